Background: an optimization exercise with open tools, aiming at small area. Do not read the settings as production practice. RTL that was checked went through simulation tests only; none was proved equivalent to the original. Order is by start time. A run may have started before the one above it ended, and the first run may already hold edits. The series may have gaps, and a smaller design here may also do less where the tests do not look. Only the layout flow was run in runs 2 to 7 and 15; the RTL was not checked for function there.

==> design.v <==
module tollboothcontroller (
    input clk, reset,
    input vehicle_detect,
    input rfid_present, rfid_valid, rfid_sufficient,
    input manual_coin, manual_card,
    input vehicle_passgate,
    input maintenance_mode,
    input updaterate,
    input [1:0] vehicle_class,
    input [7:0] rate_input,
    input reset_counters,
    output reg gateopen, gateclose,
    output reg [15:0] vehiclecount0, vehiclecount1, vehiclecount2,  
    output reg [15:0] totalrevenue0, totalrevenue1, totalrevenue2,
    output reg [7:0] evasioncount
);
reg readrfid, askmanual, showerror, evasionalarm;
reg countvehicle, countrevenue, logevasion;
parameter idle = 4'd0,
          read_rfid = 4'd1,
          rfid_ok = 4'd2,
          rfid_fail = 4'd3,
          wait_manual = 4'd4,
          manual_ok = 4'd5,
          manual_fail = 4'd6,
          open_gate = 4'd7,
          gate_evasion = 4'd8,
          maintenance = 4'd9;
reg [3:0] state, nextstate;
reg [7:0] tollrates0, tollrates1, tollrates2;
always @(posedge clk or posedge reset) begin
    if (reset)
        state <= idle;
    else
        state <= nextstate;
end
always @(*) begin
    readrfid = 0;
    gateopen = 0;
    gateclose = 1;
    askmanual = 0;
    showerror = 0;
    evasionalarm = 0;
    countvehicle = 0;
    countrevenue = 0;
    logevasion = 0;
    nextstate = state;
    case (state)
        idle: begin
            if (maintenance_mode)
                nextstate = maintenance;
            else if (vehicle_detect)
                nextstate = read_rfid;
        end
        read_rfid: begin
            readrfid = 1;
            if (rfid_present) begin
                if (rfid_valid && rfid_sufficient)
                    nextstate = rfid_ok;
                else
                    nextstate = rfid_fail;
            end else
                nextstate = rfid_fail;
        end
        rfid_ok: begin
            countvehicle = 1;
            countrevenue = 1;
            nextstate = open_gate;
        end
        rfid_fail: begin
            askmanual = 1;
            nextstate = wait_manual;
        end
        wait_manual: begin
            if (manual_coin || manual_card)
                nextstate = manual_ok;
        end
        manual_ok: begin
            countvehicle = 1;
            countrevenue = 1;
            nextstate = open_gate;
        end
        manual_fail: begin
            showerror = 1;
            nextstate = wait_manual;
        end
        open_gate: begin
            gateopen = 1;
            gateclose = 0;
            if (vehicle_passgate)
                nextstate = idle;
        end
        gate_evasion: begin
            evasionalarm = 1;
            logevasion = 1;
            nextstate = idle;
        end
        maintenance: begin
            if (!maintenance_mode)
                nextstate = idle;
        end
        default: nextstate = idle;
    endcase
    if ((state != open_gate) && vehicle_passgate)
        nextstate = gate_evasion;
end
always @(posedge clk or posedge reset) begin
    if (reset) begin
        vehiclecount0 <= 0;
        vehiclecount1 <= 0;
        vehiclecount2 <= 0;
        totalrevenue0 <= 0;
        totalrevenue1 <= 0;
        totalrevenue2 <= 0;
        tollrates0 <= 8'd50;
        tollrates1 <= 8'd100;
        tollrates2 <= 8'd150;
        evasioncount <= 0;
    end else begin
        if (reset_counters) begin
            case (vehicle_class)
                2'd0: begin vehiclecount0 <= 0; totalrevenue0 <= 0; end
                2'd1: begin vehiclecount1 <= 0; totalrevenue1 <= 0; end
                2'd2: begin vehiclecount2 <= 0; totalrevenue2 <= 0; end
            endcase
            evasioncount <= 0;
        end
        if (countvehicle) begin
            case (vehicle_class)
                2'd0: vehiclecount0 <= vehiclecount0 + 1;
                2'd1: vehiclecount1 <= vehiclecount1 + 1;
                2'd2: vehiclecount2 <= vehiclecount2 + 1;
            endcase
        end
        if (countrevenue) begin
            case (vehicle_class)
                2'd0: totalrevenue0 <= totalrevenue0 + tollrates0;
                2'd1: totalrevenue1 <= totalrevenue1 + tollrates1;
                2'd2: totalrevenue2 <= totalrevenue2 + tollrates2;
            endcase
        end
        if (logevasion)
            evasioncount <= evasioncount + 1;
        if (updaterate) begin
            case (vehicle_class)
                2'd0: tollrates0 <= rate_input;
                2'd1: tollrates1 <= rate_input;
                2'd2: tollrates2 <= rate_input;
            endcase
        end
    end
end
endmodule
==> run.sh <==
#!/bin/bash
# synth_recipe.tcl (not shown) runs the flow's synth.tcl, then flattens the netlist and writes it again
# the make line also repeats each setting of config.mk as NAME=value (left out here)
make -C /OpenROAD-flow-scripts/flow DESIGN_CONFIG=/design/flow/config.mk WORK_HOME=/design/flow/orfs CLKGATE_MAP_FILE= SYNTH_SCRIPT=/design/flow/synth_recipe.tcl finish
==> config.mk <==
export PLATFORM = sky130hd
export DESIGN_NAME = tollboothcontroller
export DESIGN_NICKNAME = tollboothcontroller
export VERILOG_FILES = /design/flow/design.v
export SDC_FILE = /design/flow/constraint.sdc
export NUM_CORES = 4
export LEC_CHECK = 0
export CAP_MARGIN = 20
export CORE_MARGIN = 2
export CORE_UTILIZATION = 40
export SLEW_MARGIN = 20
==> constraint.sdc <==
create_clock -name core_clock -period 5.0 [get_ports {clk}]
set_input_delay 1.0000 -clock core_clock [delete_from_list [all_inputs] [get_ports {clk}]]
set_output_delay 1.0000 -clock core_clock [all_outputs]
set_load 0.01 [all_outputs]
==> out/qor_table.md, run 1 <==
| Metric | Reported |
| --- | --- |
| Status | no timing/DRC/antenna violations |
| First-pass iteration count of the detailed router | 6 |
| Ant diodes | 0 |
| Die height | 136 um |
| Worst path slowest cell | sky130_fd_sc_hd__nand3_1 |
| Deepest clock path buffer count | 2 |
| Worst setup SP type | input port |
| Worst hold-check path type | flip-flop to flip-flop |
| Wire length of the first global-routing pass | 28,800 um |
| Cells along the critical path | clkdlybuf4s50_1 -> nor2b_1 -> nand3_1 -> o311ai_1 -> o41ai_1 |
| DRC violation total after the first TritonRoute iteration | 282 |
| Syn Inst Count | 690 |
| Buffers inserted by post-CTS timing repair | 0 |
| Number of ports placed on the die boundary | 128 |
| Share of cells above drive strength 1 | 10.5% |
| Total Routed Length | 18,000 um |
| Synth Area per Inst | 10.1 um2 |
| Total of max-cap violations | 0 |
| Worst R2R Start | state[3] |
| Cell taking the most area after synthesis | sky130_fd_sc_hd__dfrtp_1 |
| Combinational family with the most area after synthesis | simple AND/OR/NAND/NOR gates |
| Total overflow reported by the global router | 0 |
| Global routing's busiest layer | met2 |
| Worst reg-to-reg setup slack | 2.26 ns |
| Distinct cells, synth | 61 |
| Flip-flop and latch count after synthesis | 132 |
| Count of final hold-check violations | 0 |
| Hold Crit Depth | 1 |
| Fmax | 341 MHz |
| Primary FF master, synth | sky130_fd_sc_hd__dfrtp_1 |
| Floorplan Core Area | 17,200 um2 |
| Fraction of met3 tracks used by global routing | 5.33% |
| Reg-to-reg critical path endpoint | totalrevenue0[15] |
| Adder-Cell Fraction of Synth Area | 5.87% |
| Sequential share of the synthesized area | 47.4% |
| Level count of the clock H-tree | 4 |
| Antenna violations before repair | 0 |
| Initial standard-cell utilization of the core | 40.7% |
| Shortest clock period the worst path allows after layout | 2.93 ns |
| Longest individual stage delay on the worst path | 0.74 ns |
| Clock transition at the registers of the reported paths | 0.06 ns |
| Clock network latency to the later pin of the worst-skew pair | 0.42 ns |
| Post-cts resize count | 0 |
| Commonest cells after routing, fill and taps aside | sky130_fd_sc_hd__clkdlybuf4s50_1 (127), sky130_fd_sc_hd__dfrtp_1 (122), sky130_fd_sc_hd__nand2_1 (94) |
| Number of vias per cell after detailed routing | 5.63 |
| Post-Route Setup TNS | 0 ns |
| Final Net Count | 871 |
| Share of the synthesized area in the top cell type | 43.6% |
| DRC viols | 0 |
| Worst relative slew slack | 42.1% |
| Termination of the worst setup path | vehiclecount2[8] |
| Last weighted congestion value of the routability-driven placer | 0.887 |
| Largest net degree at the start of global routing | 76 |
| Root buffer cell | sky130_fd_sc_hd__clkbuf_16 |
| Area of the die | 18,600 um2 |
| Family with the most delay on the worst path | simple AND/OR/NAND/NOR gates |
| Routed WL per cell | 17.0 um |
| Classification of the worst setup path | input port to flip-flop |
| Share of async-settable or async-resettable flops after synthesis | 100% |
| Quantity of I/O buffers inserted on ports | 127 |
| CTS tree | yes |
| Post-synthesis instance area | 7000 um2 |
| Final Hold Slack | 0.476 ns |
| Top cells by area in the synthesized netlist | sky130_fd_sc_hd__dfrtp_1 (44%), sky130_fd_sc_hd__nand2_1 (5.0%), sky130_fd_sc_hd__ha_1 (5.0%), sky130_fd_sc_hd__nand3_1 (5.0%), sky130_fd_sc_hd__o21ai_0 (4.2%) |
| Setup Skew | 0.0104 ns |
| Number of hold buffers added after CTS | 0 |
| Total number of cells along the worst setup path | 5 |
| Arrival time worst endpoint | 3.22 ns |
| Number of global-route vias before repair | 5,735 |
| Post-DP HPWL | 12,900 um |
| Compound-Gate Fraction of Synth Area | 15.8% |
| GR Util All Layers | 19.7% |
| Start point of the critical path | vehicle_class[1] |
| Share of cell area taken by muxes after synthesis | 7.44% |
| Total count of max-transition violations in the final report | 0 |
| Most common cell after layout, fill and taps aside | sky130_fd_sc_hd__clkdlybuf4s50_1 |
| Worst EP required | 5.29 ns |
| Worst-case setup margin in the final layout | 2.07 ns |
| Worst slack, placed | 1.64 ns |
| Fin util | 52.9% |
| Chip width | 136 um |
| Signed area change from the synthesized netlist to the final layout | 29.9% |
| Detail Route Antenna Nets | 0 |
| Part of the cycle the worst path needs | 58.7% |
| Vias after detailed routing | 5,942 |
| Synth Warn # | 1 |
| Parity-gate share of the synthesized area counting xor and xnor cells | 2.63% |
| Buffers plus inverters on the worst setup path | 1 |
| Crit. End Element | flip-flop |
| Basic-gate share of the synthesized area counting and, or, nand and nor cells | 18.7% |
| Depth of the most critical reg-to-reg path | 5 |
| Met1 capacity usage during global routing | 25.6% |
| Setup repair after global routing missed its margin | no |
| Crit Path Max Fanout | 22 |
| Std cell rows | 48 |
| Number of setup violations in the final report | 0 |
| Worst slew pin tran | 0.866 ns |
| EDFF count, synth | 0 |
| GR met2 Demand/Resource | 32.4% |
| Sinks on Clock Net | 132 |
| Inserted Clock Buffers | 17 |
## area by class of cell
cell class                 instances  area (um2)
clock buffer                      21         470
clock inverter                    11         128
fill                            1538        8090
inverter                          14        55.1
multi-input combinational        524        3540
sequential                       132        3320
tap                              225         282
timing repair buffer             129        1300
## worst register-to-register path, delay by kind of cell (launching register included)
kind          cells  cell delay (ns)
mux               1             0.23
simple gates      4             1.90
flops             1             0.54
## through the flow
step / area [um2] / std cells
2_1_floorplan: 7000 / 690
3_3_place_gp: 8480 / 1024
3_5_place_dp: 8480 / 1024
4_1_cts: 9080 / 1056
5_1_grt: 9090 / 1056
6_report: 9090 / 1056
## cells in the mapped netlist (3+ instances only)
library cell and count:
sky130_fd_sc_hd__a211oi_1 3, sky130_fd_sc_hd__a21o_1 4, sky130_fd_sc_hd__a21oi_1 22, sky130_fd_sc_hd__a31oi_1 8
sky130_fd_sc_hd__and2_1 4, sky130_fd_sc_hd__and3_1 9, sky130_fd_sc_hd__and4_1 4, sky130_fd_sc_hd__buf_2 6
sky130_fd_sc_hd__clkbuf_1 12, sky130_fd_sc_hd__dfrtp_1 122, sky130_fd_sc_hd__dfstp_2 10, sky130_fd_sc_hd__fa_1 3
sky130_fd_sc_hd__ha_1 28, sky130_fd_sc_hd__inv_1 14, sky130_fd_sc_hd__mux2_2 24, sky130_fd_sc_hd__mux2i_1 25
sky130_fd_sc_hd__nand2_1 94, sky130_fd_sc_hd__nand2_2 3, sky130_fd_sc_hd__nand3_1 70, sky130_fd_sc_hd__nand4_1 21
sky130_fd_sc_hd__nor2_1 24, sky130_fd_sc_hd__nor3_1 6, sky130_fd_sc_hd__nor4_1 3, sky130_fd_sc_hd__nor4b_1 5
sky130_fd_sc_hd__o211ai_1 19, sky130_fd_sc_hd__o21ai_0 59, sky130_fd_sc_hd__o221ai_1 3, sky130_fd_sc_hd__o311ai_1 5
sky130_fd_sc_hd__o31ai_1 16, sky130_fd_sc_hd__o41ai_1 7, sky130_fd_sc_hd__xnor2_1 13, sky130_fd_sc_hd__xor2_1 8
## flip-flops by register name, summed over array words and instances, names as in the netlist
signal	count
evasioncount	8
state	4
tollrates0	8
tollrates1	8
tollrates2	8
totalrevenue0	16
totalrevenue1	16
totalrevenue2	16
vehiclecount0	16
vehiclecount1	16
vehiclecount2	16
## routing by layer
metal | share of wire, % | vias up
met4 | 1.4 | 0
li1 | - | 2838
met5 | 0 | -
met3 | 5.4 | 22
met2 | 48 | 161
met1 | 45 | 2921
## worst min-delay path by stage
stage	from	end	slack (ns)
after floorplan	tollrates1[0]	tollrates1[0]	0.48
after global placement	totalrevenue1[15]	totalrevenue1[15]	0.46
after detailed placement	evasioncount[7]	evasioncount[7]	0.47
after CTS	evasioncount[7]	evasioncount[7]	0.48
after global routing	evasioncount[7]	evasioncount[7]	0.50
final	evasioncount[7]	evasioncount[7]	0.48
## kinds of logic (layout without fill, tap and decap cells)
group | after synthesis | after routing
xor gates and xnor gates | 21 | 21
buffers and inverters | 34 | 175
AOI/OAI and AO/OA | 163 | 163
DFF | 132 | 132
adders and majority gates | 31 | 31
muxes | 49 | 49
and+or+nand+nor | 260 | 260
Power of run 1 is not shown: the default activity estimate is doubtful for this run.
==> run 2: changes to the inputs <==
==> design.v (replaced) <==
module tollboothcontroller (
    input clk, reset,
    input vehicle_detect,
    input rfid_present, rfid_valid, rfid_sufficient,
    input manual_coin, manual_card,
    input vehicle_passgate,
    input maintenance_mode,
    input updaterate,
    input [1:0] vehicle_class,
    input [7:0] rate_input,
    input reset_counters,
    output gateopen, gateclose,
    output [15:0] vehiclecount0, vehiclecount1, vehiclecount2,
    output [15:0] totalrevenue0, totalrevenue1, totalrevenue2,
    output [7:0] evasioncount
);
localparam [2:0] IDLE  = 3'd0,
                 READ  = 3'd1,
                 PAY   = 3'd2,
                 FAIL  = 3'd3,
                 WAIT  = 3'd4,
                 OPEN  = 3'd5,
                 EVA   = 3'd6,
                 MAINT = 3'd7;
reg [2:0] state, nextstate;
reg [7:0] tollrates0, tollrates1, tollrates2;
always @(*) begin
    case (state)
        IDLE:  nextstate = maintenance_mode ? MAINT : vehicle_detect ? READ : IDLE;
        READ:  nextstate = (rfid_present && rfid_valid && rfid_sufficient) ? PAY : FAIL;
        PAY:   nextstate = OPEN;
        FAIL:  nextstate = WAIT;
        WAIT:  nextstate = (manual_coin || manual_card) ? PAY : WAIT;
        OPEN:  nextstate = vehicle_passgate ? IDLE : OPEN;
        EVA:   nextstate = IDLE;
        default: nextstate = maintenance_mode ? MAINT : IDLE;
    endcase
    if (state != OPEN && vehicle_passgate)
        nextstate = EVA;
end
always @(posedge clk or posedge reset)
    if (reset) state <= IDLE;
    else       state <= nextstate;
assign gateopen  = (state == OPEN);
assign gateclose = ~gateopen;
wire pay = (state == PAY);
wire eva = (state == EVA);
wire c0 = (vehicle_class == 2'd0);
wire c1 = (vehicle_class == 2'd1);
wire c2 = (vehicle_class == 2'd2);
function [15:0] inc16;           
    input [15:0] q; input en;
    integer i; reg t;
    begin
        t = en;
        for (i = 0; i < 16; i = i + 1) begin
            inc16[i] = q[i] ^ t;
            t = q[i] & t;
        end
    end
endfunction
function [15:0] add16;           
    input [15:0] q; input [7:0] r; input en;
    integer i; reg t, b;
    begin
        t = 1'b0;
        for (i = 0; i < 16; i = i + 1) begin
            b = (i < 8) ? (r[i & 7] & en) : 1'b0;
            add16[i] = q[i] ^ b ^ t;
            t = (q[i] & b) | (q[i] & t) | (b & t);
        end
    end
endfunction
function [7:0] inc8;
    input [7:0] q; input en;
    integer i; reg t;
    begin
        t = en;
        for (i = 0; i < 8; i = i + 1) begin
            inc8[i] = q[i] ^ t;
            t = q[i] & t;
        end
    end
endfunction
wire inc0 = pay & c0, inc1 = pay & c1, inc2 = pay & c2;
reg v0, v1, v2, ve;
always @(posedge clk or posedge reset)
    if (reset) begin
        v0 <= 1'b0; v1 <= 1'b0; v2 <= 1'b0; ve <= 1'b0;
    end else begin
        v0 <= ~(reset_counters & c0 & ~pay);
        v1 <= ~(reset_counters & c1 & ~pay);
        v2 <= ~(reset_counters & c2 & ~pay);
        ve <= ~(reset_counters & ~eva);
    end
reg [15:0] vc0_q, vc1_q, vc2_q, tr0_q, tr1_q, tr2_q;
reg [7:0] ev_q;
assign vehiclecount0 = vc0_q & {16{v0}};
assign vehiclecount1 = vc1_q & {16{v1}};
assign vehiclecount2 = vc2_q & {16{v2}};
assign totalrevenue0 = tr0_q & {16{v0}};
assign totalrevenue1 = tr1_q & {16{v1}};
assign totalrevenue2 = tr2_q & {16{v2}};
assign evasioncount  = ev_q & {8{ve}};
always @(posedge clk) begin
    vc0_q <= inc16(vehiclecount0, inc0);
    vc1_q <= inc16(vehiclecount1, inc1);
    vc2_q <= inc16(vehiclecount2, inc2);
    tr0_q <= add16(totalrevenue0, tollrates0, inc0);
    tr1_q <= add16(totalrevenue1, tollrates1, inc1);
    tr2_q <= add16(totalrevenue2, tollrates2, inc2);
    ev_q  <= inc8(evasioncount, eva);
end
always @(posedge clk or posedge reset)
    if (reset) begin
        tollrates0 <= 8'd50; tollrates1 <= 8'd100; tollrates2 <= 8'd150;
    end else begin
        if (updaterate && c0) tollrates0 <= rate_input;
        if (updaterate && c1) tollrates1 <= rate_input;
        if (updaterate && c2) tollrates2 <= rate_input;
    end
endmodule
==> flow/run.sh (new file) <==
#!/bin/bash
# The standard layout, with the smallest buffer (buf_1) on each port.
set -euo pipefail
bash standard.sh "BUFFER_PORTS_ARGS=-buffer_cell sky130_fd_sc_hd__buf_1" finish > standard.log 2>&1
==> standard.sh (new file) <==
#!/bin/bash
# synth_recipe.tcl (not shown) runs the flow's synth.tcl, then flattens the netlist and writes it again
# the make line also repeats each setting of config.mk as NAME=value (left out here)
make -C /OpenROAD-flow-scripts/flow DESIGN_CONFIG=/design/flow/config.mk WORK_HOME=/design/flow/orfs CLKGATE_MAP_FILE= SYNTH_SCRIPT=/design/flow/synth_recipe.tcl "${@:-finish}"
--- a/config.mk
+++ b/config.mk
@@ -8,4 +8,5 @@
 export CAP_MARGIN = 20
 export CORE_MARGIN = 2
 export CORE_UTILIZATION = 40
+export CTS_BUF_LIST = sky130_fd_sc_hd__clkbuf_2 sky130_fd_sc_hd__clkbuf_4
 export SLEW_MARGIN = 20
removed: run.sh
==> run 2 against run 1 <==
Worst setup slack worse by 2.1 ns. Critical endpoint is now tr2_q[15]. Synthesized cell count shrank 34%. Critical path depth grew 17. Clock skew rose by 0.0041 ns. Worst hold slack improved by 0.029 ns. Via count fell by 40%. Register-to-register slack worse by 2.1 ns. Area after synthesis shrank 18%. Global-route usage fell by 4.9 points. Cell area down 23%. Flip-flop and latch count rose by 3. Fmax is 41% lower. The layout now fails its checks (setup timing).
==> out/qor_table.md, run 2 <==
| Metric | Reported | Delta |
| --- | --- | --- |
| Clock transition at the registers of the reported paths | 0.11 ns | +0.05 ns |
| Last weighted congestion value of the routability-driven placer | 0.734 | -17% |
| Sequential share of the synthesized area | 50.0% | +2.6 points |
| GR Util All Layers | 14.9% | -4.9 points |
| Most common cell in the synthesized netlist | sky130_fd_sc_hd__and2_1 |  |
| Depth of the most critical reg-to-reg path | 20 | +15 |
| Longest individual stage delay on the worst path | 0.36 ns | -0.38 ns |
| Level count of the clock H-tree | 4 | unchanged |
| Worst EP required | 5.42 ns | +0.13 ns |
| Signed area change from the synthesized netlist to the final layout | 22.3% |  |
| Number of hold buffers added after CTS | 0 | unchanged |
| Final Net Count | 723 | -17% |
| Reg-to-reg critical path endpoint | tr0_q[15] |  |
| Post-DP HPWL | 8120 um | -37% |
| Worst reg-to-reg setup slack | 0.18 ns | -2.08 ns |
| Post-route cell area | 7030 um2 | -23% |
| Number of setup violations in the final report | 1 | +1 |
| EDFF count, synth | 0 | unchanged |
| Worst setup SP type | input port |  |
| Worst slew pin tran | 0.385 ns | -0.481 ns |
| Post-DP Area | 6820 um2 | -20% |
| Primary FF master, synth | sky130_fd_sc_hd__dfxtp_1 |  |
| Number of ports placed on the die boundary | 128 | unchanged |
| Most common cell after layout, fill and taps aside | sky130_fd_sc_hd__buf_1 |  |
| Post-synthesis instance area | 5740 um2 | -18% |
| Vias after detailed routing | 3,587 | -40% |
| Chip width | 124 um | -9.1% |
| Total Routed Length | 10,400 um | -42% |
| Count of final hold-check violations | 0 | unchanged |
| Classification of the worst setup path | input port to flip-flop |  |
| Worst R2R Start | state[2] |  |
| Status | failed layout checks |  |
| Detail Route Antenna Nets | 0 | unchanged |
| Worst-case setup margin in the final layout | -0.0166 ns | -2.08 ns |
| Setup Skew | 0.0145 ns | +0.00410 ns |
| Crit Path Max Fanout | 2 | -91% |
| Std cell rows | 43 | -10% |
| Die height | 124 um | -9.1% |
| Termination of the worst setup path | tr2_q[15] |  |
| Deepest clock path buffer count | 2 | unchanged |
| Crit. End Element | flip-flop |  |
| Total count of max-transition violations in the final report | 0 | unchanged |
| Worst relative slew slack | 74.3% | +32 points |
| Arrival time worst endpoint | 5.44 ns | +2.22 ns |
| Top cells by area in the synthesized netlist | sky130_fd_sc_hd__dfxtp_1 (36%), sky130_fd_sc_hd__ha_1 (17%), sky130_fd_sc_hd__and2_1 (13%), sky130_fd_sc_hd__dfrtp_1 (9.1%), sky130_fd_sc_hd__fa_1 (7.3%) |  |
| Most frequent cells after synthesis | sky130_fd_sc_hd__and2_1 (123), sky130_fd_sc_hd__dfxtp_1 (104), sky130_fd_sc_hd__ha_1 (76), sky130_fd_sc_hd__mux2_2 (24) |  |
| Share of async-settable or async-resettable flops after synthesis | 23.0% | -77 points |
| Worst path slowest cell | sky130_fd_sc_hd__fa_2 |  |
| Flip-flop and latch count after synthesis | 135 | +2.3% |
| Synth Warn # | 1 | unchanged |
| Part of the cycle the worst path needs | 100% | +42 points |
| Worst hold-check path type | input port to async pin |  |
| Antenna violations before repair | 1 | +1 |
| Routed WL per cell | 13.0 um | -24% |
| DP Cell Count | 765 | -25% |
| Cell taking the most area after synthesis | sky130_fd_sc_hd__dfxtp_1 |  |
| Setup repair after global routing missed its margin | yes |  |
| Total of max-cap violations | 0 | unchanged |
| Worst slack, placed | -0.692 ns | -2.33 ns |
| List of failed layout checks | setup timing |  |
| DRC viols | 0 | unchanged |
| Shortest clock period the worst path allows after layout | 5.02 ns | +2.08 ns |
| Syn Inst Count | 456 | -34% |
| Distinct cells, synth | 34 | -44% |
| Floorplan Core Area | 13,900 um2 | -19% |
| Cells along the critical path | buf_1 -> and2b_2 -> nor3b_4 -> and2_1 -> ha_2 -> fa_2 -> inv_2 -> fa_2 -> inv_2 -> fa_2 -> fa_2 -> fa_2 -> fa_2 -> fa_2 -> ha_4 -> ha_4 -> ha_4 -> ha_4 -> ha_4 -> ha_4 -> ha_4 -> xor2_1 |  |
| Number of global-route vias before repair | 3,606 | -37% |
| First-pass iteration count of the detailed router | 4 | -2 |
| Quantity of I/O buffers inserted on ports | 127 | unchanged |
| Post-Route Setup TNS | -0.0166 ns | -0.0166 ns |
| Post-route insts no fill | 796 | -25% |
| Wire length of the first global-routing pass | 16,900 um | -41% |
| Start point of the critical path | vehicle_class[0] |  |
| Total overflow reported by the global router | 0 | unchanged |
| Commonest cells after routing, fill and taps aside | sky130_fd_sc_hd__buf_1 (127), sky130_fd_sc_hd__and2_1 (123), sky130_fd_sc_hd__dfxtp_1 (104) |  |
| Fmax | 199 MHz | -41% |
| Largest net degree at the start of global routing | 32 | -58% |
| CTS tree | yes |  |
| Synth Area per Inst | 12.6 um2 | +24% |
| Initial standard-cell utilization of the core | 41.2% | +0.49 points |
| Inserted Clock Buffers | 17 | unchanged |
| DRC violation total after the first TritonRoute iteration | 94 | -67% |
| Root buffer cell | sky130_fd_sc_hd__clkbuf_4 |  |
| Area of the die | 15,300 um2 | -17% |
| Sinks on Clock Net | 135 | +2.3% |
| Share of the synthesized area in the top cell type | 36.2% | -7.4 points |
| Number of vias per cell after detailed routing | 4.51 | -20% |
| Clock network latency to the later pin of the worst-skew pair | 0.52 ns | +0.10 ns |
| Share of cells above drive strength 1 | 21.5% | +11 points |
run 2: layout make-up:
| class | count | area (um2) |
|---|---|---|
| sequential | 135 | 2870 |
| inverter | 15 | 56.3 |
| clock inverter | 9 | 37.5 |
| multi-input combinational | 294 | 3080 |
| tap | 180 | 225 |
| antenna | 1 | 2.50 |
| clock buffer | 21 | 158 |
| fill | 1262 | 6910 |
| timing repair buffer | 141 | 593 |
run 2: what timing repair did:
item | CTS | global route
pin swaps | 9 | 6
setup endpoints to repair | 2 | 5
resized for setup | 1 | 2
buffers inserted | 0 | 0
run 2: through the flow:
stage               util (%)  hold WS, ns
global route            50.4        0.506
global placement        48.9        0.484
finish                  50.4        0.506
detailed placement      48.9        0.491
CTS                     50.4        0.459
floorplan                  -        0.471
run 2: cell families after synthesis:
family / Yosys count / share of synthesized area [%]
AO/OA/AOI/OAI: 11 / 1.22
flip-flops: 135 / 50.0
buffers and inverters: 27 / 1.96
multiplexers: 24 / 4.70
adder cells (fa/ha/maj): 97 / 23.9
XOR/XNOR: 7 / 1.07
AND/OR/NAND/NOR: 155 / 17.2
run 2: worst min-delay path by stage:
stage	end	cells past startpoint
final	state[2]	3
after global routing	v1	3
after global placement	tollrates1[4]	1
after CTS	state[2]	3
after floorplan	tollrates1[1]	1
after detailed placement	tollrates1[4]	1
run 2: per-layer routing:
| layer | wire length [um] | vias up | GRT usage, % | part of all wire, % |
|---|---|---|---|---|
| met5 | 0 | - | 0 | 0 |
| met1 | 4410 | 1682 | 16.9 | 43 |
| li1 | - | 1806 | - | - |
| met4 | 192 | 0 | 7.46 | 1.9 |
| met2 | 5160 | 84 | 25.2 | 50 |
| met3 | 590 | 15 | 4.62 | 5.7 |
run 2: worst max-delay path, delay by kind of cell:
family / cells / cell delay, ns
XOR/XNOR: 1 / 0.14
buffers and inverters: 3 / 0.20
adder cells (fa/ha/maj): 15 / 3.52
AND/OR/NAND/NOR: 3 / 0.57
Power of run 2 is not shown: the default activity estimate is doubtful for this run.
==> run 3: changes to the inputs <==
--- a/design.v
+++ b/design.v
@@ -61,13 +61,18 @@
 endfunction
 function [15:0] add16;           
     input [15:0] q; input [7:0] r; input en;
-    integer i; reg t, b;
+    integer i; reg t; reg [7:0] s;
     begin
         t = 1'b0;
-        for (i = 0; i < 16; i = i + 1) begin
-            b = (i < 8) ? (r[i & 7] & en) : 1'b0;
-            add16[i] = q[i] ^ b ^ t;
-            t = (q[i] & b) | (q[i] & t) | (b & t);
+        for (i = 0; i < 8; i = i + 1) begin
+            s[i] = q[i] ^ r[i] ^ t;
+            t = (q[i] & r[i]) | (q[i] & t) | (r[i] & t);
+        end
+        add16[7:0] = en ? s : q[7:0];
+        t = t & en;
+        for (i = 8; i < 16; i = i + 1) begin
+            add16[i] = q[i] ^ t;
+            t = q[i] & t;
         end
     end
 endfunction
@@ -111,12 +116,24 @@
     tr2_q <= add16(totalrevenue2, tollrates2, inc2);
     ev_q  <= inc8(evasioncount, eva);
 end
+reg [7:0] rq0, rq1, rq2;
+reg r0, r1, r2;
 always @(posedge clk or posedge reset)
     if (reset) begin
-        tollrates0 <= 8'd50; tollrates1 <= 8'd100; tollrates2 <= 8'd150;
+        r0 <= 1'b0; r1 <= 1'b0; r2 <= 1'b0;
     end else begin
-        if (updaterate && c0) tollrates0 <= rate_input;
-        if (updaterate && c1) tollrates1 <= rate_input;
-        if (updaterate && c2) tollrates2 <= rate_input;
+        if (updaterate && c0) r0 <= 1'b1;
+        if (updaterate && c1) r1 <= 1'b1;
+        if (updaterate && c2) r2 <= 1'b1;
     end
+always @(posedge clk) begin
+    if (updaterate && c0) rq0 <= rate_input;
+    if (updaterate && c1) rq1 <= rate_input;
+    if (updaterate && c2) rq2 <= rate_input;
+end
+always @(*) begin
+    tollrates0 = r0 ? rq0 : 8'd50;
+    tollrates1 = r1 ? rq1 : 8'd100;
+    tollrates2 = r2 ? rq2 : 8'd150;
+end
 endmodule
==> run 3 against run 2 <==
The run now finishes clean. Cell count is 3.1% higher. Area after synthesis up 3.6%. Routed wire length is 3.4% higher. Clock-buffer cell count down 4. First-iteration DRC count grew 5.3%. Synthesized cell count is 4.6% higher. Highest routed layer unchanged.
==> out/qor_table.md, run 3 <==
| Metric | Reported | Delta |
| --- | --- | --- |
| Post-Route Setup TNS | 0 ns | +0.0166 ns |
| Crit. End Element | flip-flop |  |
| Last weighted congestion value of the routability-driven placer | 0.754 | +2.8% |
| Worst relative slew slack | 69.9% | -4.4 points |
| Largest net degree at the start of global routing | 31 | -3.1% |
| Number of vias per cell after detailed routing | 4.54 | +0.69% |
| Cell taking the most area after synthesis | sky130_fd_sc_hd__dfxtp_1 |  |
| Inserted Clock Buffers | 17 | unchanged |
| Most common cell in the synthesized netlist | sky130_fd_sc_hd__and2_1 |  |
| Basic-gate share of the synthesized area counting and, or, nand and nor cells | 16.4% | -0.81 points |
| Std cell rows | 44 | +2.3% |
| Number of setup violations in the final report | 0 | -1 |
| GR met2 Demand/Resource | 23.6% | -1.6 points |
| CTS tree | yes |  |
| Distinct cells, synth | 35 | +2.9% |
| DRC violation total after the first TritonRoute iteration | 99 | +5.3% |
| Number of ports placed on the die boundary | 128 | unchanged |
| Commonest cells after routing, fill and taps aside | sky130_fd_sc_hd__buf_1 (127), sky130_fd_sc_hd__and2_1 (109), sky130_fd_sc_hd__dfxtp_1 (104) |  |
| Signed area change from the synthesized netlist to the final layout | 17.5% |  |
| Antenna violations before repair | 1 | unchanged |
| Clock network latency to the later pin of the worst-skew pair | 0.53 ns | about the same |
| Total overflow reported by the global router | 0 | unchanged |
| Shortest clock period the worst path allows after layout | 4.78 ns | -0.237 ns |
| Count of final hold-check violations | 0 | unchanged |
| Post-synthesis instance area | 5950 um2 | +3.6% |
| Initial standard-cell utilization of the core | 41.0% | -0.27 points |
| Combinational family with the most area after synthesis | adder cells |  |
| First-pass iteration count of the detailed router | 4 | unchanged |
| Number of hold buffers added after CTS | 0 | unchanged |
| Compound-Gate Fraction of Synth Area | 1.18% | -0.043 points |
| Clock transition at the registers of the reported paths | 0.11 ns | about the same |
| Fmax | 209 MHz | +4.9% |
| Total Routed Length | 10,700 um | +3.4% |
| Floorplan Core Area | 14,500 um2 | +4.3% |
| Routed WL per cell | 13.0 um | +0.23% |
| Most frequent cells after synthesis | sky130_fd_sc_hd__and2_1 (111), sky130_fd_sc_hd__dfxtp_1 (104), sky130_fd_sc_hd__ha_1 (76), sky130_fd_sc_hd__inv_1 (29), sky130_fd_sc_hd__edfxtp_1 (24) |  |
| EDFF count, synth | 24 | +24 |
| Flip-flop and latch count after synthesis | 138 | +2.2% |
| Crit Path Max Fanout | 5 | +3 |
| Die height | 126 um | +1.7% |
| Setup Skew | 0.0106 ns | -0.00389 ns |
| Share of async-settable or async-resettable flops after synthesis | 7.25% | -16 points |
| Post-DP HPWL | 8310 um | +2.4% |
| Synth Warn # | 1 | unchanged |
| Share of cell area taken by muxes after synthesis | 4.35% | -0.35 points |
| Fill cell count | 1,409 | +12% |
| Primary FF master, synth | sky130_fd_sc_hd__dfxtp_1 |  |
| Final Net Count | 742 | +2.6% |
| Top cells by area in the synthesized netlist | sky130_fd_sc_hd__dfxtp_1 (35%), sky130_fd_sc_hd__ha_1 (16%), sky130_fd_sc_hd__edfxtp_1 (12%), sky130_fd_sc_hd__and2_1 (12%), sky130_fd_sc_hd__fa_1 (7.1%) |  |
| Level count of the clock H-tree | 4 | unchanged |
| Area of the die | 15,900 um2 | +3.5% |
| Wire length of the first global-routing pass | 17,700 um | +4.5% |
| Chip width | 126 um | +1.7% |
| Root buffer cell | sky130_fd_sc_hd__clkbuf_4 |  |
| Worst slew pin tran | 0.451 ns | +0.0662 ns |
| Arrival time worst endpoint | 5.21 ns | -0.23 ns |
| Deepest clock path buffer count | 2 | unchanged |
| Adder-Cell Fraction of Synth Area | 23.0% | -0.83 points |
| Worst EP required | 5.43 ns | about the same |
| Share of the synthesized area in the top cell type | 35.0% | -1.3 points |
| Status | no timing/DRC/antenna violations |  |
| Most common cell after layout, fill and taps aside | sky130_fd_sc_hd__buf_1 |  |
| Sinks on Clock Net | 138 | +2.2% |
| GR Util All Layers | 14.2% | -0.69 points |
| DRC viols | 0 | unchanged |
| Fraction of met3 tracks used by global routing | 4.42% | -0.21 points |
| Parity-gate share of the synthesized area counting xor and xnor cells | 1.03% | -0.037 points |
| Part of the cycle the worst path needs | 95.6% | -4.7 points |
| Worst reg-to-reg setup slack | 0.22 ns | +0.04 ns |
| Worst hold-check path type | input port to async pin |  |
| Quantity of I/O buffers inserted on ports | 127 | unchanged |
| Detail Route Antenna Nets | 0 | unchanged |
| Syn Inst Count | 477 | +4.6% |
| Classification of the worst setup path | flip-flop to flip-flop |  |
| Worst setup SP type | flip-flop |  |
| Share of cells above drive strength 1 | 11.9% | -9.5 points |
| Met1 capacity usage during global routing | 16.6% | -0.28 points |
| Global routing's busiest layer | met2 |  |
| Number of global-route vias before repair | 3,753 | +4.1% |
| Total of max-cap violations | 0 | unchanged |
| Vias after detailed routing | 3,725 | +3.8% |
| Total count of max-transition violations in the final report | 0 | unchanged |
| Synth Area per Inst | 12.5 um2 | -0.95% |
| Sequential share of the synthesized area | 51.3% | +1.3 points |
==> run 3: cell types whose count changed in the layout (fill, tap and decap cells not counted), sizes merged, moves of 9 or more <==
cell	change
and2	-12
dfrtp	-11
dfstp	-10
edfxtp	+24
inv	+15
mux2	-9
mux2i	+9
nor2b	+13
==> run 3: per-layer routing <==
| layer | vias to the layer above | part of all wire [%] |
|---|---|---|
| met3 | 14 | 5.5 |
| met4 | 0 | 2.0 |
| met1 | 1746 | 43 |
| li1 | 1877 | - |
| met2 | 88 | 50 |
| met5 | - | 0 |
==> run 3: final cells by class <==
class	instances	area [um2]	area share, %
Tap cell	184	230	3.29
Clock inverter	15	133	1.90
Timing Repair Buffer	139	571	8.16
Clock buffer	17	128	1.83
Multi-Input combinational cell	298	2770	39.5
Sequential cell	138	3060	43.7
Inverter	29	109	1.56
Antenna cell	1	2.50	0.0358
==> run 3: final timing paths <==
path	start	end	depth (start not counted)
min in group core_clock	tr0_q[2]	tr0_q[2]	2
min reg2reg	tr0_q[2]	tr0_q[2]	2
max	r0	tr0_q[15]	22
min	reset	v2	2
max reg2reg	r0	tr0_q[15]	22
max in group asynchronous	reset	r1	2
==> run 3: cell families after synthesis <==
| kind of cell | after synthesis |
|---|---|
| and+or+nand+nor | 161 |
| DFF | 138 |
| adders and majority gates | 97 |
| buffers and inverters | 41 |
| muxes | 24 |
| AOI/OAI and AO/OA | 9 |
| xor gates and xnor gates | 7 |
==> run 3: worst max-delay path, stage by stage (launching register included) <==
cell and delay [ns]:
sky130_fd_sc_hd__dfrtp_2 0.45, sky130_fd_sc_hd__and2_1 0.15, sky130_fd_sc_hd__ha_1 0.21, sky130_fd_sc_hd__fa_1 0.38
sky130_fd_sc_hd__inv_1 0.08, sky130_fd_sc_hd__fa_1 0.16, sky130_fd_sc_hd__inv_1 0.05, sky130_fd_sc_hd__fa_1 0.38
sky130_fd_sc_hd__inv_1 0.09, sky130_fd_sc_hd__fa_2 0.20, sky130_fd_sc_hd__fa_1 0.16, sky130_fd_sc_hd__inv_1 0.05
sky130_fd_sc_hd__fa_2 0.36, sky130_fd_sc_hd__fa_1 0.38, sky130_fd_sc_hd__and3_1 0.16, sky130_fd_sc_hd__ha_1 0.18
sky130_fd_sc_hd__ha_1 0.18, sky130_fd_sc_hd__ha_1 0.18, sky130_fd_sc_hd__ha_1 0.18, sky130_fd_sc_hd__ha_1 0.18
sky130_fd_sc_hd__ha_1 0.18, sky130_fd_sc_hd__ha_1 0.19, sky130_fd_sc_hd__xor2_1 0.16
==> run 3: repair_timing <==
| item | 4_1_cts | 5_1_grt |
|---|---|---|
| buffers inserted | 0 | 3 |
| setup endpoints to repair | 0 | 5 |
| gates resized for setup | 0 | 16 |
==> run 3: per-stage QoR <==
stage | cell area (um2) | setup WS, ns | instances | utilization, % | hold WS [ns]
3_3_place_gp | 6670 | 0.220 | 785 | 45.9 | 0.534
2_1_floorplan | 5950 | 0.308 | 477 | - | 0.509
3_5_place_dp | 6670 | 0.0661 | 785 | 45.9 | 0.548
6_report | 6990 | 0.220 | 821 | 48.1 | 0.425
4_1_cts | 6930 | 0.0388 | 817 | 47.7 | 0.393
5_1_grt | 6990 | -0.00653 | 821 | 48.1 | 0.414
Power of run 3 is not shown: the default activity estimate is doubtful for this run.
==> run 4: changes to the inputs <==
--- a/design.v
+++ b/design.v
@@ -61,18 +61,13 @@
 endfunction
 function [15:0] add16;           
     input [15:0] q; input [7:0] r; input en;
-    integer i; reg t; reg [7:0] s;
+    integer i; reg t, b;
     begin
         t = 1'b0;
-        for (i = 0; i < 8; i = i + 1) begin
-            s[i] = q[i] ^ r[i] ^ t;
-            t = (q[i] & r[i]) | (q[i] & t) | (r[i] & t);
-        end
-        add16[7:0] = en ? s : q[7:0];
-        t = t & en;
-        for (i = 8; i < 16; i = i + 1) begin
-            add16[i] = q[i] ^ t;
-            t = q[i] & t;
+        for (i = 0; i < 16; i = i + 1) begin
+            b = (i < 8) ? (r[i & 7] & en) : 1'b0;
+            add16[i] = q[i] ^ b ^ t;
+            t = (q[i] & b) | (q[i] & t) | (b & t);
         end
     end
 endfunction
==> run 4 against run 3 <==
Still clean on timing, DRC and antenna. Synthesized cell count is 6.3% lower. Core utilization up 2.7 points. Fmax shrank 3.7%. Global-route usage up 0.15 points. Worst setup slack got worse by 0.18 ns. Cell area up 1.2%. Flip-flop and latch count did not move. Sequential share of layout area fell by 0.55 points. Worst hold slack better by 0.018 ns. Cell count down 4.3%. Area after synthesis down 4.0%. Highest routed layer unchanged.
==> out/qor_table.md, run 4 <==
| Metric | Reported | Delta |
| --- | --- | --- |
| Status | no timing/DRC/antenna violations |  |
| Worst path slowest cell | sky130_fd_sc_hd__fa_2 |  |
| Vias after detailed routing | 3,523 | -5.4% |
| Number of setup violations in the final report | 0 | unchanged |
| Most frequent cells after synthesis | sky130_fd_sc_hd__and2_1 (113), sky130_fd_sc_hd__dfxtp_1 (104), sky130_fd_sc_hd__ha_1 (76), sky130_fd_sc_hd__edfxtp_1 (24) |  |
| Share of async-settable or async-resettable flops after synthesis | 7.25% | unchanged |
| Post-Route Setup TNS | 0 ns | unchanged |
| Clock transition at the registers of the reported paths | 0.11 ns | about the same |
| Share of the synthesized area in the top cell type | 36.4% | +1.4 points |
| Worst reg-to-reg setup slack | 0.18 ns | -0.04 ns |
| Cells along the critical path | buf_4 -> nor2b_4 -> and3_4 -> and2_4 -> ha_4 -> fa_2 -> inv_2 -> fa_2 -> inv_2 -> fa_2 -> fa_2 -> fa_2 -> fa_2 -> fa_2 -> ha_4 -> ha_4 -> ha_4 -> ha_4 -> ha_4 -> ha_4 -> ha_4 -> xor2_1 |  |
| Buffers plus inverters on the worst setup path | 3 | -1 |
| Fmax | 202 MHz | -3.7% |
| Share of cells above drive strength 1 | 18.6% | +6.7 points |
| Largest net degree at the start of global routing | 31 | unchanged |
| CTS tree | yes |  |
| Most common cell in the synthesized netlist | sky130_fd_sc_hd__and2_1 |  |
| Root buffer cell | sky130_fd_sc_hd__clkbuf_4 |  |
| Synth Warn # | 1 | unchanged |
| Total length of routed met3 wires | 762 um | +30% |
| Worst hold-check path type | input port to async pin |  |
| Cell taking the most area after synthesis | sky130_fd_sc_hd__dfxtp_1 |  |
| Floorplan Core Area | 13,900 um2 | -4.1% |
| Family with the most delay on the worst path | adder cells |  |
| Worst slew pin tran | 0.425 ns | -0.0265 ns |
| Last weighted congestion value of the routability-driven placer | 0.791 | +4.9% |
| Total Routed Length | 10,100 um | -5.4% |
| DRC violation total after the first TritonRoute iteration | 196 | +98% |
| Footprint of the flip-flops and latches | 3050 um2 | about the same |
| Inserted Clock Buffers | 17 | unchanged |
| Arrival time worst endpoint | 5.36 ns | +0.15 ns |
| Classification of the worst setup path | input port to flip-flop |  |
| Post-DP Area | 6820 um2 | +2.2% |
| Flip-flop and latch count after synthesis | 138 | unchanged |
| Area of the die | 15,300 um2 | -3.9% |
| Post-synthesis instance area | 5720 um2 | -4.0% |
| Number of global-route vias before repair | 3,523 | -6.1% |
| Depth of the most critical reg-to-reg path | 21 | -4.5% |
| Final Hold Slack | 0.443 ns | +0.0179 ns |
| EDFF count, synth | 24 | unchanged |
| Ant diodes | 0 | -1 |
| Level count of the clock H-tree | 4 | unchanged |
| Reg-to-reg critical path endpoint | tr2_q[15] |  |
| Clock network latency to the later pin of the worst-skew pair | 0.50 ns | -0.03 ns |
| Most common cell after layout, fill and taps aside | sky130_fd_sc_hd__buf_1 |  |
| Max Used Layer | met4 |  |
| Sequential share of the synthesized area | 53.4% | +2.1 points |
| Part of the cycle the worst path needs | 99.2% | +3.6 points |
| Wire length of the first global-routing pass | 16,500 um | -6.7% |
| Most Frequent Cell on Critical Path | sky130_fd_sc_hd__ha_4 |  |
| Primary FF master, synth | sky130_fd_sc_hd__dfxtp_1 |  |
| Start point of the critical path | vehicle_class[1] |  |
| Commonest cells after routing, fill and taps aside | sky130_fd_sc_hd__buf_1 (125), sky130_fd_sc_hd__and2_1 (111), sky130_fd_sc_hd__dfxtp_1 (104) |  |
| Initial standard-cell utilization of the core | 41.0% | +0.064 points |
| Termination of the worst setup path | tr2_q[15] |  |
| First-pass iteration count of the detailed router | 4 | unchanged |
| Number of vias per cell after detailed routing | 4.48 | -1.2% |
| Worst EP required | 5.40 ns | -0.03 ns |
| Antenna violations before repair | 0 | -1 |
| Deepest clock path buffer count | 2 | unchanged |
| DRC viols | 0 | unchanged |
| Sinks on Clock Net | 138 | unchanged |
| Total of max-cap violations | 0 | unchanged |
| Worst R2R Start | state[1] |  |
| Area occupied by multi-input gates | 2920 um2 | +5.5% |
| Shortest clock period the worst path allows after layout | 4.96 ns | +0.182 ns |
| Longest individual stage delay on the worst path | 0.39 ns | -0.06 ns |
| Fill cell count | 1,253 | -11% |
| Final Net Count | 712 | -4.0% |
| Fin util | 50.8% | +2.7 points |
| Crit. End Element | flip-flop |  |
| Post-route cell area | 7080 um2 | +1.2% |
| Met2 WL post-DR | 4920 um | -7.6% |
| Number of ports placed on the die boundary | 128 | unchanged |
| Worst relative slew slack | 71.7% | +1.8 points |
| Die height | 124 um | -1.9% |
| Chip width | 124 um | -1.9% |
| Crit Path Max Fanout | 7 | +2 |
| Top cells by area in the synthesized netlist | sky130_fd_sc_hd__dfxtp_1 (36%), sky130_fd_sc_hd__ha_1 (17%), sky130_fd_sc_hd__edfxtp_1 (13%), sky130_fd_sc_hd__and2_1 (12%), sky130_fd_sc_hd__fa_1 (7.4%) |  |
| Syn Inst Count | 447 | -6.3% |
| Synth Area per Inst | 12.8 um2 | +2.5% |
| Signed area change from the synthesized netlist to the final layout | 23.8% |  |
| Detail Route Antenna Nets | 0 | unchanged |
| M1 wire length | 4350 um | -5.3% |
| GR Util All Layers | 14.3% | +0.15 points |
| Std cell rows | 43 | -2.3% |
| Setup Skew | 0.00838 ns | -0.00221 ns |
| Worst setup SP type | input port |  |
| Total overflow reported by the global router | 0 | unchanged |
| Total number of cells along the worst setup path | 22 | unchanged |
| Routed WL per cell | 12.9 um | -1.2% |
| Distinct cells, synth | 36 | +2.9% |
| Total count of max-transition violations in the final report | 0 | unchanged |
| Post-DP HPWL | 7970 um | -4.2% |
| Setup repair after global routing missed its margin | yes |  |
| Quantity of I/O buffers inserted on ports | 127 | unchanged |
| Count of final hold-check violations | 0 | unchanged |
## run 4: cell types whose count changed after synthesis, moves of 4 or more
cell                      before  now
sky130_fd_sc_hd__o21a_1        0    5
sky130_fd_sc_hd__inv_1        29   21
sky130_fd_sc_hd__mux2i_1       9    0
sky130_fd_sc_hd__o21ai_0       0    4
sky130_fd_sc_hd__nand2_1      15    8
sky130_fd_sc_hd__nor2b_1      13    3
sky130_fd_sc_hd__mux2_2       14    0
sky130_fd_sc_hd__and2_2        0    5
## run 4: kinds of logic after synthesis
kind of cell             after synthesis  share of synthesized area, %
flip-flops                           138                          53.4
AO/OA/AOI/OAI                         20                          2.41
XOR/XNOR                               9                          1.38
AND/OR/NAND/NOR                      150                          16.5
buffers and inverters                 33                          2.34
adder cells (fa/ha/maj)               97                          24.0
## run 4: worst register-to-register path, stage by stage (launching register included)
cell and delay [ns]:
sky130_fd_sc_hd__dfrtp_1 0.40, sky130_fd_sc_hd__nor3b_2 0.18, sky130_fd_sc_hd__and3_4 0.20, sky130_fd_sc_hd__and2_4 0.14, sky130_fd_sc_hd__ha_4 0.15, sky130_fd_sc_hd__fa_2 0.35, sky130_fd_sc_hd__inv_2 0.07, sky130_fd_sc_hd__fa_2 0.19
sky130_fd_sc_hd__inv_2 0.04, sky130_fd_sc_hd__fa_2 0.36, sky130_fd_sc_hd__fa_2 0.35, sky130_fd_sc_hd__fa_2 0.34, sky130_fd_sc_hd__fa_2 0.35, sky130_fd_sc_hd__fa_2 0.39, sky130_fd_sc_hd__ha_4 0.18, sky130_fd_sc_hd__ha_4 0.15
sky130_fd_sc_hd__ha_4 0.15, sky130_fd_sc_hd__ha_4 0.15, sky130_fd_sc_hd__ha_4 0.15, sky130_fd_sc_hd__ha_4 0.15, sky130_fd_sc_hd__ha_4 0.15, sky130_fd_sc_hd__xor2_1 0.13
## run 4: routing by layer
metal / vias up / GRT usage (%)
li1: 1782 / -
met1: 1644 / 17.1
met2: 92 / 23.4
met3: 5 / 6.09
met4: 0 / 4.47
met5: - / 0
## run 4: metrics by stage
stage | setup WS (ns) | cells
after floorplan | -0.323 | 447
after global placement | -0.628 | 753
after detailed placement | -0.694 | 753
after CTS | 0.00821 | 785
after global routing | -0.00424 | 786
final | 0.0382 | 786
## run 4: how the worst min path moves through the flow
stage,start,end,slack (ns),cells after the start
floorplan,r1,r1,0.46,1
global placement,r1,r1,0.48,1
detailed placement,r1,r1,0.49,1
CTS,reset,state[0],0.42,2
global route,reset,v1,0.40,2
finish,reset,v1,0.44,2
## run 4: cell type report
type	count	area share, %
flip-flops and latches	138	43.1
clock inverters	14	1.24
inverters	21	1.11
repair buffers	139	8.17
clock buffers	18	1.91
well taps	180	3.18
multi-input cells	276	41.2
## run 4: repair_timing
item                       4_1_cts  5_1_grt
pin swaps                        3       17
setup buffers                    0        1
setup endpoints to repair        6        4
resized for setup                2        8
hold buffers                     0        0
Power of run 4 is not shown: the default activity estimate is doubtful for this run.
==> run 5: changes to the inputs <==
--- a/design.v
+++ b/design.v
@@ -61,13 +61,18 @@
 endfunction
 function [15:0] add16;           
     input [15:0] q; input [7:0] r; input en;
-    integer i; reg t, b;
+    integer i; reg t; reg [7:0] s;
     begin
         t = 1'b0;
-        for (i = 0; i < 16; i = i + 1) begin
-            b = (i < 8) ? (r[i & 7] & en) : 1'b0;
-            add16[i] = q[i] ^ b ^ t;
-            t = (q[i] & b) | (q[i] & t) | (b & t);
+        for (i = 0; i < 8; i = i + 1) begin
+            s[i] = q[i] ^ r[i] ^ t;
+            t = (q[i] & r[i]) | (q[i] & t) | (r[i] & t);
+        end
+        add16[7:0] = en ? s : q[7:0];
+        t = t & en;
+        for (i = 8; i < 16; i = i + 1) begin
+            add16[i] = q[i] ^ t;
+            t = q[i] & t;
         end
     end
 endfunction
==> flow/run.sh (replaced) <==
#!/bin/bash
# The standard layout, with the smallest buffer (buf_1) on each port and a
# clock tree of few, larger clusters without dummy loads.
set -euo pipefail
CTS="-sink_clustering_enable -repair_clock_nets -sink_clustering_size 40 -sink_clustering_max_diameter 100 -buf_list sky130_fd_sc_hd__clkbuf_8 -dont_use_dummy_load"
bash standard.sh "BUFFER_PORTS_ARGS=-buffer_cell sky130_fd_sc_hd__buf_1" "CTS_ARGS=$CTS" finish > standard.log 2>&1
==> config.mk (replaced) <==
export PLATFORM = sky130hd
export DESIGN_NAME = tollboothcontroller
export DESIGN_NICKNAME = tollboothcontroller
export VERILOG_FILES = /design/flow/design.v
export SDC_FILE = /design/flow/constraint.sdc
export NUM_CORES = 4
export LEC_CHECK = 0
export CAP_MARGIN = 0
export CORE_MARGIN = 2
export CORE_UTILIZATION = 40
export SLEW_MARGIN = 0
==> run 5 against run 4 <==
Highest routed layer unchanged. Die area rose by 4.0%. Sequential share of layout area grew 0.80 points. Synthesized cell count grew 6.7%. Cell count rose by 2.3%. Worst hold slack better by 0.098 ns. Global-route usage is 0.14 points lower. Register-to-register slack gained 0.05 ns.
==> out/qor_table.md, run 5 <==
| Metric | Reported | Delta |
| --- | --- | --- |
| Synth Area per Inst | 12.5 um2 | -2.4% |
| Footprint of the flip-flops and latches | 3060 um2 | about the same |
| Number of setup violations in the final report | 0 | unchanged |
| EDFF count, synth | 24 | unchanged |
| Last weighted congestion value of the routability-driven placer | 0.754 | -4.7% |
| Antenna violations before repair | 0 | unchanged |
| Classification of the worst setup path | flip-flop to flip-flop |  |
| Worst reg-to-reg setup slack | 0.23 ns | +0.05 ns |
| Level count of the clock H-tree | 4 | unchanged |
| Share of the synthesized area in the top cell type | 35.0% | -1.4 points |
| Met2 WL post-DR | 5290 um | +7.5% |
| Deepest clock path buffer count | 2 | unchanged |
| DRC violation total after the first TritonRoute iteration | 115 | -41% |
| Std cell rows | 44 | +2.3% |
| Wire length of the first global-routing pass | 17,600 um | +6.9% |
| Synth Warn # | 1 | unchanged |
| Total count of max-transition violations in the final report | 0 | unchanged |
| Number of vias per cell after detailed routing | 4.57 | +1.9% |
| Reg-to-reg critical path endpoint | tr0_q[15] |  |
| DRC viols | 0 | unchanged |
| Worst R2R Start | r0 |  |
| Inserted Clock Buffers | 17 | unchanged |
| Quantity of I/O buffers inserted on ports | 127 | unchanged |
| Depth of the most critical reg-to-reg path | 22 | +4.8% |
| First-pass iteration count of the detailed router | 4 | unchanged |
| Fill cell count | 1,392 | +11% |
| Worst relative slew slack | 69.1% | -2.5 points |
| Root buffer cell | sky130_fd_sc_hd__clkbuf_8 |  |
| Most frequent cells after synthesis | sky130_fd_sc_hd__and2_1 (111), sky130_fd_sc_hd__dfxtp_1 (104), sky130_fd_sc_hd__ha_1 (76), sky130_fd_sc_hd__inv_1 (29), sky130_fd_sc_hd__edfxtp_1 (24) |  |
| Fmax | 210 MHz | +4.0% |
| Post-synthesis instance area | 5950 um2 | +4.1% |
| Total Routed Length | 10,600 um | +4.8% |
| Commonest cells after routing, fill and taps aside | sky130_fd_sc_hd__buf_1 (127), sky130_fd_sc_hd__and2_1 (110), sky130_fd_sc_hd__dfxtp_1 (104) |  |
| Largest net degree at the start of global routing | 31 | unchanged |
| Max Used Layer | met4 |  |
| Cell taking the most area after synthesis | sky130_fd_sc_hd__dfxtp_1 |  |
| Clock transition at the registers of the reported paths | 0.07 ns | -0.04 ns |
| Setup repair after global routing missed its margin | no |  |
| Number of ports placed on the die boundary | 128 | unchanged |
| Worst EP required | 5.31 ns | -0.09 ns |
| Ant diodes | 0 | unchanged |
| Most common cell in the synthesized netlist | sky130_fd_sc_hd__and2_1 |  |
| Total of max-cap violations | 0 | unchanged |
| Vias after detailed routing | 3,673 | +4.3% |
| Top cells by area in the synthesized netlist | sky130_fd_sc_hd__dfxtp_1 (35%), sky130_fd_sc_hd__ha_1 (16%), sky130_fd_sc_hd__edfxtp_1 (12%), sky130_fd_sc_hd__and2_1 (12%), sky130_fd_sc_hd__fa_1 (7.1%) |  |
| Detail Route Antenna Nets | 0 | unchanged |
| Distinct cells, synth | 35 | -2.8% |
| Routed WL per cell | 13.2 um | +2.4% |
| Total length of routed met3 wires | 619 um | -19% |
| M1 wire length | 4540 um | +4.4% |
| Signed area change from the synthesized netlist to the final layout | 16.8% |  |
| Worst slew pin tran | 0.463 ns | +0.0379 ns |
| Primary FF master, synth | sky130_fd_sc_hd__dfxtp_1 |  |
| Crit Path Max Fanout | 5 | -2 |
| Termination of the worst setup path | tr0_q[15] |  |
| Chip width | 126 um | +2.0% |
| Post-DP HPWL | 8310 um | +4.4% |
| Number of hold buffers added after CTS | 0 | unchanged |
| Area of the die | 15,900 um2 | +4.0% |
| Worst hold-check path type | input port to async pin |  |
| Crit. End Element | flip-flop |  |
| Share of cells above drive strength 1 | 10.6% | -8.0 points |
| Most common cell after layout, fill and taps aside | sky130_fd_sc_hd__buf_1 |  |
| Start point of the critical path | r0 |  |
| Count of final hold-check violations | 0 | unchanged |
| Setup Skew | 0.0168 ns | +0.00840 ns |
| CTS tree | yes |  |
| Clock network latency to the later pin of the worst-skew pair | 0.43 ns | -0.07 ns |
| Total overflow reported by the global router | 0 | unchanged |
| Sinks on Clock Net | 138 | unchanged |
| Sequential share of the synthesized area | 51.3% | -2.1 points |
| Worst setup SP type | flip-flop |  |
| GR Util All Layers | 14.2% | -0.14 points |
| Flip-flop and latch count after synthesis | 138 | unchanged |
| Arrival time worst endpoint | 5.08 ns | -0.28 ns |
| Syn Inst Count | 477 | +6.7% |
| Share of async-settable or async-resettable flops after synthesis | 7.25% | unchanged |
| Final Net Count | 741 | +4.1% |
| Status | no timing/DRC/antenna violations |  |
| Post-Route Setup TNS | 0 ns | unchanged |
| Part of the cycle the worst path needs | 95.4% | -3.8 points |
| Die height | 126 um | +2.0% |
| Initial standard-cell utilization of the core | 41.0% | -0.064 points |
| Floorplan Core Area | 14,500 um2 | +4.3% |
| Shortest clock period the worst path allows after layout | 4.77 ns | -0.192 ns |
| Area occupied by multi-input gates | 2770 um2 | -5.2% |
| Number of global-route vias before repair | 3,733 | +6.0% |
==> run 5: area by class of cell <==
class                      count  share of cell area, %
multi-input combinational    298                   39.8
timing repair buffer         138                   8.04
clock buffer                  17                   3.37
sequential                   138                   43.9
inverter                      29                   1.57
tap                          184                   3.31
==> run 5: how the worst min path moves through the flow <==
stage / startpoint / endpoint / cells past startpoint
floorplan: tr0_q[2] / tr0_q[2] / 2
global placement: tr2_q[7] / tr2_q[7] / 2
detailed placement: vc1_q[15] / vc1_q[15] / 2
CTS: reset / r0 / 2
global route: reset / v2 / 2
finish: reset / v2 / 2
==> run 5: kinds of logic (layout without fill, tap and decap cells) <==
family                   Yosys count  after routing  synth area share, %
AO/OA/AOI/OAI                      9              9                 1.18
XOR/XNOR                           7              7                 1.03
adder cells (fa/ha/maj)           97             97                 23.0
buffers and inverters             41            184                 2.71
flip-flops                       138            138                 51.3
multiplexers                      24             24                 4.35
AND/OR/NAND/NOR                  161            161                 16.4
==> run 5: what timing repair did <==
item | CTS | global route
setup endpoints to repair | 0 | 6
setup buffers | 0 | 2
resized for setup | 0 | 16
==> run 5: stage by stage <==
| step | worst slack (ns) | std cells | instance area [um2] | util [%] | hold slack (ns) |
|---|---|---|---|---|---|
| 6_report | 0.230 | 804 | 6950 | 47.8 | 0.541 |
| 5_1_grt | 0.00347 | 804 | 6950 | 47.8 | 0.544 |
| 4_1_cts | 0.0553 | 802 | 6910 | 47.5 | 0.523 |
| 3_5_place_dp | 0.0661 | 785 | 6670 | 45.9 | 0.548 |
| 3_3_place_gp | 0.220 | 785 | 6670 | 45.9 | 0.534 |
| 2_1_floorplan | 0.308 | 477 | 5950 | - | 0.509 |
==> run 5: per-layer routing <==
layer,GRT usage [%],vias to the layer above
met2,23.8,93
met3,5.06,12
met5,0,-
met1,16.4,1712
li1,-,1856
met4,6.08,0
==> run 5: critical path, cell delays in order (launching register included) <==
cell and delay (ns):
sky130_fd_sc_hd__dfrtp_2 0.43, sky130_fd_sc_hd__and2_1 0.15, sky130_fd_sc_hd__ha_2 0.18, sky130_fd_sc_hd__fa_1 0.39, sky130_fd_sc_hd__inv_2 0.07, sky130_fd_sc_hd__fa_1 0.15
sky130_fd_sc_hd__inv_1 0.05, sky130_fd_sc_hd__fa_1 0.38, sky130_fd_sc_hd__inv_1 0.09, sky130_fd_sc_hd__fa_2 0.20, sky130_fd_sc_hd__fa_1 0.16, sky130_fd_sc_hd__inv_1 0.05
sky130_fd_sc_hd__fa_2 0.36, sky130_fd_sc_hd__fa_1 0.39, sky130_fd_sc_hd__and3_1 0.16, sky130_fd_sc_hd__ha_1 0.18, sky130_fd_sc_hd__ha_1 0.18, sky130_fd_sc_hd__ha_1 0.18
sky130_fd_sc_hd__ha_1 0.18, sky130_fd_sc_hd__ha_1 0.18, sky130_fd_sc_hd__ha_1 0.18, sky130_fd_sc_hd__ha_1 0.19, sky130_fd_sc_hd__xor2_1 0.16
Power of run 5 is not shown: the default activity estimate is doubtful for this run.
==> run 6: changes to the inputs <==
--- a/config.mk
+++ b/config.mk
@@ -7,5 +7,5 @@
 export LEC_CHECK = 0
 export CAP_MARGIN = 0
 export CORE_MARGIN = 2
-export CORE_UTILIZATION = 40
+export CORE_UTILIZATION = 70
 export SLEW_MARGIN = 0
==> run 6 against run 5 <==
Largest cell class unchanged. Critical path depth is the same. Routed wire length shrank 1.9%. Area after synthesis is the same. First-iteration DRC count shrank 5.2%. Worst setup slack lost 0.053 ns. Flip-flop and latch count is the same. Global-route usage grew 8.7 points. Die area shrank 42%.
==> out/qor_table.md, run 6 <==
| Metric | Reported | Delta |
| --- | --- | --- |
| Global routing's busiest layer | met2 |  |
| Deepest clock path buffer count | 2 | unchanged |
| Largest net degree at the start of global routing | 30 | -3.2% |
| Total count of max-transition violations in the final report | 0 | unchanged |
| Cell taking the most area after synthesis | sky130_fd_sc_hd__dfxtp_1 |  |
| Status | no timing/DRC/antenna violations |  |
| Worst slew pin tran | 0.448 ns | -0.0146 ns |
| Most frequent cells after synthesis | sky130_fd_sc_hd__and2_1 (111), sky130_fd_sc_hd__dfxtp_1 (104), sky130_fd_sc_hd__ha_1 (76), sky130_fd_sc_hd__inv_1 (29), sky130_fd_sc_hd__edfxtp_1 (24) |  |
| Flip-flop and latch count after synthesis | 138 | unchanged |
| Worst EP required | 5.30 ns | about the same |
| Share of the synthesized area in the top cell type | 35.0% | unchanged |
| Fraction of met3 tracks used by global routing | 7.52% | +2.5 points |
| Longest individual stage delay on the worst path | 0.41 ns | -0.02 ns |
| EDFF count, synth | 24 | unchanged |
| GR met2 Demand/Resource | 39.5% | +16 points |
| Last weighted congestion value of the routability-driven placer | 0.724 | -4.0% |
| Vias after detailed routing | 3,821 | +4.0% |
| Distinct cells, synth | 35 | unchanged |
| Post-DP HPWL | 7630 um | -8.2% |
| Synth Warn # | 1 | unchanged |
| First-pass iteration count of the detailed router | 4 | unchanged |
| Top cells by area in the synthesized netlist | sky130_fd_sc_hd__dfxtp_1 (35%), sky130_fd_sc_hd__ha_1 (16%), sky130_fd_sc_hd__edfxtp_1 (12%), sky130_fd_sc_hd__and2_1 (12%), sky130_fd_sc_hd__fa_1 (7.1%) |  |
| Sequential share of the synthesized area | 51.3% | unchanged |
| Post-route cell area | 6870 um2 | -1.2% |
| Primary FF master, synth | sky130_fd_sc_hd__dfxtp_1 |  |
| GR Util All Layers | 22.9% | +8.7 points |
| Total overflow reported by the global router | 0 | unchanged |
| Most common cell in the synthesized netlist | sky130_fd_sc_hd__and2_1 |  |
| Root buffer cell | sky130_fd_sc_hd__clkbuf_8 |  |
| Routed WL per cell | 14.3 um | +8.2% |
| Crit. End Element | flip-flop |  |
| Most Frequent Cell on Critical Path | sky130_fd_sc_hd__ha_1 |  |
| Detail Route Antenna Nets | 0 | unchanged |
| Worst relative slew slack | 70.1% | +0.98 points |
| Floorplan Core Area | 8220 um2 | -43% |
| Number of setup violations in the final report | 0 | unchanged |
| Buffers plus inverters on the worst setup path | 4 | unchanged |
| Part of the cycle the worst path needs | 96.5% | +1.1 points |
| Quantity of I/O buffers inserted on ports | 127 | unchanged |
| Share of async-settable or async-resettable flops after synthesis | 7.25% | unchanged |
| Signed area change from the synthesized netlist to the final layout | 15.5% |  |
| Worst path slowest cell | sky130_fd_sc_hd__fa_1 |  |
| Share of cells above drive strength 1 | 10.4% | -0.23 points |
| Level count of the clock H-tree | 4 | unchanged |
| Synth Area per Inst | 12.5 um2 | unchanged |
| Number of hold buffers added after CTS | 0 | unchanged |
| CTS tree | yes |  |
| Arrival time worst endpoint | 5.12 ns | +0.04 ns |
| Commonest cells after routing, fill and taps aside | sky130_fd_sc_hd__buf_1 (127), sky130_fd_sc_hd__and2_1 (111), sky130_fd_sc_hd__dfxtp_1 (104) |  |
| Number of vias per cell after detailed routing | 5.24 | +15% |
| Total of max-cap violations | 0 | unchanged |
| Die height | 96.2 um | -24% |
| DRC violation total after the first TritonRoute iteration | 109 | -5.2% |
| Inserted Clock Buffers | 17 | unchanged |
| Classification of the worst setup path | flip-flop to flip-flop |  |
| Syn Inst Count | 477 | unchanged |
| Shortest clock period the worst path allows after layout | 4.82 ns | +0.0525 ns |
| Post-synthesis instance area | 5950 um2 | unchanged |
| Worst hold-check path type | input port to async pin |  |
| Cells along the critical path | and2_1 -> ha_1 -> fa_1 -> inv_1 -> fa_1 -> inv_1 -> fa_2 -> fa_1 -> inv_2 -> fa_2 -> fa_1 -> inv_1 -> fa_1 -> and3_1 -> ha_1 -> ha_1 -> ha_1 -> ha_1 -> ha_1 -> ha_1 -> ha_1 -> xor2_1 |  |
| Sinks on Clock Net | 138 | unchanged |
| Crit Path Max Fanout | 3 | -2 |
| Worst setup SP type | flip-flop |  |
| Most common cell after layout, fill and taps aside | sky130_fd_sc_hd__buf_1 |  |
| Count of final hold-check violations | 0 | unchanged |
| Total Routed Length | 10,400 um | -1.9% |
| Wire length of the first global-routing pass | 15,800 um | -10% |
| Family with the most delay on the worst path | adder cells |  |
| Std cell rows | 33 | -25% |
| Initial standard-cell utilization of the core | 72.4% | +31 points |
| Final Net Count | 745 | +0.54% |
| Number of global-route vias before repair | 3,606 | -3.4% |
| Clock network latency to the later pin of the worst-skew pair | 0.42 ns | about the same |
| Number of ports placed on the die boundary | 128 | unchanged |
| Antenna violations before repair | 0 | unchanged |
| Chip width | 96.2 um | -24% |
| DRC viols | 0 | unchanged |
| Fmax | 207 MHz | -1.1% |
| Area of the die | 9260 um2 | -42% |
| Post-DP Area | 6580 um2 | -1.5% |
| Setup Skew | 0.0265 ns | +0.00972 ns |
| Clock transition at the registers of the reported paths | 0.08 ns | about the same |
| Ant diodes | 0 | unchanged |
| Met1 capacity usage during global routing | 26.1% | +9.6 points |
## run 6: area by class of cell
cell class              instances  area [um2]
multi-input cells             298        2750
inverters                      29         109
flip-flops and latches        138        3060
repair buffers                142         589
well taps                     105         131
clock buffers                  17         234
fillers                       477        1350
## run 6: cells by family (layout without fill, tap and decap cells)
kind of cell / count (synthesis) / after routing / share of synthesized area (%)
AOI/OAI and AO/OA: 9 / 9 / 1.18
xor gates and xnor gates: 7 / 7 / 1.03
adders and majority gates: 97 / 97 / 23.0
buffers and inverters: 41 / 188 / 2.71
DFF: 138 / 138 / 51.3
muxes: 24 / 24 / 4.35
and+or+nand+nor: 161 / 161 / 16.4
## run 6: timing repair
| action | in CTS | in global routing |
|---|---|---|
| hold endpoints to repair | 0 | 0 |
| setup buffers | 0 | 6 |
| setup endpoints to repair | 0 | 5 |
| resized for setup | 0 | 11 |
## run 6: path summary, 6_finish.rpt
kind | startpoint | endpoint | slack (ns) | cells past startpoint
setup / recovery | v1 | tr1_q[15] | 0.18 | 22
hold / removal | reset | state[2] | 0.54 | 2
hold reg to reg | tr0_q[5] | tr0_q[5] | 0.55 | 2
max in group asynchronous | reset | r0 | 4.10 | 2
min in group core_clock | tr0_q[5] | tr0_q[5] | 0.55 | 2
setup reg to reg | v1 | tr1_q[15] | 0.18 | 22
## run 6: per-layer routing
metal | wire length (um) | vias to the layer above
met5 | 0 | -
met4 | 136 | 0
met3 | 646 | 13
met2 | 5340 | 119
met1 | 4290 | 1822
li1 | - | 1867
## run 6: metrics by stage
stage	instances	utilization [%]	hold WS [ns]	TNS, ns	setup slack [ns]
4_1_cts	723	82.9	0.526	0	0.0431
5_1_grt	729	83.6	0.547	-0.0266	-0.0226
3_5_place_dp	706	80.0	0.541	0	0.0562
6_report	729	83.6	0.537	0	0.177
3_3_place_gp	706	80.0	0.531	0	0.211
2_1_floorplan	477	-	0.509	0	0.308
Power of run 6 is not shown: the default activity estimate is doubtful for this run.
==> run 7: changes to the inputs <==
==> flow/run.sh (replaced) <==
#!/bin/bash
# The standard layout, with the smallest buffer (buf_1) on each port and a
# clock tree of clkbuf_4 without dummy loads.
set -euo pipefail
CTS="-sink_clustering_enable -repair_clock_nets -buf_list sky130_fd_sc_hd__clkbuf_4 -dont_use_dummy_load"
bash standard.sh "BUFFER_PORTS_ARGS=-buffer_cell sky130_fd_sc_hd__buf_1" "CTS_ARGS=$CTS" finish > standard.log 2>&1
--- a/config.mk
+++ b/config.mk
@@ -7,5 +7,5 @@
 export LEC_CHECK = 0
 export CAP_MARGIN = 0
 export CORE_MARGIN = 2
-export CORE_UTILIZATION = 70
+export CORE_UTILIZATION = 40
 export SLEW_MARGIN = 0
==> run 7 against run 6 <==
Still clean. Register-to-register slack gained 0.04 ns. Non-clock buffer count shrank 4. Clock-buffer cell count is the same. Cell area shrank 0.27%. Flip-flop and latch count is the same. Sequential share of layout area grew 0.12 points. Worst setup slack gained 0.035 ns. Via count shrank 4.2%. Worst hold slack lost 0.11 ns. Cell count grew 10%. First-iteration DRC count shrank 0.92%. Critical path type unchanged. Largest cell class unchanged.
==> out/qor_table.md, run 7 <==
| Metric | Reported | Delta |
| --- | --- | --- |
| Cell taking the most area after synthesis | sky130_fd_sc_hd__dfxtp_1 |  |
| Classification of the worst setup path | flip-flop to flip-flop |  |
| Total length of routed met3 wires | 624 um | -3.4% |
| Arrival time worst endpoint | 5.20 ns | +0.08 ns |
| Worst slew pin tran | 0.439 ns | -0.00885 ns |
| Status | no timing/DRC/antenna violations |  |
| Last weighted congestion value of the routability-driven placer | 0.754 | +4.2% |
| Number of vias per cell after detailed routing | 4.55 | -13% |
| Max Used Layer | met4 |  |
| Worst relative slew slack | 70.7% | +0.59 points |
| Synth Area per Inst | 12.5 um2 | unchanged |
| Vias after detailed routing | 3,662 | -4.2% |
| Number of hold buffers added after CTS | 0 | unchanged |
| Synth Warn # | 1 | unchanged |
| Top cells by area in the synthesized netlist | sky130_fd_sc_hd__dfxtp_1 (35%), sky130_fd_sc_hd__ha_1 (16%), sky130_fd_sc_hd__edfxtp_1 (12%), sky130_fd_sc_hd__and2_1 (12%), sky130_fd_sc_hd__fa_1 (7.1%) |  |
| Number of ports placed on the die boundary | 128 | unchanged |
| GR Util All Layers | 14.2% | -8.7 points |
| Share of async-settable or async-resettable flops after synthesis | 7.25% | unchanged |
| Share of the synthesized area in the top cell type | 35.0% | unchanged |
| Sinks on Clock Net | 138 | unchanged |
| EDFF count, synth | 24 | unchanged |
| Crit Path Max Fanout | 5 | +2 |
| DP Cell Count | 785 | +11% |
| Root buffer cell | sky130_fd_sc_hd__clkbuf_4 |  |
| Clock network latency to the later pin of the worst-skew pair | 0.53 ns | +0.11 ns |
| Routed WL per cell | 13.2 um | -7.6% |
| Level count of the clock H-tree | 4 | unchanged |
| Post-route cell area | 6850 um2 | -0.27% |
| Floorplan Core Area | 14,500 um2 | +77% |
| Sequential share of the synthesized area | 51.3% | unchanged |
| Largest net degree at the start of global routing | 31 | +3.3% |
| Post-route insts no fill | 805 | +10% |
| CTS tree | yes |  |
| Std cell rows | 44 | +33% |
| Final Net Count | 741 | -0.54% |
| Fill cell count | 1,402 | +190% |
| Clock transition at the registers of the reported paths | 0.11 ns | +0.03 ns |
| Most common cell in the synthesized netlist | sky130_fd_sc_hd__and2_1 |  |
| Part of the cycle the worst path needs | 95.7% | -0.71 points |
| Number of global-route vias before repair | 3,724 | +3.3% |
| Total of max-cap violations | 0 | unchanged |
| Detail Route Antenna Nets | 0 | unchanged |
| Number of setup violations in the final report | 0 | unchanged |
| Total overflow reported by the global router | 0 | unchanged |
| Worst hold-check path type | input port to async pin |  |
| Initial standard-cell utilization of the core | 41.0% | -31 points |
| Total Routed Length | 10,600 um | +2.1% |
| Setup Skew | 0.0344 ns | +0.00790 ns |
| Chip width | 126 um | +31% |
| Die height | 126 um | +31% |
| Distinct cells, synth | 35 | unchanged |
| Post-DP Area | 6670 um2 | +1.5% |
| Fin util | 47.2% | -36 points |
| Syn Inst Count | 477 | unchanged |
| Flip-flop and latch count after synthesis | 138 | unchanged |
| Commonest cells after routing, fill and taps aside | sky130_fd_sc_hd__buf_1 (127), sky130_fd_sc_hd__and2_1 (109), sky130_fd_sc_hd__dfxtp_1 (104) |  |
| Inserted Clock Buffers | 17 | unchanged |
| Share of cells above drive strength 1 | 10.8% | +0.39 points |
| Most frequent cells after synthesis | sky130_fd_sc_hd__and2_1 (111), sky130_fd_sc_hd__dfxtp_1 (104), sky130_fd_sc_hd__ha_1 (76), sky130_fd_sc_hd__inv_1 (29), sky130_fd_sc_hd__edfxtp_1 (24) |  |
| Antenna violations before repair | 1 | +1 |
| Area of the die | 15,900 um2 | +71% |
| Crit. End Element | flip-flop |  |
| DRC violation total after the first TritonRoute iteration | 108 | -0.92% |
| Count of final hold-check violations | 0 | unchanged |
| Post-DP HPWL | 8310 um | +8.9% |
| DRC viols | 0 | unchanged |
| Fmax | 209 MHz | +0.74% |
| Worst setup SP type | flip-flop |  |
| Post-synthesis instance area | 5950 um2 | unchanged |
| First-pass iteration count of the detailed router | 4 | unchanged |
| M1 wire length | 4610 um | +7.4% |
| Worst EP required | 5.41 ns | +0.11 ns |
| Primary FF master, synth | sky130_fd_sc_hd__dfxtp_1 |  |
| Shortest clock period the worst path allows after layout | 4.79 ns | -0.0353 ns |
| Met2 WL post-DR | 5230 um | -1.9% |
| Signed area change from the synthesized netlist to the final layout | 15.1% |  |
| Most common cell after layout, fill and taps aside | sky130_fd_sc_hd__buf_1 |  |
| Total count of max-transition violations in the final report | 0 | unchanged |
| Wire length of the first global-routing pass | 17,600 um | +11% |
| Worst reg-to-reg setup slack | 0.21 ns | +0.04 ns |
| Deepest clock path buffer count | 2 | unchanged |
| Quantity of I/O buffers inserted on ports | 127 | unchanged |
[run 7: kinds of logic after synthesis]
logic type      after synthesis  synth area share [%]
simple gates                161                  16.4
compound gates                9                  1.18
fa+ha+maj                    97                  23.0
buf+inv                      41                  2.71
mux                          24                  4.35
flops                       138                  51.3
xor+xnor                      7                  1.03
[run 7: cell type report]
| class | count | area (um2) | share of cell area [%] |
|---|---|---|---|
| Sequential cell | 138 | 3060 | 44.6 |
| Multi-Input combinational cell | 298 | 2770 | 40.4 |
| Timing Repair Buffer | 138 | 563 | 8.22 |
| Tap cell | 184 | 230 | 3.36 |
| Clock buffer | 17 | 128 | 1.86 |
| Inverter | 29 | 109 | 1.59 |
| Antenna cell | 1 | 2.50 | 0.0365 |
[run 7: path summary, 6_finish.rpt]
path | from | to | cells after the start
max | r0 | tr0_q[15] | 22
min | reset | v2 | 2
max reg2reg | r0 | tr0_q[15] | 22
min reg2reg | tr0_q[2] | tr0_q[2] | 2
max in group asynchronous | reset | r1 | 2
min in group core_clock | tr0_q[2] | tr0_q[2] | 2
[run 7: worst max-delay path, cell delays in order, from the launching register on]
cell and delay (ns):
sky130_fd_sc_hd__dfrtp_2 0.45, sky130_fd_sc_hd__and2_1 0.15, sky130_fd_sc_hd__ha_1 0.21, sky130_fd_sc_hd__fa_1 0.40
sky130_fd_sc_hd__inv_2 0.07, sky130_fd_sc_hd__fa_1 0.15, sky130_fd_sc_hd__inv_1 0.05, sky130_fd_sc_hd__fa_1 0.38
sky130_fd_sc_hd__inv_1 0.09, sky130_fd_sc_hd__fa_2 0.20, sky130_fd_sc_hd__fa_1 0.16, sky130_fd_sc_hd__inv_1 0.05
sky130_fd_sc_hd__fa_2 0.36, sky130_fd_sc_hd__fa_1 0.38, sky130_fd_sc_hd__and3_1 0.16, sky130_fd_sc_hd__ha_1 0.18
sky130_fd_sc_hd__ha_1 0.18, sky130_fd_sc_hd__ha_1 0.18, sky130_fd_sc_hd__ha_1 0.18, sky130_fd_sc_hd__ha_1 0.18
sky130_fd_sc_hd__ha_1 0.18, sky130_fd_sc_hd__ha_1 0.19, sky130_fd_sc_hd__xor2_1 0.16
[run 7: what timing repair did]
item / in CTS / in global routing
setup buffers: 0 / 2
gates resized for setup: 0 / 18
setup endpoints to repair: 0 / 6
[run 7: metal layers]
metal / global-route usage (%) / vias to the layer above
met3: 5.56 / 12
met2: 23.7 / 87
met4: 5.30 / 0
li1: - / 1856
met5: 0 / -
met1: 16.5 / 1707
[run 7: per-stage QoR]
step           setup WS (ns)  hold WS, ns  TNS [ns]
2_1_floorplan          0.308        0.509         0
3_3_place_gp           0.220        0.534         0
3_5_place_dp          0.0661        0.548         0
4_1_cts               0.0487        0.394         0
5_1_grt              -0.0116        0.402   -0.0116
6_report               0.213        0.428         0
Power of run 7 is not shown: the default activity estimate is doubtful for this run.
==> run 8: changes to the inputs <==
--- a/design.v
+++ b/design.v
@@ -61,16 +61,21 @@
 endfunction
 function [15:0] add16;           
     input [15:0] q; input [7:0] r; input en;
-    integer i; reg t; reg [7:0] s;
+    integer i; reg t, c8; reg [7:0] b;
     begin
+        b = r & {8{en}};
         t = 1'b0;
         for (i = 0; i < 8; i = i + 1) begin
-            s[i] = q[i] ^ r[i] ^ t;
-            t = (q[i] & r[i]) | (q[i] & t) | (r[i] & t);
+            add16[i] = q[i] ^ b[i] ^ t;
+            t = (q[i] & b[i]) | (q[i] & t) | (b[i] & t);
         end
-        add16[7:0] = en ? s : q[7:0];
-        t = t & en;
-        for (i = 8; i < 16; i = i + 1) begin
+        c8 = t;
+        for (i = 8; i < 12; i = i + 1) begin
+            add16[i] = q[i] ^ t;
+            t = q[i] & t;
+        end
+        t = c8 & (&q[11:8]);
+        for (i = 12; i < 16; i = i + 1) begin
             add16[i] = q[i] ^ t;
             t = q[i] & t;
         end
==> run 8 against run 7 <==
Still clean on timing, DRC and antenna. Clock-buffer cell count stayed put. Die area down 4.0%. Via count decreased by 2.0%. Global-route usage is 0.44 points higher. Area after synthesis is 4.1% lower. Synthesized cell count down 2.7%. Flip-flop and latch count is the same. Clock skew increased by 0.0025 ns. First-iteration DRC count up 45%. Register-to-register slack improved by 0.08 ns. Worst hold slack worse by 0.0073 ns.
==> out/qor_table.md, run 8 <==
| Metric | Reported | Delta |
| --- | --- | --- |
| Status | no timing/DRC/antenna violations |  |
| Top cells by area in the synthesized netlist | sky130_fd_sc_hd__dfxtp_1 (36%), sky130_fd_sc_hd__ha_1 (16%), sky130_fd_sc_hd__edfxtp_1 (13%), sky130_fd_sc_hd__and2_1 (12%), sky130_fd_sc_hd__fa_1 (7.4%) |  |
| Setup Skew | 0.0369 ns | +0.00250 ns |
| Sinks on Clock Net | 138 | unchanged |
| Worst hold-check path type | input port to async pin |  |
| Arrival time worst endpoint | 5.20 ns | about the same |
| Crit Path Max Fanout | 5 | unchanged |
| Share of the synthesized area in the top cell type | 36.5% | +1.5 points |
| Total count of max-transition violations in the final report | 0 | unchanged |
| Worst setup SP type | input port |  |
| Start point of the critical path | vehicle_class[0] |  |
| Chip width | 123 um | -2.0% |
| Combinational family with the most area after synthesis | adder cells |  |
| Die height | 123 um | -2.0% |
| Vias after detailed routing | 3,587 | -2.0% |
| Number of setup violations in the final report | 0 | unchanged |
| Commonest cells after routing, fill and taps aside | sky130_fd_sc_hd__buf_1 (127), sky130_fd_sc_hd__and2_1 (114), sky130_fd_sc_hd__dfxtp_1 (104) |  |
| Final Hold Slack | 0.421 ns | -0.00727 ns |
| Std cell rows | 43 | -2.3% |
| Deepest clock path buffer count | 2 | unchanged |
| Worst path slowest cell | sky130_fd_sc_hd__fa_1 |  |
| DRC violation total after the first TritonRoute iteration | 157 | +45% |
| Fin util | 47.3% | +0.15 points |
| Most common cell in the synthesized netlist | sky130_fd_sc_hd__and2_1 |  |
| Total of max-cap violations | 0 | unchanged |
| Family with the most delay on the worst path | adder cells |  |
| Synth Warn # | 1 | unchanged |
| Worst EP required | 5.39 ns | -0.02 ns |
| Share of cells above drive strength 1 | 7.95% | -2.9 points |
| Buffers plus inverters on the worst setup path | 3 | -1 |
| Level count of the clock H-tree | 4 | unchanged |
| DRC viols | 0 | unchanged |
| Most frequent cells after synthesis | sky130_fd_sc_hd__and2_1 (114), sky130_fd_sc_hd__dfxtp_1 (104), sky130_fd_sc_hd__ha_1 (73), sky130_fd_sc_hd__edfxtp_1 (24), sky130_fd_sc_hd__inv_1 (24) |  |
| Total Routed Length | 10,300 um | -3.2% |
| Compound-Gate Fraction of Synth Area | 2.50% | +1.3 points |
| EDFF count, synth | 24 | unchanged |
| Sequential share of the synthesized area | 53.5% | +2.2 points |
| Setup repair after global routing missed its margin | no |  |
| Basic-gate share of the synthesized area counting and, or, nand and nor cells | 16.6% | +0.24 points |
| Inserted Clock Buffers | 17 | unchanged |
| Number of vias per cell after detailed routing | 4.57 | +0.45% |
| Crit. End Element | flip-flop |  |
| Distinct cells, synth | 33 | -5.7% |
| Cells along the critical path | buf_1 -> nor2_1 -> and4bb_2 -> and2_1 -> ha_1 -> fa_1 -> inv_1 -> fa_1 -> inv_1 -> fa_2 -> fa_2 -> fa_2 -> fa_2 -> fa_2 -> nand4_1 -> nor2_1 -> ha_1 -> ha_1 -> ha_1 -> xor2_1 |  |
| Number of hold buffers added after CTS | 0 | unchanged |
| Final Net Count | 722 | -2.6% |
| Number of global-route vias before repair | 3,562 | -4.4% |
| Shortest clock period the worst path allows after layout | 4.80 ns | +0.0161 ns |
| Fmax | 208 MHz | -0.34% |
| Detail Route Antenna Nets | 0 | unchanged |
| Wire length of the first global-routing pass | 16,800 um | -4.8% |
| Routed WL per cell | 13.1 um | -0.71% |
| Share of async-settable or async-resettable flops after synthesis | 7.25% | unchanged |
| Parity-gate share of the synthesized area counting xor and xnor cells | 1.53% | +0.50 points |
| Last weighted congestion value of the routability-driven placer | 0.761 | +0.90% |
| Worst R2R Start | state[2] |  |
| Part of the cycle the worst path needs | 96.1% | +0.32 points |
| Post-synthesis instance area | 5710 um2 | -4.1% |
| Largest net degree at the start of global routing | 32 | +3.2% |
| Syn Inst Count | 464 | -2.7% |
| First-pass iteration count of the detailed router | 4 | unchanged |
| Primary FF master, synth | sky130_fd_sc_hd__dfxtp_1 |  |
| Adder-Cell Fraction of Synth Area | 23.4% | +0.32 points |
| Synth Area per Inst | 12.3 um2 | -1.4% |
| Area of the die | 15,200 um2 | -4.0% |
| Classification of the worst setup path | input port to flip-flop |  |
| Fill cell count | 1,320 | -5.8% |
| Signed area change from the synthesized netlist to the final layout | 15.5% |  |
| Worst relative slew slack | 74.1% | +3.4 points |
| Count of final hold-check violations | 0 | unchanged |
| Antenna violations before repair | 1 | unchanged |
| Clock transition at the registers of the reported paths | 0.11 ns | about the same |
| Post-DP HPWL | 8170 um | -1.8% |
| CTS tree | yes |  |
| GR Util All Layers | 14.6% | +0.44 points |
| Quantity of I/O buffers inserted on ports | 127 | unchanged |
| Number of ports placed on the die boundary | 128 | unchanged |
| Initial standard-cell utilization of the core | 41.0% | about the same |
| Most Frequent Cell on Critical Path | sky130_fd_sc_hd__fa_2 |  |
| Total overflow reported by the global router | 0 | unchanged |
| Share of cell area taken by muxes after synthesis | 0% | -4.4 points |
| Longest individual stage delay on the worst path | 0.38 ns | -0.07 ns |
| Flip-flop and latch count after synthesis | 138 | unchanged |
| Worst slew pin tran | 0.389 ns | -0.0505 ns |
| Clock network latency to the later pin of the worst-skew pair | 0.52 ns | about the same |
| Root buffer cell | sky130_fd_sc_hd__clkbuf_4 |  |
| Cell taking the most area after synthesis | sky130_fd_sc_hd__dfxtp_1 |  |
| Post-Route Setup TNS | 0 ns | unchanged |
| Floorplan Core Area | 13,900 um2 | -4.1% |
| Most common cell after layout, fill and taps aside | sky130_fd_sc_hd__buf_1 |  |
run 8: cell count changes after synthesis, moves of 5 or more:
cell                      delta
sky130_fd_sc_hd__a21oi_1     +5
sky130_fd_sc_hd__inv_1       -5
sky130_fd_sc_hd__mux2_2     -14
sky130_fd_sc_hd__mux2i_1     -9
sky130_fd_sc_hd__nor2_1      +9
sky130_fd_sc_hd__nor2b_1    -11
sky130_fd_sc_hd__o21a_1      +6
sky130_fd_sc_hd__o21ai_0     +5
run 8: cell type report:
class                           instances  area [um2]  area share [%]
Antenna cell                            1        2.50          0.0380
Clock buffer                           17         128            1.94
Inverter                               25        93.8            1.42
Multi-Input combinational cell        289        2550            38.7
Sequential cell                       138        3050            46.3
Tap cell                              180         225            3.42
Timing Repair Buffer                  135         537            8.14
run 8: logic make-up (layout without fill, tap and decap cells):
family | count (synthesis) | after routing
and+or+nand+nor | 162 | 162
xor gates and xnor gates | 10 | 10
other | 0 | 1
adders and majority gates | 94 | 94
AOI/OAI and AO/OA | 23 | 23
buffers and inverters | 37 | 177
DFF | 138 | 138
run 8: layer usage:
metal	up-vias	global-route usage, %	wire length (um)
met3	13	5.35	686
li1	1807	-	-
met4	0	5.54	159
met1	1666	18.0	4540
met2	101	23.4	4900
met5	-	0	0
run 8: metrics by stage:
stage,cells,worst slack (ns),instance area (um2)
detailed placement,767,-0.379,6460
global placement,767,-0.284,6460
floorplan,464,-0.00567,5750
finish,785,0.196,6590
global route,785,0.0201,6590
CTS,784,0.218,6590
run 8: what timing repair did:
item	in CTS	in global routing
resized for setup	0	1
setup buffers	0	0
setup endpoints to repair	0	1
run 8: final timing paths:
path,slack (ns),cells after the start,to
min in group core_clock,0.50,1,r2
setup reg to reg,0.29,19,tr1_q[15]
hold / removal,0.42,2,v0
hold reg to reg,0.50,1,r2
max in group asynchronous,4.24,2,state[1]
setup / recovery,0.20,20,tr0_q[15]
run 8: worst register-to-register path, delay by kind of cell (launching register included):
family	cells	cell delay (ns)
XOR/XNOR	1	0.16
adder cells (fa/ha/maj)	11	3.06
buffers and inverters	2	0.14
flip-flops	1	0.55
AND/OR/NAND/NOR	5	0.72
Power of run 8 is not shown: the default activity estimate is doubtful for this run.
==> run 9: changes to the inputs <==
--- a/design.v
+++ b/design.v
@@ -18,10 +18,10 @@
                  READ  = 3'd1,
                  PAY   = 3'd2,
                  FAIL  = 3'd3,
-                 WAIT  = 3'd4,
-                 OPEN  = 3'd5,
-                 EVA   = 3'd6,
-                 MAINT = 3'd7;
+                 WAIT  = 3'd7,
+                 OPEN  = 3'd6,
+                 EVA   = 3'd5,
+                 MAINT = 3'd4;
 reg [2:0] state, nextstate;
 reg [7:0] tollrates0, tollrates1, tollrates2;
 always @(*) begin
==> run 9 against run 8 <==
Register-to-register slack improved by 0.04 ns. Global-route usage fell by 0.36 points. Via count fell by 2.1%. Cell count fell by 1.9%. Clock-buffer cell count did not move. Sequential share of layout area rose by 0.34 points. Critical path type unchanged.
==> out/qor_table.md, run 9 <==
| Metric | Reported | Delta |
| --- | --- | --- |
| Status | no timing/DRC/antenna violations |  |
| Detail Route Antenna Nets | 0 | unchanged |
| Share of cells above drive strength 1 | 8.31% | +0.36 points |
| Part of the cycle the worst path needs | 95.1% | -0.95 points |
| CTS tree | yes |  |
| Routed WL per cell | 13.0 um | -0.73% |
| Flip-flop and latch count after synthesis | 138 | unchanged |
| Primary FF master, synth | sky130_fd_sc_hd__dfxtp_1 |  |
| Level count of the clock H-tree | 4 | unchanged |
| Setup repair after global routing missed its margin | no |  |
| Total count of max-transition violations in the final report | 0 | unchanged |
| Distinct cells, synth | 29 | -12% |
| Worst relative slew slack | 71.4% | -2.7 points |
| Fill cell count | 1,358 | +2.9% |
| Vias after detailed routing | 3,511 | -2.1% |
| Post-cts resize count | 0 | unchanged |
| Most frequent cells after synthesis | sky130_fd_sc_hd__and2_1 (111), sky130_fd_sc_hd__dfxtp_1 (104), sky130_fd_sc_hd__ha_1 (73), sky130_fd_sc_hd__edfxtp_1 (24), sky130_fd_sc_hd__inv_1 (24) |  |
| Classification of the worst setup path | input port to flip-flop |  |
| Worst path slowest cell | sky130_fd_sc_hd__fa_1 |  |
| Longest individual stage delay on the worst path | 0.38 ns | about the same |
| Number of hold buffers added after CTS | 0 | unchanged |
| Total Routed Length | 10,000 um | -2.6% |
| Synth Area per Inst | 12.6 um2 | +2.8% |
| Floorplan Core Area | 13,900 um2 | -0.39% |
| Sequential share of the synthesized area | 53.9% | +0.41 points |
| Signed area change from the synthesized netlist to the final layout | 15.4% | about the same |
| Sinks on Clock Net | 138 | unchanged |
| Number of vias per cell after detailed routing | 4.56 | -0.21% |
| Start point of the critical path | vehicle_class[0] |  |
| Total overflow reported by the global router | 0 | unchanged |
| Number of global-route vias before repair | 3,518 | -1.2% |
| Worst hold-check path type | input port to async pin |  |
| DRC viols | 0 | unchanged |
| DRC violation total after the first TritonRoute iteration | 170 | +8.3% |
| Arrival time worst endpoint | 5.15 ns | -0.05 ns |
| Post-route cell area | 6540 um2 | -0.78% |
| Shortest clock period the worst path allows after layout | 4.76 ns | -0.0474 ns |
| Initial standard-cell utilization of the core | 40.8% | -0.16 points |
| Buffers plus inverters on the worst setup path | 3 | unchanged |
| Worst setup SP type | input port |  |
| Fmax | 210 MHz | +1.0% |
| Count of final hold-check violations | 0 | unchanged |
| Last weighted congestion value of the routability-driven placer | 0.783 | +2.9% |
| Buffers inserted by post-CTS timing repair | 0 | unchanged |
| Post-synthesis instance area | 5670 um2 | -0.77% |
| Std cell rows | 43 | unchanged |
| Post-DP HPWL | 7830 um | -4.2% |
| First-pass iteration count of the detailed router | 4 | unchanged |
| Synth Warn # | 1 | unchanged |
| Worst R2R Start | state[0] |  |
| Syn Inst Count | 448 | -3.4% |
| Clock network latency to the later pin of the worst-skew pair | 0.53 ns | about the same |
| Clock transition at the registers of the reported paths | 0.09 ns | -0.02 ns |
| Cells along the critical path | buf_1 -> nor2b_1 -> and3_2 -> and2_1 -> ha_1 -> fa_1 -> inv_1 -> fa_1 -> inv_1 -> fa_2 -> fa_2 -> fa_2 -> fa_2 -> fa_2 -> nand4_1 -> nor2_1 -> ha_1 -> ha_1 -> ha_1 -> xor2_1 |  |
| Share of async-settable or async-resettable flops after synthesis | 7.25% | unchanged |
| Most common cell in the synthesized netlist | sky130_fd_sc_hd__and2_1 |  |
| Fraction of met3 tracks used by global routing | 5.44% | +0.092 points |
| Final Net Count | 708 | -1.9% |
| Quantity of I/O buffers inserted on ports | 127 | unchanged |
| Global routing's busiest layer | met2 |  |
| GR Util All Layers | 14.2% | -0.36 points |
| Number of setup violations in the final report | 0 | unchanged |
| Met1 capacity usage during global routing | 16.7% | -1.3 points |
| Ant diodes | 0 | -1 |
| Largest net degree at the start of global routing | 32 | unchanged |
| Deepest clock path buffer count | 2 | unchanged |
| Most Frequent Cell on Critical Path | sky130_fd_sc_hd__fa_2 |  |
| Final Hold Slack | 0.459 ns | +0.0387 ns |
| Antenna violations before repair | 0 | -1 |
| Root buffer cell | sky130_fd_sc_hd__clkbuf_4 |  |
| Crit Path Max Fanout | 5 | unchanged |
| Worst slack, placed | -0.286 ns | +0.0931 ns |
| Wire length of the first global-routing pass | 16,200 um | -3.5% |
| GR met2 Demand/Resource | 23.1% | -0.29 points |
| EDFF count, synth | 24 | unchanged |
| Family with the most delay on the worst path | adder cells |  |
| Worst EP required | 5.39 ns | about the same |
| Crit. End Element | flip-flop |  |
| Setup Skew | 0.0300 ns | -0.00690 ns |
| Commonest cells after routing, fill and taps aside | sky130_fd_sc_hd__buf_1 (127), sky130_fd_sc_hd__and2_1 (111), sky130_fd_sc_hd__dfxtp_1 (104) |  |
| Share of the synthesized area in the top cell type | 36.7% | +0.28 points |
| Post-Route Setup TNS | 0 ns | unchanged |
| Post-DP Area | 6410 um2 | -0.74% |
| Total of max-cap violations | 0 | unchanged |
| Top cells by area in the synthesized netlist | sky130_fd_sc_hd__dfxtp_1 (37%), sky130_fd_sc_hd__ha_1 (16%), sky130_fd_sc_hd__edfxtp_1 (13%), sky130_fd_sc_hd__and2_1 (12%), sky130_fd_sc_hd__fa_1 (7.4%) |  |
| Chip width | 123 um | -0.37% |
| Worst-case setup margin in the final layout | 0.244 ns | +0.0474 ns |
| Most common cell after layout, fill and taps aside | sky130_fd_sc_hd__buf_1 |  |
| Cell taking the most area after synthesis | sky130_fd_sc_hd__dfxtp_1 |  |
| Inserted Clock Buffers | 17 | unchanged |
| Area of the die | 15,100 um2 | -0.74% |
| Die height | 123 um | -0.37% |
| Number of ports placed on the die boundary | 128 | unchanged |
| Worst slew pin tran | 0.429 ns | +0.0406 ns |
run 9: final timing paths:
kind                       slack, ns        end  depth (start not counted)
max                             0.24  tr1_q[15]                         20
min                             0.46         ve                          2
max reg2reg                     0.33  tr1_q[15]                         19
min reg2reg                     0.53         r1                          1
max in group asynchronous       4.24         r2                          2
min in group core_clock         0.53         r1                          1
run 9: layout make-up:
| type | count | area [um2] | area share, % |
|---|---|---|---|
| tap | 180 | 225 | 3.44 |
| timing repair buffer | 137 | 552 | 8.44 |
| clock buffer | 17 | 128 | 1.95 |
| multi-input combinational | 274 | 2490 | 38.1 |
| sequential | 138 | 3050 | 46.7 |
| inverter | 24 | 90.1 | 1.38 |
run 9: through the flow:
stage / utilization (%) / cells
final: 47.1 / 770
after global routing: 47.1 / 770
after CTS: 47.1 / 770
after detailed placement: 46.2 / 753
after global placement: 46.2 / 753
after floorplan: - / 448
run 9: per-layer routing:
layer / part of all wire, % / wire length [um]
met1: 44 / 4390
met2: 47 / 4750
met3: 7.0 / 704
met4: 1.7 / 170
met5: 0 / 0
run 9: cells by family after synthesis:
group	count (synthesis)	synth area share [%]
fa+ha+maj	94	23.5
buf+inv	36	2.78
xor+xnor	10	1.55
simple gates	152	16.3
flops	138	53.9
compound gates	18	1.94
Power of run 9 is not shown: the default activity estimate is doubtful for this run.
==> run 10: changes to the inputs <==
--- a/config.mk
+++ b/config.mk
@@ -7,5 +7,5 @@
 export LEC_CHECK = 0
 export CAP_MARGIN = 0
 export CORE_MARGIN = 2
-export CORE_UTILIZATION = 40
+export CORE_UTILIZATION = 75
 export SLEW_MARGIN = 0
==> run 10 against run 9 <==
Core utilization is 41 points higher. Critical path depth stayed put. Largest cell class unchanged. Worst hold slack worse by 0.013 ns. Highest routed layer unchanged. Routed wire length is 1.5% higher. Flip-flop and latch count stayed put. Area after synthesis stayed put. Register-to-register slack hardly changed. Worst setup slack worse by 0.044 ns. Still clean. Synthesized cell count stayed put.
==> out/qor_table.md, run 10 <==
| Metric | Reported | Delta |
| --- | --- | --- |
| Status | no timing/DRC/antenna violations |  |
| Most common cell in the synthesized netlist | sky130_fd_sc_hd__and2_1 |  |
| Wire length of the first global-routing pass | 17,100 um | +5.8% |
| Total count of max-transition violations in the final report | 0 | unchanged |
| Clock network latency to the later pin of the worst-skew pair | 0.51 ns | -0.02 ns |
| Clock transition at the registers of the reported paths | 0.10 ns | about the same |
| Final Net Count | 710 | +0.28% |
| Share of the synthesized area in the top cell type | 36.7% | unchanged |
| Post-DP HPWL | 7790 um | -0.48% |
| Root buffer cell | sky130_fd_sc_hd__clkbuf_4 |  |
| CTS tree | yes |  |
| Initial standard-cell utilization of the core | 77.7% | +37 points |
| Compound-Gate Fraction of Synth Area | 1.94% | unchanged |
| Ant diodes | 0 | unchanged |
| Most common cell after layout, fill and taps aside | sky130_fd_sc_hd__buf_1 |  |
| Parity-gate share of the synthesized area counting xor and xnor cells | 1.55% | unchanged |
| Total Routed Length | 10,200 um | +1.5% |
| Detail Route Antenna Nets | 0 | unchanged |
| Worst-case setup margin in the final layout | 0.200 ns | -0.0443 ns |
| Most Frequent Cell on Critical Path | sky130_fd_sc_hd__fa_2 |  |
| GR Util All Layers | 26.7% | +12 points |
| Number of setup violations in the final report | 0 | unchanged |
| Floorplan Core Area | 7290 um2 | -47% |
| Share of cells above drive strength 1 | 8.78% | +0.48 points |
| Longest individual stage delay on the worst path | 0.40 ns | +0.02 ns |
| Number of ports placed on the die boundary | 128 | unchanged |
| Worst EP required | 5.39 ns | about the same |
| Post-Route Setup TNS | 0 ns | unchanged |
| Crit. End Element | flip-flop |  |
| Share of async-settable or async-resettable flops after synthesis | 7.25% | unchanged |
| Inserted Clock Buffers | 17 | unchanged |
| Fin util | 88.5% | +41 points |
| Sinks on Clock Net | 138 | unchanged |
| Number of global-route vias before repair | 3,774 | +7.3% |
| Post-synthesis instance area | 5670 um2 | unchanged |
| Basic-gate share of the synthesized area counting and, or, nand and nor cells | 16.3% | unchanged |
| Top cells by area in the synthesized netlist | sky130_fd_sc_hd__dfxtp_1 (37%), sky130_fd_sc_hd__ha_1 (16%), sky130_fd_sc_hd__edfxtp_1 (13%), sky130_fd_sc_hd__and2_1 (12%), sky130_fd_sc_hd__fa_1 (7.4%) |  |
| Routed WL per cell | 14.7 um | +13% |
| Quantity of I/O buffers inserted on ports | 127 | unchanged |
| Shortest clock period the worst path allows after layout | 4.80 ns | +0.0443 ns |
| Die height | 90.9 um | -26% |
| Chip width | 90.9 um | -26% |
| Crit Path Max Fanout | 3 | -2 |
| Most frequent cells after synthesis | sky130_fd_sc_hd__and2_1 (111), sky130_fd_sc_hd__dfxtp_1 (104), sky130_fd_sc_hd__ha_1 (73), sky130_fd_sc_hd__edfxtp_1 (24), sky130_fd_sc_hd__inv_1 (24) |  |
| Std cell rows | 31 | -28% |
| Synth Warn # | 1 | unchanged |
| EDFF count, synth | 24 | unchanged |
| DRC viols | 0 | unchanged |
| Adder-Cell Fraction of Synth Area | 23.5% | unchanged |
| Share of cell area taken by muxes after synthesis | 0% | unchanged |
| First-pass iteration count of the detailed router | 5 | +1 |
| Worst slack, placed | -0.331 ns | -0.0447 ns |
| Fmax | 208 MHz | -0.92% |
| Signed area change from the synthesized netlist to the final layout | 13.9% |  |
| Arrival time worst endpoint | 5.19 ns | +0.04 ns |
| Cell taking the most area after synthesis | sky130_fd_sc_hd__dfxtp_1 |  |
| Worst slew pin tran | 0.419 ns | -0.00979 ns |
| Commonest cells after routing, fill and taps aside | sky130_fd_sc_hd__buf_1 (127), sky130_fd_sc_hd__and2_1 (111), sky130_fd_sc_hd__dfxtp_1 (104) |  |
| Primary FF master, synth | sky130_fd_sc_hd__dfxtp_1 |  |
| Total overflow reported by the global router | 0 | unchanged |
| Combinational family with the most area after synthesis | adder cells |  |
| Final Hold Slack | 0.447 ns | -0.0128 ns |
| Worst setup SP type | input port |  |
| Vias after detailed routing | 3,647 | +3.9% |
| Setup repair after global routing missed its margin | no |  |
| Flip-flop and latch count after synthesis | 138 | unchanged |
| Deepest clock path buffer count | 2 | unchanged |
| Last weighted congestion value of the routability-driven placer | 0.806 | +2.8% |
| Worst path slowest cell | sky130_fd_sc_hd__fa_1 |  |
| DRC violation total after the first TritonRoute iteration | 134 | -21% |
| Count of final hold-check violations | 0 | unchanged |
| Area of the die | 8270 um2 | -45% |
| Setup Skew | 0.0364 ns | +0.00637 ns |
| Number of vias per cell after detailed routing | 5.28 | +16% |
| Cells along the critical path | buf_1 -> nor2_1 -> and3_2 -> and2_1 -> ha_1 -> fa_1 -> inv_1 -> fa_1 -> inv_1 -> fa_2 -> fa_2 -> fa_2 -> fa_2 -> fa_2 -> nand4_1 -> nor2_1 -> ha_1 -> ha_1 -> ha_1 -> xor2_1 |  |
| Sequential share of the synthesized area | 53.9% | unchanged |
| Largest net degree at the start of global routing | 19 | -41% |
| Worst hold-check path type | input port to async pin |  |
| Total of max-cap violations | 0 | unchanged |
| Distinct cells, synth | 29 | unchanged |
| Antenna violations before repair | 0 | unchanged |
| Classification of the worst setup path | input port to flip-flop |  |
| Part of the cycle the worst path needs | 96.0% | +0.89 points |
| Synth Area per Inst | 12.6 um2 | unchanged |
| Worst relative slew slack | 72.0% | +0.68 points |
| Syn Inst Count | 448 | unchanged |
| Level count of the clock H-tree | 4 | unchanged |
run 10: cell counts after synthesis:
Identical to the previous run, type by type.
run 10: final cells by class:
| class | instances | area [um2] |
|---|---|---|
| clock buffer | 17 | 128 |
| fill | 345 | 837 |
| inverter | 24 | 90.1 |
| multi-input combinational | 274 | 2490 |
| sequential | 138 | 3050 |
| tap | 99 | 124 |
| timing repair buffer | 139 | 567 |
run 10: worst max-delay path, delay by kind of cell:
family / cells / cell delay, ns
xor+xnor: 1 / 0.15
fa+ha+maj: 11 / 3.14
buf+inv: 3 / 0.29
simple gates: 5 / 0.62
run 10: layer usage:
metal / track usage, % / share of wire (%) / wire (um) / vias up
met4: 10.1 / 2.3 / 235 / 0
met5: 0 / 0 / 0 / -
met3: 9.02 / 6.5 / 659 / 22
met2: 46.3 / 52 / 5240 / 134
met1: 30.5 / 40 / 4030 / 1726
li1: - / - / - / 1765
run 10: cell families after synthesis:
family / count (synthesis)
AND/OR/NAND/NOR: 152
flip-flops: 138
adder cells (fa/ha/maj): 94
buffers and inverters: 36
AO/OA/AOI/OAI: 18
XOR/XNOR: 10
run 10: timing repair:
item / 4_1_cts / 5_1_grt
gates resized for setup: 0 / 1
buffers inserted: 0 / 0
hold buffers: 0 / 0
setup endpoints to repair: 0 / 1
run 10: worst paths after layout:
path / startpoint / to / slack, ns / cells past startpoint
max in group asynchronous: reset / r0 / 4.24 / 2
worst max register to register: state[0] / tr0_q[15] / 0.34 / 19
worst min-delay path: reset / ve / 0.45 / 2
min in group core_clock: r1 / r1 / 0.50 / 1
worst max-delay path: vehicle_class[1] / tr0_q[15] / 0.20 / 20
worst min register to register: r1 / r1 / 0.50 / 1
run 10: metrics by stage:
| step | instance area (um2) | cells |
|---|---|---|
| after floorplan | 5700 | 448 |
| after global placement | 6330 | 674 |
| after detailed placement | 6330 | 674 |
| after CTS | 6450 | 691 |
| after global routing | 6450 | 691 |
| final | 6450 | 691 |
Power of run 10 is not shown: the default activity estimate is doubtful for this run.
==> run 11: changes to the inputs <==
--- a/config.mk
+++ b/config.mk
@@ -7,5 +7,5 @@
 export LEC_CHECK = 0
 export CAP_MARGIN = 0
 export CORE_MARGIN = 2
-export CORE_UTILIZATION = 75
+export CORE_UTILIZATION = 60
 export SLEW_MARGIN = 0
==> run 11 against run 10 <==
Still clean on timing, DRC and antenna. Sequential share of layout area about the same. Worst setup slack improved by 0.041 ns. Worst hold slack improved by 0.0067 ns. Routed wire length fell by 9.6%. Critical path depth did not move. First-iteration DRC count is 25% lower. Core utilization down 18 points. Clock-buffer cell count stayed put. Fmax grew 0.85%. Global-route usage shrank 7.1 points. Cell area is 0.14% lower. Via count decreased by 5.2%. Critical endpoint unchanged. Largest cell class unchanged.
==> out/qor_table.md, run 11 <==
| Metric | Reported | Delta |
| --- | --- | --- |
| Synth Warn # | 1 | unchanged |
| Crit. End Element | flip-flop |  |
| Detail Route Antenna Nets | 0 | unchanged |
| Setup repair after global routing missed its margin | no |  |
| Longest individual stage delay on the worst path | 0.38 ns | -0.02 ns |
| Signed area change from the synthesized netlist to the final layout | 13.8% |  |
| Fmax | 210 MHz | +0.85% |
| Shortest clock period the worst path allows after layout | 4.76 ns | -0.0407 ns |
| Combinational family with the most area after synthesis | adder cells |  |
| Most Frequent Cell on Critical Path | sky130_fd_sc_hd__fa_2 |  |
| Top cells by area in the synthesized netlist | sky130_fd_sc_hd__dfxtp_1 (37%), sky130_fd_sc_hd__ha_1 (16%), sky130_fd_sc_hd__edfxtp_1 (13%), sky130_fd_sc_hd__and2_1 (12%), sky130_fd_sc_hd__fa_1 (7.4%) |  |
| Largest net degree at the start of global routing | 22 | +3 |
| Chip width | 101 um | +11% |
| Number of setup violations in the final report | 0 | unchanged |
| Primary FF master, synth | sky130_fd_sc_hd__dfxtp_1 |  |
| Number of hold buffers added after CTS | 0 | unchanged |
| Post-synthesis instance area | 5670 um2 | unchanged |
| Sinks on Clock Net | 138 | unchanged |
| Most common cell after layout, fill and taps aside | sky130_fd_sc_hd__buf_1 |  |
| Family with the most delay on the worst path | adder cells |  |
| Buffers plus inverters on the worst setup path | 3 | unchanged |
| Die height | 101 um | +11% |
| Basic-gate share of the synthesized area counting and, or, nand and nor cells | 16.3% | unchanged |
| Number of ports placed on the die boundary | 128 | unchanged |
| Compound-Gate Fraction of Synth Area | 1.94% | unchanged |
| Worst slack, placed | -0.279 ns | +0.0515 ns |
| Floorplan Core Area | 9200 um2 | +26% |
| Buffers inserted by post-CTS timing repair | 0 | unchanged |
| Deepest clock path buffer count | 2 | unchanged |
| Share of cell area taken by muxes after synthesis | 0% | unchanged |
| Classification of the worst setup path | input port to flip-flop |  |
| Commonest cells after routing, fill and taps aside | sky130_fd_sc_hd__buf_1 (127), sky130_fd_sc_hd__and2_1 (111), sky130_fd_sc_hd__dfxtp_1 (104) |  |
| Worst relative slew slack | 73.4% | +1.3 points |
| Setup Skew | 0.0442 ns | +0.00785 ns |
| Count of final hold-check violations | 0 | unchanged |
| Last weighted congestion value of the routability-driven placer | 0.793 | -1.5% |
| Cell taking the most area after synthesis | sky130_fd_sc_hd__dfxtp_1 |  |
| Distinct cells, synth | 29 | unchanged |
| Share of the synthesized area in the top cell type | 36.7% | unchanged |
| Arrival time worst endpoint | 5.14 ns | -0.05 ns |
| Number of vias per cell after detailed routing | 4.94 | -6.4% |
| Total of max-cap violations | 0 | unchanged |
| Flip-flop and latch count after synthesis | 138 | unchanged |
| Wire length of the first global-routing pass | 15,200 um | -11% |
| Root buffer cell | sky130_fd_sc_hd__clkbuf_4 |  |
| Area of the die | 10,200 um2 | +24% |
| Crit Path Max Fanout | 5 | +2 |
| Parity-gate share of the synthesized area counting xor and xnor cells | 1.55% | unchanged |
| Clock transition at the registers of the reported paths | 0.11 ns | about the same |
| Total overflow reported by the global router | 0 | unchanged |
| Level count of the clock H-tree | 4 | unchanged |
| Total count of max-transition violations in the final report | 0 | unchanged |
| Most frequent cells after synthesis | sky130_fd_sc_hd__and2_1 (111), sky130_fd_sc_hd__dfxtp_1 (104), sky130_fd_sc_hd__ha_1 (73), sky130_fd_sc_hd__edfxtp_1 (24), sky130_fd_sc_hd__inv_1 (24) |  |
| DRC viols | 0 | unchanged |
| Most common cell in the synthesized netlist | sky130_fd_sc_hd__and2_1 |  |
| Final Net Count | 707 | -0.42% |
| Post-DP HPWL | 7250 um | -7.0% |
| Status | no timing/DRC/antenna violations |  |
| Total Routed Length | 9190 um | -9.6% |
| Quantity of I/O buffers inserted on ports | 127 | unchanged |
| Share of cells above drive strength 1 | 8.15% | -0.63 points |
| Worst-case setup margin in the final layout | 0.240 ns | +0.0407 ns |
| EDFF count, synth | 24 | unchanged |
| CTS tree | yes |  |
| Post-cts resize count | 0 | unchanged |
| Worst hold-check path type | input port to async pin |  |
| Std cell rows | 35 | +13% |
| Cells along the critical path | buf_1 -> nor2_1 -> and3_2 -> and2_1 -> ha_1 -> fa_1 -> inv_1 -> fa_1 -> inv_1 -> fa_2 -> fa_2 -> fa_2 -> fa_2 -> fa_2 -> nand4_1 -> nor2_1 -> ha_1 -> ha_1 -> ha_1 -> xor2_1 |  |
| Inserted Clock Buffers | 17 | unchanged |
| Part of the cycle the worst path needs | 95.2% | -0.81 points |
| Fill cell count | 725 | +110% |
| Post-route insts no fill | 700 | +1.3% |
| GR Util All Layers | 19.6% | -7.1 points |
| Clock network latency to the later pin of the worst-skew pair | 0.50 ns | about the same |
| Syn Inst Count | 448 | unchanged |
| Ant diodes | 0 | unchanged |
| Share of async-settable or async-resettable flops after synthesis | 7.25% | unchanged |
| Sequential share of the synthesized area | 53.9% | unchanged |
| Antenna violations before repair | 0 | unchanged |
| Worst path slowest cell | sky130_fd_sc_hd__fa_1 |  |
| DP Cell Count | 683 | +1.3% |
| Worst setup SP type | input port |  |
| Worst slew pin tran | 0.399 ns | -0.0207 ns |
| Adder-Cell Fraction of Synth Area | 23.5% | unchanged |
| Worst EP required | 5.38 ns | about the same |
| Number of global-route vias before repair | 3,428 | -9.2% |
| DRC violation total after the first TritonRoute iteration | 100 | -25% |
| Routed WL per cell | 13.1 um | -11% |
| Vias after detailed routing | 3,457 | -5.2% |
| Initial standard-cell utilization of the core | 61.6% | -16 points |
| Synth Area per Inst | 12.6 um2 | unchanged |
| First-pass iteration count of the detailed router | 4 | -1 |
## run 11: cell counts after synthesis
Identical to the previous run, type by type.
## run 11: area by class of cell
cell class              instances  area (um2)  share of cell area (%)
flip-flops and latches        138        3050                    47.4
multi-input cells             274        2490                    38.7
repair buffers                136         544                    8.44
well taps                     111         139                    2.15
clock buffers                  17         128                    1.98
inverters                      24        90.1                    1.40
## run 11: worst paths after layout
check / start / to / slack (ns) / cells past startpoint
max in group asynchronous: reset / r1 / 4.21 / 2
min: reset / ve / 0.45 / 2
min in group core_clock: r1 / r1 / 0.51 / 1
min reg2reg: r1 / r1 / 0.51 / 1
max reg2reg: state[0] / tr0_q[15] / 0.31 / 19
max: vehicle_class[1] / tr0_q[15] / 0.24 / 20
## run 11: through the flow
step                cell area (um2)  setup TNS [ns]  hold WS [ns]  util, %
CTS                            6450               0         0.428     70.1
global placement               6320          -0.962         0.474     68.7
global route                   6450               0         0.448     70.1
detailed placement             6320           -1.84         0.490     68.7
finish                         6450               0         0.453     70.1
floorplan                      5700         -0.0216         0.454        -
## run 11: metal layers
layer,GRT usage [%],routed length [um],vias up
met5,0,0,-
met2,32.2,4410,89
li1,-,-,1752
met3,7.32,614,9
met4,7.17,80,0
met1,23.7,4090,1607
## run 11: cell families after synthesis
kind of cell | after synthesis
AND/OR/NAND/NOR | 152
XOR/XNOR | 10
AO/OA/AOI/OAI | 18
buffers and inverters | 36
adder cells (fa/ha/maj) | 94
flip-flops | 138
## run 11: worst reg2reg max path, delay by kind of cell (launching register included)
kind	cells	cell delay, ns
buffers and inverters	2	0.14
AND/OR/NAND/NOR	5	0.65
flip-flops	1	0.52
XOR/XNOR	1	0.15
adder cells (fa/ha/maj)	11	3.13
Power of run 11 is not shown: the default activity estimate is doubtful for this run.
==> run 12: changes to the inputs <==
==> flow/run.sh (replaced) <==
#!/bin/bash
# The standard layout, with the smallest buffer (buf_1) on each port and a
# clock tree of clkbuf_4 without dummy loads.
set -euo pipefail
CTS="-sink_clustering_enable -repair_clock_nets -buf_list sky130_fd_sc_hd__clkbuf_4 -dont_use_dummy_load"
bash standard.sh "BUFFER_PORTS_ARGS=-buffer_cell sky130_fd_sc_hd__buf_1" "CTS_ARGS=$CTS" REMOVE_ABC_BUFFERS=1 finish > standard.log 2>&1
==> run 12 against run 11 <==
Flip-flop and latch count is the same. Critical path depth unchanged. Critical endpoint unchanged. Worst hold slack worse by 0.017 ns.
==> out/qor_table.md, run 12 <==
| Metric | Reported | Delta |
| --- | --- | --- |
| Buffers inserted by post-CTS timing repair | 0 | unchanged |
| Deepest clock path buffer count | 2 | unchanged |
| Sinks on Clock Net | 138 | unchanged |
| Part of the cycle the worst path needs | 97.0% | +1.8 points |
| Detail Route Antenna Nets | 0 | unchanged |
| Fmax | 206 MHz | -1.9% |
| Number of global-route vias before repair | 3,437 | +0.26% |
| Final Net Count | 712 | +0.71% |
| Inserted Clock Buffers | 17 | unchanged |
| Buffers plus inverters on the worst setup path | 3 | unchanged |
| DP Cell Count | 688 | +0.73% |
| Largest net degree at the start of global routing | 32 | +45% |
| Wire length of the first global-routing pass | 15,100 um | -0.95% |
| Shortest clock period the worst path allows after layout | 4.85 ns | +0.0904 ns |
| Clock network latency to the later pin of the worst-skew pair | 0.50 ns | about the same |
| DRC violation total after the first TritonRoute iteration | 92 | -8.0% |
| Ant diodes | 0 | unchanged |
| Family with the most delay on the worst path | adder cells |  |
| Reg-to-reg critical path endpoint | tr0_q[15] |  |
| EDFF count, synth | 24 | unchanged |
| Share of the synthesized area in the top cell type | 36.7% | unchanged |
| Antenna violations before repair | 0 | unchanged |
| Setup Skew | 0.0421 ns | -0.00210 ns |
| Setup repair after global routing missed its margin | no |  |
| Fin util | 70.4% | +0.34 points |
| Worst slew pin tran | 0.417 ns | +0.0178 ns |
| Start point of the critical path | vehicle_class[1] |  |
| Worst hold-check path type | input port to async pin |  |
| Worst reg-to-reg setup slack | 0.32 ns | about the same |
| Total number of cells along the worst setup path | 20 | unchanged |
| Initial standard-cell utilization of the core | 61.6% | unchanged |
| Share of async-settable or async-resettable flops after synthesis | 7.25% | unchanged |
| Synth Warn # | 1 | unchanged |
| Post-route insts no fill | 705 | +0.71% |
| GR Util All Layers | 19.3% | -0.27 points |
| Crit Path Max Fanout | 3 | -2 |
| Total of max-cap violations | 0 | unchanged |
| Flip-flop and latch count after synthesis | 138 | unchanged |
| Number of setup violations in the final report | 0 | unchanged |
| Number of vias per cell after detailed routing | 5.00 | +1.2% |
| Count of final hold-check violations | 0 | unchanged |
| Number of ports placed on the die boundary | 128 | unchanged |
| CTS tree | yes |  |
| Top cells by area in the synthesized netlist | sky130_fd_sc_hd__dfxtp_1 (37%), sky130_fd_sc_hd__ha_1 (16%), sky130_fd_sc_hd__edfxtp_1 (13%), sky130_fd_sc_hd__and2_1 (12%), sky130_fd_sc_hd__fa_1 (7.4%) |  |
| Worst path slowest cell | sky130_fd_sc_hd__fa_1 |  |
| Clock transition at the registers of the reported paths | 0.12 ns | about the same |
| Worst R2R Start | state[1] |  |
| Cells along the critical path | buf_1 -> nor2_1 -> and3_2 -> and2_1 -> ha_1 -> fa_1 -> inv_1 -> fa_1 -> inv_1 -> fa_2 -> fa_2 -> fa_2 -> fa_2 -> fa_1 -> nand4_1 -> nor2_1 -> ha_1 -> ha_1 -> ha_1 -> xor2_1 |  |
| Commonest cells after routing, fill and taps aside | sky130_fd_sc_hd__buf_1 (126), sky130_fd_sc_hd__and2_1 (111), sky130_fd_sc_hd__dfxtp_1 (104) |  |
| DRC viols | 0 | unchanged |
| Std cell rows | 35 | unchanged |
| Worst EP required | 5.37 ns | about the same |
| Depth of the most critical reg-to-reg path | 19 | unchanged |
| Total count of max-transition violations in the final report | 0 | unchanged |
| Total overflow reported by the global router | 0 | unchanged |
| Die height | 101 um | unchanged |
| First-pass iteration count of the detailed router | 4 | unchanged |
| Cell taking the most area after synthesis | sky130_fd_sc_hd__dfxtp_1 |  |
| Status | no timing/DRC/antenna violations |  |
| Worst relative slew slack | 72.2% | -1.2 points |
| Distinct cells, synth | 29 | unchanged |
| Total Routed Length | 9210 um | +0.21% |
| Most frequent cells after synthesis | sky130_fd_sc_hd__and2_1 (111), sky130_fd_sc_hd__dfxtp_1 (104), sky130_fd_sc_hd__ha_1 (73), sky130_fd_sc_hd__edfxtp_1 (24), sky130_fd_sc_hd__inv_1 (24) |  |
| Synth Area per Inst | 12.6 um2 | unchanged |
| Classification of the worst setup path | input port to flip-flop |  |
| Floorplan Core Area | 9200 um2 | unchanged |
| Primary FF master, synth | sky130_fd_sc_hd__dfxtp_1 |  |
| Post-DP HPWL | 7140 um | -1.5% |
| Area of the die | 10,200 um2 | unchanged |
| Root buffer cell | sky130_fd_sc_hd__clkbuf_4 |  |
| Post-synthesis instance area | 5670 um2 | unchanged |
| Vias after detailed routing | 3,523 | +1.9% |
| Chip width | 101 um | unchanged |
| Level count of the clock H-tree | 4 | unchanged |
| Share of cells above drive strength 1 | 8.59% | +0.44 points |
| Most common cell after layout, fill and taps aside | sky130_fd_sc_hd__buf_1 |  |
| Crit. End Element | flip-flop |  |
| Longest individual stage delay on the worst path | 0.43 ns | +0.05 ns |
| Sequential share of the synthesized area | 53.9% | unchanged |
| Signed area change from the synthesized netlist to the final layout | 14.3% |  |
| Last weighted congestion value of the routability-driven placer | 0.856 | +7.9% |
| Worst setup SP type | input port |  |
| Syn Inst Count | 448 | unchanged |
| Quantity of I/O buffers inserted on ports | 127 | unchanged |
| Arrival time worst endpoint | 5.22 ns | +0.08 ns |
| Routed WL per cell | 13.1 um | -0.50% |
| Most common cell in the synthesized netlist | sky130_fd_sc_hd__and2_1 |  |
## run 12: cell count changes in the layout (fill, tap and decap cells not counted)
cell / change
sky130_fd_sc_hd__clkbuf_2: +1
sky130_fd_sc_hd__buf_1: -1
sky130_fd_sc_hd__fa_2: -3
sky130_fd_sc_hd__fa_1: +3
sky130_fd_sc_hd__buf_4: +5
## run 12: cell type report
cell class / instances / area, um2
Clock buffer: 17 / 128
Timing Repair Buffer: 141 / 583
Tap cell: 111 / 139
Fill cell: 720 / 2720
Multi-Input combinational cell: 274 / 2480
Sequential cell: 138 / 3050
Inverter: 24 / 90.1
## run 12: stage by stage
step	setup slack [ns]	hold WS [ns]	setup TNS [ns]	area (um2)
floorplan	-0.353	0.454	-2.87	5600
global placement	-0.525	0.485	-6.15	6320
detailed placement	-0.619	0.481	-8.29	6320
CTS	0.0214	0.413	0	6460
global route	0.00537	0.428	0	6480
finish	0.150	0.437	0	6480
## run 12: cells by family (layout without fill, tap and decap cells)
kind of cell | count (synthesis) | after routing | share of synthesized area [%]
and+or+nand+nor | 152 | 152 | 16.3
DFF | 138 | 138 | 53.9
adders and majority gates | 94 | 94 | 23.5
buffers and inverters | 36 | 182 | 2.78
AOI/OAI and AO/OA | 18 | 18 | 1.94
xor gates and xnor gates | 10 | 10 | 1.55
## run 12: per-layer routing
metal | part of all wire, % | global-route usage, %
met1 | 44 | 23.7
met2 | 49 | 31.2
met3 | 6.7 | 7.87
met4 | 0.92 | 6.34
met5 | 0 | 0
## run 12: how the worst max path moves through the flow
stage               slack (ns)         to
floorplan                -0.35  tr2_q[15]
global placement         -0.53  tr1_q[15]
detailed placement       -0.62  tr0_q[15]
CTS                       0.02  tr2_q[15]
global route             0.005  tr0_q[15]
finish                    0.15  tr0_q[15]
## run 12: worst reg2reg max path: stages (launching register included)
cell,delay (ns)
sky130_fd_sc_hd__dfrtp_1,0.39
sky130_fd_sc_hd__nor3b_4,0.17
sky130_fd_sc_hd__and3_2,0.21
sky130_fd_sc_hd__and2_1,0.16
sky130_fd_sc_hd__ha_1,0.19
sky130_fd_sc_hd__fa_1,0.39
sky130_fd_sc_hd__inv_1,0.08
sky130_fd_sc_hd__fa_1,0.16
sky130_fd_sc_hd__inv_1,0.06
sky130_fd_sc_hd__fa_2,0.37
sky130_fd_sc_hd__fa_2,0.38
sky130_fd_sc_hd__fa_2,0.37
sky130_fd_sc_hd__fa_2,0.37
sky130_fd_sc_hd__fa_1,0.43
sky130_fd_sc_hd__nand4_1,0.11
sky130_fd_sc_hd__nor2_1,0.05
sky130_fd_sc_hd__ha_1,0.17
sky130_fd_sc_hd__ha_1,0.18
sky130_fd_sc_hd__ha_1,0.19
sky130_fd_sc_hd__xor2_1,0.15
## run 12: timing repair
action | 4_1_cts | 5_1_grt
hold buffers | 0 | 0
resized for setup | 4 | 9
endpoints found under the setup margin | 3 | 9
Power of run 12 is not shown: the default activity estimate is doubtful for this run.
==> run 13: changes to the inputs <==
==> flow/run.sh (replaced) <==
#!/bin/bash
# The standard layout, with the smallest buffer (buf_1) on each port and a
# clock tree of clkbuf_4 without dummy loads.
set -euo pipefail
CTS="-sink_clustering_enable -repair_clock_nets -buf_list sky130_fd_sc_hd__clkbuf_4 -dont_use_dummy_load"
bash standard.sh "BUFFER_PORTS_ARGS=-buffer_cell sky130_fd_sc_hd__buf_1" "CTS_ARGS=$CTS" finish > standard.log 2>&1
--- a/config.mk
+++ b/config.mk
@@ -8,4 +8,5 @@
 export CAP_MARGIN = 0
 export CORE_MARGIN = 2
 export CORE_UTILIZATION = 60
+export GPL_TIMING_DRIVEN = 0
 export SLEW_MARGIN = 0
==> run 13 against run 12 <==
Fmax is 1.1% higher. Cell area is 0.48% lower. Cell count is 0.43% lower. Clock-buffer cell count stayed put. Critical path type unchanged. Register-to-register slack worse by 0.03 ns. Worst hold slack better by 0.020 ns. Via count is 1.3% lower. Critical path depth stayed put. Sequential share of layout area is 0.23 points higher. Highest routed layer unchanged. Core utilization is 0.34 points lower. Global-route usage is 0.26 points lower. Worst setup slack better by 0.055 ns.
==> out/qor_table.md, run 13 <==
| Metric | Reported | Delta |
| --- | --- | --- |
| Most frequent cells after synthesis | sky130_fd_sc_hd__and2_1 (111), sky130_fd_sc_hd__dfxtp_1 (104), sky130_fd_sc_hd__ha_1 (73), sky130_fd_sc_hd__edfxtp_1 (24), sky130_fd_sc_hd__inv_1 (24) |  |
| Worst path slowest cell | sky130_fd_sc_hd__fa_1 |  |
| Fmax | 209 MHz | +1.1% |
| CTS tree | yes |  |
| Commonest cells after routing, fill and taps aside | sky130_fd_sc_hd__buf_1 (127), sky130_fd_sc_hd__and2_1 (111), sky130_fd_sc_hd__dfxtp_1 (104) |  |
| Worst hold-check path type | input port to async pin |  |
| Setup repair after global routing missed its margin | no |  |
| Quantity of I/O buffers inserted on ports | 127 | unchanged |
| Post-route insts no fill | 702 | -0.43% |
| Sequential share of the synthesized area | 53.9% | unchanged |
| Root buffer cell | sky130_fd_sc_hd__clkbuf_4 |  |
| Vias after detailed routing | 3,476 | -1.3% |
| Detail Route Antenna Nets | 0 | unchanged |
| Classification of the worst setup path | input port to flip-flop |  |
| Setup Skew | 0.0442 ns | +0.00205 ns |
| Post-DP HPWL | 7110 um | -0.36% |
| Part of the cycle the worst path needs | 95.9% | -1.1 points |
| Post-synthesis instance area | 5670 um2 | unchanged |
| Worst slew pin tran | 0.599 ns | +0.183 ns |
| Floorplan Core Area | 9200 um2 | unchanged |
| Die height | 101 um | unchanged |
| Total of max-cap violations | 0 | unchanged |
| Post-DP Area | 6320 um2 | unchanged |
| DRC viols | 0 | unchanged |
| Total count of max-transition violations in the final report | 0 | unchanged |
| Count of final hold-check violations | 0 | unchanged |
| Most common cell after layout, fill and taps aside | sky130_fd_sc_hd__buf_1 |  |
| Buffers plus inverters on the worst setup path | 3 | unchanged |
| Worst setup SP type | input port |  |
| Final Net Count | 709 | -0.42% |
| Most common cell in the synthesized netlist | sky130_fd_sc_hd__and2_1 |  |
| Deepest clock path buffer count | 2 | unchanged |
| Primary FF master, synth | sky130_fd_sc_hd__dfxtp_1 |  |
| Share of cells above drive strength 1 | 7.11% | -1.5 points |
| Routed WL per cell | 12.9 um | -1.3% |
| Ant diodes | 0 | unchanged |
| GR Util All Layers | 19.0% | -0.26 points |
| Area of the die | 10,200 um2 | unchanged |
| Share of the synthesized area in the top cell type | 36.7% | unchanged |
| EDFF count, synth | 24 | unchanged |
| Worst reg-to-reg setup slack | 0.29 ns | -0.03 ns |
| Crit Path Max Fanout | 5 | +2 |
| Clock transition at the registers of the reported paths | 0.10 ns | -0.02 ns |
| DP Cell Count | 686 | -0.29% |
| Chip width | 101 um | unchanged |
| Post-route cell area | 6450 um2 | -0.48% |
| Post-Route Setup TNS | 0 ns | unchanged |
| Antenna violations before repair | 0 | unchanged |
| Arrival time worst endpoint | 5.17 ns | -0.05 ns |
| Signed area change from the synthesized netlist to the final layout | 13.8% |  |
| Worst R2R Start | state[1] |  |
| Last weighted congestion value of the routability-driven placer | 0.796 | -7.0% |
| Number of vias per cell after detailed routing | 4.95 | -0.91% |
| Distinct cells, synth | 29 | unchanged |
| Inserted Clock Buffers | 17 | unchanged |
| Reg-to-reg critical path endpoint | tr2_q[15] |  |
| Family with the most delay on the worst path | adder cells |  |
| Top cells by area in the synthesized netlist | sky130_fd_sc_hd__dfxtp_1 (37%), sky130_fd_sc_hd__ha_1 (16%), sky130_fd_sc_hd__edfxtp_1 (13%), sky130_fd_sc_hd__and2_1 (12%), sky130_fd_sc_hd__fa_1 (7.4%) |  |
| First-pass iteration count of the detailed router | 4 | unchanged |
| Cells along the critical path | buf_1 -> nor2b_1 -> and3_2 -> and2_1 -> ha_1 -> fa_1 -> inv_1 -> fa_1 -> inv_1 -> fa_2 -> fa_2 -> fa_2 -> fa_2 -> fa_2 -> nand4_1 -> nor2_1 -> ha_1 -> ha_1 -> ha_1 -> xor2_1 |  |
| Std cell rows | 35 | unchanged |
| Initial standard-cell utilization of the core | 61.6% | unchanged |
| Worst relative slew slack | 60.0% | -12 points |
| Worst-case setup margin in the final layout | 0.204 ns | +0.0546 ns |
| Worst slack, placed | -0.336 ns | +0.283 ns |
| Buffers inserted by post-CTS timing repair | 0 | unchanged |
| Largest net degree at the start of global routing | 17 | -47% |
| Cell taking the most area after synthesis | sky130_fd_sc_hd__dfxtp_1 |  |
| Sinks on Clock Net | 138 | unchanged |
| Level count of the clock H-tree | 4 | unchanged |
| Wire length of the first global-routing pass | 14,900 um | -1.3% |
| Longest individual stage delay on the worst path | 0.38 ns | -0.05 ns |
| DRC violation total after the first TritonRoute iteration | 113 | +23% |
| Total overflow reported by the global router | 0 | unchanged |
| Share of async-settable or async-resettable flops after synthesis | 7.25% | unchanged |
| Synth Area per Inst | 12.6 um2 | unchanged |
| Number of global-route vias before repair | 3,352 | -2.5% |
| Fill cell count | 713 | -0.97% |
| Flip-flop and latch count after synthesis | 138 | unchanged |
| Status | no timing/DRC/antenna violations |  |
| Most Frequent Cell on Critical Path | sky130_fd_sc_hd__fa_2 |  |
| Syn Inst Count | 448 | unchanged |
| Crit. End Element | flip-flop |  |
| Number of ports placed on the die boundary | 128 | unchanged |
| Shortest clock period the worst path allows after layout | 4.80 ns | -0.0546 ns |
| Depth of the most critical reg-to-reg path | 21 | +2 |
| Worst EP required | 5.37 ns | about the same |
| Total Routed Length | 9050 um | -1.7% |
| Synth Warn # | 1 | unchanged |
| Number of setup violations in the final report | 0 | unchanged |
| Clock network latency to the later pin of the worst-skew pair | 0.51 ns | about the same |
run 13: cell counts after synthesis:
No cell type changed its count.
run 13: final cells by class:
class	instances	area [um2]	share of cell area [%]
timing repair buffer	127	477	7.40
clock buffer	17	128	1.98
buffer	11	63.8	0.990
multi-input combinational	274	2500	38.7
sequential	138	3050	47.4
inverter	24	90.1	1.40
tap	111	139	2.15
run 13: cells by family after synthesis:
| group | Yosys count | synth area share, % |
|---|---|---|
| xor gates and xnor gates | 10 | 1.55 |
| AOI/OAI and AO/OA | 18 | 1.94 |
| and+or+nand+nor | 152 | 16.3 |
| DFF | 138 | 53.9 |
| adders and majority gates | 94 | 23.5 |
| buffers and inverters | 36 | 2.78 |
run 13: how the worst max path moves through the flow:
stage,from,end,slack [ns],cells past startpoint
final,vehicle_class[0],tr1_q[15],0.20,20
after global routing,vehicle_class[0],tr1_q[15],0.04,20
after CTS,vehicle_class[0],tr1_q[15],0.19,20
after detailed placement,vehicle_class[1],tr0_q[15],-0.34,20
after global placement,vehicle_class[0],tr1_q[15],-0.29,20
after floorplan,vehicle_class[1],tr2_q[15],-0.02,20
run 13: metrics by stage:
step                      utilization (%)  hold WS [ns]
final                                70.1         0.457
after global routing                 70.1         0.475
after CTS                            70.1         0.445
after detailed placement             68.7         0.481
after global placement               68.7         0.476
after floorplan                         -         0.454
run 13: worst register-to-register path, stage by stage (launching register included):
cell,delay (ns)
sky130_fd_sc_hd__dfrtp_1,0.38
sky130_fd_sc_hd__buf_6,0.13
sky130_fd_sc_hd__nor3b_4,0.16
sky130_fd_sc_hd__and2_1,0.17
sky130_fd_sc_hd__buf_6,0.13
sky130_fd_sc_hd__and3_1,0.17
sky130_fd_sc_hd__ha_1,0.19
sky130_fd_sc_hd__fa_1,0.39
sky130_fd_sc_hd__inv_1,0.08
sky130_fd_sc_hd__fa_1,0.16
sky130_fd_sc_hd__inv_1,0.05
sky130_fd_sc_hd__fa_2,0.35
sky130_fd_sc_hd__fa_2,0.34
sky130_fd_sc_hd__fa_2,0.34
sky130_fd_sc_hd__fa_2,0.35
sky130_fd_sc_hd__fa_2,0.35
sky130_fd_sc_hd__nand4_1,0.09
sky130_fd_sc_hd__nor2_1,0.04
sky130_fd_sc_hd__ha_1,0.18
sky130_fd_sc_hd__ha_1,0.18
sky130_fd_sc_hd__ha_1,0.18
sky130_fd_sc_hd__xor2_1,0.15
run 13: layer usage:
layer	vias up	GRT usage, %	wire [um]
li1	1752	-	-
met1	1607	23.7	4000
met2	105	31.2	4290
met3	12	5.66	633
met4	0	8.00	127
met5	-	0	0
run 13: what timing repair did:
action / 4_1_cts / 5_1_grt
setup endpoints to repair: 0 / 1
hold buffers: 0 / 0
gates resized for setup: 0 / 1
Power of run 13 is not shown: the default activity estimate is doubtful for this run.
==> run 14: changes to the inputs <==
--- a/config.mk
+++ b/config.mk
@@ -7,6 +7,5 @@
 export LEC_CHECK = 0
 export CAP_MARGIN = 0
 export CORE_MARGIN = 2
-export CORE_UTILIZATION = 60
-export GPL_TIMING_DRIVEN = 0
+export CORE_UTILIZATION = 50
 export SLEW_MARGIN = 0
==> run 14 against run 13 <==
Area after synthesis unchanged. Register-to-register slack improved by 0.15 ns. Core utilization is 11 points lower. Via count decreased by 0.55%. Die area is 19% higher. Largest cell class unchanged.
==> out/qor_table.md, run 14 <==
| Metric | Reported | Delta |
| --- | --- | --- |
| Most Frequent Cell on Critical Path | sky130_fd_sc_hd__fa_2 |  |
| Count of final hold-check violations | 0 | unchanged |
| Largest net degree at the start of global routing | 22 | +5 |
| DRC viols | 0 | unchanged |
| GR Util All Layers | 16.7% | -2.3 points |
| Crit Path Max Fanout | 5 | unchanged |
| Number of ports placed on the die boundary | 128 | unchanged |
| Number of setup violations in the final report | 0 | unchanged |
| Total Routed Length | 9380 um | +3.7% |
| Root buffer cell | sky130_fd_sc_hd__clkbuf_4 |  |
| Number of vias per cell after detailed routing | 4.72 | -4.6% |
| Classification of the worst setup path | input port to flip-flop |  |
| Crit. End Element | flip-flop |  |
| First-pass iteration count of the detailed router | 4 | unchanged |
| Total of max-cap violations | 0 | unchanged |
| Total overflow reported by the global router | 0 | unchanged |
| Worst hold-check path type | input port to async pin |  |
| Part of the cycle the worst path needs | 95.2% | -0.73 points |
| Wire length of the first global-routing pass | 16,100 um | +8.1% |
| Clock network latency to the later pin of the worst-skew pair | 0.53 ns | +0.02 ns |
| Post-DP HPWL | 7240 um | +1.8% |
| Signed area change from the synthesized netlist to the final layout | 14.8% |  |
| Synth Area per Inst | 12.6 um2 | unchanged |
| Chip width | 110 um | +9.2% |
| Clock transition at the registers of the reported paths | 0.12 ns | +0.02 ns |
| Cells along the critical path | buf_1 -> nor2b_1 -> and3_2 -> and2_1 -> ha_1 -> fa_1 -> inv_1 -> fa_1 -> inv_1 -> fa_2 -> fa_2 -> fa_2 -> fa_2 -> fa_2 -> nand4_1 -> nor2_1 -> ha_1 -> ha_1 -> ha_1 -> xor2_1 |  |
| Sequential share of the synthesized area | 53.9% | unchanged |
| Inserted Clock Buffers | 17 | unchanged |
| Post-route insts no fill | 732 | +4.3% |
| Share of async-settable or async-resettable flops after synthesis | 7.25% | unchanged |
| Number of global-route vias before repair | 3,540 | +5.6% |
| Fin util | 59.5% | -11 points |
| CTS tree | yes |  |
| Last weighted congestion value of the routability-driven placer | 0.783 | -1.6% |
| Setup repair after global routing missed its margin | no |  |
| EDFF count, synth | 24 | unchanged |
| Arrival time worst endpoint | 5.16 ns | about the same |
| Cell taking the most area after synthesis | sky130_fd_sc_hd__dfxtp_1 |  |
| Deepest clock path buffer count | 2 | unchanged |
| Worst path slowest cell | sky130_fd_sc_hd__fa_1 |  |
| Primary FF master, synth | sky130_fd_sc_hd__dfxtp_1 |  |
| Worst slew pin tran | 0.410 ns | -0.189 ns |
| Top cells by area in the synthesized netlist | sky130_fd_sc_hd__dfxtp_1 (37%), sky130_fd_sc_hd__ha_1 (16%), sky130_fd_sc_hd__edfxtp_1 (13%), sky130_fd_sc_hd__and2_1 (12%), sky130_fd_sc_hd__fa_1 (7.4%) |  |
| Number of hold buffers added after CTS | 0 | unchanged |
| Sinks on Clock Net | 138 | unchanged |
| Share of the synthesized area in the top cell type | 36.7% | unchanged |
| DP Cell Count | 715 | +4.2% |
| Most frequent cells after synthesis | sky130_fd_sc_hd__and2_1 (111), sky130_fd_sc_hd__dfxtp_1 (104), sky130_fd_sc_hd__ha_1 (73), sky130_fd_sc_hd__edfxtp_1 (24), sky130_fd_sc_hd__inv_1 (24) |  |
| Worst EP required | 5.40 ns | +0.03 ns |
| Fmax | 210 MHz | +0.76% |
| Syn Inst Count | 448 | unchanged |
| Most common cell after layout, fill and taps aside | sky130_fd_sc_hd__buf_1 |  |
| Vias after detailed routing | 3,457 | -0.55% |
| DRC violation total after the first TritonRoute iteration | 119 | +5.3% |
| Status | no timing/DRC/antenna violations |  |
| Area of the die | 12,200 um2 | +19% |
| Worst setup SP type | input port |  |
| Shortest clock period the worst path allows after layout | 4.76 ns | -0.0364 ns |
| Die height | 110 um | +9.2% |
| Floorplan Core Area | 10,900 um2 | +19% |
| Worst relative slew slack | 72.6% | +13 points |
| Post-cts resize count | 0 | unchanged |
| Most common cell in the synthesized netlist | sky130_fd_sc_hd__and2_1 |  |
| Ant diodes | 0 | unchanged |
| Routed WL per cell | 12.8 um | -0.54% |
| Final Net Count | 710 | +0.14% |
| Std cell rows | 38 | +8.6% |
| Initial standard-cell utilization of the core | 51.8% | -9.8 points |
| Post-synthesis instance area | 5670 um2 | unchanged |
| Total count of max-transition violations in the final report | 0 | unchanged |
| Synth Warn # | 1 | unchanged |
| Buffers inserted by post-CTS timing repair | 0 | unchanged |
| Commonest cells after routing, fill and taps aside | sky130_fd_sc_hd__buf_1 (127), sky130_fd_sc_hd__and2_1 (111), sky130_fd_sc_hd__dfxtp_1 (104) |  |
| Setup Skew | 0.0306 ns | -0.0136 ns |
| Level count of the clock H-tree | 4 | unchanged |
| Share of cells above drive strength 1 | 8.61% | +1.5 points |
| Buffers plus inverters on the worst setup path | 3 | unchanged |
| Family with the most delay on the worst path | adder cells |  |
| Detail Route Antenna Nets | 0 | unchanged |
| Longest individual stage delay on the worst path | 0.39 ns | about the same |
| Quantity of I/O buffers inserted on ports | 127 | unchanged |
| Antenna violations before repair | 0 | unchanged |
| Distinct cells, synth | 29 | unchanged |
| Flip-flop and latch count after synthesis | 138 | unchanged |
## run 14: cell counts after synthesis
Identical to the previous run, type by type.
## run 14: layer usage
metal  vias to the layer above  GRT usage, %  wire length [um]
met5                         -             0                 0
met4                         0          8.08               204
met3                        15          6.92               674
met2                       100          25.6              4220
met1                      1578          20.5              4280
li1                       1764             -                 -
## run 14: worst reg2reg max path: cells and delay by family, from the launching register on
kind / cells / cell delay (ns)
adders and majority gates: 11 / 3.06
buffers and inverters: 2 / 0.14
xor gates and xnor gates: 1 / 0.16
DFF: 1 / 0.48
and+or+nand+nor: 5 / 0.63
## run 14: metrics by stage
step	setup TNS [ns]	worst slack, ns	hold WS, ns	instance area, um2
final	0	0.241	0.425	6500
after global routing	0	0.0590	0.399	6500
after CTS	0	0.265	0.393	6500
after detailed placement	-2.01	-0.303	0.477	6380
after global placement	-1.05	-0.227	0.475	6380
after floorplan	-0.0216	-0.0216	0.454	5700
## run 14: final timing paths
check | from | end | slack, ns | depth (start not counted)
min in group core_clock | r1 | r1 | 0.50 | 1
min reg2reg | r1 | r1 | 0.50 | 1
max reg2reg | state[2] | tr1_q[15] | 0.44 | 19
min | reset | r1 | 0.42 | 2
max in group asynchronous | reset | v0 | 4.25 | 2
max | vehicle_class[0] | tr1_q[15] | 0.24 | 20
## run 14: area by class of cell
type / count / area [um2]
clock buffers: 17 / 128
fillers: 951 / 4430
inverters: 24 / 90.1
multi-input cells: 274 / 2490
flip-flops and latches: 138 / 3050
well taps: 140 / 175
repair buffers: 139 / 567
## run 14: kinds of logic after synthesis
| logic type | after synthesis | synth area share [%] |
|---|---|---|
| DFF | 138 | 53.9 |
| xor gates and xnor gates | 10 | 1.55 |
| adders and majority gates | 94 | 23.5 |
| and+or+nand+nor | 152 | 16.3 |
| AOI/OAI and AO/OA | 18 | 1.94 |
| buffers and inverters | 36 | 2.78 |
Power of run 14 is not shown: the default activity estimate is doubtful for this run.
==> run 15: changes to the inputs <==
--- a/design.v
+++ b/design.v
@@ -75,7 +75,12 @@
             t = q[i] & t;
         end
         t = c8 & (&q[11:8]);
-        for (i = 12; i < 16; i = i + 1) begin
+        for (i = 12; i < 14; i = i + 1) begin
+            add16[i] = q[i] ^ t;
+            t = q[i] & t;
+        end
+        t = c8 & (&q[13:8]);
+        for (i = 14; i < 16; i = i + 1) begin
             add16[i] = q[i] ^ t;
             t = q[i] & t;
         end
--- a/config.mk
+++ b/config.mk
@@ -7,5 +7,5 @@
 export LEC_CHECK = 0
 export CAP_MARGIN = 0
 export CORE_MARGIN = 2
-export CORE_UTILIZATION = 50
+export CORE_UTILIZATION = 60
 export SLEW_MARGIN = 0
==> run 15 against run 14 <==
First-iteration DRC count decreased by 4.2%. Core utilization grew 11 points. Cell count shrank 3.8%. Flip-flop and latch count unchanged. Cell area shrank 0.60%.
==> out/qor_table.md, run 15 <==
| Metric | Reported | Delta |
| --- | --- | --- |
| Status | no timing/DRC/antenna violations |  |
| Largest net degree at the start of global routing | 32 | +45% |
| Area of the die | 10,200 um2 | -16% |
| Number of hold buffers added after CTS | 0 | unchanged |
| Die height | 101 um | -8.4% |
| Worst slew pin tran | 0.463 ns | +0.0522 ns |
| Commonest cells after routing, fill and taps aside | sky130_fd_sc_hd__buf_1 (127), sky130_fd_sc_hd__and2_1 (111), sky130_fd_sc_hd__dfxtp_1 (104) |  |
| Clock network latency to the later pin of the worst-skew pair | 0.49 ns | -0.04 ns |
| Total Routed Length | 9250 um | -1.4% |
| DRC violation total after the first TritonRoute iteration | 114 | -4.2% |
| Share of cells above drive strength 1 | 8.43% | -0.18 points |
| Worst hold-check path type | input port to async pin |  |
| Number of global-route vias before repair | 3,493 | -1.3% |
| Crit Path Max Fanout | 3 | -2 |
| Root buffer cell | sky130_fd_sc_hd__clkbuf_4 |  |
| DP Cell Count | 687 | -3.9% |
| DRC viols | 0 | unchanged |
| Initial standard-cell utilization of the core | 61.6% | +9.8 points |
| Chip width | 101 um | -8.4% |
| Clock transition at the registers of the reported paths | 0.11 ns | about the same |
| Flip-flop and latch count after synthesis | 138 | unchanged |
| Most frequent cells after synthesis | sky130_fd_sc_hd__and2_1 (111), sky130_fd_sc_hd__dfxtp_1 (104), sky130_fd_sc_hd__ha_1 (70), sky130_fd_sc_hd__inv_1 (25), sky130_fd_sc_hd__edfxtp_1 (24) |  |
| Count of final hold-check violations | 0 | unchanged |
| Sequential share of the synthesized area | 53.9% | about the same |
| Number of ports placed on the die boundary | 128 | unchanged |
| Floorplan Core Area | 9200 um2 | -16% |
| Quantity of I/O buffers inserted on ports | 127 | unchanged |
| Inserted Clock Buffers | 17 | unchanged |
| Signed area change from the synthesized netlist to the final layout | 14.2% |  |
| Synth Warn # | 1 | unchanged |
| CTS tree | yes |  |
| Ant diodes | 0 | unchanged |
| Level count of the clock H-tree | 4 | unchanged |
| Number of vias per cell after detailed routing | 4.97 | +5.2% |
| Cell taking the most area after synthesis | sky130_fd_sc_hd__dfxtp_1 |  |
| Wire length of the first global-routing pass | 15,200 um | -5.7% |
| Std cell rows | 35 | -7.9% |
| Crit. End Element | flip-flop |  |
| Total overflow reported by the global router | 0 | unchanged |
| Deepest clock path buffer count | 2 | unchanged |
| Worst setup SP type | input port |  |
| Total of max-cap violations | 0 | unchanged |
| Post-route cell area | 6470 um2 | -0.60% |
| Top cells by area in the synthesized netlist | sky130_fd_sc_hd__dfxtp_1 (37%), sky130_fd_sc_hd__ha_1 (15%), sky130_fd_sc_hd__edfxtp_1 (13%), sky130_fd_sc_hd__and2_1 (12%), sky130_fd_sc_hd__fa_1 (7.4%) |  |
| Share of async-settable or async-resettable flops after synthesis | 7.25% | unchanged |
| Post-DP HPWL | 7330 um | +1.2% |
| Setup repair after global routing missed its margin | no |  |
| Number of setup violations in the final report | 0 | unchanged |
| Sinks on Clock Net | 138 | unchanged |
| Post-synthesis instance area | 5660 um2 | about the same |
| Fmax | 209 MHz | -0.60% |
| Syn Inst Count | 449 | +0.22% |
| Fraction of met3 tracks used by global routing | 6.42% | -0.50 points |
| Synth Area per Inst | 12.6 um2 | -0.27% |
| Antenna violations before repair | 0 | unchanged |
| Arrival time worst endpoint | 5.13 ns | -0.03 ns |
| Classification of the worst setup path | input port to flip-flop |  |
| Share of the synthesized area in the top cell type | 36.8% | about the same |
| Primary FF master, synth | sky130_fd_sc_hd__dfxtp_1 |  |
| GR met2 Demand/Resource | 33.0% | +7.4 points |
| Global routing's busiest layer | met2 |  |
| Last weighted congestion value of the routability-driven placer | 0.792 | +1.1% |
| EDFF count, synth | 24 | unchanged |
| Worst EP required | 5.34 ns | -0.06 ns |
| Post-DP Area | 6340 um2 | -0.63% |
| Shortest clock period the worst path allows after layout | 4.79 ns | +0.0289 ns |
| Worst-case setup margin in the final layout | 0.212 ns | -0.0289 ns |
| Setup Skew | 0.0432 ns | +0.0126 ns |
| Total count of max-transition violations in the final report | 0 | unchanged |
| Fill cell count | 717 | -25% |
| Worst relative slew slack | 68.8% | -3.8 points |
| Most common cell after layout, fill and taps aside | sky130_fd_sc_hd__buf_1 |  |
| Routed WL per cell | 13.1 um | +2.5% |
| Detail Route Antenna Nets | 0 | unchanged |
| Part of the cycle the worst path needs | 95.8% | +0.58 points |
| Distinct cells, synth | 32 | +10% |
| First-pass iteration count of the detailed router | 4 | unchanged |
| Post-route insts no fill | 704 | -3.8% |
| Worst slack, placed | -0.294 ns | +0.00848 ns |
| Final Hold Slack | 0.467 ns | +0.0419 ns |
| GR Util All Layers | 19.2% | +2.4 points |
| Most common cell in the synthesized netlist | sky130_fd_sc_hd__and2_1 |  |
| Met1 capacity usage during global routing | 22.9% | +2.4 points |
| Vias after detailed routing | 3,496 | +1.1% |
| Final Net Count | 708 | -0.28% |
-- run 15: area by class of cell --
type                       instances  area, um2  share of cell area, %
timing repair buffer             138        559                   8.65
tap                              111        139                   2.15
sequential                       138       3050                   47.2
multi-input combinational        275       2490                   38.5
inverter                          25       93.8                   1.45
clock buffer                      17        128                   1.97
-- run 15: kinds of logic after synthesis --
kind of cell / Yosys count / synth area share [%]
compound gates: 16 / 1.88
xor+xnor: 13 / 2.01
fa+ha+maj: 91 / 22.9
buf+inv: 36 / 2.65
flops: 138 / 53.9
simple gates: 155 / 16.7
-- run 15: final timing paths --
check,startpoint,endpoint,slack [ns],cells after the start
max,vehicle_class[0],tr0_q[11],0.21,18
min in group core_clock,r1,r1,0.51,1
min,reset,ve,0.47,2
min reg2reg,r1,r1,0.51,1
max in group asynchronous,reset,r1,4.21,2
max reg2reg,state[1],tr0_q[11],0.24,17
-- run 15: per-layer routing --
| layer | vias up | share of wire [%] |
|---|---|---|
| met5 | - | 0 |
| met4 | 0 | 0.75 |
| met3 | 7 | 6.8 |
| met2 | 94 | 50 |
| met1 | 1630 | 43 |
| li1 | 1765 | - |
-- run 15: timing repair --
action                                  4_1_cts  5_1_grt
endpoints found under the hold margin         0        0
setup buffers                                 0        0
endpoints found under the setup margin        0        1
resized for setup                             0        1
-- run 15: stage by stage --
stage	utilization (%)	TNS, ns
global route	70.3	0
finish	70.3	0
detailed placement	68.9	-2.72
CTS	70.3	0
floorplan	-	-0.0238
global placement	68.9	-1.25
-- run 15: critical path, cell delays in order --
cell,delay [ns]
sky130_fd_sc_hd__buf_1,0.11
sky130_fd_sc_hd__nor2_1,0.07
sky130_fd_sc_hd__and3_2,0.21
sky130_fd_sc_hd__and2_1,0.16
sky130_fd_sc_hd__ha_1,0.20
sky130_fd_sc_hd__fa_1,0.38
sky130_fd_sc_hd__inv_1,0.08
sky130_fd_sc_hd__fa_1,0.17
sky130_fd_sc_hd__inv_1,0.05
sky130_fd_sc_hd__fa_1,0.41
sky130_fd_sc_hd__fa_2,0.38
sky130_fd_sc_hd__fa_2,0.38
sky130_fd_sc_hd__fa_2,0.37
sky130_fd_sc_hd__fa_1,0.44
sky130_fd_sc_hd__ha_1,0.20
sky130_fd_sc_hd__ha_1,0.18
sky130_fd_sc_hd__ha_1,0.19
sky130_fd_sc_hd__xor2_1,0.15
Power of run 15 is not shown: the default activity estimate is doubtful for this run.
==> run 16: changes to the inputs <==
--- a/design.v
+++ b/design.v
@@ -75,12 +75,7 @@
             t = q[i] & t;
         end
         t = c8 & (&q[11:8]);
-        for (i = 12; i < 14; i = i + 1) begin
-            add16[i] = q[i] ^ t;
-            t = q[i] & t;
-        end
-        t = c8 & (&q[13:8]);
-        for (i = 14; i < 16; i = i + 1) begin
+        for (i = 12; i < 16; i = i + 1) begin
             add16[i] = q[i] ^ t;
             t = q[i] & t;
         end
--- a/config.mk
+++ b/config.mk
@@ -8,4 +8,5 @@
 export CAP_MARGIN = 0
 export CORE_MARGIN = 2
 export CORE_UTILIZATION = 60
+export SETUP_SLACK_MARGIN = -0.3
 export SLEW_MARGIN = 0
==> run 16 against run 15 <==
Now fails the layout checks on setup timing. Cell area is 0.39% lower. Critical path depth is 2 higher. Synthesized cell count is 0.22% lower. Worst setup slack worse by 0.26 ns. Global-route usage is 1.1 points higher. First-iteration DRC count is 47% lower. Worst hold slack worse by 0.028 ns. Critical endpoint is now tr1_q[15].
==> out/qor_table.md, run 16 <==
| Metric | Reported | Delta |
| --- | --- | --- |
| Count of final hold-check violations | 0 | unchanged |
| Number of global-route vias before repair | 3,523 | +0.86% |
| EDFF count, synth | 24 | unchanged |
| Chip width | 101 um | about the same |
| CTS tree | yes |  |
| Distinct cells, synth | 29 | -9.4% |
| Antenna violations before repair | 0 | unchanged |
| Post-route cell area | 6440 um2 | -0.39% |
| Depth of the most critical reg-to-reg path | 19 | +2 |
| Setup Skew | 0.0431 ns | -0.0000281 ns |
| Worst reg-to-reg setup slack | 0.11 ns | -0.13 ns |
| Longest individual stage delay on the worst path | 0.43 ns | about the same |
| Inserted Clock Buffers | 17 | unchanged |
| Area of the die | 10,200 um2 | about the same |
| DRC violation total after the first TritonRoute iteration | 60 | -47% |
| Crit. End Element | flip-flop |  |
| Signed area change from the synthesized netlist to the final layout | 13.7% |  |
| Deepest clock path buffer count | 2 | unchanged |
| Number of vias per cell after detailed routing | 5.01 | +0.97% |
| Syn Inst Count | 448 | -0.22% |
| DRC viols | 0 | unchanged |
| Most frequent cells after synthesis | sky130_fd_sc_hd__and2_1 (111), sky130_fd_sc_hd__dfxtp_1 (104), sky130_fd_sc_hd__ha_1 (73), sky130_fd_sc_hd__edfxtp_1 (24), sky130_fd_sc_hd__inv_1 (24) |  |
| First-pass iteration count of the detailed router | 4 | unchanged |
| Worst-case setup margin in the final layout | -0.0479 ns | -0.260 ns |
| Worst setup SP type | input port |  |
| Fmax | 198 MHz | -5.1% |
| Post-DP HPWL | 7460 um | +1.8% |
| Die height | 101 um | about the same |
| Total Routed Length | 9550 um | +3.2% |
| Share of cells above drive strength 1 | 6.76% | -1.7 points |
| Worst path slowest cell | sky130_fd_sc_hd__fa_1 |  |
| Sequential share of the synthesized area | 53.9% | about the same |
| Post-Route Setup TNS | -0.0479 ns | -0.0479 ns |
| Post-DP Area | 6310 um2 | -0.41% |
| Routed WL per cell | 13.6 um | +3.4% |
| Synth Warn # | 1 | unchanged |
| Worst hold-check path type | input port to async pin |  |
| Most common cell in the synthesized netlist | sky130_fd_sc_hd__and2_1 |  |
| Primary FF master, synth | sky130_fd_sc_hd__dfxtp_1 |  |
| Sinks on Clock Net | 138 | unchanged |
| Status | failed layout checks |  |
| Classification of the worst setup path | input port to flip-flop |  |
| Cells along the critical path | buf_1 -> nor2b_1 -> and3_2 -> and2_1 -> ha_1 -> fa_1 -> inv_1 -> fa_1 -> inv_1 -> fa_1 -> fa_2 -> fa_1 -> fa_1 -> fa_2 -> nand4_1 -> nor2_1 -> ha_1 -> ha_1 -> ha_1 -> xor2_1 |  |
| Share of the synthesized area in the top cell type | 36.7% | about the same |
| DP Cell Count | 686 | -0.15% |
| Post-route insts no fill | 703 | -0.14% |
| Reg-to-reg critical path endpoint | tr1_q[15] |  |
| Last weighted congestion value of the routability-driven placer | 0.790 | -0.18% |
| Wire length of the first global-routing pass | 15,900 um | +4.7% |
| Worst R2R Start | state[2] |  |
| GR Util All Layers | 20.3% | +1.1 points |
| Number of setup violations in the final report | 1 | +1 |
| Cell taking the most area after synthesis | sky130_fd_sc_hd__dfxtp_1 |  |
| Crit Path Max Fanout | 5 | +2 |
| Worst slew pin tran | 0.435 ns | -0.0280 ns |
| Worst EP required | 5.39 ns | +0.05 ns |
| Std cell rows | 35 | unchanged |
| Most Frequent Cell on Critical Path | sky130_fd_sc_hd__fa_1 |  |
| Total of max-cap violations | 0 | unchanged |
| Final Net Count | 710 | +0.28% |
| Synth Area per Inst | 12.6 um2 | +0.27% |
| Clock network latency to the later pin of the worst-skew pair | 0.51 ns | +0.02 ns |
| Worst relative slew slack | 71.0% | +2.3 points |
| List of failed layout checks | setup timing |  |
| Initial standard-cell utilization of the core | 61.6% | about the same |
| Vias after detailed routing | 3,525 | +0.83% |
| Total overflow reported by the global router | 0 | unchanged |
| Number of ports placed on the die boundary | 128 | unchanged |
| Number of hold buffers added after CTS | 0 | unchanged |
| Share of async-settable or async-resettable flops after synthesis | 7.25% | unchanged |
| Most common cell after layout, fill and taps aside | sky130_fd_sc_hd__buf_1 |  |
| Total count of max-transition violations in the final report | 0 | unchanged |
| Largest net degree at the start of global routing | 31 | -3.1% |
| Detail Route Antenna Nets | 0 | unchanged |
| Flip-flop and latch count after synthesis | 138 | unchanged |
| Part of the cycle the worst path needs | 101% | +5.2 points |
| Shortest clock period the worst path allows after layout | 5.05 ns | +0.260 ns |
| Clock transition at the registers of the reported paths | 0.10 ns | about the same |
| Root buffer cell | sky130_fd_sc_hd__clkbuf_4 |  |
| Top cells by area in the synthesized netlist | sky130_fd_sc_hd__dfxtp_1 (37%), sky130_fd_sc_hd__ha_1 (16%), sky130_fd_sc_hd__edfxtp_1 (13%), sky130_fd_sc_hd__and2_1 (12%), sky130_fd_sc_hd__fa_1 (7.4%) |  |
| Ant diodes | 0 | unchanged |
| Level count of the clock H-tree | 4 | unchanged |
| Quantity of I/O buffers inserted on ports | 127 | unchanged |
| Post-synthesis instance area | 5670 um2 | about the same |
| Floorplan Core Area | 9200 um2 | unchanged |
| Commonest cells after routing, fill and taps aside | sky130_fd_sc_hd__buf_1 (127), sky130_fd_sc_hd__and2_1 (111), sky130_fd_sc_hd__dfxtp_1 (104) |  |
| Arrival time worst endpoint | 5.44 ns | +0.31 ns |
run 16: changes by cell type after synthesis, sizes merged, moves of 2 or more:
cell	delta
and3	-3
ha	+3
o21ai	+3
xor2	-3
nand2	+2
nand3	-2
run 16: area by class of cell:
class | instances | area, um2
multi-input combinational | 274 | 2460
inverter | 24 | 90.1
tap | 111 | 139
timing repair buffer | 139 | 567
clock buffer | 17 | 128
fill | 727 | 2760
sequential | 138 | 3050
run 16: per-stage QoR:
step | utilization, % | hold slack (ns) | setup slack, ns
after detailed placement | 68.6 | 0.501 | -0.633
after floorplan | - | 0.454 | -0.301
final | 70.0 | 0.438 | -0.0479
after global routing | 70.0 | 0.414 | -0.250
after global placement | 68.6 | 0.476 | -0.537
after CTS | 70.0 | 0.427 | -0.100
run 16: critical path, delay by kind of cell:
kind	cells	cell delay, ns
buffers and inverters	3	0.25
XOR/XNOR	1	0.16
AND/OR/NAND/NOR	5	0.68
adder cells (fa/ha/maj)	11	3.35
run 16: kinds of logic (layout without fill, tap and decap cells):
family,Yosys count,in the layout,share of synthesized area (%)
buffers and inverters,36,180,2.78
adders and majority gates,94,94,23.5
AOI/OAI and AO/OA,18,18,1.94
and+or+nand+nor,152,152,16.3
DFF,138,138,53.9
xor gates and xnor gates,10,10,1.55
run 16: metal layers:
metal	wire length [um]	global-route usage [%]
met1	4200	25.3
met2	4630	33.1
met3	601	7.25
met4	122	6.55
met5	0	0
run 16: how the worst max path moves through the flow:
stage                          start         to  slack, ns
floorplan           vehicle_class[1]  tr2_q[15]      -0.30
global placement    vehicle_class[0]  tr1_q[15]      -0.54
detailed placement  vehicle_class[0]  tr1_q[15]      -0.63
CTS                 vehicle_class[0]  tr1_q[15]      -0.10
global route        vehicle_class[0]  tr1_q[15]      -0.25
finish              vehicle_class[0]  tr1_q[15]      -0.05
run 16: timing repair:
item | 4_1_cts | 5_1_grt
endpoints found under the setup margin | 0 | 1
gates resized for setup | 0 | 1
buffers inserted | 0 | 0
Power of run 16 is not shown: the default activity estimate is doubtful for this run.
==> run 17: changes to the inputs <==
--- a/config.mk
+++ b/config.mk
@@ -8,5 +8,6 @@
 export CAP_MARGIN = 0
 export CORE_MARGIN = 2
 export CORE_UTILIZATION = 60
+export GPL_TIMING_DRIVEN = 0
 export SETUP_SLACK_MARGIN = -0.3
 export SLEW_MARGIN = 0
==> run 17 against run 16 <==
The layout still fails its checks (setup timing). Worst hold slack better by 0.0080 ns. Cell count fell by 0.14%. Register-to-register slack worse by 0.14 ns. Non-clock buffer count is 1 lower. Flip-flop and latch count unchanged. Via count about the same. Routed wire length down 3.5%. Sequential share of layout area grew 0.16 points. Clock skew decreased by 0.0027 ns. Cell area down 0.33%. Die area did not move. Critical path type unchanged.
==> out/qor_table.md, run 17 <==
| Metric | Reported | Delta |
| --- | --- | --- |
| Primary FF master, synth | sky130_fd_sc_hd__dfxtp_1 |  |
| Total Routed Length | 9210 um | -3.5% |
| Ant diodes | 0 | unchanged |
| Wire length of the first global-routing pass | 15,100 um | -5.2% |
| Total overflow reported by the global router | 0 | unchanged |
| Depth of the most critical reg-to-reg path | 21 | +2 |
| Last weighted congestion value of the routability-driven placer | 0.805 | +1.8% |
| Worst hold-check path type | input port to async pin |  |
| Die height | 101 um | unchanged |
| Status | failed layout checks |  |
| Sinks on Clock Net | 138 | unchanged |
| Share of cells above drive strength 1 | 5.58% | -1.2 points |
| Most Frequent Cell on Critical Path | sky130_fd_sc_hd__fa_1 |  |
| Most common cell in the synthesized netlist | sky130_fd_sc_hd__and2_1 |  |
| Area of the die | 10,200 um2 | unchanged |
| Flip-flop and latch count after synthesis | 138 | unchanged |
| Std cell rows | 35 | unchanged |
| Worst R2R Start | state[1] |  |
| DRC viols | 0 | unchanged |
| Number of hold buffers added after CTS | 0 | unchanged |
| Shortest clock period the worst path allows after layout | 5.08 ns | +0.0366 ns |
| Final Hold Slack | 0.446 ns | +0.00797 ns |
| Fill cell count | 750 | +3.2% |
| Inserted Clock Buffers | 17 | unchanged |
| List of failed layout checks | setup timing |  |
| First-pass iteration count of the detailed router | 4 | unchanged |
| Total count of max-transition violations in the final report | 0 | unchanged |
| Clock network latency to the later pin of the worst-skew pair | 0.50 ns | about the same |
| Number of setup violations in the final report | 2 | +1 |
| Synth Warn # | 1 | unchanged |
| Distinct cells, synth | 29 | unchanged |
| Total of max-cap violations | 0 | unchanged |
| Most frequent cells after synthesis | sky130_fd_sc_hd__and2_1 (111), sky130_fd_sc_hd__dfxtp_1 (104), sky130_fd_sc_hd__ha_1 (73), sky130_fd_sc_hd__edfxtp_1 (24), sky130_fd_sc_hd__inv_1 (24) |  |
| Level count of the clock H-tree | 4 | unchanged |
| Total number of cells along the worst setup path | 20 | unchanged |
| Antenna violations before repair | 0 | unchanged |
| Quantity of I/O buffers inserted on ports | 127 | unchanged |
| Number of global-route vias before repair | 3,430 | -2.6% |
| Detail Route Antenna Nets | 0 | unchanged |
| Post-DP HPWL | 7330 um | -1.7% |
| CTS tree | yes |  |
| Worst relative slew slack | 58.7% | -12 points |
| DRC violation total after the first TritonRoute iteration | 61 | +1.7% |
| Commonest cells after routing, fill and taps aside | sky130_fd_sc_hd__buf_1 (127), sky130_fd_sc_hd__and2_1 (111), sky130_fd_sc_hd__dfxtp_1 (104) |  |
| Routed WL per cell | 13.1 um | -3.4% |
| Most common cell after layout, fill and taps aside | sky130_fd_sc_hd__buf_1 |  |
| Fin util | 69.8% | -0.23 points |
| Floorplan Core Area | 9200 um2 | unchanged |
| Post-synthesis instance area | 5670 um2 | unchanged |
| Synth Area per Inst | 12.6 um2 | unchanged |
| Deepest clock path buffer count | 2 | unchanged |
| Root buffer cell | sky130_fd_sc_hd__clkbuf_4 |  |
| Classification of the worst setup path | input port to flip-flop |  |
| Worst-case setup margin in the final layout | -0.0845 ns | -0.0366 ns |
| Arrival time worst endpoint | 5.46 ns | +0.02 ns |
| Share of async-settable or async-resettable flops after synthesis | 7.25% | unchanged |
| Worst EP required | 5.37 ns | -0.02 ns |
| Syn Inst Count | 448 | unchanged |
| Family with the most delay on the worst path | adder cells |  |
| Final Net Count | 709 | -0.14% |
| Crit Path Max Fanout | 5 | unchanged |
| Crit. End Element | flip-flop |  |
| Cell taking the most area after synthesis | sky130_fd_sc_hd__dfxtp_1 |  |
| Number of ports placed on the die boundary | 128 | unchanged |
| Worst path slowest cell | sky130_fd_sc_hd__fa_1 |  |
| Cells along the critical path | buf_1 -> nor2b_1 -> and3_2 -> and2_1 -> ha_1 -> fa_1 -> inv_1 -> fa_1 -> inv_1 -> fa_1 -> fa_2 -> fa_1 -> fa_1 -> fa_2 -> nand4_1 -> nor2_1 -> ha_1 -> ha_1 -> ha_1 -> xor2_1 |  |
| Part of the cycle the worst path needs | 102% | +0.73 points |
| Sequential share of the synthesized area | 53.9% | unchanged |
| Buffers plus inverters on the worst setup path | 3 | unchanged |
| Worst slack, placed | -0.689 ns | -0.0556 ns |
| Share of the synthesized area in the top cell type | 36.7% | unchanged |
| Largest net degree at the start of global routing | 17 | -45% |
| Reg-to-reg critical path endpoint | tr2_q[15] |  |
| Fmax | 197 MHz | -0.72% |
| Worst slew pin tran | 0.620 ns | +0.186 ns |
| Top cells by area in the synthesized netlist | sky130_fd_sc_hd__dfxtp_1 (37%), sky130_fd_sc_hd__ha_1 (16%), sky130_fd_sc_hd__edfxtp_1 (13%), sky130_fd_sc_hd__and2_1 (12%), sky130_fd_sc_hd__fa_1 (7.4%) |  |
| Signed area change from the synthesized netlist to the final layout | 13.3% |  |
| Termination of the worst setup path | tr1_q[15] |  |
| GR Util All Layers | 19.1% | -1.1 points |
| Worst reg-to-reg setup slack | -0.03 ns | -0.14 ns |
| Clock transition at the registers of the reported paths | 0.12 ns | +0.02 ns |
| Setup Skew | 0.0405 ns | -0.00266 ns |
| Count of final hold-check violations | 0 | unchanged |
| Chip width | 101 um | unchanged |
| Vias after detailed routing | 3,524 | -0.028% |
| Initial standard-cell utilization of the core | 61.6% | unchanged |
| Start point of the critical path | vehicle_class[0] |  |
| EDFF count, synth | 24 | unchanged |
| Number of vias per cell after detailed routing | 5.02 | +0.11% |
| Longest individual stage delay on the worst path | 0.43 ns | about the same |
| Worst setup SP type | input port |  |
[run 17: cell types whose count changed in the layout (fill, tap and decap cells not counted), sizes merged]
cell	delta
clkbuf	+8
buf	-9
[run 17: worst min path at each step]
stage / startpoint / endpoint / slack (ns) / cells after the start
3_5_place_dp: r1 / r1 / 0.49 / 1
4_1_cts: reset / ve / 0.43 / 2
6_report: reset / ve / 0.45 / 2
2_1_floorplan: r1 / r1 / 0.45 / 1
3_3_place_gp: r1 / r1 / 0.47 / 1
5_1_grt: reset / ve / 0.45 / 2
[run 17: cell families (layout without fill, tap and decap cells)]
| group | count (synthesis) | count (layout) | synth area share [%] |
|---|---|---|---|
| compound gates | 18 | 18 | 1.94 |
| simple gates | 152 | 152 | 16.3 |
| flops | 138 | 138 | 53.9 |
| fa+ha+maj | 94 | 94 | 23.5 |
| xor+xnor | 10 | 10 | 1.55 |
| buf+inv | 36 | 179 | 2.78 |
[run 17: cell type report]
class | instances | area, um2 | area share, %
plain buffers | 11 | 63.8 | 0.994
clock buffers | 17 | 128 | 1.99
inverters | 24 | 90.1 | 1.40
multi-input cells | 274 | 2470 | 38.5
flip-flops and latches | 138 | 3050 | 47.6
well taps | 111 | 139 | 2.16
repair buffers | 127 | 477 | 7.43
[run 17: through the flow]
stage          area (um2)  cells  setup TNS, ns
2_1_floorplan        5670    448          -2.36
3_3_place_gp         6290    686          -7.46
3_5_place_dp         6290    686          -9.49
4_1_cts              6420    703         -0.853
5_1_grt              6420    702          -1.77
6_report             6420    702         -0.149
[run 17: repair_timing]
item                                   CTS  global route
buffers inserted                         0             0
endpoints found under the hold margin    0             0
gates resized for setup                  0             3
setup endpoints to repair                0             4
[run 17: routing by layer]
metal / vias up / global-route usage (%) / part of all wire (%)
met5: - / 0 / 0
met4: 0 / 7.17 / 1.3
met3: 12 / 6.83 / 7.2
met2: 96 / 31.7 / 47
met1: 1649 / 23.1 / 44
li1: 1767 / - / -
[run 17: worst register-to-register path, cell delays in order, from the launching register on]
cell,delay (ns)
sky130_fd_sc_hd__dfrtp_1,0.39
sky130_fd_sc_hd__buf_6,0.13
sky130_fd_sc_hd__nor3b_4,0.16
sky130_fd_sc_hd__and2_1,0.17
sky130_fd_sc_hd__buf_6,0.13
sky130_fd_sc_hd__and3_1,0.18
sky130_fd_sc_hd__ha_1,0.19
sky130_fd_sc_hd__fa_1,0.38
sky130_fd_sc_hd__inv_1,0.08
sky130_fd_sc_hd__fa_1,0.16
sky130_fd_sc_hd__inv_1,0.05
sky130_fd_sc_hd__fa_1,0.41
sky130_fd_sc_hd__fa_2,0.37
sky130_fd_sc_hd__fa_1,0.42
sky130_fd_sc_hd__fa_2,0.38
sky130_fd_sc_hd__fa_1,0.44
sky130_fd_sc_hd__nand4_1,0.11
sky130_fd_sc_hd__nor2_1,0.05
sky130_fd_sc_hd__ha_1,0.18
sky130_fd_sc_hd__ha_1,0.18
sky130_fd_sc_hd__ha_1,0.18
sky130_fd_sc_hd__xor2_1,0.15
Power of run 17 is not shown: the default activity estimate is doubtful for this run.

==> separate check: timing with driven ports <==
In the flow no input, the clock included, has a driving cell. The finished layouts below were timed again as built, in two steps. Step 1 sets driving cells, clkbuf_16 on the clock port and buf_2 on the other inputs (assumed; they add their load-dependent delay and slew). Step 2 adds t to the input delays and takes it off the output delays; t is the mean of the earliest and latest rising clock arrival at the registers after step 1. Input paths then give back, and output paths get back, about the clock's delay inside the block. a / b / c = ideal ports / drivers / drivers and shift; a / b = the first two.
| run | t (ns) | setup WS [ns] | worst setup path after step 2 |
|---|---|---|---|
| run 1 | 0.462 | 2.065 / 2.058 / 1.599 | input to register |
| run 2 | 0.553 | -0.017 / -0.014 / -0.567 | input to register |
| run 3 | 0.564 | 0.220 / 0.220 / 0.220 | register to register |
| run 4 | 0.528 | 0.038 / 0.028 / -0.500 | input to register |
| run 5 | 0.455 | 0.230 / 0.230 / 0.230 | register to register |
| run 6 | 0.446 | 0.177 / 0.177 / 0.177 | register to register |
| run 7 | 0.544 | 0.213 / 0.213 / 0.213 | register to register |
| run 8 | 0.534 | 0.196 / 0.185 / -0.350 | input to register |
| run 9 | 0.538 | 0.244 / 0.238 / -0.299 | input to register |
| run 10 | 0.532 | 0.200 / 0.182 / -0.350 | input to register |
| run 11 | 0.514 | 0.240 / 0.222 / -0.292 | input to register |
| run 12 | 0.514 | 0.150 / 0.125 / -0.389 | input to register |
| run 13 | 0.514 | 0.204 / 0.198 / -0.316 | input to register |
| run 14 | 0.548 | 0.241 / 0.238 / -0.310 | input to register |
| run 15 | 0.497 | 0.212 / 0.203 / -0.294 | input to register |
| run 16 | 0.525 | -0.048 / -0.051 / -0.576 | input to register |
| run 17 | 0.512 | -0.085 / -0.088 / -0.600 | input to register |
Met with ideal ports but missed after step 2: setup timing in 9 of these runs. For run 14, which loses most, drivers alone change the setup slack by -0.003 ns; drivers and shift together by -0.551 ns.
